Context: an optimization exercise on an open-source flow, tuned for small area, a short achievable clock period and few clock cycles per item. The choices shown serve that exercise and are no tape-out recipe.
At most, simulation tests tie the RTL to the original design; equivalence was not proved.
Runs are listed by start time; runs that overlapped did not see each other's results, and the first one shown may already differ from the original design.
The series may have gaps, and a smaller design here may also do less where the tests do not look.
No functional check of the RTL was part of runs 2, 5, 6, 12 and 13.

==> design/flow/design.v <==
module dnn_top#(
    parameter performance = 0,           
    parameter i_w = 7                    
)
(
    input signed [i_w-1:0] x0, x1, x2, x3, 
    input signed[4:0] w04, w05, w06, w07, w14, w15, w16, w17, w24, w25, w26, w27, w34,           
    w35, w36, w37, w48, w58, w49, w59, w68, w69, w78, w79,
    input in_ready,
    input clk,
    output logic signed[(i_w+12):0] out0, out1,
    output logic out0_ready, out1_ready
);
    genvar i,j;
    wire signed[(i_w-1):0] x_[0:3];
    assign x_[0] = x0; assign x_[1] = x1; assign x_[2] = x2; assign x_[3] = x3;                                         
    wire signed[4:0] w1[0:3][0:3];
    assign w1[0][0] = w04; assign w1[0][1] = w05; assign w1[0][2] = w06; assign w1[0][3] = w07;
    assign w1[1][0] = w14; assign w1[1][1] = w15; assign w1[1][2] = w16; assign w1[1][3] = w17;
    assign w1[2][0] = w24; assign w1[2][1] = w25; assign w1[2][2] = w26; assign w1[2][3] = w27;
    assign w1[3][0] = w34; assign w1[3][1] = w35; assign w1[3][2] = w36; assign w1[3][3] = w37;                                        
    logic signed[(i_w+3):0] p1[0:3][0:3];                                                               
    logic signed[(i_w-1):0] x[0:3];
    generate;
        if(performance == 2) begin
            for(i = 0; i < 4; i=i+1) begin
                always_ff @(posedge clk) begin
                    if(in_ready)
                        x[i] <= x_[i];
                end 
            end
        end else begin
            for(i = 0; i < 4; i=i+1) begin
                assign x[i] = x_[i];
            end
        end
    endgenerate
    generate            
        for(i = 0; i < 4; i=i+1) begin
            for(j = 0; j < 4; j=j+1) begin
                if(performance != 0) begin
                    always_ff @(posedge clk) begin
                        p1[i][j] <= x[i] * w1[i][j];    
                    end    
                end else begin
                    assign p1[i][j] = x[i] * w1[i][j]; 
                end
            end
        end
    endgenerate
    logic signed[(i_w+5):0] s1[0:3];                                                             
    generate             
        for(i = 0; i < 4; i=i+1) begin
            if(performance == 2) begin
                always_ff @(posedge clk) begin
                    s1[i] <= p1[0][i] + p1[1][i] + p1[2][i] + p1[3][i];
                end
            end else begin
                assign s1[i] = p1[0][i] + p1[1][i] + p1[2][i] + p1[3][i];
            end
        end
    endgenerate
    logic signed[(i_w+5):0] s_o1[0:3];    
    generate             
        for (i = 0; i < 4; i=i+1) begin
            always_ff @(posedge clk) begin
                if(in_ready)
                    s_o1[i] <= (s1[i][i_w+5]) ? 'd0 : {1'b0, s1[i][i_w+4:0]};
            end
        end
    endgenerate
    wire signed[4:0] w2[0:3][0:1];
    assign w2[0][0] = w48; assign w2[0][1] = w49; assign w2[1][0] = w58; assign w2[1][1] = w59;
    assign w2[2][0] = w68; assign w2[2][1] = w69; assign w2[3][0] = w78; assign w2[3][1] = w79;                                                            
    logic signed[(i_w+9):0] p2[0:3][0:1];
    generate            
        for(i = 0; i < 4; i=i+1) begin
            for(j = 0; j < 2; j=j+1) begin
                if(performance == 2) begin
                    always_ff @(posedge clk) begin
                        p2[i][j] <= s_o1[i] * w2[i][j];
                    end
                end else begin
                    assign p2[i][j] = s_o1[i] * w2[i][j];
                end
            end
        end
    endgenerate
    logic signed[(i_w+12):0] s2[0:1];  
    generate             
        for(i = 0; i < 2; i=i+1) begin
            if(performance != 0) begin
                always_ff @(posedge clk) begin
                    s2[i] <= p2[0][i] + p2[1][i] + p2[2][i] + p2[3][i];
                end
            end else begin
                assign s2[i] = p2[0][i] + p2[1][i] + p2[2][i] + p2[3][i];
            end
        end
    endgenerate
    generate
        if(performance == 2) begin
            logic[4:0] rdy_sft;
            always_ff @(posedge clk) begin
                rdy_sft <= {rdy_sft[3:0],in_ready};
            end
            always_ff @(posedge clk) begin
                if(rdy_sft[4]) begin
                    out0_ready <= 1;
                    out1_ready <= 1;
                end else if(rdy_sft[0]) begin  
                    out0_ready <= 0;
                    out1_ready <= 0;
                end
            end
        end else if(performance == 1) begin
            logic[1:0] rdy_sft;
            always_ff @(posedge clk) begin
                rdy_sft <= {rdy_sft[0],in_ready};
            end
            always_ff @(posedge clk) begin
                if(rdy_sft[1]) begin
                    out0_ready <= 1;
                    out1_ready <= 1;
                end else if(rdy_sft[0]) begin  
                    out0_ready <= 0;
                    out1_ready <= 0;
                end
            end
        end else begin
            always_ff @(posedge clk) begin
                if(in_ready) begin
                    out0_ready <= 1;
                    out1_ready <= 1;
                end
            end 
        end
    endgenerate
    assign {out0, out1} = {s2[0],s2[1]};  
endmodule
module top ( x0_node0, x1_node0, x2_node0, x3_node0,
x0_node1, x1_node1, x2_node1, x3_node1,
x0_node2, x1_node2, x2_node2, x3_node2,
x0_node3, x1_node3, x2_node3, x3_node3,
w04, w14, w24, w34,
w05, w15, w25, w35,
w06, w16, w26, w36,
w07, w17, w27, w37,
w48, w58, w68, w78,
w49, w59, w69, w79,
out0_node0, out1_node0,
out0_node1, out1_node1,
out0_node2, out1_node2,
out0_node3, out1_node3,
in_ready,
out10_ready_node0, out11_ready_node0,
out10_ready_node1, out11_ready_node1,
out10_ready_node2, out11_ready_node2,
out10_ready_node3, out11_ready_node3,
clk);
input signed [4:0] x0_node0, x1_node0, x2_node0, x3_node0;
input signed [4:0] x0_node1, x1_node1, x2_node1, x3_node1;
input signed [4:0] x0_node2, x1_node2, x2_node2, x3_node2;
input signed [4:0] x0_node3, x1_node3, x2_node3, x3_node3;
input signed [4:0] w04, w14, w24, w34;
input signed [4:0] w05, w15, w25, w35;
input signed [4:0] w06, w16, w26, w36;
input signed [4:0] w07, w17, w27, w37;
input signed [4:0] w48, w58, w68, w78;
input signed [4:0] w49, w59, w69, w79;
input clk;
input in_ready;
output logic signed [20:0] out0_node0, out1_node0;
output logic signed [20:0] out0_node1, out1_node1;
output logic signed [20:0] out0_node2, out1_node2;
output logic signed [20:0] out0_node3, out1_node3;
output logic out10_ready_node0, out11_ready_node0;
output logic out10_ready_node1, out11_ready_node1;
output logic out10_ready_node2, out11_ready_node2;
output logic out10_ready_node3, out11_ready_node3;
localparam optimize_param = 0;
wire signed[4:0] xnode[0:3][0:3];
assign xnode[0][0] = x0_node0; assign xnode[0][1] = x1_node0; assign xnode[0][2] = x2_node0; assign xnode[0][3] = x3_node0;
assign xnode[1][0] = x0_node1; assign xnode[1][1] = x1_node1; assign xnode[1][2] = x2_node1; assign xnode[1][3] = x3_node1;
assign xnode[2][0] = x0_node2; assign xnode[2][1] = x1_node2; assign xnode[2][2] = x2_node2; assign xnode[2][3] = x3_node2;
assign xnode[3][0] = x0_node3; assign xnode[3][1] = x1_node3; assign xnode[3][2] = x2_node3; assign xnode[3][3] = x3_node3; 
wire signed[6:0] x_in[0:3][0:3];          
genvar i;
generate;
      for(i = 0; i <= 3; i++) begin
            assign x_in[0][i] = xnode[0][i] + xnode[1][i] + xnode[2][i];   
      end
endgenerate
generate;
      for(i = 0; i <= 3; i++) begin
            assign x_in[1][i] = xnode[1][i] + xnode[0][i] + xnode[3][i];   
      end
endgenerate
generate;
      for(i = 0; i <= 3; i++) begin
            assign x_in[2][i] = xnode[2][i] + xnode[0][i] + xnode[3][i];   
      end
endgenerate
generate;
      for(i = 0; i <= 3; i++) begin
            assign x_in[3][i] = xnode[3][i] + xnode[1][i] + xnode[2][i];   
      end
endgenerate
wire signed[19:0] out[0:3][0:1];      
assign out0_node0 = out[0][0] + out[1][0] + out[2][0];
assign out1_node0 = out[0][1] + out[1][1] + out[2][1];
assign out0_node1 = out[1][0] + out[0][0] + out[3][0];
assign out1_node1 = out[1][1] + out[0][1] + out[3][1];
assign out0_node2 = out[2][0] + out[0][0] + out[3][0];
assign out1_node2 = out[2][1] + out[0][1] + out[3][1];
assign out0_node3 = out[3][0] + out[1][0] + out[2][0];
assign out1_node3 = out[3][1] + out[1][1] + out[2][1];
wire out_ready[0:3][0:1];      
assign out10_ready_node0 = out_ready[0][0] & out_ready[1][0] & out_ready[2][0];
assign out11_ready_node0 = out_ready[0][1] & out_ready[1][1] & out_ready[2][1];
assign out10_ready_node1 = out_ready[1][0] & out_ready[0][0] & out_ready[3][0];
assign out11_ready_node1 = out_ready[1][1] & out_ready[0][1] & out_ready[3][1];
assign out10_ready_node2 = out_ready[2][0] & out_ready[0][0] & out_ready[3][0];
assign out11_ready_node2 = out_ready[2][1] & out_ready[0][1] & out_ready[3][1];
assign out10_ready_node3 = out_ready[3][0] & out_ready[1][0] & out_ready[2][0];
assign out11_ready_node3 = out_ready[3][1] & out_ready[1][1] & out_ready[2][1];
logic signed [4:0] w48_r, w58_r, w68_r, w78_r, w49_r, w59_r, w69_r, w79_r;
always_ff @(posedge clk) begin
      if(in_ready) begin
            w48_r <= w48; w58_r <= w58; w68_r <= w68; w78_r <= w78;
            w49_r <= w49; w59_r <= w59; w69_r <= w69; w79_r <= w79;
      end
end
dnn_top #(.performance(optimize_param)) node0 (
      .x0            (x_in[0][0]),
      .x1            (x_in[0][1]),
      .x2            (x_in[0][2]),
      .x3            (x_in[0][3]),
      .w04           (w04),
      .w05           (w05),
      .w06           (w06),
      .w07           (w07),
      .w14           (w14),
      .w15           (w15),
      .w16           (w16),
      .w17           (w17),
      .w24           (w24),
      .w25           (w25),
      .w26           (w26),
      .w27           (w27),
      .w34           (w34),
      .w35           (w35),
      .w36           (w36),
      .w37           (w37),
      .w48           (w48_r),
      .w58           (w58_r),
      .w49           (w49_r),
      .w59           (w59_r),
      .w68           (w68_r),
      .w69           (w69_r),
      .w78           (w78_r),
      .w79           (w79_r),
      .in_ready      (in_ready),
      .clk           (clk),
      .out0          (out[0][0]),
      .out1          (out[0][1]),
      .out0_ready    (out_ready[0][0]),
      .out1_ready    (out_ready[0][1])
);
dnn_top #(.performance(optimize_param)) node1 (
      .x0            (x_in[1][0]),
      .x1            (x_in[1][1]),
      .x2            (x_in[1][2]),
      .x3            (x_in[1][3]),
      .w04           (w04),
      .w05           (w05),
      .w06           (w06),
      .w07           (w07),
      .w14           (w14),
      .w15           (w15),
      .w16           (w16),
      .w17           (w17),
      .w24           (w24),
      .w25           (w25),
      .w26           (w26),
      .w27           (w27),
      .w34           (w34),
      .w35           (w35),
      .w36           (w36),
      .w37           (w37),
      .w48           (w48_r),
      .w58           (w58_r),
      .w49           (w49_r),
      .w59           (w59_r),
      .w68           (w68_r),
      .w69           (w69_r),
      .w78           (w78_r),
      .w79           (w79_r),
      .in_ready      (in_ready),
      .clk           (clk),
      .out0          (out[1][0]),
      .out1          (out[1][1]),
      .out0_ready    (out_ready[1][0]),
      .out1_ready    (out_ready[1][1])
);
dnn_top #(.performance(optimize_param)) node2 (
      .x0            (x_in[2][0]),
      .x1            (x_in[2][1]),
      .x2            (x_in[2][2]),
      .x3            (x_in[2][3]),
      .w04           (w04),
      .w05           (w05),
      .w06           (w06),
      .w07           (w07),
      .w14           (w14),
      .w15           (w15),
      .w16           (w16),
      .w17           (w17),
      .w24           (w24),
      .w25           (w25),
      .w26           (w26),
      .w27           (w27),
      .w34           (w34),
      .w35           (w35),
      .w36           (w36),
      .w37           (w37),
      .w48           (w48_r),
      .w58           (w58_r),
      .w49           (w49_r),
      .w59           (w59_r),
      .w68           (w68_r),
      .w69           (w69_r),
      .w78           (w78_r),
      .w79           (w79_r),
      .in_ready      (in_ready),
      .clk           (clk),
      .out0          (out[2][0]),
      .out1          (out[2][1]),
      .out0_ready    (out_ready[2][0]),
      .out1_ready    (out_ready[2][1])
);
dnn_top #(.performance(optimize_param)) node3 (
      .x0            (x_in[3][0]),
      .x1            (x_in[3][1]),
      .x2            (x_in[3][2]),
      .x3            (x_in[3][3]),
      .w04           (w04),
      .w05           (w05),
      .w06           (w06),
      .w07           (w07),
      .w14           (w14),
      .w15           (w15),
      .w16           (w16),
      .w17           (w17),
      .w24           (w24),
      .w25           (w25),
      .w26           (w26),
      .w27           (w27),
      .w34           (w34),
      .w35           (w35),
      .w36           (w36),
      .w37           (w37),
      .w48           (w48_r),
      .w58           (w58_r),
      .w49           (w49_r),
      .w59           (w59_r),
      .w68           (w68_r),
      .w69           (w69_r),
      .w78           (w78_r),
      .w79           (w79_r),
      .in_ready      (in_ready),
      .clk           (clk),
      .out0          (out[3][0]),
      .out1          (out[3][1]),
      .out0_ready    (out_ready[3][0]),
      .out1_ready    (out_ready[3][1])
);
endmodule
==> design/flow/run.sh <==
#!/bin/bash
# synth_recipe.tcl (not shown) runs the flow's synth.tcl, then flattens the netlist and writes it again
# the make line also repeats each setting of config.mk as NAME=value (left out here)
make -C /OpenROAD-flow-scripts/flow DESIGN_CONFIG=/design/flow/config.mk WORK_HOME=/design/flow/orfs CLKGATE_MAP_FILE= SYNTH_SCRIPT=/design/flow/synth_recipe.tcl finish
==> design/flow/config.mk <==
export PLATFORM = sky130hd
export DESIGN_NAME = top
export DESIGN_NICKNAME = top
export VERILOG_FILES = /design/flow/design.v
export SDC_FILE = /design/flow/constraint.sdc
export NUM_CORES = 4
export LEC_CHECK = 0
export CAP_MARGIN = 20
export CORE_MARGIN = 2
export CORE_UTILIZATION = 45
export PLACE_DENSITY = 0.6
export SETUP_SLACK_MARGIN = 0.5
export SLEW_MARGIN = 20
==> design/flow/constraint.sdc <==
create_clock -name core_clock -period 15.0 [get_ports {clk}]
set_input_delay 3.0000 -clock core_clock [delete_from_list [all_inputs] [get_ports {clk}]]
set_output_delay 3.0000 -clock core_clock [all_outputs]
set_load 0.01 [all_outputs]
==> qor.yml, run 1 <==
die:
  num_rows: 238
  floorplan.initialDensity: 0.452
  fp.dieH_um: 653
  die_w_um: 653
  core_area_um2: 420000
  pin_count: 378
  dieArea_um2: 427000
clock_tree:
  htreeDepth: 2
  ctsHoldBuffers: 0
  cts_num_sinks: 232
  cts_made_buffers: 38
  cts_root_buf: "clkbuf_16"
  cts_tree: "done"
  clockBufferDepth: 3
  path_clk_slew_ns: 0.07
yosys:
  synth_edf_count: 232
  synthCells: 22200
  synth_flop_cell: "edfxtp_1"
  ys.warnings.count: 8
  synth_cell_type_count: 88
  seq_area_frac_synth: 0.0367
  syn_avg_cell_area_um2: 8.53
  synth_seq_cells: 232
  synth_area_um2: 190000
  synthArstFlopShare: 0
timing:
  drv_slew: 0
  worst_pin_slew_ns: 1.34
  setup_viol: 0
  relSlewSlack: 0.100
  period_minus_slack_ns: 14.25
  fmaxAchievable_mhz: 70.2
  tns_ns: 0
  rsz0062_at_grt: "yes"
  period_share: 0.950
  setup_slack_ns: 0.752
  hold_viol: 0
routing:
  via_count: 146000
  dr.pass1.iters: 6
  ant_nets: 0
  drtIter0Drc: 8960
  vias_per_cell: 5.23
  wl_per_cell_um: 22.2
  drc: 0
  drt-total-wl_um: 617000
layout:
  drive_above_1_share: 0.0356
  multi_input_area_um2: 163000
  register_area_um2: 6970
  area_delta_synth_final_pct: 7.22
  fill_cells: 40900
  nets: 28500
  fin_cells: 27900
setup_path:
  crit_required_ns: 12.00
  crit_type: "reg -> out"
  cpMostUsedCell: "fa_1"
  crit_path_end_kind: "output port"
  cp_slowest_cell: "xnor2_1"
  cpPeakStageDelay_ns: 0.69
  arrival_ns: 11.25
  start_kind: "register"
  path_max_fanout: 11
hold_path:
  min_path_cells: 1
  hold_class: "in -> reg"
global_routing:
  grt_pass1_vias: 148000
  overflow: 0
  grtUsageTotal: 0.290
  grt_max_degree: 63
  grt_pass1_wl_um: 923000
  antenna_found_initial: 38
placement:
  io_buffers: 369
  gp_congestion: 0.997
  dpl_worst_slack_ns: 0.557
  dp.cells: 27700
  hpwlAfterDp_um: 533000
run:
  max_cap_viol_count: 0
status:
  outcome: "complete, no violations"
worst paths after layout:
check                start              to  slack [ns]
hold / removal    in_ready        w58_r[1]        2.84
setup / recovery  w48_r[0]  out0_node0[18]        0.75
cell type report:
cell class                 count  area share
antenna                       13    0.000160
clock buffer                  41     0.00484
clock inverter                27     0.00130
inverter                    4632      0.0856
multi-input combinational  16600       0.804
sequential                   232      0.0343
tap                         5520      0.0340
timing repair buffer         816      0.0360
synthesized netlist by cell type, drive strengths merged, types with 11 or more instances:
cell / number / area share
o21a: 118 / 0.0047
fa: 2870 / 0.30
buf: 32 / 0.00090
nor2b: 237 / 0.0078
a311oi: 13 / 0.00063
xor2: 397 / 0.018
o2111ai: 14 / 0.00065
or3: 48 / 0.0016
nor3: 226 / 0.0060
a21o: 448 / 0.018
o21ai: 235 / 0.0062
clkbuf: 751 / 0.015
edfxtp: 232 / 0.037
and3: 70 / 0.0023
nand2: 1596 / 0.032
mux2: 12 / 0.00071
o31ai: 27 / 0.0011
mux2i: 66 / 0.0035
o41ai: 51 / 0.0024
a2111oi: 27 / 0.0016
a31oi: 30 / 0.00099
o31a: 38 / 0.0018
or2: 33 / 0.0011
and2: 1997 / 0.066
a21boi: 20 / 0.00079
a211oi: 36 / 0.0015
nand4: 11 / 0.00036
xnor2: 1572 / 0.073
nor2: 762 / 0.015
nand3: 113 / 0.0030
a211o: 26 / 0.0012
a22o: 18 / 0.00083
ha: 3112 / 0.21
a31o: 48 / 0.0022
a21oi: 1113 / 0.029
o21bai: 439 / 0.017
nand2b: 567 / 0.019
o211ai: 56 / 0.0022
nor4: 19 / 0.00063
inv: 4628 / 0.092
flip-flops by register name (all words and copies together), names as in the netlist:
name,count
node0.s_o1,48
node1.s_o1,48
node2.s_o1,48
node3.s_o1,48
w48_r,5
w49_r,5
w58_r,5
w59_r,5
w68_r,5
w69_r,5
w78_r,5
w79_r,5
metal layers:
| layer | track usage | part of all wire |
|---|---|---|
| met1 | 0.359 | 0.41 |
| met2 | 0.492 | 0.47 |
| met3 | 0.0273 | 0.045 |
| met4 | 0.169 | 0.074 |
| met5 | 0 | 0.000044 |
worst max-delay path, delay by kind of cell, from the launching register on:
family | cells | cell delay (ns)
buf+inv | 9 | 1.53
compound gates | 11 | 2.70
simple gates | 4 | 0.88
fa+ha+maj | 9 | 3.80
xor+xnor | 4 | 1.21
flops | 1 | 0.46
timing repair:
action                                  in CTS  in global routing
buffers inserted                            26                103
endpoints found under the setup margin      20                 31
cloned                                       0                  1
gates resized for setup                     17                120
pin swaps                                    0                 15
kinds of logic (layout without fill, tap and decap cells):
kind of cell    after synthesis  count (layout)  share of synthesized area
mux                          78              78                    0.00420
buf+inv                    5415            5516                      0.107
flops                       232             232                     0.0367
compound gates             2825            2825                     0.0967
xor+xnor                   1969            1969                     0.0909
fa+ha+maj                  5982            5982                      0.508
other cells                   1              21                  0.0000198
simple gates               5722            5722                      0.156
placed cells by master, fill, tap and decap left out, types with 48 or more instances in the layout:
master / n
and2_1: 1997
o21a_1: 118
and3_1: 70
inv_1: 4628
a31o_2: 48
a21oi_1: 1092
xnor2_1: 1501
o41ai_1: 48
nand3_1: 113
edfxtp_1: 232
nor2b_1: 236
fa_1: 2866
buf_4: 416
xnor2_2: 59
a21o_1: 448
o21bai_1: 439
or3_1: 48
mux2i_1: 66
ha_1: 3101
xor2_1: 378
o211ai_1: 56
clkdlybuf4s50_1: 361
o21ai_0: 206
nand2b_1: 567
nor3_1: 218
nand2_1: 1596
nor2_1: 761
stage by stage:
stage	cell area [µm²]	util	hold slack, ns
floorplan	190000	-	3.10
CTS	202000	0.481	2.81
finish	203000	0.484	2.84
global route	203000	0.484	2.84
detailed placement	200000	0.477	3.48
global placement	200000	0.477	3.48
Testbench counts, summed over its fixed seeds: cycles 4,800, items 4,800.
Power of run 1 is not shown: default switching activity piles up to over one toggle a cycle in this logic, so the estimate is an artifact.
==> run 2: too many edits to list; what changed since run 1 <==
design/flow/design.v: 378 -> 12541 lines; modules unchanged: 0
  gnn_fa: new, 3 lines
  gnn_ha: new, 3 lines
  top: edited, 238 -> 12535 lines, shown in part
  removed: dnn_top
==> module gnn_fa as of run 2 <==
module gnn_fa (input a, input b, input c, output s, output co);
  assign {co, s} = a + b + c;
endmodule
==> module gnn_ha as of run 2 <==
module gnn_ha (input a, input b, output s, output co);
  assign {co, s} = a + b;
endmodule
==> module top as of run 2, first 54 of 12535 lines <==
module top ( x0_node0, x1_node0, x2_node0, x3_node0,
x0_node1, x1_node1, x2_node1, x3_node1,
x0_node2, x1_node2, x2_node2, x3_node2,
x0_node3, x1_node3, x2_node3, x3_node3,
w04, w14, w24, w34,
w05, w15, w25, w35,
w06, w16, w26, w36,
w07, w17, w27, w37,
w48, w58, w68, w78,
w49, w59, w69, w79,
out0_node0, out1_node0,
out0_node1, out1_node1,
out0_node2, out1_node2,
out0_node3, out1_node3,
in_ready,
out10_ready_node0, out11_ready_node0,
out10_ready_node1, out11_ready_node1,
out10_ready_node2, out11_ready_node2,
out10_ready_node3, out11_ready_node3,
clk);
input signed [4:0] x0_node0, x1_node0, x2_node0, x3_node0;
input signed [4:0] x0_node1, x1_node1, x2_node1, x3_node1;
input signed [4:0] x0_node2, x1_node2, x2_node2, x3_node2;
input signed [4:0] x0_node3, x1_node3, x2_node3, x3_node3;
input signed [4:0] w04, w14, w24, w34;
input signed [4:0] w05, w15, w25, w35;
input signed [4:0] w06, w16, w26, w36;
input signed [4:0] w07, w17, w27, w37;
input signed [4:0] w48, w58, w68, w78;
input signed [4:0] w49, w59, w69, w79;
input clk;
input in_ready;
output logic signed [20:0] out0_node0, out1_node0;
output logic signed [20:0] out0_node1, out1_node1;
output logic signed [20:0] out0_node2, out1_node2;
output logic signed [20:0] out0_node3, out1_node3;
output logic out10_ready_node0, out11_ready_node0;
output logic out10_ready_node1, out11_ready_node1;
output logic out10_ready_node2, out11_ready_node2;
output logic out10_ready_node3, out11_ready_node3;
  logic rdy;
  logic [11:0] h_n0_j0;
  logic [11:0] h_n0_j1;
  logic [11:0] h_n0_j2;
  logic [11:0] h_n0_j3;
  logic [11:0] h_n1_j0;
  logic [11:0] h_n1_j1;
  logic [11:0] h_n1_j2;
  logic [11:0] h_n1_j3;
  logic [11:0] h_n2_j0;
  logic [11:0] h_n2_j1;
  logic [11:0] h_n2_j2;
  logic [11:0] h_n2_j3;
  logic [11:0] h_n3_j0;
--- a/design/flow/config.mk
+++ b/design/flow/config.mk
@@ -13 +13,3 @@
 export SLEW_MARGIN = 20
+export SYNTH_HIERARCHICAL = 1
+export SYNTH_MINIMUM_KEEP_SIZE = 0
==> qor.yml, run 2 <==
layout:
  register_area_um2: 6970
  drive_above_1_share: 0.126
  layout_commonest_cell: "fa_1"
  multi_input_area_um2: 94100
  nets: 13700
  fill_cells: 20900
  area_delta_synth_final_pct: 12.2
  final_cell_mix: "3,304 x fa_1, 2,594 x nand2_1, 952 x and2_1, 597 x buf_4, 575 x inv_1"
yosys:
  synthArstFlopShare: 0
  synth.most_common_cell: "fa_1"
  synth_area_um2: 106000
  synth_cell_type_count: 14
  syn_avg_cell_area_um2: 11.6
  synth_top_area_share: 0.688
  synth_seq_cells: 232
  synthCells: 9201
  seq_area_frac_synth: 0.0655
  synth_common_cells: "3,656 x fa_1, 2,600 x nand2_1, 952 x and2_1"
  synth.largest_area_cell: "fa_1"
  ys.warnings.count: 7
  post_synth_main_area_contributors: "fa_1 69%, nand2_1 9.2%, edfxtp_1 6.6%, and2_1 5.6%, ha_1 3.0%"
  synth_edf_count: 232
  synth_flop_cell: "edfxtp_1"
timing:
  period_share: 0.966
  rsz0062_at_grt: "yes"
  drv_slew: 0
  relSlewSlack: 0.159
  hold_viol: 0
  period_minus_slack_ns: 14.49
  worst_pin_slew_ns: 1.26
  setup_viol: 0
  tns_ns: 0
  fmaxAchievable_mhz: 69.0
die:
  floorplan.initialDensity: 0.452
  dieArea_um2: 240000
  num_rows: 178
  fp.dieH_um: 490
  pin_count: 378
  core_area_um2: 235000
  die_w_um: 490
setup_path:
  cpPeakStageDelay_ns: 0.55
  cp_slowest_cell: "fa_2"
  cpLargestDelayFamily: "adder cells"
  crit_path_end_kind: "output port"
  crit_type: "reg -> out"
  crit_buf_inv: 8
  cpMostUsedCell: "fa_2"
  start_kind: "register"
  crit_required_ns: 12.00
  crit_cells: 32
  path_max_fanout: 14
  arrival_ns: 11.49
routing:
  wl_per_cell_um: 34.8
  vias_per_cell: 5.82
  drc: 0
  drtIter0Drc: 7058
  dr.pass1.iters: 8
  drt-total-wl_um: 446000
  ant_nets: 0
  via_count: 74600
hold_path:
  hp-start: "in_ready"
  hold_class: "in -> reg"
  min_path_cells: 1
  holdPathEnd: "h_n1_j1[11]"
clock_tree:
  cts_made_buffers: 36
  cts_tree: "done"
  cts_num_sinks: 232
  clockBufferDepth: 3
  path_clk_slew_ns: 0.06
  ctsHoldBuffers: 0
  cts_root_buf: "clkbuf_16"
  htreeDepth: 2
placement:
  hpwlAfterDp_um: 361000
  io_buffers: 369
  gp_congestion: 1.04
global_routing:
  grtUsageTotal: 0.378
  grt_max_degree: 75
  grt_pass1_vias: 85700
  overflow: 0
  antenna_found_initial: 44
  grt_pass1_wl_um: 635000
run:
  max_cap_viol_count: 0
status:
  outcome: "complete, no violations"
## run 2: kinds of logic after synthesis
kind of cell / Yosys count / share of synthesized area
adder cells (fa/ha/maj): 3908 / 0.718
buffers and inverters: 1348 / 0.0591
flip-flops: 232 / 0.0655
other: 1 / 0.0000353
AND/OR/NAND/NOR: 3712 / 0.157
## run 2: area by class of cell
class,count,area share
clock inverters,22,0.00110
well taps,3150,0.0330
inverters,604,0.0191
repair buffers,1120,0.0920
flip-flops and latches,232,0.0584
clock buffers,41,0.00771
diodes,20,0.000419
multi-input cells,7628,0.788
## run 2: worst max-delay path by stage
stage / startpoint / end / slack [ns]
3_3_place_gp: w48_r[1] / out0_node2[19] / 0.01
3_5_place_dp: w58_r[2] / out0_node1[19] / 0.06
2_1_floorplan: w48_r[0] / out0_node1[19] / 1.56
5_1_grt: w68_r[0] / out0_node1[19] / 0.26
6_report: w48_r[1] / out0_node1[19] / 0.51
4_1_cts: w48_r[0] / out0_node1[19] / 0.36
## run 2: metrics by stage
step | cell area (µm²) | std cells | util | worst slack, ns | hold slack (ns)
detailed placement | 114000 | 12500 | 0.486 | 0.0583 | 3.56
finish | 119000 | 12800 | 0.507 | 0.505 | 2.88
floorplan | 106000 | 9208 | - | 1.56 | 3.10
global placement | 114000 | 12500 | 0.486 | 0.0126 | 3.55
global route | 119000 | 12800 | 0.507 | 0.258 | 2.90
CTS | 119000 | 12800 | 0.504 | 0.361 | 2.88
## run 2: modules after synthesis, one instance, submodules excluded
module / flops+latches / times used
gnn_ha: 0 / 48
top: 232 / 1
gnn_fa: 0 / 3656
## run 2: what timing repair did
item                                   in CTS  in global routing
buffers inserted                          186                 37
gates cloned                               16                  3
gates resized for setup                   381                139
endpoints found under the hold margin       0                  0
pin swaps                                 104                 70
setup endpoints to repair                  32                 25
## run 2: routing by layer
metal  part of all wire  GRT usage  up-vias
met2               0.44      0.567     5207
met5            0.00079          0        -
met3               0.11      0.110     1540
li1                   -          -    27700
met4               0.10      0.300       52
met1               0.34      0.457    40200
Power of run 2 is left out for the same reason.
## Run 3: large edit since run 2, in outline
design/flow/design.v: 12541 -> 12957 lines; modules unchanged: 2
  top: edited, 12535 -> 12951 lines, shown in part
==> module top as of run 3, first 54 of 12951 lines <==
module top ( x0_node0, x1_node0, x2_node0, x3_node0,
x0_node1, x1_node1, x2_node1, x3_node1,
x0_node2, x1_node2, x2_node2, x3_node2,
x0_node3, x1_node3, x2_node3, x3_node3,
w04, w14, w24, w34,
w05, w15, w25, w35,
w06, w16, w26, w36,
w07, w17, w27, w37,
w48, w58, w68, w78,
w49, w59, w69, w79,
out0_node0, out1_node0,
out0_node1, out1_node1,
out0_node2, out1_node2,
out0_node3, out1_node3,
in_ready,
out10_ready_node0, out11_ready_node0,
out10_ready_node1, out11_ready_node1,
out10_ready_node2, out11_ready_node2,
out10_ready_node3, out11_ready_node3,
clk);
input signed [4:0] x0_node0, x1_node0, x2_node0, x3_node0;
input signed [4:0] x0_node1, x1_node1, x2_node1, x3_node1;
input signed [4:0] x0_node2, x1_node2, x2_node2, x3_node2;
input signed [4:0] x0_node3, x1_node3, x2_node3, x3_node3;
input signed [4:0] w04, w14, w24, w34;
input signed [4:0] w05, w15, w25, w35;
input signed [4:0] w06, w16, w26, w36;
input signed [4:0] w07, w17, w27, w37;
input signed [4:0] w48, w58, w68, w78;
input signed [4:0] w49, w59, w69, w79;
input clk;
input in_ready;
output logic signed [20:0] out0_node0, out1_node0;
output logic signed [20:0] out0_node1, out1_node1;
output logic signed [20:0] out0_node2, out1_node2;
output logic signed [20:0] out0_node3, out1_node3;
output logic out10_ready_node0, out11_ready_node0;
output logic out10_ready_node1, out11_ready_node1;
output logic out10_ready_node2, out11_ready_node2;
output logic out10_ready_node3, out11_ready_node3;
  logic rdy;
  logic [11:0] h_n0_j0;
  logic [11:0] h_n0_j1;
  logic [11:0] h_n0_j2;
  logic [11:0] h_n0_j3;
  logic [11:0] h_n1_j0;
  logic [11:0] h_n1_j1;
  logic [11:0] h_n1_j2;
  logic [11:0] h_n1_j3;
  logic [11:0] h_n2_j0;
  logic [11:0] h_n2_j1;
  logic [11:0] h_n2_j2;
  logic [11:0] h_n2_j3;
  logic [11:0] h_n3_j0;
==> qor.yml, run 3 <==
setup_path:
  crit_required_ns: 12.00
  cpLargestDelayFamily: "adder cells"
  path_cells: "buf_4 -> nand2_1 -> fa_1 -> fa_1 -> fa_1 -> fa_1 -> fa_1 -> fa_1 -> fa_1 -> fa_1 -> fa_1 -> fa_1 -> inv_1 -> ha_1 -> nand4b_1 -> o211ai_1 -> a21oi_1 -> o21ai_0 -> a2bb2oi_1 -> xnor2_1 -> clkdlybuf4s50_1"
  crit_buf_inv: 3
  arrival_ns: 10.25
  path_max_fanout: 34
  cpMostUsedCell: "fa_1"
  cp_slowest_cell: "edfxtp_1"
  crit_cells: 21
  cpPeakStageDelay_ns: 0.92
  crit_type: "reg -> out"
  crit_path_end_kind: "output port"
  start_kind: "register"
yosys:
  synthArstFlopShare: 0
  synth_edf_count: 232
  synth_area_um2: 112000
  synth_flop_cell: "edfxtp_1"
  synth_seq_cells: 232
  ys.warnings.count: 7
  synth_top_area_share: 0.664
  syn_avg_cell_area_um2: 11.2
  post_synth_main_area_contributors: "fa_1 66%, nand2_1 8.9%, edfxtp_1 6.2%, and2_1 5.3%, ha_1 3.3%"
  synth.largest_area_cell: "fa_1"
  seq_area_frac_synth: 0.0624
  synthCells: 10000
  synth.most_common_cell: "fa_1"
  synth_common_cells: "3,704 x fa_1, 2,638 x nand2_1, 952 x and2_1"
  synth_cell_type_count: 70
layout:
  fin_cells: 13000
  layout_commonest_cell: "fa_1"
  area_delta_synth_final_pct: 5.33
  nets: 13900
  final_cell_mix: "3,704 x fa_1, 2,638 x nand2_1, 952 x and2_1, 534 x inv_1, 348 x clkdlybuf4s50_1"
  drive_above_1_share: 0.0269
  fill_cells: 22300
global_routing:
  busiest_layer: "met2"
  grt_pass1_vias: 88700
  met1_usage: 0.433
  grt_pass1_wl_um: 606000
  grt_use_met2: 0.487
  antenna_found_initial: 33
  grt_max_degree: 84
  grtUsageTotal: 0.335
  overflow: 0
  gr-usage-met3: 0.118
timing:
  worst_pin_slew_ns: 1.22
  period_share: 0.884
  setup_viol: 0
  drv_slew: 0
  hold_viol: 0
  fmaxAchievable_mhz: 75.4
  period_minus_slack_ns: 13.25
  rsz0062_at_grt: "no"
  tns_ns: 0
  setup_slack_ns: 1.75
  holdWs_ns: 2.91
  relSlewSlack: 0.184
clock_tree:
  clockBufferDepth: 3
  cts_resized: 0
  ctsHoldBuffers: 0
  cts_made_buffers: 25
  htreeDepth: 1
  cts_setup_buffers: 0
  cts_root_buf: "clkbuf_16"
  cts_num_sinks: 232
  path_clk_slew_ns: 0.07
  cts_tree: "done"
status:
  outcome: "complete, no violations"
routing:
  ant_nets: 0
  drtIter0Drc: 8414
  dr.pass1.iters: 8
  drt-total-wl_um: 411000
  via_count: 76600
  drc: 0
  wl_per_cell_um: 31.6
  vias_per_cell: 5.89
die:
  die_w_um: 502
  num_rows: 182
  floorplan.initialDensity: 0.453
  pin_count: 378
  fp.dieH_um: 502
  core_area_um2: 246000
  dieArea_um2: 252000
placement:
  io_buffers: 369
  hpwlAfterDp_um: 320000
  gp_congestion: 0.999
  dpl_worst_slack_ns: 2.42
  dp.cells: 13000
run:
  max_cap_viol_count: 0
hold_path:
  min_path_cells: 1
  hold_class: "in -> reg"
-- run 3: cell families after synthesis --
group | Yosys count | synth area share
AO/OA/AOI/OAI | 241 | 0.0144
adder cells (fa/ha/maj) | 4000 | 0.697
multiplexers | 6 | 0.000538
AND/OR/NAND/NOR | 3956 | 0.162
XOR/XNOR | 122 | 0.00957
other | 1 | 0.0000336
flip-flops | 232 | 0.0624
buffers and inverters | 1442 | 0.0544
-- run 3: Yosys stat by module (local to each module, per instance) --
module	area, µm²	times used	cells inside	flops+latches
top	36900	1	6248	232
gnn_fa	20.0	3704	1	0
gnn_ha	12.5	48	1	0
-- run 3: metrics by stage --
stage / area (µm²) / utilization
after CTS: 118000 / 0.477
after global placement: 117000 / 0.474
after floorplan: 112000 / -
after detailed placement: 117000 / 0.474
after global routing: 118000 / 0.477
final: 118000 / 0.477
-- run 3: final timing paths --
kind              startpoint              to
setup / recovery    w59_r[1]  out1_node0[18]
hold / removal      in_ready        w48_r[2]
-- run 3: cell type report --
cell class | instances | area [µm²] | share of cell area
Multi-Input combinational cell | 8333 | 98700 | 0.839
Sequential cell | 232 | 6970 | 0.0592
Clock buffer | 26 | 629 | 0.00535
Tap cell | 3312 | 4140 | 0.0352
Timing Repair Buffer | 545 | 4940 | 0.0420
Inverter | 534 | 2000 | 0.0170
Antenna cell | 17 | 42.5 | 0.000362
Clock inverter | 20 | 233 | 0.00198
-- run 3: layer usage --
layer,up-vias,wire length [µm]
li1,29000,-
met1,40800,149000
met2,5660,173000
met3,1131,56000
met4,36,32500
met5,-,232
Testbench counts for the RTL of run 3, summed over its fixed seeds: cycles 4,800, items 4,800.
Power of run 3 is left out for the same reason.
==> run 4, diff against run 3 <==
--- a/design/flow/config.mk
+++ b/design/flow/config.mk
@@ -11,3 +11,3 @@
 export PLACE_DENSITY = 0.6
-export SETUP_SLACK_MARGIN = 0.5
+export SETUP_SLACK_MARGIN = 4
 export SLEW_MARGIN = 20
==> qor.yml, run 4 <==
status:
  outcome: "complete, no violations"
clock_tree:
  cts_num_sinks: 232
  cts_root_buf: "clkbuf_16"
  clockBufferDepth: 3
  ctsHoldBuffers: 0
  cts_made_buffers: 25
  path_clk_slew_ns: 0.07
  cts_tree: "done"
  htreeDepth: 1
routing:
  wl_per_cell_um: 34.5
  ant_nets: 0
  drtIter0Drc: 10400
  vias_per_cell: 6.05
  dr.pass1.iters: 7
  drt-total-wl_um: 481000
  drc: 0
  via_count: 84300
yosys:
  synth_area_um2: 112000
  synthArstFlopShare: 0
  synth_cell_type_count: 70
  synth_seq_cells: 232
  synth_edf_count: 232
  synth_top_family_by_area: "adder cells"
  synth.most_common_cell: "fa_1"
  synth_top_area_share: 0.664
  synth_common_cells: "3,704 x fa_1, 2,638 x nand2_1, 952 x and2_1"
  synthXorXnorAreaFrac: 0.00957
  synth_flop_cell: "edfxtp_1"
  synth.largest_area_cell: "fa_1"
  seq_area_frac_synth: 0.0624
  synth_adder_area_share: 0.697
  synth-simple-area-share: 0.162
  synth_compound_area_frac: 0.0144
  syn_avg_cell_area_um2: 11.2
  post_synth_main_area_contributors: "fa_1 66%, nand2_1 8.9%, edfxtp_1 6.2%, and2_1 5.3%, ha_1 3.3%"
  ys.warnings.count: 7
  synthMuxAreaShare: 0.000538
  synthCells: 10000
timing:
  tns_ns: 0
  period_minus_slack_ns: 11.42
  setup_viol: 0
  hold_viol: 0
  fmaxAchievable_mhz: 87.5
  worst_pin_slew_ns: 1.05
  drv_slew: 0
  relSlewSlack: 0.297
  period_share: 0.762
  holdWs_ns: 2.90
  rsz0062_at_grt: "yes"
setup_path:
  arrival_ns: 8.42
  crit_path_end_kind: "output port"
  crit_type: "reg -> out"
  crit_required_ns: 12.00
  path_max_fanout: 11
  start_kind: "register"
die:
  dieArea_um2: 252000
  die_w_um: 502
  core_area_um2: 246000
  pin_count: 378
  floorplan.initialDensity: 0.453
  fp.dieH_um: 502
  num_rows: 182
global_routing:
  grt_pass1_wl_um: 679000
  antenna_found_initial: 45
  grt_pass1_vias: 94600
  grt_max_degree: 84
  grtUsageTotal: 0.382
  overflow: 0
layout:
  drive_above_1_share: 0.214
  nets: 14800
  final_cell_mix: "3,098 x fa_1, 2,621 x nand2_1, 918 x and2_1, 606 x fa_2, 500 x inv_1"
  area_delta_synth_final_pct: 21.5
  layout_commonest_cell: "fa_1"
placement:
  io_buffers: 369
  hpwlAfterDp_um: 320000
  gp_congestion: 0.999
run:
  max_cap_viol_count: 0
hold_path:
  hold_class: "in -> reg"
[run 4: cell types whose count changed in the layout (fill, tap and decap cells not counted), moves of 52 or more]
cell / before / now
fa_1: 3704 / 3098
ha_1: 296 / 226
buf_2: 20 / 91
buf_12: 2 / 326
buf_6: 0 / 111
buf_16: 0 / 52
buf_4: 174 / 487
clkdlybuf4s50_1: 348 / 136
bufbuf_16: 0 / 90
ha_4: 0 / 55
fa_2: 0 / 606
[run 4: layer usage]
layer / track usage / share of wire
met3: 0.159 / 0.15
met4: 0.299 / 0.11
met5: 0.000772 / 0.00064
met1: 0.466 / 0.33
met2: 0.536 / 0.41
[run 4: worst max-delay path, cell delays in order, from the launching register on]
cell	delay, ns
edfxtp_1	0.42
buf_4	0.16
buf_6	0.15
buf_16	0.16
buf_4	0.17
nand2_1	0.08
fa_1	0.42
fa_1	0.42
fa_1	0.51
fa_2	0.37
fa_2	0.36
fa_1	0.48
fa_2	0.41
fa_1	0.49
fa_2	0.39
fa_1	0.48
fa_2	0.36
fa_2	0.35
fa_2	0.48
nor2_2	0.17
and2_4	0.20
nor3_1	0.06
a31oi_1	0.18
o21ai_1	0.10
a311o_1	0.28
clkbuf_2	0.13
[run 4: per-module statistics from Yosys, one instance, submodules excluded]
module	copies in the design	cells	cell area (µm²)
gnn_fa	3704	1	20.0
top	1	6248	36900
gnn_ha	48	1	12.5
[run 4: what timing repair did]
| action | in CTS | in global routing |
|---|---|---|
| buffers inserted | 624 | 115 |
| resized for setup | 1842 | 632 |
| gates cloned | 139 | 20 |
| endpoints found under the setup margin | 307 | 298 |
| pin swaps | 364 | 291 |
[run 4: logic make-up after synthesis]
kind of cell | Yosys count
buf+inv | 1442
simple gates | 3956
other cells | 1
flops | 232
fa+ha+maj | 4000
xor+xnor | 122
mux | 6
compound gates | 241
[run 4: final cells by class]
cell class                 instances  area, µm²
antenna                           32       80.1
clock buffer                      26        629
clock inverter                    20        233
fill                           20500     111000
inverter                         534       2010
multi-input combinational       8333     102000
sequential                       232       6970
tap                             3312       4140
timing repair buffer            1443      19300
[run 4: worst paths after layout]
| path | cells after the start | start | endpoint |
|---|---|---|---|
| worst min-delay path | 1 | in_ready | w48_r[3] |
| worst max-delay path | 25 | w49_r[2] | out1_node0[17] |
[run 4: through the flow]
step                      area, µm²  instances  worst slack [ns]   util
after floorplan              112000      10000              4.06      -
after global placement       117000      13000              2.45  0.474
after detailed placement     117000      13000              2.42  0.474
after CTS                    133000      13800              3.49  0.540
after global routing         136000      13900              3.45  0.550
final                        136000      13900              3.58  0.551
Power of run 4 is left out for the same reason.
==> run 5: too many edits to list; what changed since run 4 <==
design/flow/design.v: 12957 -> 13641 lines; modules unchanged: 2
  top: edited, 12951 -> 13635 lines, shown in part
==> module top, changes in run 5, first 51 of 19432 lines <==
@@ -49,10 +49,10 @@
   logic [11:0] h_n1_j3;
-  logic [11:0] h_n2_j0;
-  logic [11:0] h_n2_j1;
-  logic [11:0] h_n2_j2;
-  logic [11:0] h_n2_j3;
-  logic [11:0] h_n3_j0;
-  logic [11:0] h_n3_j1;
-  logic [11:0] h_n3_j2;
-  logic [11:0] h_n3_j3;
+  logic [11:0] hn_n2_j0;
+  logic [11:0] hn_n2_j1;
+  logic [11:0] hn_n2_j2;
+  logic [11:0] hn_n2_j3;
+  logic [11:0] hn_n3_j0;
+  logic [11:0] hn_n3_j1;
+  logic [11:0] hn_n3_j2;
+  logic [11:0] hn_n3_j3;
   logic [4:0] w48_r;
@@ -65,2 +65,10 @@
   logic [4:0] w79_r;
+  logic [4:0] w48_rn;
+  logic [4:0] w49_rn;
+  logic [4:0] w58_rn;
+  logic [4:0] w59_rn;
+  logic [4:0] w68_rn;
+  logic [4:0] w69_rn;
+  logic [4:0] w78_rn;
+  logic [4:0] w79_rn;
   wire _n1 = ~(x0_node0[0] & w04[0]);
@@ -205,184 +213,184 @@
   gnn_fa u136 (.a(_n101), .b(_n106), .c(_c133), .s(_s136), .co(_c136));
-  wire _s137, _c137;
-  gnn_fa u137 (.a(_s134), .b(_s135), .c(_s136), .s(_s137), .co(_c137));
-  wire _s138, _c138;
-  gnn_fa u138 (.a(_n3), .b(_n8), .c(_n13), .s(_s138), .co(_c138));
+  wire _n137 = ~(_s134 ^ _s135);
+  wire _n138 = _s134 | _s135;
   wire _s139, _c139;
-  gnn_fa u139 (.a(_n36), .b(_n41), .c(_n46), .s(_s139), .co(_c139));
+  gnn_fa u139 (.a(_n3), .b(_n8), .c(_n13), .s(_s139), .co(_c139));
   wire _s140, _c140;
-  gnn_fa u140 (.a(_n69), .b(_n74), .c(_n79), .s(_s140), .co(_c140));
+  gnn_fa u140 (.a(_n36), .b(_n41), .c(_n46), .s(_s140), .co(_c140));
   wire _s141, _c141;
-  gnn_fa u141 (.a(_n102), .b(_n107), .c(_n112), .s(_s141), .co(_c141));
+  gnn_fa u141 (.a(_n69), .b(_n74), .c(_n79), .s(_s141), .co(_c141));
   wire _s142, _c142;
-  gnn_fa u142 (.a(_c134), .b(_c135), .c(_s138), .s(_s142), .co(_c142));
+  gnn_fa u142 (.a(_n102), .b(_n107), .c(_n112), .s(_s142), .co(_c142));
   wire _s143, _c143;
--- a/design/flow/config.mk
+++ b/design/flow/config.mk
@@ -9,5 +9,5 @@
 export CORE_MARGIN = 2
-export CORE_UTILIZATION = 45
-export PLACE_DENSITY = 0.6
-export SETUP_SLACK_MARGIN = 4
+export CORE_UTILIZATION = 60
+export PLACE_DENSITY = 0.7
+export SETUP_SLACK_MARGIN = 2.5
 export SLEW_MARGIN = 20
==> qor.yml, run 5 <==
status:
  outcome: "complete, no violations"
layout:
  final_cell_mix: "3,749 x fa_1, 1,894 x nand2_1, 958 x nor2_1, 945 x inv_1, 732 x and2_1"
  fin_cells: 13100
  nets: 14800
  utilization: 0.666
  area_delta_synth_final_pct: 10.7
  drive_above_1_share: 0.0841
  fill_cells: 14100
  layout_commonest_cell: "fa_1"
clock_tree:
  path_clk_slew_ns: 0.08
  ctsHoldBuffers: 0
  cts_tree: "done"
  clockBufferDepth: 3
  cts_root_buf: "clkbuf_16"
  htreeDepth: 1
  cts_num_sinks: 272
  cts_made_buffers: 31
yosys:
  synth_area_um2: 114000
  synthMuxAreaShare: 0
  synth_adder_area_share: 0.701
  ys.warnings.count: 7
  post_synth_main_area_contributors: "fa_1 67%, edfxtp_1 7.2%, nand2_1 6.3%, and2_1 4.0%, ha_1 3.5%"
  synth_edf_count: 272
  synth-simple-area-share: 0.148
  synth_seq_cells: 272
  synthXorXnorAreaFrac: 0.00553
  synth.largest_area_cell: "fa_1"
  seq_area_frac_synth: 0.0716
  syn_avg_cell_area_um2: 11.1
  synth_common_cells: "3,796 x fa_1, 1,899 x nand2_1, 974 x nor2_1"
  synthArstFlopShare: 0
  synth_top_area_share: 0.666
  synth_top_family_by_area: "adder cells"
  synth_flop_cell: "edfxtp_1"
  synth_cell_type_count: 45
  synthCells: 10300
  synth_compound_area_frac: 0.00811
  synth.most_common_cell: "fa_1"
global_routing:
  overflow: 0
  grt_pass1_vias: 94000
  grt_pass1_wl_um: 615000
  grtUsageTotal: 0.448
  grt_max_degree: 171
  antenna_found_initial: 21
timing:
  relSlewSlack: 0.167
  worst_pin_slew_ns: 1.24
  fmaxAchievable_mhz: 81.2
  rsz0062_at_grt: "yes"
  setup_viol: 0
  hold_viol: 0
  period_share: 0.821
  period_minus_slack_ns: 12.32
  tns_ns: 0
  drv_slew: 0
hold_path:
  hp-start: "in_ready"
  hold_class: "in -> reg"
  min_path_cells: 1
  holdPathEnd: "hn_n3_j3[11]"
routing:
  via_count: 82200
  ant_nets: 0
  wl_met2_um: 177000
  topRoutingLayerUsed: "met5"
  wl_per_cell_um: 32.0
  wl_met3_um: 61100
  dr.pass1.iters: 8
  drt-total-wl_um: 418000
  wl_met1_um: 133000
  vias_per_cell: 6.29
  drc: 0
  drtIter0Drc: 9564
die:
  die_w_um: 440
  floorplan.initialDensity: 0.602
  dieArea_um2: 194000
  fp.dieH_um: 440
  num_rows: 160
  pin_count: 378
  core_area_um2: 190000
setup_path:
  path_cells: "buf_4 -> nor2_1 -> fa_1 -> fa_1 -> fa_1 -> fa_1 -> fa_2 -> inv_1 -> fa_1 -> fa_1 -> inv_1 -> fa_1 -> fa_1 -> fa_1 -> fa_1 -> ha_1 -> and4_1 -> a21oi_4 -> o21ai_4 -> a31oi_1 -> fa_1 -> inv_1 -> clkdlybuf4s50_1"
  arrival_ns: 9.32
  cpMostUsedCell: "fa_1"
  cpPeakStageDelay_ns: 0.62
  crit_type: "reg -> out"
  path_max_fanout: 11
  crit_required_ns: 12.00
  cp_slowest_cell: "fa_2"
  start_kind: "register"
  crit_path_end_kind: "output port"
placement:
  io_buffers: 369
  dp.cells: 12500
  gp_congestion: 1.07
  hpwlAfterDp_um: 324000
run:
  max_cap_viol_count: 0
[run 5: changes by cell type in the layout (fill, tap and decap cells not counted), moves of 87 or more]
cell	previous run	this run
fa_2	606	47
and2_1	918	732
nand2_1	2621	1894
ha_1	226	313
clkdlybuf4s50_1	136	358
fa_1	3098	3749
inv_1	500	945
nor2_1	54	958
buf_12	326	196
bufbuf_16	90	0
[run 5: stage by stage]
stage	hold slack [ns]	instance area, µm²	worst slack, ns
after global routing	2.98	126000	2.37
after CTS	2.95	125000	2.48
after detailed placement	3.59	119000	2.30
after floorplan	3.10	114000	3.98
after global placement	3.58	119000	2.30
final	2.94	126000	2.68
[run 5: cell type report]
class / count / area, µm² / area share
clock inverters: 19 / 223 / 0.00176
multi-input cells: 8181 / 98800 / 0.782
clock buffers: 36 / 795 / 0.00629
well taps: 2511 / 3140 / 0.0249
inverters: 946 / 3550 / 0.0281
flip-flops and latches: 272 / 8170 / 0.0647
repair buffers: 1080 / 11600 / 0.0916
diodes: 18 / 45.0 / 0.000357
[run 5: worst max-delay path, delay by kind of cell (launching register included)]
family          cells  cell delay [ns]
fa+ha+maj          13             6.24
flops               1             0.47
simple gates        2             0.33
buf+inv             5             1.02
compound gates      3             0.59
[run 5: how the worst max path moves through the flow]
| stage | end | startpoint | slack, ns |
|---|---|---|---|
| after floorplan | hn_n3_j0[10] | x0_node1[3] | 3.98 |
| after global placement | hn_n3_j3[0] | x0_node2[0] | 2.30 |
| after detailed placement | hn_n3_j3[0] | x0_node2[2] | 2.30 |
| after CTS | out0_node3[18] | w48_rn[2] | 2.48 |
| after global routing | out1_node3[18] | w59_rn[1] | 2.37 |
| final | out0_node3[18] | w58_rn[1] | 2.68 |
[run 5: what timing repair did]
| item | in CTS | in global routing |
|---|---|---|
| buffers inserted | 376 | 98 |
| pin swaps | 0 | 22 |
| resized for setup | 5 | 125 |
| endpoints found under the setup margin | 66 | 43 |
[run 5: cell families after synthesis]
| kind of cell | after synthesis |
|---|---|
| xor gates and xnor gates | 72 |
| buffers and inverters | 1810 |
| other | 1 |
| DFF | 272 |
| and+or+nand+nor | 3844 |
| adders and majority gates | 4112 |
| AOI/OAI and AO/OA | 145 |
[run 5: metal layers]
layer,vias up,GRT usage
li1,30400,-
met1,42700,0.545
met2,7057,0.649
met3,2092,0.160
met4,14,0.363
met5,-,0.00174
[run 5: per-module statistics from Yosys, one instance, submodules excluded]
module / flip-flops and latches / cells inside
gnn_ha: 0 / 1
top: 272 / 6488
gnn_fa: 0 / 1
Power of run 5 is left out for the same reason.
## Run 6: large edit since run 5, in outline
design/flow/design.v: 13641 -> 13509 lines; modules unchanged: 2
  top: edited, 13635 -> 13503 lines, shown in part
==> module top, changes in run 6, first 53 of 11068 lines <==
@@ -49,10 +49,10 @@
   logic [11:0] h_n1_j3;
-  logic [11:0] hn_n2_j0;
-  logic [11:0] hn_n2_j1;
-  logic [11:0] hn_n2_j2;
-  logic [11:0] hn_n2_j3;
-  logic [11:0] hn_n3_j0;
-  logic [11:0] hn_n3_j1;
-  logic [11:0] hn_n3_j2;
-  logic [11:0] hn_n3_j3;
+  logic [11:0] h_n2_j0;
+  logic [11:0] h_n2_j1;
+  logic [11:0] h_n2_j2;
+  logic [11:0] h_n2_j3;
+  logic [11:0] h_n3_j0;
+  logic [11:0] h_n3_j1;
+  logic [11:0] h_n3_j2;
+  logic [11:0] h_n3_j3;
   logic [4:0] w48_r;
@@ -65,10 +65,2 @@
   logic [4:0] w79_r;
-  logic [4:0] w48_rn;
-  logic [4:0] w49_rn;
-  logic [4:0] w58_rn;
-  logic [4:0] w59_rn;
-  logic [4:0] w68_rn;
-  logic [4:0] w69_rn;
-  logic [4:0] w78_rn;
-  logic [4:0] w79_rn;
   wire _n1 = ~(x0_node0[0] & w04[0]);
@@ -7457,6126 +7449,6010 @@
   gnn_fa u5264 (.a(_c5260), .b(_s5263), .c(_c5261), .s(_s5264), .co(_c5264));
-  wire _n5265 = ~(hn_n2_j0[0] | w48_rn[0]);
-  wire _n5266 = ~(hn_n2_j0[0] | w48_rn[1]);
-  wire _n5267 = ~(hn_n2_j0[0] | w48_rn[2]);
-  wire _n5268 = ~(hn_n2_j0[0] | w48_rn[3]);
-  wire _n5269 = ~(hn_n2_j0[0] | w48_rn[4]);
-  wire _n5270 = ~(hn_n2_j0[1] | w48_rn[0]);
-  wire _n5271 = ~(hn_n2_j0[1] | w48_rn[1]);
-  wire _n5272 = ~(hn_n2_j0[1] | w48_rn[2]);
-  wire _n5273 = ~(hn_n2_j0[1] | w48_rn[3]);
-  wire _n5274 = ~(hn_n2_j0[1] | w48_rn[4]);
-  wire _n5275 = ~(hn_n2_j0[2] | w48_rn[0]);
-  wire _n5276 = ~(hn_n2_j0[2] | w48_rn[1]);
-  wire _n5277 = ~(hn_n2_j0[2] | w48_rn[2]);
-  wire _n5278 = ~(hn_n2_j0[2] | w48_rn[3]);
-  wire _n5279 = ~(hn_n2_j0[2] | w48_rn[4]);
-  wire _n5280 = ~(hn_n2_j0[3] | w48_rn[0]);
-  wire _n5281 = ~(hn_n2_j0[3] | w48_rn[1]);
-  wire _n5282 = ~(hn_n2_j0[3] | w48_rn[2]);
-  wire _n5283 = ~(hn_n2_j0[3] | w48_rn[3]);
-  wire _n5284 = ~(hn_n2_j0[3] | w48_rn[4]);
-  wire _n5285 = ~(hn_n2_j0[4] | w48_rn[0]);
==> qor.yml, run 6 <==
status:
  outcome: "complete, no violations"
placement:
  dpl_worst_slack_ns: 2.47
  place_area_um2: 117000
  gp_congestion: 1.03
  io_buffers: 369
  hpwlAfterDp_um: 306000
timing:
  hold_viol: 0
  period_minus_slack_ns: 12.30
  worst_pin_slew_ns: 1.25
  fmaxAchievable_mhz: 81.3
  drv_slew: 0
  setup_slack_ns: 2.70
  setup_viol: 0
  tns_ns: 0
  period_share: 0.820
  relSlewSlack: 0.164
  rsz0062_at_grt: "no"
layout:
  final_cell_mix: "3,785 x fa_1, 2,667 x nand2_1, 945 x and2_1, 689 x inv_1, 349 x clkdlybuf4s50_1"
  design_area_um2: 122000
  nets: 14300
  multi_input_area_um2: 99200
  register_area_um2: 6970
  drive_above_1_share: 0.0537
  area_delta_synth_final_pct: 8.35
  layout_commonest_cell: "fa_1"
  fill_cells: 14200
  utilization: 0.652
routing:
  vias_per_cell: 6.31
  drtIter0Drc: 9038
  dr.pass1.iters: 9
  drt-total-wl_um: 403000
  via_count: 79000
  wl_per_cell_um: 32.2
  ant_nets: 0
  drc: 0
clock_tree:
  htreeDepth: 1
  path_clk_slew_ns: 0.10
  cts_tree: "done"
  cts_num_sinks: 232
  cts_made_buffers: 25
  clockBufferDepth: 3
  cts_root_buf: "clkbuf_16"
  ctsHoldBuffers: 0
setup_path:
  start_kind: "register"
  cp_slowest_cell: "clkdlybuf4s50_1"
  cpLargestDelayFamily: "adder cells"
  arrival_ns: 9.30
  crit_type: "reg -> out"
  crit_start: "w48_r[3]"
  crit_path_end_kind: "output port"
  path_max_fanout: 18
  cpMostUsedCell: "fa_1"
  crit_required_ns: 12.00
  cpPeakStageDelay_ns: 0.55
  crit_buf_inv: 5
yosys:
  synth.largest_area_cell: "fa_1"
  synth_common_cells: "3,796 x fa_1, 2,667 x nand2_1, 945 x and2_1"
  synth_seq_cells: 232
  synth_flop_cell: "edfxtp_1"
  synth_top_area_share: 0.674
  seq_area_frac_synth: 0.0618
  synth_cell_type_count: 41
  ys.warnings.count: 7
  post_synth_main_area_contributors: "fa_1 67%, nand2_1 8.9%, edfxtp_1 6.2%, and2_1 5.2%, ha_1 3.5%"
  synth_edf_count: 232
  synth_area_um2: 113000
  synthCells: 10000
  synthArstFlopShare: 0
  synth.most_common_cell: "fa_1"
  syn_avg_cell_area_um2: 11.2
die:
  num_rows: 159
  core_area_um2: 187000
  die_w_um: 437
  floorplan.initialDensity: 0.602
  pin_count: 378
  dieArea_um2: 191000
  fp.dieH_um: 437
global_routing:
  overflow: 0
  grt_pass1_vias: 89900
  grtUsageTotal: 0.435
  grt_max_degree: 93
  antenna_found_initial: 16
  grt_pass1_wl_um: 594000
hold_path:
  hold_class: "in -> reg"
  min_path_cells: 1
  hp-start: "w79[0]"
  holdPathEnd: "w79_r[0]"
run:
  max_cap_viol_count: 0
## run 6: logic make-up (layout without fill, tap and decap cells)
kind of cell / Yosys count / count (layout) / synth area share
XOR/XNOR: 72 / 72 / 0.00560
flip-flops: 232 / 232 / 0.0618
buffers and inverters: 1593 / 1546 / 0.0589
other: 1 / 28 / 0.0000333
adder cells (fa/ha/maj): 4112 / 4112 / 0.709
AND/OR/NAND/NOR: 3876 / 3876 / 0.156
AO/OA/AOI/OAI: 152 / 152 / 0.00838
## run 6: area by class of cell
type | instances | share of cell area
multi-input combinational | 8220 | 0.812
sequential | 232 | 0.0571
antenna | 20 | 0.000410
clock inverter | 15 | 0.00136
clock buffer | 29 | 0.00525
timing repair buffer | 813 | 0.0770
inverter | 689 | 0.0212
tap | 2495 | 0.0256
## run 6: metrics by stage
| stage | cells | hold WS, ns |
|---|---|---|
| 3_5_place_dp | 12200 | 3.56 |
| 2_1_floorplan | 10000 | 3.10 |
| 4_1_cts | 12300 | 2.89 |
| 5_1_grt | 12500 | 2.92 |
| 6_report | 12500 | 2.90 |
| 3_3_place_gp | 12200 | 3.56 |
## run 6: worst max path at each step
stage          cells after the start        endpoint
3_5_place_dp                      21      h_n1_j0[0]
6_report                          25  out0_node0[19]
4_1_cts                           21  out1_node2[15]
5_1_grt                           23  out1_node2[19]
2_1_floorplan                     22      h_n0_j0[0]
3_3_place_gp                      21      h_n0_j3[0]
## run 6: routing by layer
layer	global-route usage	wire length (µm)	vias up
met1	0.542	130000	41200
met4	0.322	42100	4
li1	-	-	29300
met5	0.00353	26	-
met3	0.143	57300	1726
met2	0.638	173000	6759
## run 6: per-module statistics from Yosys, one instance, submodules excluded
module	cell area, µm²	cells
top	37700	6282
gnn_fa	20.0	1
gnn_ha	12.5	1
## run 6: timing repair
action,CTS,global route
endpoints found under the setup margin,72,64
pin swaps,0,0
resized for setup,28,125
gates cloned,0,2
setup buffers,56,202
Power of run 6 is left out for the same reason.
==> run 7, diff against run 6 <==
==> design/flow/design.v: back to that of run 3 <==
==> design/flow/flow/run.sh (new file) <==
#!/bin/bash
# The standard layout (standard.sh, standard synthesis unchanged), with the port
# buffers that placement inserts made plain buf_4 cells instead of the default
# delay buffer (clkdlybuf4s50_1). Every port still gets its own buffer.
set -euo pipefail
bash standard.sh 'BUFFER_PORTS_ARGS=-buffer_cell sky130_fd_sc_hd__buf_4' finish > make_finish.log 2>&1
==> design/flow/standard.sh (new file) <==
#!/bin/bash
# synth_recipe.tcl (not shown) runs the flow's synth.tcl, then flattens the netlist and writes it again
# the make line also repeats each setting of config.mk as NAME=value (left out here)
make -C /OpenROAD-flow-scripts/flow DESIGN_CONFIG=/design/flow/config.mk WORK_HOME=/design/flow/orfs CLKGATE_MAP_FILE= SYNTH_SCRIPT=/design/flow/synth_recipe.tcl "${@:-finish}"
--- a/design/flow/config.mk
+++ b/design/flow/config.mk
@@ -9,4 +9,4 @@
 export CORE_MARGIN = 2
-export CORE_UTILIZATION = 60
-export PLACE_DENSITY = 0.7
+export CORE_UTILIZATION = 45
+export PLACE_DENSITY = 0.6
 export SETUP_SLACK_MARGIN = 2.5
removed: design/flow/run.sh
==> qor.yml, run 7 <==
timing:
  tns_ns: 0
  hold_viol: 0
  fmaxAchievable_mhz: 80.8
  setup_viol: 0
  period_minus_slack_ns: 12.37
  period_share: 0.825
  relSlewSlack: 0.176
  rsz0062_at_grt: "no"
  holdWs_ns: 2.54
  worst_pin_slew_ns: 1.24
  drv_slew: 0
routing:
  wl_met3_um: 55500
  drt-total-wl_um: 416000
  vias_per_cell: 5.94
  wl_met2_um: 175000
  dr.pass1.iters: 6
  ant_nets: 0
  drtIter0Drc: 8319
  via_count: 76800
  wl_per_cell_um: 32.2
  topRoutingLayerUsed: "met5"
  wl_met1_um: 153000
  drc: 0
clock_tree:
  cts_num_sinks: 232
  ctsHoldBuffers: 0
  cts_root_buf: "clkbuf_16"
  cts_tree: "done"
  htreeDepth: 1
  clockBufferDepth: 3
  cts_made_buffers: 26
  path_clk_slew_ns: 0.07
global_routing:
  grt_pass1_vias: 88100
  grt_max_degree: 152
  grt_pass1_wl_um: 611000
  overflow: 0
  grtUsageTotal: 0.340
  antenna_found_initial: 45
yosys:
  synth.most_common_cell: "fa_1"
  synthCells: 10000
  synthArstFlopShare: 0
  synth_cell_type_count: 70
  seq_area_frac_synth: 0.0624
  synth_seq_cells: 232
  post_synth_main_area_contributors: "fa_1 66%, nand2_1 8.9%, edfxtp_1 6.2%, and2_1 5.3%, ha_1 3.3%"
  synth_flop_cell: "edfxtp_1"
  ys.warnings.count: 7
  synth.largest_area_cell: "fa_1"
  synth_common_cells: "3,704 x fa_1, 2,638 x nand2_1, 952 x and2_1"
  synth_area_um2: 112000
  synth_edf_count: 232
  syn_avg_cell_area_um2: 11.2
  synth_top_area_share: 0.664
layout:
  drive_above_1_share: 0.0536
  area_delta_synth_final_pct: 4.20
  fill_cells: 22500
  final_cell_mix: "3,704 x fa_1, 2,638 x nand2_1, 952 x and2_1, 534 x inv_1, 411 x buf_4"
  layout_commonest_cell: "fa_1"
  nets: 13800
status:
  outcome: "complete, no violations"
die:
  die_w_um: 502
  core_area_um2: 246000
  dieArea_um2: 252000
  fp.dieH_um: 502
  floorplan.initialDensity: 0.453
  num_rows: 182
  pin_count: 378
run:
  max_cap_viol_count: 0
setup_path:
  arrival_ns: 9.37
  crit_path_end_kind: "output port"
  start_kind: "register"
  crit_required_ns: 12.00
  path_max_fanout: 10
  crit_type: "reg -> out"
hold_path:
  hold_class: "in -> reg"
placement:
  gp_congestion: 0.989
  io_buffers: 369
  hpwlAfterDp_um: 320000
==> run 7: cell count changes after synthesis, sizes merged, moves of 13 or more <==
cell    delta
nor2      +36
nand4b    +13
xor2      +47
inv      -155
a21oi     +20
nand3     +26
ha        -20
fa        -92
nor2b     -13
a31oi     +24
nand2     -34
==> run 7: area by class of cell <==
cell class / instances / area [µm²] / share of cell area
tap: 3312 / 4140 / 0.0356
sequential: 232 / 6970 / 0.0599
multi-input combinational: 8333 / 98700 / 0.848
timing repair buffer: 448 / 3650 / 0.0314
clock buffer: 28 / 658 / 0.00566
clock inverter: 20 / 204 / 0.00175
inverter: 534 / 2000 / 0.0172
antenna: 29 / 72.6 / 0.000624
==> run 7: per-module statistics from Yosys (local to each module, per instance) <==
module / flip-flops and latches / times used / cell area [µm²]
top: 232 / 1 / 36900
gnn_fa: 0 / 3704 / 20.0
gnn_ha: 0 / 48 / 12.5
==> run 7: repair_timing <==
action,CTS,global route
setup endpoints to repair,23,23
setup buffers,2,30
gates resized for setup,3,19
==> run 7: path summary, 6_finish.rpt <==
| check | from | endpoint | slack (ns) | depth (start not counted) |
|---|---|---|---|---|
| setup / recovery | h_n1_j0[7] | out1_node0[18] | 2.63 | 20 |
| hold / removal | w68[0] | w68_r[0] | 2.54 | 1 |
==> run 7: worst max-delay path: stages (launching register included) <==
cell,delay (ns)
edfxtp_1,1.06
nand2_1,0.19
fa_1,0.56
fa_1,0.59
fa_1,0.45
fa_1,0.41
fa_1,0.51
fa_1,0.61
fa_1,0.47
fa_1,0.45
fa_1,0.47
fa_1,0.49
inv_1,0.07
ha_1,0.37
nand4b_1,0.20
o211ai_1,0.50
a21oi_1,0.27
o21ai_1,0.46
a2bb2oi_1,0.31
xnor2_1,0.16
buf_4,0.15
==> run 7: routing by layer <==
layer / track usage / up-vias
met1: 0.446 / 41100
met3: 0.111 / 1136
met5: 0 / -
li1: - / 28900
met4: 0.209 / 52
met2: 0.489 / 5642
==> run 7: cells by family (layout without fill, tap and decap cells) <==
| family | Yosys count | in the layout | share of synthesized area |
|---|---|---|---|
| other | 1 | 37 | 0.0000336 |
| and+or+nand+nor | 3956 | 3956 | 0.162 |
| AOI/OAI and AO/OA | 241 | 241 | 0.0144 |
| muxes | 6 | 6 | 0.000538 |
| xor gates and xnor gates | 122 | 122 | 0.00957 |
| adders and majority gates | 4000 | 4000 | 0.697 |
| DFF | 232 | 232 | 0.0624 |
| buffers and inverters | 1442 | 1030 | 0.0544 |
==> run 7: per-stage QoR <==
stage / std cells / instance area [µm²] / utilization / setup slack (ns)
3_3_place_gp: 12800 / 115000 / 0.466 / 2.95
2_1_floorplan: 10000 / 112000 / - / 4.06
5_1_grt: 12900 / 116000 / 0.472 / 2.51
6_report: 12900 / 116000 / 0.472 / 2.63
3_5_place_dp: 12800 / 115000 / 0.466 / 2.89
4_1_cts: 12900 / 116000 / 0.470 / 2.51
Testbench counts for the RTL of run 7, summed over its fixed seeds: cycles 4,800, items 4,800.
Power of run 7 is left out for the same reason.
==> run 8, diff against run 7 <==
==> design/flow/run.sh (new file) <==
#!/bin/bash
# synth_recipe.tcl (not shown) runs the flow's synth.tcl, then flattens the netlist and writes it again
# the make line also repeats each setting of config.mk as NAME=value (left out here)
make -C /OpenROAD-flow-scripts/flow DESIGN_CONFIG=/design/flow/config.mk WORK_HOME=/design/flow/orfs CLKGATE_MAP_FILE= SYNTH_SCRIPT=/design/flow/synth_recipe.tcl finish
removed: design/flow/flow/run.sh
removed: design/flow/standard.sh
==> qor.yml, run 8 <==
setup_path:
  crit_path_end_kind: "output port"
  start_kind: "register"
  path_max_fanout: 10
  arrival_ns: 9.33
  crit_required_ns: 12.00
  crit_type: "reg -> out"
yosys:
  synth_edf_count: 232
  synthArstFlopShare: 0
  synth_adder_area_share: 0.697
  synth_seq_cells: 232
  seq_area_frac_synth: 0.0624
  synthMuxAreaShare: 0.000538
  post_synth_main_area_contributors: "fa_1 66%, nand2_1 8.9%, edfxtp_1 6.2%, and2_1 5.3%, ha_1 3.3%"
  synth.largest_area_cell: "fa_1"
  synth_common_cells: "3,704 x fa_1, 2,638 x nand2_1, 952 x and2_1"
  syn_avg_cell_area_um2: 11.2
  ys.warnings.count: 7
  synthXorXnorAreaFrac: 0.00957
  synth_top_family_by_area: "adder cells"
  synth_area_um2: 112000
  synth_cell_type_count: 70
  synth_flop_cell: "edfxtp_1"
  synth.most_common_cell: "fa_1"
  synthCells: 10000
  synth_compound_area_frac: 0.0144
  synth_top_area_share: 0.664
  synth-simple-area-share: 0.162
status:
  outcome: "complete, no violations"
clock_tree:
  cts_root_buf: "clkbuf_16"
  htreeDepth: 1
  cts_num_sinks: 232
  cts_made_buffers: 25
  clockBufferDepth: 3
  cts_tree: "done"
  ctsHoldBuffers: 0
  path_clk_slew_ns: 0.07
hold_path:
  holdPathEnd: "w48_r[3]"
  hp-start: "in_ready"
  hold_class: "in -> reg"
  min_path_cells: 1
routing:
  via_count: 78300
  drc: 0
  drt-total-wl_um: 414000
  dr.pass1.iters: 8
  vias_per_cell: 5.88
  drtIter0Drc: 8623
  ant_nets: 0
  wl_per_cell_um: 31.1
die:
  fp.dieH_um: 502
  pin_count: 378
  dieArea_um2: 252000
  die_w_um: 502
  num_rows: 182
  floorplan.initialDensity: 0.453
  core_area_um2: 246000
timing:
  period_share: 0.822
  worst_pin_slew_ns: 1.22
  relSlewSlack: 0.186
  setup_slack_ns: 2.67
  tns_ns: 0
  hold_viol: 0
  setup_viol: 0
  rsz0062_at_grt: "no"
  period_minus_slack_ns: 12.33
  fmaxAchievable_mhz: 81.1
  drv_slew: 0
run:
  max_cap_viol_count: 0
placement:
  gp_congestion: 0.999
  io_buffers: 369
  dpl_worst_slack_ns: 2.42
  hpwlAfterDp_um: 320000
layout:
  drive_above_1_share: 0.0577
  area_delta_synth_final_pct: 9.29
  layout_commonest_cell: "fa_1"
  final_cell_mix: "3,697 x fa_1, 2,638 x nand2_1, 952 x and2_1, 534 x inv_1, 348 x clkdlybuf4s50_1"
  nets: 14200
global_routing:
  grtUsageTotal: 0.336
  overflow: 0
  grt_pass1_wl_um: 609000
  grt_pass1_vias: 89400
  grt_max_degree: 84
  antenna_found_initial: 37
run 8: cell families (layout without fill, tap and decap cells):
family | Yosys count | in the layout
adder cells (fa/ha/maj) | 4000 | 4000
AND/OR/NAND/NOR | 3956 | 3956
buffers and inverters | 1442 | 1420
AO/OA/AOI/OAI | 241 | 241
flip-flops | 232 | 232
XOR/XNOR | 122 | 122
multiplexers | 6 | 6
other | 1 | 32
run 8: what timing repair did:
item / in CTS / in global routing
setup endpoints to repair: 57 / 45
setup buffers: 110 / 185
gates resized for setup: 35 / 78
run 8: critical path: stages (launching register included):
cell and delay, ns:
edfxtp_1 0.98, nand2_1 0.17, fa_1 0.47, fa_1 0.48, fa_1 0.45, fa_1 0.41, fa_1 0.43, fa_1 0.48
fa_1 0.49, fa_1 0.46, fa_1 0.47, fa_1 0.48, fa_1 0.39, fa_1 0.39, fa_1 0.50, nor2_1 0.26
nand3_1 0.15, a41o_1 0.23, a21oi_1 0.19, xor2_1 0.23, clkdlybuf4s50_1 0.58
run 8: layout make-up:
| class | instances | area [µm²] |
|---|---|---|
| well taps | 3312 | 4140 |
| flip-flops and latches | 232 | 6970 |
| fillers | 21900 | 124000 |
| repair buffers | 840 | 9270 |
| diodes | 24 | 60.1 |
| clock inverters | 20 | 233 |
| multi-input cells | 8333 | 98700 |
| clock buffers | 26 | 629 |
| inverters | 534 | 2000 |
run 8: layer usage:
| metal | GRT usage | routed length [µm] |
|---|---|---|
| met5 | 0 | 285 |
| met4 | 0.205 | 33000 |
| met3 | 0.118 | 55400 |
| met2 | 0.487 | 175000 |
| met1 | 0.434 | 150000 |
run 8: per-module statistics from Yosys (local to each module, per instance):
module / area, µm² / copies in the design / cells inside / flops+latches
top: 36900 / 1 / 6248 / 232
gnn_ha: 12.5 / 48 / 1 / 0
gnn_fa: 20.0 / 3704 / 1 / 0
run 8: per-stage QoR:
stage | hold WS (ns) | utilization | area [µm²] | instances
floorplan | 3.10 | - | 112000 | 10000
global placement | 3.56 | 0.474 | 117000 | 13000
detailed placement | 3.56 | 0.474 | 117000 | 13000
CTS | 2.91 | 0.483 | 119000 | 13100
global route | 2.93 | 0.495 | 122000 | 13300
finish | 2.90 | 0.495 | 122000 | 13300
run 8: worst max path at each step:
stage	startpoint	endpoint	slack, ns	depth (start not counted)
3_5_place_dp	x1_node3[0]	h_n2_j0[0]	2.42	25
2_1_floorplan	w04[0]	h_n0_j0[0]	4.06	26
5_1_grt	h_n2_j3[5]	out1_node3[19]	2.49	20
6_report	h_n2_j3[5]	out1_node3[19]	2.67	20
4_1_cts	w58_r[2]	out0_node1[19]	2.50	22
3_3_place_gp	x0_node3[0]	h_n2_j0[11]	2.45	25
Power of run 8 is left out for the same reason.
==> run 9, diff against run 8 <==
==> design/flow/flow/run.sh (new file) <==
#!/bin/bash
# The standard layout (standard.sh, standard synthesis unchanged), with the port
# buffers that placement inserts made plain buf_4 cells instead of the default
# delay buffer (clkdlybuf4s50_1). Every port still gets its own buffer.
set -euo pipefail
bash standard.sh 'BUFFER_PORTS_ARGS=-buffer_cell sky130_fd_sc_hd__buf_4' finish > make_finish.log 2>&1
==> design/flow/standard.sh (new file) <==
#!/bin/bash
# synth_recipe.tcl (not shown) runs the flow's synth.tcl, then flattens the netlist and writes it again
# the make line also repeats each setting of config.mk as NAME=value (left out here)
make -C /OpenROAD-flow-scripts/flow DESIGN_CONFIG=/design/flow/config.mk WORK_HOME=/design/flow/orfs CLKGATE_MAP_FILE= SYNTH_SCRIPT=/design/flow/synth_recipe.tcl "${@:-finish}"
--- a/design/flow/config.mk
+++ b/design/flow/config.mk
@@ -11,3 +11,3 @@
 export PLACE_DENSITY = 0.6
-export SETUP_SLACK_MARGIN = 2.5
+export SETUP_SLACK_MARGIN = 3.5
 export SLEW_MARGIN = 20
removed: design/flow/run.sh
==> qor.yml, run 9 <==
placement:
  dp.cells: 12800
  io_buffers: 369
  gp_congestion: 0.989
  hpwlAfterDp_um: 320000
  dpl_worst_slack_ns: 2.89
yosys:
  syn_avg_cell_area_um2: 11.2
  synth.most_common_cell: "fa_1"
  synth_common_cells: "3,704 x fa_1, 2,638 x nand2_1, 952 x and2_1"
  synth_top_area_share: 0.664
  synth_edf_count: 232
  synthCells: 10000
  synth.largest_area_cell: "fa_1"
  post_synth_main_area_contributors: "fa_1 66%, nand2_1 8.9%, edfxtp_1 6.2%, and2_1 5.3%, ha_1 3.3%"
  seq_area_frac_synth: 0.0624
  synth_seq_cells: 232
  synth_flop_cell: "edfxtp_1"
  synth_area_um2: 112000
  synthArstFlopShare: 0
  ys.warnings.count: 7
  synth_cell_type_count: 70
timing:
  period_share: 0.765
  hold_viol: 0
  rsz0062_at_grt: "yes"
  drv_slew: 0
  setup_slack_ns: 3.53
  relSlewSlack: 0.249
  setup_viol: 0
  fmaxAchievable_mhz: 87.2
  worst_pin_slew_ns: 1.13
  tns_ns: 0
  period_minus_slack_ns: 11.47
setup_path:
  crit_type: "reg -> out"
  path_cells: "buf_12 -> buf_4 -> bufbuf_16 -> and2_1 -> fa_1 -> fa_2 -> fa_1 -> fa_1 -> fa_1 -> fa_2 -> fa_1 -> fa_2 -> fa_1 -> fa_2 -> fa_2 -> fa_1 -> inv_2 -> ha_4 -> or4b_2 -> o211ai_1 -> nor3_2 -> buf_4"
  cp_slowest_cell: "or4b_2"
  crit_path_end_kind: "output port"
  path_max_fanout: 17
  arrival_ns: 8.47
  crit_required_ns: 12.00
  start_kind: "register"
  cpMostUsedCell: "fa_1"
  cpPeakStageDelay_ns: 0.66
clock_tree:
  cts_tree: "done"
  htreeDepth: 1
  ctsHoldBuffers: 0
  cts_num_sinks: 232
  cts_made_buffers: 26
  clockBufferDepth: 3
  cts_root_buf: "clkbuf_16"
  path_clk_slew_ns: 0.07
die:
  core_area_um2: 246000
  die_w_um: 502
  floorplan.initialDensity: 0.453
  num_rows: 182
  pin_count: 378
  fp.dieH_um: 502
  dieArea_um2: 252000
routing:
  vias_per_cell: 5.97
  drt-total-wl_um: 442000
  ant_nets: 0
  via_count: 80100
  dr.pass1.iters: 6
  wl_per_cell_um: 33.0
  drtIter0Drc: 9302
  drc: 0
global_routing:
  overflow: 0
  grt_pass1_wl_um: 636000
  grtUsageTotal: 0.355
  grt_pass1_vias: 90700
  antenna_found_initial: 45
  grt_max_degree: 152
layout:
  layout_commonest_cell: "fa_1"
  final_cell_mix: "3,439 x fa_1, 2,638 x nand2_1, 948 x and2_1, 643 x buf_4, 529 x inv_1"
  fin_cells: 13400
  utilization: 0.507
  drive_above_1_share: 0.136
  nets: 14300
  area_delta_synth_final_pct: 12.0
status:
  outcome: "complete, no violations"
hold_path:
  hold_class: "in -> reg"
run:
  max_cap_viol_count: 0
run 9: cell counts after synthesis:
Identical to the previous run, type by type.
run 9: per-stage QoR:
step	instance area (µm²)	hold slack, ns
6_report	125000	2.52
5_1_grt	125000	2.52
4_1_cts	123000	2.52
3_5_place_dp	115000	3.18
3_3_place_gp	115000	3.18
2_1_floorplan	112000	3.10
run 9: cell families (layout without fill, tap and decap cells):
kind of cell | count (synthesis) | count (layout) | synth area share
buf+inv | 1442 | 1516 | 0.0544
mux | 6 | 6 | 0.000538
fa+ha+maj | 4000 | 4000 | 0.697
flops | 232 | 232 | 0.0624
compound gates | 241 | 241 | 0.0144
xor+xnor | 122 | 122 | 0.00957
simple gates | 3956 | 3956 | 0.162
other cells | 1 | 24 | 0.0000336
run 9: layer usage:
metal | GRT usage | wire [µm] | vias up
li1 | - | - | 29800
met1 | 0.456 | 156000 | 42500
met2 | 0.504 | 181000 | 6218
met3 | 0.128 | 64400 | 1468
met4 | 0.238 | 40500 | 60
met5 | 0 | 384 | -
run 9: timing repair:
item                                    4_1_cts  5_1_grt
pin swaps                                    57      146
endpoints found under the hold margin         0        0
gates resized for setup                     287      300
gates cloned                                 29       17
buffers inserted                            397       75
endpoints found under the setup margin       91       65
run 9: final timing paths:
kind     start              to  slack (ns)  cells after the start
max   w59_r[4]  out1_node2[18]        3.53                     22
min     w68[0]        w68_r[0]        2.52                      1
run 9: layout make-up:
class / instances / area [µm²]
multi-input cells: 8333 / 100000
flip-flops and latches: 232 / 6970
diodes: 16 / 40.0
inverters: 534 / 2000
clock buffers: 28 / 658
repair buffers: 934 / 10900
fillers: 21700 / 121000
clock inverters: 20 / 204
well taps: 3312 / 4140
run 9: modules after synthesis, one instance, submodules excluded:
| module | times used | area (µm²) |
|---|---|---|
| top | 1 | 36900 |
| gnn_fa | 3704 | 20.0 |
| gnn_ha | 48 | 12.5 |
run 9: critical path, delay by kind of cell (launching register included):
| family | cells | cell delay [ns] |
|---|---|---|
| AOI/OAI and AO/OA | 1 | 0.13 |
| adders and majority gates | 13 | 5.51 |
| buffers and inverters | 5 | 0.86 |
| DFF | 1 | 0.42 |
| and+or+nand+nor | 3 | 0.88 |
Power of run 9 is left out for the same reason.
==> run 10, diff against run 9 <==
--- a/design/flow/config.mk
+++ b/design/flow/config.mk
@@ -9,4 +9,4 @@
 export CORE_MARGIN = 2
-export CORE_UTILIZATION = 45
-export PLACE_DENSITY = 0.6
+export CORE_UTILIZATION = 60
+export PLACE_DENSITY = 0.7
 export SETUP_SLACK_MARGIN = 3.5
==> qor.yml, run 10 <==
yosys:
  synth_area_um2: 112000
  syn_avg_cell_area_um2: 11.2
  synth.largest_area_cell: "fa_1"
  synthCells: 10000
  synth_top_area_share: 0.664
  seq_area_frac_synth: 0.0624
  synth.most_common_cell: "fa_1"
  synth_seq_cells: 232
  synth_cell_type_count: 70
  synth_common_cells: "3,704 x fa_1, 2,638 x nand2_1, 952 x and2_1"
  ys.warnings.count: 7
  post_synth_main_area_contributors: "fa_1 66%, nand2_1 8.9%, edfxtp_1 6.2%, and2_1 5.3%, ha_1 3.3%"
  synth_flop_cell: "edfxtp_1"
  synthArstFlopShare: 0
  synth_edf_count: 232
die:
  fp.dieH_um: 435
  core_area_um2: 185000
  pin_count: 378
  num_rows: 158
  die_w_um: 435
  floorplan.initialDensity: 0.603
  dieArea_um2: 190000
routing:
  wl_met2_um: 175000
  via_count: 81500
  wl_met1_um: 131000
  drc: 0
  ant_nets: 0
  wl_met3_um: 64800
  drtIter0Drc: 10000
  wl_per_cell_um: 33.0
  vias_per_cell: 6.48
  topRoutingLayerUsed: "met5"
  dr.pass1.iters: 9
  drt-total-wl_um: 415000
layout:
  area_delta_synth_final_pct: 10.0
  fill_cells: 13900
  register_area_um2: 6970
  drive_above_1_share: 0.133
  nets: 14200
  layout_commonest_cell: "fa_1"
  final_cell_mix: "3,463 x fa_1, 2,636 x nand2_1, 948 x and2_1, 674 x buf_4, 528 x inv_1"
  utilization: 0.663
  multi_input_area_um2: 100000
placement:
  hpwlAfterDp_um: 299000
  dpl_worst_slack_ns: 2.94
  io_buffers: 369
  gp_congestion: 1.01
setup_path:
  crit_start: "w49_r[0]"
  cpPeakStageDelay_ns: 0.62
  arrival_ns: 8.49
  crit_buf_inv: 5
  path_max_fanout: 12
  worstSetupEndpoint: "out1_node2[17]"
  cpMostUsedCell: "fa_1"
  crit_path_end_kind: "output port"
  crit_cells: 23
  crit_type: "reg -> out"
  cpLargestDelayFamily: "adder cells"
  cp_slowest_cell: "fa_2"
  path_cells: "buf_8 -> buf_12 -> nand2_1 -> fa_1 -> fa_2 -> fa_1 -> fa_1 -> fa_1 -> fa_2 -> fa_2 -> fa_2 -> fa_1 -> fa_1 -> inv_1 -> ha_1 -> nand4b_1 -> buf_4 -> nor2_1 -> o31a_1 -> o31a_4 -> mux2i_1 -> a2111o_1 -> buf_4"
  start_kind: "register"
  crit_required_ns: 12.00
status:
  outcome: "complete, no violations"
hold_path:
  hold_class: "in -> reg"
  hp-start: "w79[2]"
timing:
  period_minus_slack_ns: 11.49
  setup_viol: 0
  drv_slew: 0
  hold_viol: 0
  relSlewSlack: 0.223
  fmaxAchievable_mhz: 87.0
  setup_slack_ns: 3.51
  tns_ns: 0
  rsz0062_at_grt: "yes"
  worst_pin_slew_ns: 1.16
  period_share: 0.766
clock_tree:
  cts_num_sinks: 232
  cts_tree: "done"
  clockBufferDepth: 3
  path_clk_slew_ns: 0.08
  cts_made_buffers: 29
  htreeDepth: 1
  cts_root_buf: "clkbuf_16"
global_routing:
  antenna_found_initial: 36
  grtUsageTotal: 0.444
  overflow: 0
  grt_max_degree: 111
  grt_pass1_vias: 91900
  grt_pass1_wl_um: 604000
run:
  max_cap_viol_count: 0
-- run 10: what timing repair did --
action | in CTS | in global routing
buffers inserted | 367 | 80
pin swaps | 74 | 121
setup endpoints to repair | 86 | 70
hold buffers | 0 | 0
gates cloned | 17 | 19
resized for setup | 265 | 288
-- run 10: worst min-delay path by stage --
stage,slack (ns),to,cells after the start
6_report,2.53,w79_r[2],1
2_1_floorplan,3.10,w48_r[0],0
3_5_place_dp,3.18,w48_r[0],1
3_3_place_gp,3.18,w79_r[1],1
5_1_grt,2.54,w68_r[4],1
4_1_cts,2.53,w79_r[2],1
-- run 10: layer usage --
metal	track usage	up-vias
li1	-	29800
met1	0.541	42300
met2	0.644	7384
met3	0.174	1983
met4	0.332	30
met5	0	-
-- run 10: kinds of logic (layout without fill, tap and decap cells) --
logic type / Yosys count / after routing / synth area share
other: 1 / 44 / 0.0000336
flip-flops: 232 / 232 / 0.0624
AO/OA/AOI/OAI: 241 / 241 / 0.0144
XOR/XNOR: 122 / 122 / 0.00957
buffers and inverters: 1442 / 1497 / 0.0544
multiplexers: 6 / 6 / 0.000538
adder cells (fa/ha/maj): 4000 / 4000 / 0.697
AND/OR/NAND/NOR: 3956 / 3956 / 0.162
-- run 10: metrics by stage --
stage	cells	hold slack (ns)	cell area, µm²
2_1_floorplan	10000	3.10	112000
6_report	12600	2.53	123000
3_5_place_dp	12000	3.18	114000
5_1_grt	12600	2.54	123000
4_1_cts	12400	2.53	121000
3_3_place_gp	12000	3.18	114000
-- run 10: layout make-up --
type | instances | area share
multi-input cells | 8333 | 0.814
repair buffers | 911 | 0.0799
flip-flops and latches | 232 | 0.0567
well taps | 2480 | 0.0253
inverters | 534 | 0.0163
clock buffers | 31 | 0.00597
clock inverters | 21 | 0.00151
diodes | 36 | 0.000733
-- run 10: modules after synthesis (local to each module, per instance) --
module,cells,flip-flops and latches,area (µm²),times used
gnn_fa,1,0,20.0,3704
top,6248,232,36900,1
gnn_ha,1,0,12.5,48
Power of run 10 is left out for the same reason.
--- run 11: outline of the changes from run 10 ---
design/flow/design.v: 12957 -> 13269 lines; modules unchanged: 2
  top: edited, 12951 -> 13263 lines, shown in part
==> module top, changes in run 11, first 34 of 18483 lines <==
@@ -205,184 +205,184 @@
   gnn_fa u136 (.a(_n101), .b(_n106), .c(_c133), .s(_s136), .co(_c136));
-  wire _s137, _c137;
-  gnn_fa u137 (.a(_s134), .b(_s135), .c(_s136), .s(_s137), .co(_c137));
-  wire _s138, _c138;
-  gnn_fa u138 (.a(_n3), .b(_n8), .c(_n13), .s(_s138), .co(_c138));
+  wire _n137 = ~(_s134 ^ _s135);
+  wire _n138 = _s134 | _s135;
   wire _s139, _c139;
-  gnn_fa u139 (.a(_n36), .b(_n41), .c(_n46), .s(_s139), .co(_c139));
+  gnn_fa u139 (.a(_n3), .b(_n8), .c(_n13), .s(_s139), .co(_c139));
   wire _s140, _c140;
-  gnn_fa u140 (.a(_n69), .b(_n74), .c(_n79), .s(_s140), .co(_c140));
+  gnn_fa u140 (.a(_n36), .b(_n41), .c(_n46), .s(_s140), .co(_c140));
   wire _s141, _c141;
-  gnn_fa u141 (.a(_n102), .b(_n107), .c(_n112), .s(_s141), .co(_c141));
+  gnn_fa u141 (.a(_n69), .b(_n74), .c(_n79), .s(_s141), .co(_c141));
   wire _s142, _c142;
-  gnn_fa u142 (.a(_c134), .b(_c135), .c(_s138), .s(_s142), .co(_c142));
+  gnn_fa u142 (.a(_n102), .b(_n107), .c(_n112), .s(_s142), .co(_c142));
   wire _s143, _c143;
-  gnn_fa u143 (.a(_s139), .b(_s140), .c(_s141), .s(_s143), .co(_c143));
+  gnn_fa u143 (.a(_c134), .b(_c135), .c(_s139), .s(_s143), .co(_c143));
   wire _s144, _c144;
-  gnn_fa u144 (.a(_c136), .b(_s142), .c(_s143), .s(_s144), .co(_c144));
+  gnn_fa u144 (.a(_s140), .b(_s141), .c(_s142), .s(_s144), .co(_c144));
   wire _s145, _c145;
-  gnn_fa u145 (.a(_n4), .b(_n9), .c(_n14), .s(_s145), .co(_c145));
+  gnn_fa u145 (.a(_n138), .b(_c136), .c(_s143), .s(_s145), .co(_c145));
   wire _s146, _c146;
-  gnn_fa u146 (.a(_n19), .b(_n37), .c(_n42), .s(_s146), .co(_c146));
+  gnn_fa u146 (.a(_n4), .b(_n9), .c(_n14), .s(_s146), .co(_c146));
   wire _s147, _c147;
-  gnn_fa u147 (.a(_n47), .b(_n52), .c(_n70), .s(_s147), .co(_c147));
--- a/design/flow/config.mk
+++ b/design/flow/config.mk
@@ -9,5 +9,5 @@
 export CORE_MARGIN = 2
-export CORE_UTILIZATION = 60
-export PLACE_DENSITY = 0.7
-export SETUP_SLACK_MARGIN = 3.5
+export CORE_UTILIZATION = 45
+export PLACE_DENSITY = 0.6
+export SETUP_SLACK_MARGIN = 4.2
 export SLEW_MARGIN = 20
==> qor.yml, run 11 <==
yosys:
  ys.warnings.count: 7
  post_synth_main_area_contributors: "fa_1 67%, nand2_1 8.6%, edfxtp_1 6.0%, and2_1 5.0%, ha_1 3.3%"
  synth.most_common_cell: "fa_1"
  synth_seq_cells: 232
  synth.largest_area_cell: "fa_1"
  synth_top_area_share: 0.666
  synth_common_cells: "3,856 x fa_1, 2,643 x nand2_1, 930 x and2_1"
  synth_flop_cell: "edfxtp_1"
  syn_avg_cell_area_um2: 11.2
  synth_cell_type_count: 74
  synth_area_um2: 116000
  synthArstFlopShare: 0
  synth_edf_count: 232
  synthCells: 10400
  seq_area_frac_synth: 0.0601
timing:
  tns_ns: 0
  relSlewSlack: 0.353
  period_share: 0.732
  rsz0062_at_grt: "yes"
  hold_viol: 0
  drv_slew: 0
  fmaxAchievable_mhz: 91.1
  worst_pin_slew_ns: 0.970
  holdWs_ns: 2.52
  setup_viol: 0
  period_minus_slack_ns: 10.97
layout:
  nets: 15000
  area_delta_synth_final_pct: 16.0
  utilization: 0.524
  layout_commonest_cell: "fa_1"
  final_cell_mix: "3,182 x fa_1, 2,627 x nand2_1, 920 x and2_1, 674 x fa_2, 640 x buf_4"
  drive_above_1_share: 0.205
setup_path:
  cpMostUsedCell: "fa_1"
  path_max_fanout: 7
  arrival_ns: 7.97
  start_kind: "register"
  cp_slowest_cell: "fa_2"
  crit_cells: 24
  cpLargestDelayFamily: "adder cells"
  crit_buf_inv: 8
  crit_path_end_kind: "output port"
  crit_required_ns: 12.00
  crit_type: "reg -> out"
  path_cells: "buf_6 -> buf_6 -> buf_12 -> buf_16 -> and2_4 -> fa_2 -> fa_1 -> fa_1 -> fa_2 -> fa_1 -> fa_2 -> fa_1 -> fa_1 -> fa_1 -> inv_2 -> ha_4 -> a211oi_2 -> o211ai_1 -> buf_4 -> a221oi_4 -> buf_4 -> o21ai_4 -> a21oi_2 -> buf_4"
  cpPeakStageDelay_ns: 0.65
global_routing:
  grtUsageTotal: 0.357
  antenna_found_initial: 28
  overflow: 0
  grt_pass1_wl_um: 666000
  grt_pass1_vias: 94900
  grt_max_degree: 86
die:
  fp.dieH_um: 512
  num_rows: 186
  pin_count: 378
  dieArea_um2: 262000
  die_w_um: 512
  floorplan.initialDensity: 0.452
  core_area_um2: 256000
placement:
  gp_congestion: 1.01
  io_buffers: 369
  hpwlAfterDp_um: 333000
clock_tree:
  clockBufferDepth: 3
  cts_made_buffers: 25
  htreeDepth: 1
  cts_num_sinks: 232
  cts_tree: "done"
  path_clk_slew_ns: 0.09
  cts_root_buf: "clkbuf_16"
hold_path:
  min_path_cells: 1
  hold_class: "in -> reg"
routing:
  dr.pass1.iters: 6
  drt-total-wl_um: 468000
  drtIter0Drc: 9607
  vias_per_cell: 5.99
  via_count: 84000
  ant_nets: 0
  drc: 0
  wl_per_cell_um: 33.4
status:
  outcome: "complete, no violations"
run:
  max_cap_viol_count: 0
==> run 11: final timing paths <==
path | slack [ns] | start | endpoint
worst min-delay path | 2.52 | w49[2] | w49_r[2]
worst max-delay path | 4.03 | w48_r[4] | out0_node2[20]
==> run 11: logic make-up after synthesis <==
| family | count (synthesis) | share of synthesized area |
|---|---|---|
| AOI/OAI and AO/OA | 328 | 0.0188 |
| xor gates and xnor gates | 140 | 0.0106 |
| adders and majority gates | 4160 | 0.699 |
| buffers and inverters | 1571 | 0.0566 |
| DFF | 232 | 0.0601 |
| muxes | 1 | 0.0000864 |
| other | 1 | 0.0000324 |
| and+or+nand+nor | 3947 | 0.155 |
==> run 11: layout make-up <==
type                            instances  area [µm²]
Fill cell                           21800      122000
Multi-Input combinational cell       8584      106000
Timing Repair Buffer                 1098       13700
Sequential cell                       232        6970
Tap cell                             3384        4230
Inverter                              654        2460
Clock buffer                           29         641
Clock inverter                         15         150
Antenna cell                           22        55.1
==> run 11: metrics by stage <==
stage                     std cells  setup slack [ns]  area (µm²)
after floorplan               10400              4.20      116000
after global placement        13300              3.42      119000
after detailed placement      13300              3.34      119000
after CTS                     13800              4.05      129000
after global routing          14000              3.88      134000
final                         14000              4.03      134000
==> run 11: what timing repair did <==
item,CTS,global route
setup endpoints to repair,269,259
hold buffers,0,0
setup buffers,435,159
cloned,46,23
resized for setup,718,910
pin swaps,149,383
==> run 11: metal layers <==
layer / part of all wire / global-route usage
met1: 0.34 / 0.448
met2: 0.43 / 0.524
met3: 0.14 / 0.124
met4: 0.089 / 0.237
met5: 0.00015 / 0
==> run 11: Yosys stat by module (local to each module, per instance) <==
module | cells inside | times used | flops+latches
top | 6500 | 1 | 232
gnn_ha | 1 | 32 | 0
gnn_fa | 1 | 3848 | 0
Testbench counts for the RTL of run 11, summed over its fixed seeds: cycles 4,800, items 4,800.
Power of run 11 is left out for the same reason.
==> run 12: too many edits to list; what changed since run 11 <==
design/flow/design.v: 13269 -> 14349 lines; modules unchanged: 2
  top: edited, 13263 -> 14343 lines, shown in part
==> module top, changes in run 12, first 54 of 8839 lines <==
@@ -8995,4224 +8995,5304 @@
   wire _n6330 = _s6328 | _c6326;
-  wire _n6331 = ~_s6265;
-  wire _n6332 = ~_s6268;
-  wire _n6333 = ~_s6273;
-  wire _n6334 = ~_s6276;
-  wire _n6335 = ~_s6277;
-  wire _n6336 = ~_s6280;
-  wire _n6337 = ~_c6280;
-  wire _n6338 = ~_s6287;
-  wire _n6339 = ~_c6287;
-  wire _n6340 = ~_c6291;
-  wire _n6341 = ~_c6295;
-  wire _n6342 = ~_c6299;
-  wire _n6343 = ~_c6303;
-  wire _n6344 = ~_c6307;
-  wire _n6345 = ~_c6311;
-  wire _n6346 = ~_c6315;
-  wire _n6347 = ~_c6319;
-  wire _n6348 = ~_c6323;
-  wire _n6349 = ~_c6327;
-  wire _n6350 = ~_n6330;
-  wire _n6351 = ~_s6266;
-  wire _n6352 = ~_s6269;
-  wire _n6353 = ~_s6278;
-  wire _n6354 = ~_s6283;
-  wire _n6355 = ~_s6291;
-  wire _n6356 = ~_s6295;
-  wire _n6357 = ~_s6299;
-  wire _n6358 = ~_s6303;
-  wire _n6359 = ~_s6307;
-  wire _n6360 = ~_s6311;
-  wire _n6361 = ~_s6315;
-  wire _n6362 = ~_s6319;
-  wire _n6363 = ~_s6323;
-  wire _n6364 = ~_s6327;
-  wire _n6365 = ~_n6329;
-  wire _n6366 = ~_c6328;
-  wire [20:0] _n6367 = {1'b1, _n6350, _n6349, _n6348, _n6347, _n6346, _n6345, _n6344, _n6343, _n6342, _n6341, _n6340, _n6339, _n6338, _n6337, _n6336, _n6335, _n6334, _n6333, _n6332, _n6331};
-  wire [20:0] _n6368 = {1'b0, _n6366, _n6365, _n6364, _n6363, _n6362, _n6361, _n6360, _n6359, _n6358, _n6357, _n6356, _n6355, 1'b0, _n6354, 1'b0, _n6353, 1'b0, 1'b0, _n6352, _n6351};
-  wire [20:0] _n6369 = _n6367 + _n6368;
-  wire _n6370 = _n6369[0];
-  wire _n6371 = _n6369[1];
-  wire _n6372 = _n6369[2];
-  wire _n6373 = _n6369[3];
-  wire _n6374 = _n6369[4];
-  wire _n6375 = _n6369[5];
-  wire _n6376 = _n6369[6];
-  wire _n6377 = _n6369[7];
-  wire _n6378 = _n6369[8];
-  wire _n6379 = _n6369[9];
-  wire _n6380 = _n6369[10];
-  wire _n6381 = _n6369[11];
-  wire _n6382 = _n6369[12];
--- a/design/flow/config.mk
+++ b/design/flow/config.mk
@@ -11,3 +11,3 @@
 export PLACE_DENSITY = 0.6
-export SETUP_SLACK_MARGIN = 4.2
+export SETUP_SLACK_MARGIN = 3.5
 export SLEW_MARGIN = 20
==> qor.yml, run 12 <==
routing:
  drtIter0Drc: 8525
  wl_per_cell_um: 31.5
  via_count: 79900
  dr.pass1.iters: 8
  drc: 0
  vias_per_cell: 5.88
  drt-total-wl_um: 428000
  ant_nets: 0
global_routing:
  grt_pass1_vias: 91600
  antenna_found_initial: 45
  grt_pass1_wl_um: 628000
  overflow: 0
  grt_max_degree: 99
  grtUsageTotal: 0.334
layout:
  design_area_um2: 124000
  drive_above_1_share: 0.0763
  area_delta_synth_final_pct: 7.63
  final_cell_mix: "3,849 x fa_1, 2,655 x nand2_1, 931 x and2_1, 673 x inv_1, 500 x buf_4"
  layout_commonest_cell: "fa_1"
  nets: 14500
yosys:
  synth_cell_type_count: 73
  synth_area_um2: 116000
  synth_top_area_share: 0.668
  synth_flop_cell: "edfxtp_1"
  post_synth_main_area_contributors: "fa_1 67%, nand2_1 8.6%, edfxtp_1 6.0%, and2_1 5.0%, ha_1 3.3%"
  synth.largest_area_cell: "fa_1"
  ys.warnings.count: 7
  synth_seq_cells: 232
  synth.most_common_cell: "fa_1"
  syn_avg_cell_area_um2: 11.2
  synth_common_cells: "3,856 x fa_1, 2,655 x nand2_1, 931 x and2_1"
  synthArstFlopShare: 0
  synthCells: 10300
  seq_area_frac_synth: 0.0603
  synth_edf_count: 232
timing:
  worst_pin_slew_ns: 1.09
  period_minus_slack_ns: 11.33
  fmaxAchievable_mhz: 88.3
  period_share: 0.755
  hold_viol: 0
  relSlewSlack: 0.271
  rsz0062_at_grt: "yes"
  setup_slack_ns: 3.67
  setup_viol: 0
  drv_slew: 0
  tns_ns: 0
die:
  num_rows: 186
  core_area_um2: 256000
  die_w_um: 511
  pin_count: 378
  fp.dieH_um: 511
  floorplan.initialDensity: 0.451
  dieArea_um2: 261000
clock_tree:
  cts_made_buffers: 26
  cts_num_sinks: 232
  cts_tree: "done"
  clockBufferDepth: 3
  htreeDepth: 1
  cts_root_buf: "clkbuf_16"
  path_clk_slew_ns: 0.07
setup_path:
  crit_path_end_kind: "output port"
  crit_type: "reg -> out"
  start_kind: "register"
  crit_required_ns: 12.00
  arrival_ns: 8.33
  path_max_fanout: 24
placement:
  io_buffers: 369
  gp_congestion: 1.02
  hpwlAfterDp_um: 328000
  place_area_um2: 119000
  dpl_worst_slack_ns: 3.32
run:
  max_cap_viol_count: 0
hold_path:
  hold_class: "in -> reg"
status:
  outcome: "complete, no violations"
[run 12: changes by cell type after synthesis, sizes merged, moves of 12 or more]
cell / previous run / this run
buf: 213 / 262
a21o: 61 / 40
clkbuf: 704 / 646
a21oi: 106 / 90
inv: 654 / 673
nand2: 2643 / 2655
[run 12: cells by family after synthesis]
| logic type | count (synthesis) | synth area share |
|---|---|---|
| DFF | 232 | 0.0603 |
| xor gates and xnor gates | 132 | 0.0100 |
| other | 1 | 0.0000324 |
| muxes | 5 | 0.000433 |
| and+or+nand+nor | 3951 | 0.155 |
| adders and majority gates | 4160 | 0.701 |
| buffers and inverters | 1581 | 0.0571 |
| AOI/OAI and AO/OA | 282 | 0.0165 |
[run 12: final cells by class]
cell class	instances	area [µm²]
inverters	673	2530
repair buffers	694	7580
multi-input cells	8538	102000
flip-flops and latches	232	6970
fillers	22800	132000
well taps	3384	4230
diodes	21	52.6
clock buffers	30	666
clock inverters	18	160
[run 12: final timing paths]
kind	start	endpoint	slack, ns	cells past startpoint
max	w49_r[2]	out1_node2[20]	3.67	22
min	w79[2]	w79_r[2]	2.54	1
[run 12: per-module statistics from Yosys, one instance, submodules excluded]
module	area, µm²	copies in the design
gnn_fa	20.0	3848
gnn_ha	12.5	32
top	38100	1
[run 12: repair_timing]
item                                   CTS  global route
endpoints found under the hold margin    0             0
cloned                                   1             5
pin swaps                                0             3
buffers inserted                       221            42
setup endpoints to repair               51            35
hold buffers                             0             0
gates resized for setup                 75            84
[run 12: layer usage]
metal  vias to the layer above  track usage  part of all wire
met1                     42800        0.431              0.36
met2                      5703        0.489              0.43
met4                        52        0.199             0.077
met3                      1134        0.112              0.13
li1                      30200            -                 -
met5                         -      0.00384            0.0010
[run 12: through the flow]
| stage | util | instances | hold slack, ns |
|---|---|---|---|
| after detailed placement | 0.464 | 13300 | 3.18 |
| after CTS | 0.482 | 13500 | 2.51 |
| after global routing | 0.485 | 13600 | 2.52 |
| final | 0.485 | 13600 | 2.54 |
| after floorplan | - | 10400 | 3.10 |
| after global placement | 0.464 | 13300 | 3.18 |
[run 12: worst max-delay path, stage by stage, from the launching register on]
cell	delay (ns)
edfxtp_1	0.41
buf_4	0.22
buf_6	0.35
nand2_1	0.13
fa_1	0.48
fa_1	0.41
fa_1	0.44
fa_1	0.43
fa_1	0.42
fa_1	0.46
fa_1	0.65
fa_1	0.49
fa_1	0.48
fa_1	0.55
inv_1	0.06
ha_1	0.27
nor3_2	0.26
o211ai_1	0.14
a31o_1	0.26
and2_1	0.18
a221o_1	0.30
a21oi_1	0.16
buf_4	0.14
Power of run 12 is left out for the same reason.
==> run 13, diff against run 12 <==
--- a/design/flow/config.mk
+++ b/design/flow/config.mk
@@ -11,3 +11,3 @@
 export PLACE_DENSITY = 0.6
-export SETUP_SLACK_MARGIN = 3.5
+export SETUP_SLACK_MARGIN = 3.0
 export SLEW_MARGIN = 20
==> qor.yml, run 13 <==
yosys:
  synth_cell_type_count: 73
  synth_seq_cells: 232
  synth.most_common_cell: "fa_1"
  synthCells: 10300
  synthArstFlopShare: 0
  post_synth_main_area_contributors: "fa_1 67%, nand2_1 8.6%, edfxtp_1 6.0%, and2_1 5.0%, ha_1 3.3%"
  ys.warnings.count: 7
  seq_area_frac_synth: 0.0603
  synth_edf_count: 232
  syn_avg_cell_area_um2: 11.2
  synth_common_cells: "3,856 x fa_1, 2,655 x nand2_1, 931 x and2_1"
  synth_flop_cell: "edfxtp_1"
  synth.largest_area_cell: "fa_1"
  synth_top_area_share: 0.668
  synth_area_um2: 116000
hold_path:
  holdPathEnd: "w49_r[2]"
  hp-start: "w49[2]"
  hold_class: "in -> reg"
  min_path_cells: 1
clock_tree:
  clockBufferDepth: 3
  cts_num_sinks: 232
  cts_tree: "done"
  path_clk_slew_ns: 0.07
  cts_made_buffers: 26
  htreeDepth: 1
  cts_root_buf: "clkbuf_16"
  ctsHoldBuffers: 0
global_routing:
  overflow: 0
  grt_pass1_wl_um: 623000
  grtUsageTotal: 0.331
  grt_pass1_vias: 90600
  antenna_found_initial: 43
  grt_max_degree: 99
timing:
  relSlewSlack: 0.223
  setup_viol: 0
  tns_ns: 0
  hold_viol: 0
  fmaxAchievable_mhz: 84.4
  setup_slack_ns: 3.15
  period_share: 0.790
  rsz0062_at_grt: "yes"
  worst_pin_slew_ns: 1.17
  period_minus_slack_ns: 11.85
  drv_slew: 0
status:
  outcome: "complete, no violations"
setup_path:
  crit_path_end_kind: "output port"
  crit_type: "reg -> out"
  crit_required_ns: 12.00
  arrival_ns: 8.85
  start_kind: "register"
  path_max_fanout: 10
routing:
  drc: 0
  wl_per_cell_um: 31.6
  dr.pass1.iters: 6
  drt-total-wl_um: 422000
  drtIter0Drc: 8370
  via_count: 78800
  ant_nets: 0
  vias_per_cell: 5.89
layout:
  utilization: 0.472
  multi_input_area_um2: 102000
  fin_cells: 13400
  fill_cells: 23200
  final_cell_mix: "3,856 x fa_1, 2,655 x nand2_1, 931 x and2_1, 673 x inv_1, 425 x buf_4"
  layout_commonest_cell: "fa_1"
  nets: 14300
  drive_above_1_share: 0.0547
  register_area_um2: 6970
  area_delta_synth_final_pct: 4.55
die:
  floorplan.initialDensity: 0.451
  core_area_um2: 256000
  die_w_um: 511
  fp.dieH_um: 511
  num_rows: 186
  pin_count: 378
  dieArea_um2: 261000
placement:
  dpl_worst_slack_ns: 3.32
  dp.cells: 13300
  hpwlAfterDp_um: 328000
  gp_congestion: 1.02
  io_buffers: 369
run:
  max_cap_viol_count: 0
==> run 13: cell count changes in the layout (fill, tap and decap cells not counted), moves of 4 or more <==
cell       change
buf_6         +17
fa_1           +7
clkbuf_16      -6
buf_4         -75
diode_2        +4
fa_2           -7
buf_8          -9
a31oi_1        +4
buf_12       -134
==> run 13: final cells by class <==
cell class                 count  share of cell area
clock buffer                  30             0.00551
timing repair buffer         483              0.0345
inverter                     673              0.0209
tap                         3384              0.0350
multi-input combinational   8538               0.845
clock inverter                18             0.00133
antenna                       25            0.000518
sequential                   232              0.0577
==> run 13: through the flow <==
stage	instance area [µm²]	hold WS (ns)
2_1_floorplan	116000	3.10
3_3_place_gp	119000	3.18
3_5_place_dp	119000	3.18
4_1_cts	120000	2.51
5_1_grt	121000	2.52
6_report	121000	2.54
==> run 13: kinds of logic after synthesis <==
| kind of cell | synth area share |
|---|---|
| flip-flops | 0.0603 |
| AO/OA/AOI/OAI | 0.0165 |
| multiplexers | 0.000433 |
| adder cells (fa/ha/maj) | 0.701 |
| AND/OR/NAND/NOR | 0.155 |
| other | 0.0000324 |
| buffers and inverters | 0.0571 |
| XOR/XNOR | 0.0100 |
==> run 13: worst max-delay path, cell delays in order (launching register included) <==
cell and delay (ns):
edfxtp_1 1.08, nand2_1 0.19, fa_1 0.55, fa_1 0.44, fa_1 0.44, fa_1 0.54
fa_1 0.44, fa_1 0.60, fa_1 0.45, fa_1 0.49, fa_1 0.51, inv_1 0.05
ha_1 0.33, nor2b_1 0.19, o211ai_1 0.26, o21bai_1 0.35, o21ai_2 0.25, o21ai_0 0.28
o31ai_1 0.36, xor2_1 0.21, buf_4 0.15
==> run 13: worst max path at each step <==
stage	end	slack [ns]	from
2_1_floorplan	h_n0_j0[0]	4.09	x0_node1[3]
3_3_place_gp	h_n0_j3[0]	3.37	w07[0]
3_5_place_dp	h_n0_j3[0]	3.32	w07[0]
4_1_cts	out0_node0[19]	3.06	w68_r[3]
5_1_grt	out0_node0[19]	3.00	h_n2_j0[2]
6_report	out0_node0[19]	3.15	h_n2_j1[3]
==> run 13: routing by layer <==
metal  GRT usage  up-vias  part of all wire
met5           0        -           0.00053
met4       0.184       40             0.072
met3       0.110     1055              0.13
met2       0.488     5728              0.43
met1       0.431    42200              0.37
li1            -    29800                 -
==> run 13: Yosys stat by module (local to each module, per instance) <==
module	flops+latches	cells inside	times used	cell area, µm²
top	232	6464	1	38100
gnn_fa	0	1	3848	20.0
gnn_ha	0	1	32	12.5
==> run 13: what timing repair did <==
| item | CTS | global route |
|---|---|---|
| gates cloned | 0 | 0 |
| endpoints found under the setup margin | 1 | 22 |
| buffers inserted | 0 | 58 |
| gates resized for setup | 1 | 20 |
| pin swaps | 0 | 0 |
Power of run 13 is left out for the same reason.
==> run 14, diff against run 13 <==
==> design/flow/design.v: back to that of run 11 <==
--- a/design/flow/config.mk
+++ b/design/flow/config.mk
@@ -10,4 +10,5 @@
 export CORE_UTILIZATION = 45
-export PLACE_DENSITY = 0.6
-export SETUP_SLACK_MARGIN = 3.0
+export GPL_ROUTABILITY_DRIVEN = 0
+export PLACE_DENSITY = 0.75
+export SETUP_SLACK_MARGIN = 3.5
 export SLEW_MARGIN = 20
==> qor.yml, run 14 <==
status:
  outcome: "complete, no violations"
layout:
  layout_commonest_cell: "fa_1"
  nets: 14600
  register_area_um2: 6970
  multi_input_area_um2: 103000
  drive_above_1_share: 0.0782
  final_cell_mix: "3,847 x fa_1, 2,643 x nand2_1, 930 x and2_1, 654 x inv_1, 540 x buf_4"
  area_delta_synth_final_pct: 7.42
  utilization: 0.485
  fill_cells: 22100
  design_area_um2: 125000
timing:
  relSlewSlack: 0.221
  fmaxAchievable_mhz: 87.3
  hold_viol: 0
  tns_ns: 0
  holdWs_ns: 2.53
  rsz0062_at_grt: "no"
  period_share: 0.764
  drv_slew: 0
  period_minus_slack_ns: 11.45
  setup_viol: 0
  worst_pin_slew_ns: 1.17
run:
  max_cap_viol_count: 0
yosys:
  synthCells: 10400
  synth_seq_cells: 232
  post_synth_main_area_contributors: "fa_1 67%, nand2_1 8.6%, edfxtp_1 6.0%, and2_1 5.0%, ha_1 3.3%"
  synth_edf_count: 232
  synth-simple-area-share: 0.155
  synth_flop_cell: "edfxtp_1"
  synth_top_family_by_area: "adder cells"
  synth.largest_area_cell: "fa_1"
  synth_area_um2: 116000
  synthArstFlopShare: 0
  synthMuxAreaShare: 0.0000864
  synth_common_cells: "3,856 x fa_1, 2,643 x nand2_1, 930 x and2_1"
  synth.most_common_cell: "fa_1"
  synth_adder_area_share: 0.699
  synth_cell_type_count: 74
  synth_top_area_share: 0.666
  synth_compound_area_frac: 0.0188
  syn_avg_cell_area_um2: 11.2
  synthXorXnorAreaFrac: 0.0106
  seq_area_frac_synth: 0.0601
  ys.warnings.count: 7
setup_path:
  path_max_fanout: 10
  crit_type: "reg -> out"
  crit_path_end_kind: "output port"
  start_kind: "register"
  arrival_ns: 8.45
  crit_required_ns: 12.00
routing:
  ant_nets: 0
  vias_per_cell: 6.06
  via_count: 82500
  drc: 0
  wl_per_cell_um: 29.9
  dr.pass1.iters: 10
  drt-total-wl_um: 408000
  drtIter0Drc: 10700
clock_tree:
  cts_made_buffers: 25
  cts_num_sinks: 232
  cts_tree: "done"
  ctsHoldBuffers: 0
  path_clk_slew_ns: 0.07
  clockBufferDepth: 3
  htreeDepth: 1
  cts_root_buf: "clkbuf_16"
global_routing:
  overflow: 0
  grt_pass1_wl_um: 597000
  grt_max_degree: 87
  antenna_found_initial: 22
  grtUsageTotal: 0.313
  grt_pass1_vias: 91300
die:
  die_w_um: 512
  floorplan.initialDensity: 0.452
  core_area_um2: 256000
  num_rows: 186
  fp.dieH_um: 512
  dieArea_um2: 262000
  pin_count: 378
placement:
  hpwlAfterDp_um: 307000
  place_area_um2: 119000
  io_buffers: 369
hold_path:
  hold_class: "in -> reg"
run 14: cells by family after synthesis:
group	after synthesis
multiplexers	1
buffers and inverters	1571
AND/OR/NAND/NOR	3947
adder cells (fa/ha/maj)	4160
XOR/XNOR	140
other	1
AO/OA/AOI/OAI	328
flip-flops	232
run 14: worst paths after layout:
| path | startpoint | to | cells past startpoint |
|---|---|---|---|
| worst max-delay path | h_n0_j3[8] | out1_node0[19] | 22 |
| worst min-delay path | w79[1] | w79_r[1] | 1 |
run 14: through the flow:
| stage | cells | worst slack, ns |
|---|---|---|
| after floorplan | 10400 | 4.09 |
| after global placement | 13300 | 3.43 |
| after detailed placement | 13300 | 3.40 |
| after CTS | 13500 | 3.50 |
| after global routing | 13600 | 3.38 |
| final | 13600 | 3.55 |
run 14: timing repair:
action	in CTS	in global routing
endpoints found under the setup margin	43	47
buffers inserted	143	150
pin swaps	0	5
cloned	0	1
gates resized for setup	62	74
run 14: area by class of cell:
type / instances / area share
Timing Repair Buffer: 719 / 0.0602
Clock buffer: 28 / 0.00512
Inverter: 654 / 0.0197
Antenna cell: 10 / 0.000201
Clock inverter: 18 / 0.00139
Sequential cell: 232 / 0.0560
Multi-Input combinational cell: 8584 / 0.823
Tap cell: 3384 / 0.0340
run 14: routing by layer:
| metal | global-route usage | share of wire |
|---|---|---|
| met5 | 0.00347 | 0.00067 |
| met4 | 0.196 | 0.092 |
| met3 | 0.161 | 0.18 |
| met2 | 0.439 | 0.41 |
| met1 | 0.379 | 0.32 |
run 14: critical path, stage by stage (launching register included):
cell	delay, ns
edfxtp_1	1.07
nand2_1	0.16
fa_1	0.44
fa_1	0.42
fa_1	0.40
fa_1	0.41
fa_1	0.46
fa_1	0.49
inv_1	0.04
ha_1	0.51
inv_1	0.21
fa_1	0.46
fa_1	0.47
fa_1	0.51
inv_1	0.05
ha_1	0.37
a21o_1	0.24
a21o_1	0.21
or3_1	0.34
o21ai_0	0.07
a21oi_1	0.08
xor2_1	0.21
buf_4	0.17
run 14: Yosys stat by module, one instance, submodules excluded:
module  flops+latches  times used  cells inside
top               232           1          6500
gnn_fa              0        3848             1
gnn_ha              0          32             1
Testbench counts for the RTL of run 14, summed over its fixed seeds: cycles 4,800, items 4,800.
Power of run 14 is left out for the same reason.
==> run 15, diff against run 14 <==
--- a/design/flow/config.mk
+++ b/design/flow/config.mk
@@ -10,4 +10,3 @@
 export CORE_UTILIZATION = 45
-export GPL_ROUTABILITY_DRIVEN = 0
-export PLACE_DENSITY = 0.75
+export PLACE_DENSITY = 0.6
 export SETUP_SLACK_MARGIN = 3.5
==> qor.yml, run 15 <==
global_routing:
  grt_pass1_vias: 92500
  grt_pass1_wl_um: 637000
  grtUsageTotal: 0.339
  overflow: 0
  grt_max_degree: 86
  antenna_found_initial: 31
clock_tree:
  cts_root_buf: "clkbuf_16"
  ctsHoldBuffers: 0
  cts_num_sinks: 232
  path_clk_slew_ns: 0.09
  htreeDepth: 1
  cts_made_buffers: 26
  clockBufferDepth: 3
  cts_tree: "done"
yosys:
  synth.largest_area_cell: "fa_1"
  synth_common_cells: "3,856 x fa_1, 2,643 x nand2_1, 930 x and2_1"
  synthMuxAreaShare: 0.0000864
  synth.most_common_cell: "fa_1"
  synth_edf_count: 232
  synthXorXnorAreaFrac: 0.0106
  synthArstFlopShare: 0
  synth_compound_area_frac: 0.0188
  synth_seq_cells: 232
  synth_area_um2: 116000
  syn_avg_cell_area_um2: 11.2
  synth_top_area_share: 0.666
  synthCells: 10400
  synth_adder_area_share: 0.699
  post_synth_main_area_contributors: "fa_1 67%, nand2_1 8.6%, edfxtp_1 6.0%, and2_1 5.0%, ha_1 3.3%"
  synth_cell_type_count: 74
  synth_flop_cell: "edfxtp_1"
  synth-simple-area-share: 0.155
  ys.warnings.count: 7
  seq_area_frac_synth: 0.0601
  synth_top_family_by_area: "adder cells"
die:
  core_area_um2: 256000
  dieArea_um2: 262000
  floorplan.initialDensity: 0.452
  num_rows: 186
  die_w_um: 512
  fp.dieH_um: 512
  pin_count: 378
routing:
  dr.pass1.iters: 6
  drtIter0Drc: 8504
  drc: 0
  wl_per_cell_um: 31.8
  vias_per_cell: 5.92
  via_count: 80700
  drt-total-wl_um: 433000
  ant_nets: 0
setup_path:
  path_max_fanout: 48
  cpMostUsedCell: "fa_1"
  cpPeakStageDelay_ns: 0.67
  crit_path_end_kind: "output port"
  start_kind: "register"
  arrival_ns: 8.35
  crit_required_ns: 12.00
  crit_type: "reg -> out"
  path_cells: "buf_12 -> nand2_1 -> fa_1 -> fa_1 -> fa_1 -> fa_1 -> fa_1 -> fa_1 -> fa_2 -> fa_1 -> fa_1 -> fa_1 -> inv_1 -> ha_1 -> a211oi_1 -> o211ai_1 -> a221oi_2 -> buf_4 -> nor4bb_1 -> a311o_1 -> buf_4"
  cp_slowest_cell: "fa_1"
layout:
  drive_above_1_share: 0.0777
  fill_cells: 23000
  final_cell_mix: "3,847 x fa_1, 2,643 x nand2_1, 930 x and2_1, 654 x inv_1, 538 x buf_4"
  nets: 14600
  layout_commonest_cell: "fa_1"
  area_delta_synth_final_pct: 7.34
timing:
  hold_viol: 0
  rsz0062_at_grt: "no"
  period_share: 0.756
  relSlewSlack: 0.261
  setup_viol: 0
  tns_ns: 0
  drv_slew: 0
  worst_pin_slew_ns: 1.09
  fmaxAchievable_mhz: 88.1
  period_minus_slack_ns: 11.35
status:
  outcome: "complete, no violations"
placement:
  io_buffers: 369
  hpwlAfterDp_um: 332000
  gp_congestion: 1.02
hold_path:
  hold_class: "in -> reg"
run:
  max_cap_viol_count: 0
run 15: changes by cell type in the layout (fill, tap and decap cells not counted), moves of 4 or more:
cell	before	now
buf_8	10	6
diode_2	10	15
clkbuf_16	26	32
buf_12	155	149
clkinv_1	6	2
run 15: modules after synthesis (local to each module, per instance):
module / copies in the design / cell area (µm²) / cells / flops+latches
gnn_fa: 3848 / 20.0 / 1 / 0
gnn_ha: 32 / 12.5 / 1 / 0
top: 1 / 38500 / 6500 / 232
run 15: cell families after synthesis:
kind of cell    Yosys count
other cells               1
fa+ha+maj              4160
mux                       1
xor+xnor                140
buf+inv                1571
flops                   232
simple gates           3947
compound gates          328
run 15: worst paths after layout:
path	from	end	slack, ns	cells past startpoint
worst max-delay path	w68_r[2]	out0_node2[18]	3.65	21
worst min-delay path	w78[3]	w78_r[3]	2.52	1
run 15: critical path: cells and delay by family, from the launching register on:
kind,cells,cell delay (ns)
adders and majority gates,11,5.26
AOI/OAI and AO/OA,4,1.07
buffers and inverters,4,0.71
DFF,1,0.40
and+or+nand+nor,2,0.19
run 15: repair_timing:
| action | CTS | global route |
|---|---|---|
| resized for setup | 65 | 87 |
| cloned | 0 | 2 |
| pin swaps | 1 | 5 |
| buffers inserted | 153 | 112 |
| setup endpoints to repair | 45 | 50 |
run 15: cell type report:
type / count / area, µm² / share of cell area
inverters: 654 / 2450 / 0.0197
multi-input cells: 8584 / 103000 / 0.824
flip-flops and latches: 232 / 6970 / 0.0560
diodes: 15 / 37.5 / 0.000302
repair buffers: 707 / 7360 / 0.0592
well taps: 3384 / 4230 / 0.0340
clock buffers: 31 / 691 / 0.00555
clock inverters: 17 / 160 / 0.00129
run 15: per-stage QoR:
step / hold WS (ns) / cells / setup slack, ns / cell area [µm²] / util
after floorplan: 3.10 / 10400 / 4.09 / 116000 / -
final: 2.52 / 13600 / 3.65 / 124000 / 0.485
after CTS: 2.51 / 13500 / 3.50 / 122000 / 0.477
after global placement: 3.18 / 13300 / 3.26 / 119000 / 0.465
after detailed placement: 3.18 / 13300 / 3.29 / 119000 / 0.465
after global routing: 2.52 / 13600 / 3.44 / 124000 / 0.485
run 15: per-layer routing:
layer | routed length, µm | global-route usage
met2 | 188000 | 0.505
met5 | 161 | 0
met1 | 155000 | 0.437
met3 | 56300 | 0.106
met4 | 33200 | 0.198
Power of run 15 is left out for the same reason.
==> run 16, diff against run 15 <==
--- a/design/flow/config.mk
+++ b/design/flow/config.mk
@@ -15 +15,2 @@
 export SYNTH_MINIMUM_KEEP_SIZE = 0
+export TNS_END_PERCENT = 20
==> qor.yml, run 16 <==
clock_tree:
  path_clk_slew_ns: 0.08
  cts_root_buf: "clkbuf_16"
  clockBufferDepth: 3
  cts_made_buffers: 26
  cts_tree: "done"
  ctsHoldBuffers: 0
  htreeDepth: 1
  cts_num_sinks: 232
setup_path:
  arrival_ns: 8.38
  path_cells: "nand2_1 -> fa_1 -> fa_1 -> fa_1 -> fa_1 -> fa_1 -> fa_1 -> fa_1 -> fa_1 -> fa_1 -> fa_1 -> inv_1 -> ha_1 -> a21o_1 -> a21o_1 -> or3_1 -> o21ai_0 -> a21oi_1 -> xor2_1 -> buf_4"
  crit_path_end_kind: "output port"
  crit_required_ns: 12.00
  crit_type: "reg -> out"
  start_kind: "register"
  cpMostUsedCell: "fa_1"
  cp_slowest_cell: "edfxtp_1"
  path_max_fanout: 10
  cpPeakStageDelay_ns: 1.05
yosys:
  seq_area_frac_synth: 0.0601
  synth_cell_type_count: 74
  synth_common_cells: "3,856 x fa_1, 2,643 x nand2_1, 930 x and2_1"
  synth_area_um2: 116000
  synthArstFlopShare: 0
  synth_edf_count: 232
  synth.most_common_cell: "fa_1"
  ys.warnings.count: 7
  synth_seq_cells: 232
  synth_flop_cell: "edfxtp_1"
  synth.largest_area_cell: "fa_1"
  syn_avg_cell_area_um2: 11.2
  synthCells: 10400
  post_synth_main_area_contributors: "fa_1 67%, nand2_1 8.6%, edfxtp_1 6.0%, and2_1 5.0%, ha_1 3.3%"
  synth_top_area_share: 0.666
routing:
  drt-total-wl_um: 433000
  wl_met3_um: 56500
  wl_per_cell_um: 31.8
  wl_met2_um: 188000
  topRoutingLayerUsed: "met5"
  vias_per_cell: 5.94
  dr.pass1.iters: 6
  ant_nets: 0
  via_count: 80800
  drc: 0
  wl_met1_um: 155000
  drtIter0Drc: 8703
timing:
  fmaxAchievable_mhz: 87.9
  rsz0062_at_grt: "yes"
  setup_viol: 0
  worst_pin_slew_ns: 1.08
  setup_slack_ns: 3.62
  tns_ns: 0
  hold_viol: 0
  period_minus_slack_ns: 11.38
  drv_slew: 0
  relSlewSlack: 0.272
  period_share: 0.759
global_routing:
  grtUsageTotal: 0.338
  grt_pass1_vias: 92500
  antenna_found_initial: 30
  grt_max_degree: 86
  overflow: 0
  grt_pass1_wl_um: 637000
layout:
  nets: 14500
  design_area_um2: 124000
  fin_cells: 13600
  final_cell_mix: "3,847 x fa_1, 2,643 x nand2_1, 930 x and2_1, 654 x inv_1, 524 x buf_4"
  layout_commonest_cell: "fa_1"
  multi_input_area_um2: 103000
  fill_cells: 23100
  drive_above_1_share: 0.0759
  register_area_um2: 6970
  area_delta_synth_final_pct: 7.19
die:
  floorplan.initialDensity: 0.452
  num_rows: 186
  die_w_um: 512
  dieArea_um2: 262000
  core_area_um2: 256000
  fp.dieH_um: 512
  pin_count: 378
placement:
  gp_congestion: 1.02
  place_area_um2: 119000
  io_buffers: 369
  dpl_worst_slack_ns: 3.29
  hpwlAfterDp_um: 332000
  dp.cells: 13300
run:
  max_cap_viol_count: 0
status:
  outcome: "complete, no violations"
hold_path:
  min_path_cells: 1
  hold_class: "in -> reg"
run 16: routing by layer:
layer,track usage,vias up
li1,-,30400
met1,0.436,43200
met2,0.504,5927
met3,0.107,1240
met4,0.198,30
met5,0.00311,-
run 16: path summary, 6_finish.rpt:
path	startpoint	end	slack [ns]
worst min-delay path	w78[3]	w78_r[3]	2.53
worst max-delay path	h_n0_j3[8]	out1_node0[19]	3.62
run 16: final cells by class:
class	count	area share
antenna	24	0.000483
clock buffer	31	0.00556
clock inverter	17	0.00129
inverter	654	0.0198
multi-input combinational	8584	0.825
sequential	232	0.0561
tap	3384	0.0341
timing repair buffer	688	0.0576
run 16: metrics by stage:
stage               utilization  hold WS (ns)
finish                    0.484          2.53
global route              0.484          2.52
floorplan                     -          3.10
CTS                       0.477          2.51
detailed placement        0.465          3.18
global placement          0.465          3.18
run 16: timing repair:
item	CTS	global route
gates cloned	0	2
endpoints found under the setup margin	45	50
pin swaps	1	5
gates resized for setup	65	88
buffers inserted	149	97
run 16: worst max-delay path: cells and delay by family, from the launching register on:
kind	cells	cell delay (ns)
XOR/XNOR	1	0.19
buffers and inverters	2	0.21
flip-flops	1	1.05
adder cells (fa/ha/maj)	11	5.14
AND/OR/NAND/NOR	2	0.52
AO/OA/AOI/OAI	4	0.60
run 16: modules after synthesis, one instance, submodules excluded:
module / cells / copies in the design
gnn_ha: 1 / 32
gnn_fa: 1 / 3848
top: 6500 / 1
run 16: kinds of logic (layout without fill, tap and decap cells):
family                     after synthesis  count (layout)  synth area share
DFF                                    232             232            0.0601
and+or+nand+nor                       3947            3947             0.155
other                                    1              32         0.0000324
buffers and inverters                 1571            1390            0.0566
xor gates and xnor gates               140             140            0.0106
muxes                                    1               1         0.0000864
AOI/OAI and AO/OA                      328             328            0.0188
adders and majority gates             4160            4160             0.699
Power of run 16 is left out for the same reason.
==> run 17, diff against run 16 <==
--- a/design/flow/config.mk
+++ b/design/flow/config.mk
@@ -11,3 +11,3 @@
 export PLACE_DENSITY = 0.6
-export SETUP_SLACK_MARGIN = 3.5
+export SETUP_SLACK_MARGIN = 3.75
 export SLEW_MARGIN = 20
@@ -15,2 +15 @@
 export SYNTH_MINIMUM_KEEP_SIZE = 0
-export TNS_END_PERCENT = 20
==> qor.yml, run 17 <==
status:
  outcome: "complete, no violations"
yosys:
  synth_edf_count: 232
  ys.warnings.count: 7
  post_synth_main_area_contributors: "fa_1 67%, nand2_1 8.6%, edfxtp_1 6.0%, and2_1 5.0%, ha_1 3.3%"
  synth_flop_cell: "edfxtp_1"
  synthArstFlopShare: 0
  synth_area_um2: 116000
  synth_seq_cells: 232
  synth_top_area_share: 0.666
  synth_cell_type_count: 74
  syn_avg_cell_area_um2: 11.2
  synthCells: 10400
  seq_area_frac_synth: 0.0601
  synth.most_common_cell: "fa_1"
  synth.largest_area_cell: "fa_1"
  synth_common_cells: "3,856 x fa_1, 2,643 x nand2_1, 930 x and2_1"
timing:
  relSlewSlack: 0.274
  tns_ns: 0
  worst_pin_slew_ns: 1.07
  fmaxAchievable_mhz: 89.6
  drv_slew: 0
  setup_viol: 0
  rsz0062_at_grt: "yes"
  period_minus_slack_ns: 11.16
  hold_viol: 0
  period_share: 0.744
clock_tree:
  htreeDepth: 1
  clockBufferDepth: 3
  cts_num_sinks: 232
  ctsHoldBuffers: 0
  path_clk_slew_ns: 0.08
  cts_root_buf: "clkbuf_16"
  cts_made_buffers: 26
  cts_tree: "done"
setup_path:
  path_max_fanout: 48
  crit_required_ns: 12.00
  crit_type: "reg -> out"
  crit_path_end_kind: "output port"
  arrival_ns: 8.16
  start_kind: "register"
die:
  num_rows: 186
  core_area_um2: 256000
  fp.dieH_um: 512
  die_w_um: 512
  pin_count: 378
  floorplan.initialDensity: 0.452
  dieArea_um2: 262000
layout:
  nets: 14700
  final_cell_mix: "3,797 x fa_1, 2,643 x nand2_1, 930 x and2_1, 654 x inv_1, 582 x buf_4"
  layout_commonest_cell: "fa_1"
  fill_cells: 22800
  drive_above_1_share: 0.0964
  area_delta_synth_final_pct: 9.24
routing:
  ant_nets: 0
  dr.pass1.iters: 7
  vias_per_cell: 5.96
  drtIter0Drc: 9215
  via_count: 81900
  drt-total-wl_um: 448000
  drc: 0
  wl_per_cell_um: 32.6
placement:
  gp_congestion: 1.02
  hpwlAfterDp_um: 332000
  io_buffers: 369
global_routing:
  grt_max_degree: 86
  antenna_found_initial: 31
  grt_pass1_vias: 93100
  overflow: 0
  grt_pass1_wl_um: 641000
  grtUsageTotal: 0.340
hold_path:
  hp-start: "w78[3]"
  hold_class: "in -> reg"
  holdPathEnd: "w78_r[3]"
  min_path_cells: 1
run:
  max_cap_viol_count: 0
[run 17: worst max path at each step]
stage | slack [ns] | end | cells after the start | startpoint
after floorplan | 4.09 | h_n0_j0[0] | 22 | x0_node1[3]
after global placement | 3.26 | h_n0_j3[9] | 21 | x0_node1[3]
after detailed placement | 3.29 | h_n1_j2[0] | 21 | w16[1]
after CTS | 3.75 | out1_node1[15] | 20 | w69_r[3]
after global routing | 3.59 | out0_node2[18] | 21 | w48_r[0]
final | 3.84 | out0_node2[18] | 21 | w48_r[0]
[run 17: Yosys stat by module, one instance, submodules excluded]
module  flops+latches  copies in the design  cell area (µm²)  cells
top               232                     1            38500   6500
gnn_fa              0                  3848             20.0      1
gnn_ha              0                    32             12.5      1
[run 17: cells by family after synthesis]
logic type               count (synthesis)  synth area share
AO/OA/AOI/OAI                          328            0.0188
buffers and inverters                 1571            0.0566
flip-flops                             232            0.0601
AND/OR/NAND/NOR                       3947             0.155
adder cells (fa/ha/maj)               4160             0.699
multiplexers                             1         0.0000864
other                                    1         0.0000324
XOR/XNOR                               140            0.0106
[run 17: area by class of cell]
class,instances,area (µm²),area share
Sequential cell,232,6970,0.0550
Antenna cell,21,52.6,0.000415
Inverter,654,2450,0.0194
Clock inverter,17,160,0.00126
Timing Repair Buffer,824,9180,0.0725
Multi-Input combinational cell,8584,103000,0.813
Clock buffer,31,691,0.00545
Tap cell,3384,4230,0.0334
[run 17: routing by layer]
| layer | part of all wire | global-route usage | routed length (µm) | up-vias |
|---|---|---|---|---|
| met4 | 0.083 | 0.203 | 37200 | 28 |
| met2 | 0.43 | 0.506 | 192000 | 6228 |
| met1 | 0.35 | 0.436 | 158000 | 43600 |
| met5 | 0.00040 | 0 | 181 | - |
| li1 | - | - | - | 30700 |
| met3 | 0.14 | 0.109 | 61000 | 1385 |
[run 17: critical path: stages (launching register included)]
cell	delay, ns
edfxtp_1	0.39
clkbuf_16	0.33
nand2_1	0.13
fa_1	0.51
fa_1	0.45
fa_1	0.46
fa_1	0.39
fa_1	0.39
fa_2	0.65
fa_2	0.53
fa_1	0.46
fa_1	0.51
fa_1	0.49
inv_1	0.04
ha_2	0.31
a211oi_2	0.28
o211ai_1	0.12
buf_4	0.17
a221oi_4	0.27
nor4bb_1	0.10
a311o_1	0.33
buf_4	0.15
[run 17: stage by stage]
step / hold WS, ns / util / setup slack (ns) / cell area, µm² / cells
after detailed placement: 3.18 / 0.465 / 3.29 / 119000 / 13300
after floorplan: 3.10 / - / 4.09 / 116000 / 10400
after global routing: 2.52 / 0.494 / 3.59 / 127000 / 13700
after global placement: 3.18 / 0.465 / 3.26 / 119000 / 13300
final: 2.53 / 0.494 / 3.84 / 127000 / 13700
after CTS: 2.51 / 0.485 / 3.75 / 124000 / 13600
[run 17: repair_timing]
action | 4_1_cts | 5_1_grt
resized for setup | 128 | 201
hold endpoints to repair | 0 | 0
gates cloned | 2 | 33
setup buffers | 265 | 84
pin swaps | 3 | 25
endpoints found under the setup margin | 69 | 102
Power of run 17 is left out for the same reason.
==> run 18, diff against run 17 <==
--- a/design/flow/config.mk
+++ b/design/flow/config.mk
@@ -9,5 +9,5 @@
 export CORE_MARGIN = 2
-export CORE_UTILIZATION = 45
-export PLACE_DENSITY = 0.6
-export SETUP_SLACK_MARGIN = 3.75
+export CORE_UTILIZATION = 60
+export PLACE_DENSITY = 0.7
+export SETUP_SLACK_MARGIN = 3.5
 export SLEW_MARGIN = 20
==> qor.yml, run 18 <==
status:
  outcome: "complete, no violations"
yosys:
  synth_edf_count: 232
  synth_top_area_share: 0.666
  seq_area_frac_synth: 0.0601
  synth_common_cells: "3,856 x fa_1, 2,643 x nand2_1, 930 x and2_1"
  synth_flop_cell: "edfxtp_1"
  syn_avg_cell_area_um2: 11.2
  synthCells: 10400
  synth_seq_cells: 232
  post_synth_main_area_contributors: "fa_1 67%, nand2_1 8.6%, edfxtp_1 6.0%, and2_1 5.0%, ha_1 3.3%"
  synth.most_common_cell: "fa_1"
  synthArstFlopShare: 0
  synth.largest_area_cell: "fa_1"
  synth_area_um2: 116000
  synth_cell_type_count: 74
  ys.warnings.count: 7
clock_tree:
  cts_num_sinks: 232
  path_clk_slew_ns: 0.06
  clockBufferDepth: 3
  cts_root_buf: "clkbuf_16"
  htreeDepth: 1
  cts_made_buffers: 26
  cts_tree: "done"
setup_path:
  crit_path_end_kind: "output port"
  crit_start: "w68_r[2]"
  start_kind: "register"
  worstSetupEndpoint: "out0_node2[18]"
  arrival_ns: 8.42
  crit_type: "reg -> out"
  crit_required_ns: 12.00
  path_max_fanout: 48
routing:
  drt-total-wl_um: 411000
  via_count: 80900
  wl_per_cell_um: 32.2
  vias_per_cell: 6.34
  ant_nets: 0
  drtIter0Drc: 9038
  dr.pass1.iters: 7
  drc: 0
die:
  dieArea_um2: 197000
  pin_count: 378
  fp.dieH_um: 444
  die_w_um: 444
  floorplan.initialDensity: 0.603
  core_area_um2: 192000
  num_rows: 161
layout:
  multi_input_area_um2: 103000
  fin_cells: 12800
  nets: 14600
  final_cell_mix: "3,845 x fa_1, 2,642 x nand2_1, 930 x and2_1, 654 x inv_1, 513 x buf_4"
  fill_cells: 14800
  area_delta_synth_final_pct: 6.67
  layout_commonest_cell: "fa_1"
  drive_above_1_share: 0.0778
  register_area_um2: 6970
hold_path:
  hold_class: "in -> reg"
  hp-start: "w48[2]"
global_routing:
  grtUsageTotal: 0.431
  grt_pass1_wl_um: 606000
  grt_pass1_vias: 92100
  overflow: 0
  grt_max_degree: 98
  antenna_found_initial: 21
timing:
  period_share: 0.761
  setup_viol: 0
  fmaxAchievable_mhz: 87.6
  hold_viol: 0
  tns_ns: 0
  drv_slew: 0
  holdWs_ns: 2.55
  worst_pin_slew_ns: 1.10
  relSlewSlack: 0.268
  period_minus_slack_ns: 11.42
  rsz0062_at_grt: "yes"
placement:
  gp_congestion: 1.03
  io_buffers: 369
  hpwlAfterDp_um: 317000
  dp.cells: 12400
run:
  max_cap_viol_count: 0
[run 18: layout make-up]
| type | instances | share of cell area |
|---|---|---|
| Sequential cell | 232 | 0.0563 |
| Antenna cell | 16 | 0.000324 |
| Inverter | 654 | 0.0199 |
| Multi-Input combinational cell | 8584 | 0.829 |
| Clock buffer | 30 | 0.00556 |
| Tap cell | 2526 | 0.0256 |
| Timing Repair Buffer | 709 | 0.0620 |
| Clock inverter | 17 | 0.00111 |
[run 18: worst min path at each step]
stage | end | slack (ns) | depth (start not counted)
floorplan | w48_r[0] | 3.10 | 0
global placement | w48_r[2] | 3.18 | 1
detailed placement | w49_r[2] | 3.18 | 1
CTS | w58_r[4] | 2.53 | 1
global route | w48_r[4] | 2.54 | 1
finish | w48_r[2] | 2.55 | 1
[run 18: timing repair]
action                                  in CTS  in global routing
endpoints found under the setup margin      35                 47
pin swaps                                    0                  5
resized for setup                           51                106
cloned                                       0                  3
hold buffers                                 0                  0
buffers inserted                           128                154
[run 18: metrics by stage]
stage / util / area, µm² / setup slack (ns)
after floorplan: - / 116000 / 4.09
after global placement: 0.615 / 118000 / 3.58
after detailed placement: 0.615 / 118000 / 3.41
after CTS: 0.629 / 121000 / 3.50
after global routing: 0.643 / 124000 / 3.43
final: 0.643 / 124000 / 3.58
[run 18: worst max-delay path: stages, from the launching register on]
cell and delay (ns):
edfxtp_1 0.38, buf_12 0.34, nand2_1 0.15, fa_1 0.54, fa_1 0.44, fa_1 0.47
fa_1 0.44, fa_1 0.40, fa_1 0.55, fa_2 0.56, fa_1 0.43, fa_1 0.43
fa_1 0.52, inv_1 0.05, ha_1 0.38, a211oi_1 0.30, o211ai_1 0.26, a221oi_4 0.48
nor4bb_1 0.12, a311o_1 0.34, buf_4 0.15
[run 18: routing by layer]
layer	track usage	share of wire	vias up
met5	0	0.00017	-
met4	0.301	0.093	10
met1	0.539	0.33	42600
met2	0.639	0.44	6337
met3	0.144	0.14	1584
li1	-	-	30400
[run 18: logic make-up (layout without fill, tap and decap cells)]
kind of cell               after synthesis  after routing  synth area share
adders and majority gates             4160           4160             0.699
and+or+nand+nor                       3947           3947             0.155
buffers and inverters                 1571           1410            0.0566
AOI/OAI and AO/OA                      328            328            0.0188
DFF                                    232            232            0.0601
xor gates and xnor gates               140            140            0.0106
other                                    1             24         0.0000324
muxes                                    1              1         0.0000864
[run 18: modules after synthesis (local to each module, per instance)]
| module | times used | area, µm² | flops+latches | cells inside |
|---|---|---|---|---|
| gnn_fa | 3848 | 20.0 | 0 | 1 |
| gnn_ha | 32 | 12.5 | 0 | 1 |
| top | 1 | 38500 | 232 | 6500 |
Power of run 18 is left out for the same reason.

[re-timing with driven ports]
No port has a modelled driver above. Below, the same layouts with a new extraction and two added sets of constraints. Step 1 sets driving cells, clkbuf_16 on the clock port and buf_2 on the other inputs (assumed; they add their load-dependent delay and slew). Step 2, shift: input delay + t, output delay - t, t = (earliest + latest rising clock arrival at the registers) / 2. This alone moves slack from input paths to output paths. a / b / c = ideal / step 1 / step 2; a / b = the first two.
run	t, ns	setup WS [ns]	worst setup path after step 2	latest minus earliest clock arrival (ns)	slew at the worst register clock pin (ns)
run 1	0.724	0.752 / 0.658 / 1.383	register to output	0.067 / 0.067	0.07 / 0.07
run 2	0.703	0.505 / 0.419 / 1.122	register to output	0.059 / 0.059	0.07 / 0.07
run 3	0.697	1.746 / 1.661 / 2.358	register to output	0.028 / 0.028	0.07 / 0.07
run 4	0.702	3.575 / 3.489 / 3.420	input to register	0.029 / 0.029	0.07 / 0.07
run 5	0.712	2.678 / 2.596 / 2.117	input to register	0.030 / 0.031	0.08 / 0.08
run 6	0.707	2.699 / 2.613 / 2.215	input to register	0.039 / 0.040	0.10 / 0.10
run 7	0.698	2.626 / 2.551 / 3.024	input to register	0.023 / 0.023	0.08 / 0.08
run 8	0.696	2.671 / 2.585 / 2.343	input to register	0.017 / 0.017	0.07 / 0.07
run 9	0.718	3.528 / 3.453 / 3.082	input to register	0.026 / 0.026	0.08 / 0.08
run 10	0.703	3.507 / 3.431 / 2.988	input to register	0.028 / 0.028	0.09 / 0.09
run 11	0.721	4.027 / 3.933 / 3.611	input to register	0.045 / 0.046	0.09 / 0.09
run 12	0.696	3.674 / 3.590 / 3.115	input to register	0.076 / 0.076	0.10 / 0.10
run 13	0.690	3.154 / 3.077 / 3.125	input to register	0.085 / 0.085	0.09 / 0.09
run 14	0.726	3.546 / 3.452 / 3.138	input to register	0.025 / 0.025	0.07 / 0.07
run 15	0.710	3.655 / 3.578 / 3.130	input to register	0.029 / 0.029	0.09 / 0.09
run 16	0.724	3.619 / 3.526 / 3.140	input to register	0.030 / 0.030	0.09 / 0.09
run 17	0.710	3.842 / 3.759 / 3.294	input to register	0.029 / 0.029	0.09 / 0.09
run 18	0.692	3.582 / 3.493 / 3.286	input to register	0.056 / 0.056	0.07 / 0.07
After both steps setup and hold are still met in every run listed. The setup slack of run 5, which loses most, moves by -0.082 ns with the drivers and by -0.561 ns with both steps.
